Background: an optimization exercise with open tools, aiming at a short achievable clock period and few clock cycles. Do not read the settings as production practice.
The RTL was checked by simulation tests, not by an equivalence proof against the original design.
The runs stand in the order in which they began. Some may have run side by side, so a run need not build on the results above it, and the first need not be the original design.
Not every run is shown, and edits may drop behaviour that the tests do not exercise.

===== flow/run.sh =====
#!/bin/bash
# synth_recipe.tcl (not shown) runs the flow's synth.tcl, then flattens the netlist and writes it again
# the make line also repeats each setting of config.mk as NAME=value (left out here)
make -C /OpenROAD-flow-scripts/flow DESIGN_CONFIG=/design/flow/config.mk WORK_HOME=/design/flow/orfs CLKGATE_MAP_FILE= SYNTH_SCRIPT=/design/flow/synth_recipe.tcl finish

===== flow/config.mk =====
export PLATFORM = sky130hd
export DESIGN_NAME = cpu
export DESIGN_NICKNAME = cpu
export VERILOG_FILES = /design/flow/design.v
export SDC_FILE = /design/flow/constraint.sdc
export NUM_CORES = 8
export LEC_CHECK = 0
export CAP_MARGIN = 40
export CORE_MARGIN = 2
export CORE_UTILIZATION = 25
export SETUP_SLACK_MARGIN = 0.5
export SLEW_MARGIN = 40

===== flow/constraint.sdc =====
create_clock -name core_clock -period 18.0 [get_ports {clk}]
set_input_delay 3.6000 -clock core_clock [delete_from_list [all_inputs] [get_ports {clk}]]
set_output_delay 3.6000 -clock core_clock [all_outputs]
set_load 0.01 [all_outputs]

===== flow/design.v =====
`timescale 1ns / 1ps
module add1(
	input add1, add2,
	input c,
	output gg,	
	output pp,	
	output data_out
	);
	assign pp = add1 | add2;
	assign data_out = add1 ^ add2 ^ c;
	assign gg = add1 & add2;
endmodule
`timescale 1ns / 1ps
module cla4(
    input [3:0] gg, pp,
    input data_in,
    output ogg,
    output oper,
    output [4:1] data_out
);
    wire [4:0] carry;
    assign carry[0] = data_in;
    genvar i;
    generate
        for (i = 1; i <= 4; i = i + 1) begin : generate_carry
            assign carry[i] = gg[i-1] | (pp[i-1] & carry[i-1]);
        end
    endgenerate
    assign data_out = carry[4:1];
    assign ogg = carry[4];
    assign oper = &pp;
endmodule
`timescale 1ns / 1ps
module add4(
    input [3:0] add1, add2,
    input data_in,
    output ogg,
    output oper,
    output [3:0] s
);
    wire [3:0] gg;
    wire [3:0] pp;
    wire [4:1] c;
    genvar i;
    generate
        for (i = 0; i < 4; i = i + 1) begin : add_block
            if (i == 0) 
                add1 u_add(add1[i], add2[i], data_in, gg[i], pp[i], s[i]);
            else 
                add1 u_add(add1[i], add2[i], c[i], gg[i], pp[i], s[i]);
        end
    endgenerate
    cla4 u_cla4(gg, pp, data_in, ogg, oper, c);
endmodule
`timescale 1ns / 1ps
module add16(
    input [15:0] add1,
    input [15:0] add2,
    input data_in,
    output ogg,
    output oper,
    output [15:0] s
);
    wire [4:1] c;
    wire [3:0] gg, pp;
    genvar i;
    generate
        for (i = 0; i < 4; i = i + 1) begin : gen_add4
            if (i == 0) begin
                add4 add_1(add1[3:0], add2[3:0], data_in, gg[0], pp[0], s[3:0]);
            end else begin
                add4 add_i(add1[(i+1)*4-1:i*4], add2[(i+1)*4-1:i*4], c[i], gg[i], pp[i], s[(i+1)*4-1:i*4]);
            end
        end
    endgenerate
    cla4 cla4_inst(gg, pp, data_in, ogg, oper, c);
endmodule
`timescale 1ns / 1ps
module add32(
    input [31:0] add1,
    input [31:0] add2,
    input data_in,
    output [31:0] res,
    output data_out
);
    wire [1:0] gg;
	wire [1:0] pp;
	wire TEMP;
	assign TEMP = gg[0]|(pp[0]&data_in);
	assign data_out = gg[1]|(pp[1]&gg[0])|(pp[1]&pp[0]&data_in);
	add16 add_1_inst(
	    .add1(add1[15:0]), 
	    .add2(add2[15:0]), 
	    .data_in(data_in), 
	    .ogg(gg[0]), 
	    .oper(pp[0]), 
	    .s(res[15:0])
	);
	add16 add_2_inst(
	.add1(add1[31:16]), 
	.add2(add2[31:16]), 
	.data_in(TEMP), 
	.ogg(gg[1]), 
	.oper(pp[1]), 
	.s(res[31:16])
	);
endmodule
`timescale 1ns / 1ps
module neg32(
    input [31:0] data_in,
    input s,
    output [31:0] data_out
);
    genvar i;
    generate
        for (i = 0; i < 32; i = i + 1) begin : neg_logic
            assign data_out[i] = s ^ data_in[i];
        end
    endgenerate
endmodule
`timescale 1ns / 1ps
module add(
	input [31:0] add1,
	input [31:0] add2,
	input aluc,
	output [31:0] res
	);
	wire c_IN, c_OUT;
	wire [31:0] b_real;
	assign c_IN = aluc ? 1: 0;
	neg32 neg32_inst(
	    .data_in(add2), 
	    .s(aluc), 
	    .data_out(b_real)
	);
	add32 add32_inst(
	    .add1(add1), 
	    .add2(b_real), 
	    .data_in(c_IN), 
	    .res(res), 
	    .data_out(c_OUT)
	);
endmodule
`timescale 1ns / 1ps
module luislt(
    input [31:0] alu1,
    input [31:0] alu2,
    input [1:0] aluc,
    output reg [31:0] res
);
    reg [2:0] cmp;
    reg res_low;
    wire [31:0] res_lui = {alu2[15:0], 16'b0};
    wire [31:0] res_slt = {31'b0, res_low};
    wire [32:0] alur1 = {1'b0, alu1};
    wire [32:0] alur2 = {1'b0, alu2};
    always @(*) begin
        cmp = (alur1 > alur2) ? 3'b100 : 
              (alur1 == alur2) ? 3'b010 : 
              3'b001;
    end
    always @(*) begin
        casez ({aluc[0], alu1[31], alu2[31]})
            3'b0_??: res_low = cmp[0]; 
            3'b1_00, 3'b1_11: res_low = cmp[0]; 
            3'b1_01: res_low = 1'b0; 
            3'b1_10: res_low = 1'b1; 
            default: res_low = 1'b0;
        endcase
    end
    always @(*) begin
        res = aluc[1] ? res_slt : res_lui;
    end
endmodule
`timescale 1ns / 1ps
module alu(
    input [31:0] alu1,
    input [31:0] alu2,
    input [3:0] aluc,
    output reg [31:0] result
);
    wire [31:0] result0;
    wire [31:0] result1;
    add add_inst(
        .add1(alu1), 
        .add2(alu2), 
        .aluc(aluc[0]),
        .res(result0)
    );
    luislt luislt_inst(
        .alu1(alu1), 
        .alu2(alu2), 
        .aluc(aluc[1:0]),
        .res(result1)
    );
function [31:0] shift_operation(
        input [31:0] value,
        input [31:0] shift,
        input is_arithmetic,
        input is_left
    );
        reg [31:0] temp;
        integer i;
        begin
            temp = value;
            for (i = 0; i < 5; i = i + 1) begin
                if (shift[i]) begin
                    if (is_left)
                        temp = temp << (1 << i);
                    else if (is_arithmetic)
                        temp = $signed(temp) >>> (1 << i);
                    else
                        temp = temp >> (1 << i);
                end
            end
            shift_operation = temp;
        end
    endfunction
    always @(*) begin
        case (aluc[3:2])
            2'b00: result = result0;
            2'b10: result = result1;
            2'b01: begin
                case (aluc[1:0])
                    2'b00: result = alu1 & alu2;
                    2'b01: result = alu1 | alu2;
                    2'b10: result = alu1 ^ alu2;
                    default: result = ~(alu1 | alu2);
                endcase
            end
            2'b11: begin
                case (aluc[1:0])
                    2'b00: result = shift_operation(alu2, alu1, 1'b1, 1'b0);
                    2'b01: result = shift_operation(alu2, alu1, 1'b0, 1'b0);
                    default: result = shift_operation(alu2, alu1, 1'b0, 1'b1);
                endcase
            end
            default: result = 32'b0;
        endcase
    end
endmodule
`timescale 1ns / 1ps
module mux (
    input [4:0] rs,
    input [4:0] rt,
    input [31:0] rs_wire,
    input [31:0] rt_wire,
    input [31:0] npc_EX,
    input [31:0] mul_EX,
    input [31:0] alu_EX,
    input [4:0] w_addr_EX,
    input write_EX,
    input is_lw_EX,
    input is_jal_EX,
    input is_mul_EX,
    input [31:0] npc_MEM,
    input [31:0] mul_MEM,
    input [31:0] alu_MEM,
    input [4:0] w_addr_MEM,
    input write_MEM,
    input is_lw_MEM,
    input is_jal_MEM,
    input is_mul_MEM,
    output reg [31:0] rs_mux,
    output reg [31:0] rt_mux,
    output reg conflict_lw
);
    reg conflict_lw_rs;
    reg conflict_lw_rt;
    task handle_mux(
        input [4:0] reg_addr,
        input [31:0] wire_data,
        input [31:0] npc_stage,
        input [31:0] mul_stage,
        input [31:0] alu_stage,
        input [4:0] w_addr_stage,
        input write_stage,
        input is_lw_stage,
        input is_jal_stage,
        input is_mul_stage,
        output reg [31:0] mux_out,
        output reg conflict_lw_out
    );
    begin
        if (write_stage && w_addr_stage == reg_addr && reg_addr != 5'b0) begin
            if (is_jal_stage) begin
                conflict_lw_out = 1'b0;
                mux_out = npc_stage;
            end else if (is_mul_stage) begin
                conflict_lw_out = 1'b0;
                mux_out = mul_stage;
            end else if (is_lw_stage) begin
                conflict_lw_out = 1'b1;
                mux_out = 32'b0;
            end else begin
                conflict_lw_out = 1'b0;
                mux_out = alu_stage;
            end
        end else begin
            conflict_lw_out = 1'b0;
            mux_out = wire_data;
        end
    end
    endtask
    always @(*) begin
        conflict_lw = conflict_lw_rs || conflict_lw_rt;
    end
    always @(*) begin
        handle_mux(
            rs, rs_wire,
            npc_EX, mul_EX, alu_EX, w_addr_EX, write_EX, is_lw_EX, is_jal_EX, is_mul_EX,
            rs_mux, conflict_lw_rs
        );
        if (!conflict_lw_rs && !(write_EX && w_addr_EX == rs && rs != 5'b0)) begin  
            handle_mux(
                rs, rs_mux,
                npc_MEM, mul_MEM, alu_MEM, w_addr_MEM, write_MEM, is_lw_MEM, is_jal_MEM, is_mul_MEM,
                rs_mux, conflict_lw_rs
            );
        end
    end
    always @(*) begin
        handle_mux(
            rt, rt_wire,
            npc_EX, mul_EX, alu_EX, w_addr_EX, write_EX, is_lw_EX, is_jal_EX, is_mul_EX,
            rt_mux, conflict_lw_rt
        );
        if (!conflict_lw_rt && !(write_EX && w_addr_EX == rt && rt != 5'b0)) begin  
            handle_mux(
                rt, rt_mux,
                npc_MEM, mul_MEM, alu_MEM, w_addr_MEM, write_MEM, is_lw_MEM, is_jal_MEM, is_mul_MEM,
                rt_mux, conflict_lw_rt
            );
        end
    end
endmodule
`timescale 1ns / 1ps
module controller(
        input [5:0] operation,
        input [5:0] funct,
        input [31:0] rs_wire,
        input [31:0] rt_wire,
        output is_jump,
        output dm_w_signal_id,
        output write_id,
        output [3:0] aluc_id,
        output [1:0] mux_pc, 
        output mux_alu1_id,
        output [1:0] mux_alu2_id, 
        output [1:0] mux_waddr_id,
        output is_lw_id,
        output is_jal_id,
        output is_mul_id
        );
        wire r_type = (operation == 6'b000000);
        wire ADD = r_type & (funct == 6'b100000);
        wire ADDU = r_type & (funct == 6'b100001);
        wire SUB = r_type & (funct == 6'b100010);
        wire SUBU = r_type & (funct == 6'b100011);
        wire AND = r_type & (funct == 6'b100100);
        wire OR = r_type & (funct == 6'b100101);
        wire XOR = r_type & (funct == 6'b100110);
        wire NOR = r_type & (funct == 6'b100111);
        wire SLT = r_type & (funct == 6'b101010);
        wire SLTU = r_type & (funct == 6'b101011);
        wire SLL = r_type & (funct == 6'b000000);
        wire SRL = r_type & (funct == 6'b000010);
        wire SRA = r_type & (funct == 6'b000011);
        wire SLLV = r_type & (funct == 6'b000100);
        wire SRLV = r_type & (funct == 6'b000110);
        wire SRAV = r_type & (funct == 6'b000111);
        wire JR = r_type & (funct == 6'b001000);
        wire MUL = (operation == 6'b011100) & (funct == 6'b000010);
        wire ADDI = (operation == 6'b001000);
        wire ADDIU = (operation == 6'b001001);
        wire ANDI = (operation == 6'b001100);
        wire ORI = (operation == 6'b001101);
        wire XORI = (operation == 6'b001110);
        wire LUI = (operation == 6'b001111);
        wire LW = (operation == 6'b100011);
        wire SW = (operation == 6'b101011);
        wire BEQ = (operation == 6'b000100);
        wire BNE = (operation == 6'b000101);
        wire SLTI = (operation == 6'b001010);
        wire SLTIU = (operation == 6'b001011);
        wire J = (operation == 6'b000010);
        wire JAL = (operation == 6'b000011);
        assign is_jal_id = JAL;
        assign is_lw_id = LW;
        assign is_mul_id = MUL;
        assign dm_w_signal_id = SW;
        assign write_id = ~(JR | SW | BEQ | BNE | J);
        assign is_jump = JR | J | JAL | (BEQ & (rs_wire == rt_wire)) | (BNE & (rs_wire != rt_wire));
        assign aluc_id = { 
            LUI | SLL | SLLV | SLT | SLTI | SLTIU | SLTU | SRA | SRAV | SRL | SRLV,
            AND | ANDI | NOR | OR | ORI | SLL | SLLV | SRA | SRAV | SRL | SRLV | XOR | XORI,
            ADD | ADDI | BEQ | BNE | LW | NOR | SLL | SLLV | SLT | SLTI | SLTIU | SLTU | SUB | SW | XOR | XORI,
            BEQ | BNE | NOR | OR | ORI | SLT | SLTI | SRL | SRLV | SUB | SUBU
        };
        assign mux_pc = (J | JAL) ? 2'b00 :
                        (JR) ? 2'b01 :
                        (BNE | BEQ) ? 2'b11 : 2'bxx;
        assign mux_alu1_id = SLL | SRA | SRL;
        assign mux_alu2_id = {~(ADDI | ADDIU | LUI | LW | SLTI | SW | ANDI | ORI | SLTIU | XORI),
                              ANDI | ORI | SLTIU | XORI};
        assign mux_waddr_id = {JAL, ~(ADDI | ADDIU | ANDI | LUI | LW | ORI | SLTI | SLTIU | XORI | JAL)};
    endmodule
`timescale 1ns / 1ps
module conflict_judge(
    input [31:0] instr,
    input is_lw_ID,
    input is_lw_EX,
    input is_lw_MEM,
    input write_ID,
    input write_EX,
    input write_MEM,
    input [4:0] w_addr_ID,
    input [4:0] w_addr_EX,
    input [4:0] w_addr_MEM,
    output is_stall
    );
    wire [4:0] rs, rt;
    assign rt = instr[20:16];
    assign rs = instr[25:21];
    wire condition1 = (is_lw_ID && write_ID && w_addr_ID != 5'b0) && ((rs == w_addr_ID) || (rt == w_addr_ID));
    wire condition2 = (is_lw_MEM && write_MEM && w_addr_MEM != 5'b0) && ((rs == w_addr_MEM) || (rt == w_addr_MEM));
    wire condition3 = (is_lw_EX && write_EX && w_addr_EX != 5'b0) && ((rs == w_addr_EX) || (rt == w_addr_EX));
    assign is_stall = condition1 || condition2 || condition3;
endmodule
`timescale 1ns / 1ps
module regfiles (
    input clk,
    input rst,
    input write,
    input [4:0] rn1,
    input [4:0] rn2,
    input [4:0] w_addr,
    input [4:0] r_addr,
    input [31:0] data_in,
    output [31:0] data_out1,
    output [31:0] data_out2,
    output [31:0] data_out
);
    reg [31:0] regs[31:0];
    integer i;
    assign data_out = (r_addr)?regs[r_addr]:0;
    assign data_out1 = (rn1)?regs[rn1]:0;
    assign data_out2 = (rn2)?regs[rn2]:0;
    always@(negedge clk or posedge rst) begin
        if(rst==1) begin
            for(i=0;i<32;i=i+1) 
            begin
                regs[i]<=0; 
            end 
        end
        else if(w_addr != 0 && write) 
            regs[w_addr]<=data_in; 
    end
endmodule
`timescale 1ns / 1ps
module PC_reg(
    input clk,
    input rst,
    input [31:0] data_in,
    output reg [31:0] data_out
    );
    localparam RESET_VALUE = 32'h00400000;
    always@(posedge rst or posedge clk) begin
        if(rst==1)
            data_out <= RESET_VALUE;
        else
            data_out <= data_in;  
    end
endmodule
`timescale 1ns / 1ps
module regs_IF_ID(
    input clk,
    input rst,
    input [31:0] npc_if,
    input [31:0] instr_if,
    output reg [31:0] npc_id,
    output reg [31:0] instr_id
    );
    localparam RESET_VALUE = 32'b0;
    always @(posedge clk or posedge rst) begin
        if(rst==1) begin
            {npc_id, instr_id} <= {RESET_VALUE, RESET_VALUE}; 
        end 
        else  begin
            {npc_id, instr_id} <= {npc_if, instr_if}; 
        end
    end
endmodule
`timescale 1ns / 1ps
module regs_ID_EX(
    input clk,
    input rst,
    input dm_w_signal_ID,
    input write_ID, is_lw_ID, is_jal_ID, is_mul_ID, mux_alu1_ID,
    input [1:0] mux_alu2_ID,
    input [3:0] aluc_ID,
    input [31:0] npc_ID,
    input [4:0] w_addr_ID,
    input [31:0] shamt_ID, simmediate_ID, uimmediate_ID, rs_wire_ID, rt_wire_ID, dm_wdata_ID,
    output reg dm_w_signal_EX,
    output reg write_EX,
    output reg is_lw_EX,
    output reg is_jal_EX,
    output reg is_mul_EX,
    output reg mux_alu1_EX,
    output reg [1:0] mux_alu2_EX,
    output reg [3:0] aluc_EX,
    output reg [31:0] npc_EX,
    output reg [4:0] w_addr_EX,
    output reg [31:0] shamt_EX,
    output reg [31:0] simmediate_EX,
    output reg [31:0] uimmediate_EX,
    output reg [31:0] rs_wire_EX,
    output reg [31:0] rt_wire_EX,
    output reg [31:0] dm_wdata_EX
);
    task assign_or_reset;
        input reset;
        begin
            dm_w_signal_EX <= reset ? 1'b0 : dm_w_signal_ID;
            write_EX <= reset ? 1'b0 : write_ID;
            is_lw_EX <= reset ? 1'b0 : is_lw_ID;
            is_jal_EX <= reset ? 1'b0 : is_jal_ID;
            is_mul_EX <= reset ? 1'b0 : is_mul_ID;
            mux_alu1_EX <= reset ? 1'b0 : mux_alu1_ID;
            mux_alu2_EX <= reset ? 2'b0 : mux_alu2_ID;
            aluc_EX <= reset ? 4'b0 : aluc_ID;
            npc_EX <= reset ? 32'b0 : npc_ID;
            w_addr_EX <= reset ? 5'b0 : w_addr_ID;
            shamt_EX <= reset ? 32'b0 : shamt_ID;
            simmediate_EX <= reset ? 32'b0 : simmediate_ID;
            uimmediate_EX <= reset ? 32'b0 : uimmediate_ID;
            rs_wire_EX <= reset ? 32'b0 : rs_wire_ID;
            rt_wire_EX <= reset ? 32'b0 : rt_wire_ID;
            dm_wdata_EX <= reset ? 32'b0 : dm_wdata_ID;
        end
    endtask
    always @(posedge rst or posedge clk) begin
        if (rst) 
            assign_or_reset(1'b1);
        else 
            assign_or_reset(1'b0);
    end
endmodule
`timescale 1ns / 1ps
module regs_EX_MEM(
    input clk,
    input rst,
    input dm_w_signal_ex,
    input write_ex, is_lw_ex, is_jal_ex, is_mul_ex,
    input [4:0] w_addr_ex,
    input [31:0] alu_ex, mul_ex, npc_ex, dm_wdata_ex,
    output reg dm_w_signal_mem,
    output reg write_mem,
    output reg is_lw_mem,
    output reg is_jal_mem,
    output reg is_mul_mem,
    output reg [4:0] w_addr_mem,
    output reg [31:0] alu_mem,
    output reg [31:0] mul_mem,
    output reg [31:0] npc_mem,
    output reg [31:0] dm_wdata_mem
);
    task assign_or_reset;
        input reset;
        begin
            dm_w_signal_mem <= reset ? 1'b0 : dm_w_signal_ex;
            write_mem <= reset ? 1'b0 : write_ex;
            is_lw_mem <= reset ? 1'b0 : is_lw_ex;
            is_jal_mem <= reset ? 1'b0 : is_jal_ex;
            is_mul_mem <= reset ? 1'b0 : is_mul_ex;
            w_addr_mem <= reset ? 5'b0 : w_addr_ex;
            alu_mem <= reset ? 32'b0 : alu_ex;
            mul_mem <= reset ? 32'b0 : mul_ex;
            npc_mem <= reset ? 32'b0 : npc_ex;
            dm_wdata_mem <= reset ? 32'b0 : dm_wdata_ex;
        end
    endtask
    always @(posedge rst or posedge clk) begin
        if (rst) 
            assign_or_reset(1'b1);
        else 
            assign_or_reset(1'b0);
    end
endmodule
`timescale 1ns / 1ps
module regs_MEM_WB(
    input clk,
    input rst,
    input write_me, is_lw_me, is_jal_me, is_mul_me,
    input [4:0] w_addr_me,
    input [31:0] alu_me, mul_me, npc_me, dm_rdata_me,
    output reg write_w,
    output reg is_lw_w,
    output reg is_jal_w,
    output reg is_mul_w,
    output reg [4:0] w_addr_w,
    output reg [31:0] alu_w,
    output reg [31:0] mul_w,
    output reg [31:0] npc_w,
    output reg [31:0] dm_rdata_w
);
    task assign_or_reset;
        input reset;
        begin
            write_w <= reset ? 1'b0 : write_me;
            is_lw_w <= reset ? 1'b0 : is_lw_me;
            is_jal_w <= reset ? 1'b0 : is_jal_me;
            is_mul_w <= reset ? 1'b0 : is_mul_me;
            w_addr_w <= reset ? 5'b0 : w_addr_me;
            alu_w <= reset ? 32'b0 : alu_me;
            mul_w <= reset ? 32'b0 : mul_me;
            npc_w <= reset ? 32'b0 : npc_me;
            dm_rdata_w <= reset ? 32'b0 : dm_rdata_me;
        end
    endtask
    always @(posedge rst or posedge clk) begin
        if (rst)
            assign_or_reset(1'b1);
        else
            assign_or_reset(1'b0);
    end
endmodule
`timescale 1ns / 1ps
module cpu(
    input clk,
    input rst,
    input [31:0] instr,
    input [4:0] raddr,
    output [31:0] dm_addr,    
    output [31:0] dm_wdata,   
    output dm_we,             
    input [31:0] dm_rdata,    
    output [31:0] pc,
    output [31:0] odata
    );
    wire is_jump, is_stall;      
    wire [31:0] npc_if, pc_id, pc_if, instr_if;
    assign npc_if   = pc + 32'd4;
    assign instr_if  = (is_stall) ? 32'b0 : instr;
    reg jump_pend;
    reg [31:0] jump_pend_pc;
    always @(posedge clk or posedge rst) begin
        if (rst) begin
            jump_pend <= 1'b0;
            jump_pend_pc <= 32'b0;
        end else if (is_stall) begin
            if (is_jump) begin
                jump_pend <= 1'b1;
                jump_pend_pc <= pc_id;
            end
        end else begin
            jump_pend <= 1'b0;
        end
    end
    assign pc_if    = (is_stall) ? pc : (jump_pend) ? jump_pend_pc : (is_jump) ? pc_id : npc_if;
    PC_reg PC_inst(
        .clk(clk),
        .rst(rst),
        .data_in(pc_if),
        .data_out(pc)
    );
    wire [31:0] instr_id, npc_id;
    regs_IF_ID regs_IF_ID_inst(
        .clk(clk),
        .rst(rst), 
        .npc_if(npc_if), 
        .instr_if(instr_if), 
        .npc_id(npc_id), 
        .instr_id(instr_id)
        );
    wire [5:0] op,func;
    wire [4:0] rs,rt,rd,shamt;
    wire [15:0] immediate;
    wire [25:0] index;
    wire [31:0] shamt_id, uimmediate_id, simmediate_id, offset; 
    assign func     = instr_id[5:0];
    assign shamt       = instr_id[10:6];
    assign immediate    = instr_id[15:0];
    assign index    = instr_id[25:0];
    assign op       = instr_id[31:26];
    assign rs       = instr_id[25:21];
    assign rt       = instr_id[20:16];
    assign rd       = instr_id[15:11];
    assign shamt_id     = {27'b0, shamt};
    assign uimmediate_id   = {16'b0, immediate};
    assign simmediate_id   = {{16{immediate[15]}}, immediate};
    assign offset = {{14{immediate[15]}}, immediate, 2'b0};
    wire [1:0] mux_pc;
    wire [31:0] rs_wire, rt_wire;  
    wire [31:0]  pc_offset, pc_index, pc_rs; 
    assign pc_rs  = rs_mux;
    assign  pc_offset  = pc + offset;
    assign  pc_index  = {npc_if[31:28], index, 2'b0};
    assign pc_id = (mux_pc[1]) ?  pc_offset : (mux_pc[0]) ? pc_rs :  pc_index;
    wire write_ex, write_mem, conflict_lw; 
    wire is_lw_ex, is_jal_ex, is_mul_ex;
    wire is_lw_mem, is_jal_mem, is_mul_mem;
    wire [4:0] w_addr_ex, w_addr_mem;  
    wire [31:0] alu_ex, mul_ex, npc_ex;
    wire [31:0] alu_mem, mul_mem, npc_mem; 
    wire [31:0] rs_mux, rt_mux;
    mux mux_INST(rs, rt, rs_wire, rt_wire, npc_ex, mul_ex, alu_ex, w_addr_ex, write_ex, is_lw_ex, is_jal_ex, is_mul_ex,
            npc_mem, mul_mem, alu_mem, w_addr_mem, write_mem, is_lw_mem, is_jal_mem, is_mul_mem, rs_mux, rt_mux, conflict_lw);
    wire dm_w_signal_id, write_id;       
    wire is_lw_id, is_jal_id, is_mul_id;
    wire [3:0] aluc_id;    
    reg [4:0] w_addr_id;    
    wire mux_alu1_id;           
    wire [1:0] mux_alu2_id, mux_w_addr_id, mux_wdata_id;   
    always @(*) begin
        if (mux_w_addr_id[1])
            w_addr_id = 5'd31;
        else if (mux_w_addr_id[0])
            w_addr_id = rd;
        else
            w_addr_id = rt;
    end
    controller controller_INST(op, func, rs_mux, rt_mux, is_jump, dm_w_signal_id, 
                               write_id, aluc_id, mux_pc, mux_alu1_id, mux_alu2_id, 
                               mux_w_addr_id, is_lw_id, is_jal_id, is_mul_id);
    conflict_judge conflict_judge_INST(instr, is_lw_id, is_lw_ex, is_lw_mem, write_id, 
                                       write_ex, write_mem, w_addr_id, w_addr_ex, 
                                       w_addr_mem, is_stall);
    wire dm_w_signal_ex;
    wire mux_alu1_ex;
    wire dm_w_id_real;
    wire [1:0] mux_alu2_ex, mux_wdata_ex;
    wire [3:0] aluc_ex;
    wire [31:0] shamt_ex, simmediate_ex, uimmediate_ex;
    wire [31:0] rs_wire_ex, rt_wire_ex, dm_wdata_ex;
    wire judge;
    assign dm_w_id_real = judge;
    assign judge = dm_w_signal_id && (~conflict_lw);
    regs_ID_EX regs_ID_EX_INST(clk,rst, dm_w_id_real, write_id, is_lw_id, is_jal_id, is_mul_id, mux_alu1_id,
                            mux_alu2_id, aluc_id, npc_id, w_addr_id, shamt_id, simmediate_id, uimmediate_id,
                            rs_mux, rt_mux, rt_mux, dm_w_signal_ex, write_ex, is_lw_ex, is_jal_ex, 
                            is_mul_ex, mux_alu1_ex, mux_alu2_ex, aluc_ex, npc_ex, w_addr_ex,
                            shamt_ex, simmediate_ex, uimmediate_ex, rs_wire_ex, rt_wire_ex, dm_wdata_ex);
    reg [31:0] alu1, alu2;
    wire [63:0] mul_out;
    always @(*) begin
        if (mux_alu1_ex) alu1 = shamt_ex;
        else alu1 = rs_wire_ex;
        if (mux_alu2_ex[1])
            alu2 = rt_wire_ex;
        else if (mux_alu2_ex[0])
            alu2 = uimmediate_ex;
        else
            alu2 = simmediate_ex;
    end
    alu alu_inst(
        .alu1(alu1),
        .alu2(alu2),
        .aluc(aluc_ex),
        .result(alu_ex)
    );
    assign mul_out = alu1 * alu2;
    assign mul_ex = mul_out[31:0];
    wire DM_W_SIGNAL_MEM;
    wire [1:0] MUX_WDATA_MEM;
    wire [31:0] DM_WDATA_MEM;
    regs_EX_MEM regs_EX_MEM_INST(
        clk, 
        rst, 
        dm_w_signal_ex, 
        write_ex, 
        is_lw_ex, 
        is_jal_ex, 
        is_mul_ex, 
        w_addr_ex,
        npc_ex, 
        alu_ex, 
        mul_ex, 
        dm_wdata_ex, 
        DM_W_SIGNAL_MEM, 
        write_mem, 
        is_lw_mem, 
        is_jal_mem, 
        is_mul_mem, 
        w_addr_mem, 
        npc_mem, 
        alu_mem, 
        mul_mem, 
        DM_WDATA_MEM
    );
    wire [31:0] dm_addr_int, dm_rdata_int, dm_wdata_int;
    wire dm_w;
    assign dm_addr_int = alu_mem;
    assign dm_wdata_int = DM_WDATA_MEM;
    assign dm_w = DM_W_SIGNAL_MEM;
    assign dm_we = dm_w;
    assign dm_addr = dm_addr_int;
    assign dm_wdata = dm_wdata_int;
    assign dm_rdata_int = dm_rdata;
    wire [1:0] mux_wdata_wb;
    wire [4:0] w_addr_wb;
    wire write_wb, is_lw_wb, is_jal_wb, is_mul_wb;
    wire [31:0] alu_wb, mul_wb, npc_wb, dm_rdata_wb;
    wire [31:0] wb_signals[3:0];
    assign alu_wb = wb_signals[0];
    assign mul_wb = wb_signals[1];
    assign npc_wb = wb_signals[2];
    assign dm_rdata_wb = wb_signals[3];
    regs_MEM_WB regs_MEM_WB_INST(
        clk, 
        rst, 
        write_mem, 
        is_lw_mem, 
        is_jal_mem, 
        is_mul_mem, 
        w_addr_mem, 
        alu_mem,
        mul_mem, 
        npc_mem, 
        dm_rdata_int, 
        write_wb, 
        is_lw_wb, 
        is_jal_wb, 
        is_mul_wb,
        w_addr_wb, 
        wb_signals[0], 
        wb_signals[1], 
        wb_signals[2], 
        wb_signals[3]
    );
    reg [31:0] wdata_wb;
    always @(*) begin
        if (is_lw_wb)
            wdata_wb = dm_rdata_wb;
        else if (is_jal_wb)
            wdata_wb = npc_wb;
        else if (is_mul_wb)
            wdata_wb = mul_wb;
        else
            wdata_wb = alu_wb;
    end
    regfiles regfiles_INST(
        .clk(clk),
        .rst(rst),
        .write(write_wb),
        .rn1(rs),
        .rn2(rt),
        .w_addr(w_addr_wb),
        .r_addr(raddr),
        .data_in(wdata_wb),
        .data_out1(rs_wire),
        .data_out2(rt_wire),
        .data_out(odata)
    );
endmodule

==> reports/results.txt, run 1 <==
Outcome -> no timing/DRC/antenna violations
Largest net degree at the start of global routing -> 151
Compound-Gate Fraction of Synth Area -> 0.236
Share of cells above drive strength 1 -> 0.105
Clk_skew -> 0.125 ns
Register area share after synthesis -> 0.377
DR WL/cell -> 36.9 um
Post-DP Area -> 112000 um^2
Post-Syn Instances -> 11536
First-pass iteration count of the detailed router -> 21
# DRC -> 0
Synth-to-Final Area Change -> 17.2%
Chip height -> 640 um
Worst path required time -> 18.70 ns
Largest family of logic cells by synthesized area -> compound AO/OA/AOI/OAI gates
Worst r2r src -> regs_ID_EX_INST.mux_alu2_EX[1]$_DFF_PP0_
Asr flop ratio synth -> 1.00
R2R Setup Slk -> 0.82 ns
Initial antenna violation count -> 79
Final worst slack -> 0.823 ns
TritonCTS Buffers -> 171
Avg Cell Area, Syn -> 8.77 um^2
Number of flops mapped to enable cells by yosys -> 0
Synthesis-stage register bit count -> 1525
Least-Margin Pin Slew -> 1.07 ns
Design area -> 119000 um^2
Vias in the first global route -> 98279
CP max stage delay -> 0.49 ns
Fin crit period -> 17.18 ns
Arrival time worst endpoint -> 17.88 ns
PortBufs -> 199
Fraction of the cycle the final worst path needs -> 0.954
Hold_sp -> regs_IF_ID_inst.npc_id[29]$_DFF_PP0_
Post-synthesis mux area share -> 0.0200
Final #Nets -> 12251
CTS Buffer Depth -> 4
Die X -> 640 um
Dominant cell type by area after synthesis -> dfrtn_1
Crit path kind -> flop to flop
Die area -> 410000 um^2
Fillers -> 42644
RePlAce Congestion -> 1.07
Setup TNS -> 0 ns
Detail Route Antenna Nets -> 0
Grt ovf -> 0
Row Count -> 233
Simple-gate share of the synthesized area -> 0.161
TritonCTS clock tree -> done
Root Buffer -> clkbuf_16
Worst path slowest cell -> or4_4
Ys flop type -> dfrtn_1
Area of the multi-input gates -> 58400 um^2
XOR/XNOR share of the synthesized area -> 0.0210
Cell mode on critical path -> fa_2
Final setup viols -> 0
RSZ-0062 raised after global routing -> false
Reg clk slew, reported paths -> 0.06 ns
Hold_ws -> 0.335 ns
HP Class -> flop to flop
Most common cell after layout, fill and taps aside -> nand2_1
Mapped Area -> 101000 um^2
Maximum Capacitance Violations -> 0
DR iter-0 viols -> 20944
Total I/O pin count -> 200
Worst setup SP type -> flop
Setup WS pre-CTS -> -1.72 ns
Worst Setup SP -> regs_ID_EX_INST.mux_alu2_EX[1]$_DFF_PP0_
DRT Wirelength -> 629000 um
Library cells used by synthesis -> 109
DR vias -> 107240
Synth top area share -> 0.245
Starting Density -> 0.251
Ys Warns -> 11
Crit path max fanout -> 7
Most frequent cells in the layout -> nand2_1, nor2_1, a22oi_1
Area share of fa/ha/maj cells after synthesis -> 0.121
Core Region -> 403000 um^2
HPWL Detailed -> 412000 um
Slew margin rel. -> 0.284
Clk sinks -> 1525
Vias per inst -> 6.29
Top cells by area, synth -> dfrtn_1, dfrtp_1, fa_1
Pins Over Slew Limit -> 0
First-pass GRT wire length -> 846000 um
Fin. Hold Viols -> 0
Seq. cell area -> 38200 um^2
CTS H-tree lvls -> 4
Hold_buf cts -> 0
Crit end category -> flop
FMAX -> 58.2 MHz
Gr usage total -> 0.295
Clock Latency Late Sink -> 0.92 ns
## routing by layer
| metal | up-vias | GRT usage | routed length, um |
|---|---|---|---|
| met4 | 53 | 0.226 | 64000 |
| met1 | 52589 | 0.363 | 228000 |
| met5 | - | 0.0132 | 620 |
| met2 | 10273 | 0.396 | 241000 |
| met3 | 3313 | 0.134 | 95500 |
| li1 | 41012 | - | - |
## through the flow
step | cells | utilization
after floorplan | 11536 | -
after global placement | 16631 | 0.275
after CTS | 16972 | 0.293
final | 17052 | 0.294
after global routing | 17014 | 0.294
after detailed placement | 16663 | 0.278
## worst max-delay path, delay by kind of cell, from the launching register on
| family | cells | cell delay, ns |
|---|---|---|
| buffers and inverters | 5 | 0.58 |
| flip-flops | 1 | 0.42 |
| adder cells (fa/ha/maj) | 30 | 11.32 |
| AO/OA/AOI/OAI | 12 | 2.38 |
| multiplexers | 2 | 0.64 |
| XOR/XNOR | 5 | 0.66 |
| AND/OR/NAND/NOR | 4 | 1.00 |
## sequential cells by signal, summed over array words and instances, names as in the netlist, 2 cells and up
name,count
PC_inst.data_out,32
jump_pend_pc,32
regfiles_INST.regs,992
regs_EX_MEM_INST.alu_mem,32
regs_EX_MEM_INST.dm_wdata_mem,32
regs_EX_MEM_INST.mul_mem,32
regs_EX_MEM_INST.npc_mem,32
regs_EX_MEM_INST.w_addr_mem,5
regs_ID_EX_INST.aluc_EX,4
regs_ID_EX_INST.mux_alu2_EX,2
regs_ID_EX_INST.npc_EX,32
regs_ID_EX_INST.rs_wire_EX,32
regs_ID_EX_INST.rt_wire_EX,32
regs_ID_EX_INST.simmediate_EX,15
regs_ID_EX_INST.w_addr_EX,5
regs_IF_ID_inst.instr_id,32
regs_IF_ID_inst.npc_id,32
regs_MEM_WB_INST.alu_w,32
regs_MEM_WB_INST.dm_rdata_w,32
regs_MEM_WB_INST.mul_w,32
regs_MEM_WB_INST.npc_w,32
regs_MEM_WB_INST.w_addr_w,5
## cell type report
| type | instances | share of cell area |
|---|---|---|
| antenna | 59 | 0.00125 |
| inverter | 714 | 0.0227 |
| timing repair buffer | 703 | 0.0555 |
| multi-input combinational | 8348 | 0.493 |
| tap | 5405 | 0.0571 |
| sequential | 1525 | 0.322 |
| clock buffer | 236 | 0.0418 |
| clock inverter | 62 | 0.00674 |
## cell usage after synthesis, drive strengths merged, types with 41 or more instances
cell and instances:
nand2 1313, nor2 1224, a22oi 1051, dfrtn 992, a21oi 925, clkbuf 754, inv 700, o21ai 635
dfrtp 532, fa 439, ha 278, nand3 202, buf 195, nand4 194, xnor2 183, a221oi 164
and3 147, a22o 145, nor3 126, mux2i 122, nor4 81, a222oi 63, a211oi 61, xor2 59
and2 57, a2111oi 55, nand2b 52, nor2b 52, o22ai 50, a31oi 49, mux2 48, or3 46
or4 42, o211ai 41
## repair_timing
item,4_1_cts,5_1_grt
setup buffers,10,7
pin swaps,22,40
endpoints found under the setup margin,67,65
gates cloned,1,0
resized for setup,43,30
endpoints found under the hold margin,0,0
## final timing paths
path,end,cells after the start
hold / removal,regs_ID_EX_INST.npc_EX[29]$_DFF_PP0_,0
setup reg to reg,jump_pend_pc[24]$_DFFE_PP0P_,58
hold reg to reg,regs_ID_EX_INST.npc_EX[29]$_DFF_PP0_,0
max in group asynchronous,regfiles_INST.regs[31][18]$_DFFE_NP0P_,4
min in group asynchronous,regs_MEM_WB_INST.dm_rdata_w[3]$_DFF_PP0_,3
setup / recovery,jump_pend_pc[24]$_DFFE_PP0P_,58
## kinds of logic after synthesis
group                      count (synthesis)
and+or+nand+nor                         3641
muxes                                    179
xor gates and xnor gates                 242
AOI/OAI and AO/OA                       3569
DFF                                     1525
buffers and inverters                   1663
adders and majority gates                717
Testbench counts, summed over its fixed seeds: cycles 204,167.
Power of run 1 is not shown: default switching activity piles up to over one toggle a cycle in this logic, so the estimate is an artifact.
==> run 2, diff against run 1 <==
==> flow/design.v (replaced) <==
`timescale 1ns / 1ps
module cpu(
    input clk,
    input rst,
    input [31:0] instr,
    input [4:0] raddr,
    output [31:0] dm_addr,    
    output [31:0] dm_wdata,   
    output dm_we,             
    input [31:0] dm_rdata,    
    output [31:0] pc,
    output [31:0] odata
    );
    reg [31:0] pc_r;
    reg [31:0] ex_a, ex_b, ex_sd, ex_tgt;
    reg [4:0]  ex_samt, ex_wd;
    reg        ex_wen, ex_sw, ex_lw;
    reg        ex_beq, ex_bne, ex_jmp;
    reg        ex_add, ex_sub, ex_and, ex_or, ex_xor, ex_nor;
    reg        ex_slt, ex_sltu, ex_sll, ex_srl, ex_sra, ex_mul, ex_passb;
    wire [5:0]  op  = instr[31:26];
    wire [4:0]  rs  = instr[25:21];
    wire [4:0]  rt  = instr[20:16];
    wire [4:0]  rd  = instr[15:11];
    wire [4:0]  sh  = instr[10:6];
    wire [5:0]  fn  = instr[5:0];
    wire [15:0] imm = instr[15:0];
    wire r_type = (op == 6'h00);
    wire f_add  = r_type & ((fn == 6'h20) | (fn == 6'h21));
    wire f_sub  = r_type & ((fn == 6'h22) | (fn == 6'h23));
    wire f_and  = r_type & (fn == 6'h24);
    wire f_or   = r_type & (fn == 6'h25);
    wire f_xor  = r_type & (fn == 6'h26);
    wire f_nor  = r_type & (fn == 6'h27);
    wire f_slt  = r_type & (fn == 6'h2a);
    wire f_sltu = r_type & (fn == 6'h2b);
    wire f_sll  = r_type & (fn == 6'h00);
    wire f_srl  = r_type & (fn == 6'h02);
    wire f_sra  = r_type & (fn == 6'h03);
    wire f_sllv = r_type & (fn == 6'h04);
    wire f_srlv = r_type & (fn == 6'h06);
    wire f_srav = r_type & (fn == 6'h07);
    wire f_jr   = r_type & (fn == 6'h08);
    wire i_mul  = (op == 6'h1c);
    wire i_addi = (op == 6'h08) | (op == 6'h09);
    wire i_andi = (op == 6'h0c);
    wire i_ori  = (op == 6'h0d);
    wire i_xori = (op == 6'h0e);
    wire i_slti = (op == 6'h0a);
    wire i_sltiu= (op == 6'h0b);
    wire i_lui  = (op == 6'h0f);
    wire i_lw   = (op == 6'h23);
    wire i_sw   = (op == 6'h2b);
    wire i_beq  = (op == 6'h04);
    wire i_bne  = (op == 6'h05);
    wire i_j    = (op == 6'h02);
    wire i_jal  = (op == 6'h03);
    wire use_simm = i_addi | i_slti | i_lw | i_sw;
    wire use_zimm = i_andi | i_ori | i_xori | i_sltiu;
    wire wr_rt    = i_addi | i_andi | i_ori | i_xori | i_slti | i_sltiu | i_lui | i_lw;
    wire wr_rd    = r_type & ~f_jr | i_mul;
    wire [4:0] wd = i_jal ? 5'd31 : wr_rt ? rt : rd;
    wire wen      = (wr_rt | wr_rd | i_jal) & (wd != 5'd0);
    wire [31:0] ex_res;
    wire [31:0] rfv [0:31];
    assign rfv[0] = 32'd0;
    genvar g;
    generate
        for (g = 1; g < 32; g = g + 1) begin : RF
            reg [31:0] q;
            always @(posedge clk or posedge rst) begin
                if (rst)
                    q <= 32'd0;
                else if (ex_wen && ex_wd == g)
                    q <= ex_res;
            end
            assign rfv[g] = q;
        end
    endgenerate
    assign odata = rfv[raddr];
    wire [31:0] rs_rf = rfv[rs];
    wire [31:0] rt_rf = rfv[rt];
    wire fw_rs = ex_wen & (ex_wd == rs);
    wire fw_rt = ex_wen & (ex_wd == rt);
    wire [31:0] rs_v = fw_rs ? ex_res : rs_rf;
    wire [31:0] rt_v = fw_rt ? ex_res : rt_rf;
    wire [31:0] pc4   = pc_r + 32'd4;
    wire [31:0] simm  = {{16{imm[15]}}, imm};
    wire [31:0] btgt  = pc4 + {simm[29:0], 2'b00};
    wire [31:0] jtgt  = {pc4[31:28], instr[25:0], 2'b00};
    wire [31:0] b_in = use_simm ? simm :
                       use_zimm ? {16'd0, imm} :
                       i_lui    ? {imm, 16'd0} :
                       i_jal    ? pc4 : rt_v;
    wire shv = f_sllv | f_srlv | f_srav;
    always @(posedge clk or posedge rst) begin
        if (rst) begin
            ex_a <= 32'd0; ex_b <= 32'd0; ex_sd <= 32'd0; ex_tgt <= 32'd0;
            ex_samt <= 5'd0; ex_wd <= 5'd0;
            ex_wen <= 1'b0; ex_sw <= 1'b0; ex_lw <= 1'b0;
            ex_beq <= 1'b0; ex_bne <= 1'b0; ex_jmp <= 1'b0;
            ex_add <= 1'b0; ex_sub <= 1'b0; ex_and <= 1'b0; ex_or <= 1'b0;
            ex_xor <= 1'b0; ex_nor <= 1'b0; ex_slt <= 1'b0; ex_sltu <= 1'b0;
            ex_sll <= 1'b0; ex_srl <= 1'b0; ex_sra <= 1'b0; ex_mul <= 1'b0;
            ex_passb <= 1'b0;
        end else begin
            ex_a    <= rs_v;
            ex_b    <= b_in;
            ex_sd   <= rt_v;
            ex_tgt  <= f_jr ? rs_v : (i_j | i_jal) ? jtgt : btgt;
            ex_samt <= shv ? rs_v[4:0] : sh;
            ex_wd   <= wd;
            ex_wen  <= wen;
            ex_sw   <= i_sw;
            ex_lw   <= i_lw;
            ex_beq  <= i_beq;
            ex_bne  <= i_bne;
            ex_jmp  <= f_jr | i_j | i_jal;
            ex_add  <= f_add | i_addi;
            ex_sub  <= f_sub;
            ex_and  <= f_and | i_andi;
            ex_or   <= f_or | i_ori;
            ex_xor  <= f_xor | i_xori;
            ex_nor  <= f_nor;
            ex_slt  <= f_slt | i_slti;
            ex_sltu <= f_sltu | i_sltiu;
            ex_sll  <= f_sll | f_sllv;
            ex_srl  <= f_srl | f_srlv;
            ex_sra  <= f_sra | f_srav;
            ex_mul  <= i_mul;
            ex_passb <= i_lui | i_jal;
        end
    end
    wire [31:0] sum  = ex_a + ex_b;
    wire [31:0] diff = ex_a - ex_b;
    wire        lts  = $signed(ex_a) < $signed(ex_b);
    wire        ltu  = ex_a < ex_b;
    wire [31:0] prod = ex_a * ex_b;
    wire [31:0] shl  = ex_b << ex_samt;
    wire [31:0] shr  = ex_b >> ex_samt;
    wire [31:0] sha  = $signed(ex_b) >>> ex_samt;
    assign ex_res = ex_lw   ? dm_rdata :
                    ({32{ex_add}}  & sum)  |
                    ({32{ex_sub}}  & diff) |
                    ({32{ex_and}}  & (ex_a & ex_b)) |
                    ({32{ex_or}}   & (ex_a | ex_b)) |
                    ({32{ex_xor}}  & (ex_a ^ ex_b)) |
                    ({32{ex_nor}}  & ~(ex_a | ex_b)) |
                    ({32{ex_slt}}  & {31'd0, lts}) |
                    ({32{ex_sltu}} & {31'd0, ltu}) |
                    ({32{ex_sll}}  & shl) |
                    ({32{ex_srl}}  & shr) |
                    ({32{ex_sra}}  & sha) |
                    ({32{ex_mul}}  & prod) |
                    ({32{ex_passb}} & ex_b);
    assign dm_addr  = sum;
    assign dm_wdata = ex_sd;
    assign dm_we    = ex_sw;
    wire eq    = (ex_a == ex_sd);
    wire taken = ex_jmp | (ex_beq & eq) | (ex_bne & ~eq);
    always @(posedge clk or posedge rst) begin
        if (rst)
            pc_r <= 32'h00400000;
        else
            pc_r <= taken ? ex_tgt : pc4;
    end
    assign pc = pc_r;
endmodule
==> reports/results.txt, run 2 <==
Avg Cell Area, Syn -> 9.64 um^2
R2r worst-path depth -> 25
RSZ-0062 raised after global routing -> false
Pins Over Slew Limit -> 0
RePlAce Congestion -> 1.02
Post-CTS Resized -> 0
Reg-to-Reg End -> ex_tgt[31]$_DFF_PP0_
DR iter-0 viols -> 18052
CTS Buffer Depth -> 3
Setup TNS -> 0 ns
Vias in the first global route -> 83271
Fillers -> 36166
Dominant cell type by area after synthesis -> dfrtp_1
Hold_ws -> 0.455 ns
Synthesis-stage register bit count -> 1181
Worst path required time -> 14.40 ns
Row Count -> 216
# DRC -> 0
Synth cell count leaders -> dfrtp_1, nand2_1, a22oi_1, clkbuf_1, nor2_1
Mapped Area -> 86600 um^2
HPWL Detailed -> 340000 um
Final setup viols -> 0
Ys flop type -> dfrtp_1
Ys Warns -> 1
Core Region -> 345000 um^2
First-pass GRT wire length -> 719000 um
Total I/O pin count -> 200
Clk_skew -> 0.0633 ns
Least-Margin Pin Slew -> 1.09 ns
Crit end category -> primary output
Hold_sp -> ex_tgt[31]$_DFF_PP0_
Detail Route Antenna Nets -> 0
HP Class -> flop to flop
Final #Nets -> 9613
TritonCTS Buffers -> 139
Worst Hold Path EP -> pc_r[31]$_DFF_PP0_
Clk sinks -> 1181
Fraction of the cycle the final worst path needs -> 0.622
Reg clk slew, reported paths -> 0.06 ns
Top cells by area, synth -> dfrtp_1, fa_1, mux2_2
Most common cell after layout, fill and taps aside -> dfrtp_1
Maximum Capacitance Violations -> 0
Setup WS pre-CTS -> 6.96 ns
Post-Syn Instances -> 8983
DRT Wirelength -> 534000 um
Worst r2r src -> ex_b[4]$_DFF_PP0_
Crit path max fanout -> 21
Die area -> 351000 um^2
CTS H-tree lvls -> 4
FMAX -> 89.3 MHz
Largest net degree at the start of global routing -> 156
DR WL/cell -> 39.3 um
First-pass iteration count of the detailed router -> 13
DR vias -> 88792
Initial antenna violation count -> 71
Register area share after synthesis -> 0.341
Share of cells above drive strength 1 -> 0.165
Die X -> 593 um
Outcome -> no timing/DRC/antenna violations
Fin. Hold Viols -> 0
Asr flop ratio synth -> 1.00
Crit path kind -> input pin to primary output
R2R Setup Slk -> 8.49 ns
Synth top area share -> 0.341
Final worst slack -> 6.81 ns
Clock Latency Late Sink -> 0.85 ns
Chip height -> 593 um
TritonCTS clock tree -> done
Starting Density -> 0.251
Register name with the most flops -> RF.q
Post-CTS setup buffers -> 0
Vias per inst -> 6.53
Library cells used by synthesis -> 104
Number of flops mapped to enable cells by yosys -> 0
Synth-to-Final Area Change -> 16.1%
Hold path cells -> 2
Hold_buf cts -> 0
Most frequent cells in the layout -> dfrtp_1, nand2_1, a22oi_1
PortBufs -> 199
Fin crit period -> 11.19 ns
Root Buffer -> clkbuf_16
Grt ovf -> 0
Worst setup SP type -> input pin
Arrival time worst endpoint -> 7.59 ns
Gr usage total -> 0.295
Count leader, synth -> dfrtp_1
Max FFs per register -> 992
Slew margin rel. -> 0.271
==> run 2: changes by cell type after synthesis, moves of 204 or more <==
cell      change
a21oi_1     -743
a22o_1      +207
nor2_1      -591
a22oi_1     -378
dfrtp_1     +648
mux2_2      +571
dfrtn_1     -992
a221oi_1    +204
nand2_1     -474
==> run 2: critical path: stages <==
cell	delay, ns
clkdlybuf4s50_1	0.55
nand2_1	0.48
nor2_4	0.75
buf_4	0.66
a22o_1	0.24
a221oi_1	0.05
nand3_1	0.12
or4_1	0.45
clkdlybuf4s50_1	0.65
==> run 2: logic make-up (layout without fill, tap and decap cells) <==
family | after synthesis | count (layout) | share of synthesized area
xor gates and xnor gates | 217 | 217 | 0.0221
other | 0 | 37 | 0
and+or+nand+nor | 2186 | 2186 | 0.112
AOI/OAI and AO/OA | 2694 | 2694 | 0.228
DFF | 1181 | 1181 | 0.341
muxes | 735 | 735 | 0.106
buffers and inverters | 1310 | 1316 | 0.0597
adders and majority gates | 660 | 660 | 0.131
==> run 2: metrics by stage <==
step                      area (um^2)  instances   util
after global placement          94900      13294  0.275
final                          100000      13604  0.291
after floorplan                 86600       8983      -
after detailed placement        95500      13311  0.276
after global routing           100000      13574  0.291
after CTS                      100000      13559  0.290
==> run 2: worst max path at each step <==
stage,from,end,slack [ns],depth (start not counted)
CTS,raddr[2],odata[30],6.95,9
finish,raddr[3],odata[5],6.81,9
global route,raddr[3],odata[5],6.88,9
floorplan,rst,RF[10].q[0]$_DFFE_PP0P_,-1.91,1
detailed placement,raddr[2],odata[30],6.96,9
global placement,raddr[0],odata[5],6.92,9
==> run 2: layer usage <==
layer / vias to the layer above / track usage / wire [um]
li1: 33081 / - / -
met1: 43660 / 0.347 / 187000
met2: 8776 / 0.405 / 208000
met3: 3204 / 0.155 / 86500
met4: 71 / 0.207 / 52000
met5: - / 0.0233 / 1340
==> run 2: cell type report <==
| class | count | area (um^2) | area share |
|---|---|---|---|
| multi-input cells | 6492 | 53400 | 0.531 |
| flip-flops and latches | 1181 | 29600 | 0.294 |
| well taps | 4578 | 5730 | 0.0570 |
| repair buffers | 542 | 5060 | 0.0503 |
| clock buffers | 191 | 4020 | 0.0400 |
| inverters | 526 | 1980 | 0.0197 |
| clock inverters | 57 | 649 | 0.00646 |
| diodes | 37 | 92.6 | 0.000921 |
Testbench counts for the RTL of run 2, summed over its fixed seeds: cycles 170,631.
Power of run 2 is not shown: the default activity estimate is doubtful for this run.
==> run 3, diff against run 2 <==
==> flow/design.v (replaced) <==
`timescale 1ns / 1ps
module mul32(
    input  [31:0] a,
    input  [31:0] b,
    output [31:0] p
    );
    wire one0 = b[0] ^ 1'b0;
    wire two0 = (b[1] & ~b[0] & ~1'b0) | (~b[1] & b[0] & 1'b0);
    wire neg0 = b[1];
    wire one1 = b[2] ^ b[1];
    wire two1 = (b[3] & ~b[2] & ~b[1]) | (~b[3] & b[2] & b[1]);
    wire neg1 = b[3];
    wire one2 = b[4] ^ b[3];
    wire two2 = (b[5] & ~b[4] & ~b[3]) | (~b[5] & b[4] & b[3]);
    wire neg2 = b[5];
    wire one3 = b[6] ^ b[5];
    wire two3 = (b[7] & ~b[6] & ~b[5]) | (~b[7] & b[6] & b[5]);
    wire neg3 = b[7];
    wire one4 = b[8] ^ b[7];
    wire two4 = (b[9] & ~b[8] & ~b[7]) | (~b[9] & b[8] & b[7]);
    wire neg4 = b[9];
    wire one5 = b[10] ^ b[9];
    wire two5 = (b[11] & ~b[10] & ~b[9]) | (~b[11] & b[10] & b[9]);
    wire neg5 = b[11];
    wire one6 = b[12] ^ b[11];
    wire two6 = (b[13] & ~b[12] & ~b[11]) | (~b[13] & b[12] & b[11]);
    wire neg6 = b[13];
    wire one7 = b[14] ^ b[13];
    wire two7 = (b[15] & ~b[14] & ~b[13]) | (~b[15] & b[14] & b[13]);
    wire neg7 = b[15];
    wire one8 = b[16] ^ b[15];
    wire two8 = (b[17] & ~b[16] & ~b[15]) | (~b[17] & b[16] & b[15]);
    wire neg8 = b[17];
    wire one9 = b[18] ^ b[17];
    wire two9 = (b[19] & ~b[18] & ~b[17]) | (~b[19] & b[18] & b[17]);
    wire neg9 = b[19];
    wire one10 = b[20] ^ b[19];
    wire two10 = (b[21] & ~b[20] & ~b[19]) | (~b[21] & b[20] & b[19]);
    wire neg10 = b[21];
    wire one11 = b[22] ^ b[21];
    wire two11 = (b[23] & ~b[22] & ~b[21]) | (~b[23] & b[22] & b[21]);
    wire neg11 = b[23];
    wire one12 = b[24] ^ b[23];
    wire two12 = (b[25] & ~b[24] & ~b[23]) | (~b[25] & b[24] & b[23]);
    wire neg12 = b[25];
    wire one13 = b[26] ^ b[25];
    wire two13 = (b[27] & ~b[26] & ~b[25]) | (~b[27] & b[26] & b[25]);
    wire neg13 = b[27];
    wire one14 = b[28] ^ b[27];
    wire two14 = (b[29] & ~b[28] & ~b[27]) | (~b[29] & b[28] & b[27]);
    wire neg14 = b[29];
    wire one15 = b[30] ^ b[29];
    wire two15 = (b[31] & ~b[30] & ~b[29]) | (~b[31] & b[30] & b[29]);
    wire neg15 = b[31];
    wire pp1, pp2, pp3, pp4, pp5, pp6, pp7, pp8, pp9, pp10, pp11, pp12, pp13, pp14, pp15, pp16;
    wire pp17, pp18, pp19, pp20, pp21, pp22, pp23, pp24, pp25, pp26, pp27, pp28, pp29, pp30, pp31, pp32;
    wire pp33, pp34, pp35, pp36, pp37, pp38, pp39, pp40, pp41, pp42, pp43, pp44, pp45, pp46, pp47, pp48;
    wire pp49, pp50, pp51, pp52, pp53, pp54, pp55, pp56, pp57, pp58, pp59, pp60, pp61, pp62, pp63, pp64;
    wire pp65, pp66, pp67, pp68, pp69, pp70, pp71, pp72, pp73, pp74, pp75, pp76, pp77, pp78, pp79, pp80;
    wire pp81, pp82, pp83, pp84, pp85, pp86, pp87, pp88, pp89, pp90, pp91, pp92, pp93, pp94, pp95, pp96;
    wire pp97, pp98, pp99, pp100, pp101, pp102, pp103, pp104, pp105, pp106, pp107, pp108, pp109, pp110, pp111, pp112;
    wire pp113, pp114, pp115, pp116, pp117, pp118, pp119, pp120, pp121, pp122, pp123, pp124, pp125, pp126, pp127, pp128;
    wire pp129, pp130, pp131, pp132, pp133, pp134, pp135, pp136, pp137, pp138, pp139, pp140, pp141, pp142, pp143, pp144;
    wire pp145, pp146, pp147, pp148, pp149, pp150, pp151, pp152, pp153, pp154, pp155, pp156, pp157, pp158, pp159, pp160;
    wire pp161, pp162, pp163, pp164, pp165, pp166, pp167, pp168, pp169, pp170, pp171, pp172, pp173, pp174, pp175, pp176;
    wire pp177, pp178, pp179, pp180, pp181, pp182, pp183, pp184, pp185, pp186, pp187, pp188, pp189, pp190, pp191, pp192;
    wire pp193, pp194, pp195, pp196, pp197, pp198, pp199, pp200, pp201, pp202, pp203, pp204, pp205, pp206, pp207, pp208;
    wire pp209, pp210, pp211, pp212, pp213, pp214, pp215, pp216, pp217, pp218, pp219, pp220, pp221, pp222, pp223, pp224;
    wire pp225, pp226, pp227, pp228, pp229, pp230, pp231, pp232, pp233, pp234, pp235, pp236, pp237, pp238, pp239, pp240;
    wire pp241, pp242, pp243, pp244, pp245, pp246, pp247, pp248, pp249, pp250, pp251, pp252, pp253, pp254, pp255, pp256;
    wire pp257, pp258, pp259, pp260, pp261, pp262, pp263, pp264, pp265, pp266, pp267, pp268, pp269, pp270, pp271, pp272;
    wire s273, c274, s275, c276, s277, c278, s279, c280, s281, c282, s283, c284, s285, c286, s287, c288;
    wire s289, c290, s291, c292, s293, c294, s295, c296, s297, c298, s299, c300, s301, c302, s303, c304;
    wire s305, c306, s307, c308, s309, c310, s311, c312, s313, c314, s315, c316, s317, c318, s319, c320;
    wire s321, c322, s323, c324, s325, c326, s327, c328, s329, c330, s331, c332, s333, c334, s335, c336;
    wire s337, c338, s339, c340, s341, c342, s343, c344, s345, c346, s347, c348, s349, c350, s351, c352;
    wire s353, c354, s355, c356, s357, c358, s359, c360, s361, c362, s363, c364, s365, c366, s367, c368;
    wire s369, c370, s371, c372, s373, c374, s375, c376, s377, c378, s379, c380, s381, c382, s383, c384;
    wire s385, c386, s387, c388, s389, c390, s391, c392, s393, c394, s395, c396, s397, c398, s399, c400;
    wire s401, c402, s403, c404, s405, c406, s407, c408, s409, c410, s411, c412, s413, c414, s415, c416;
    wire s417, c418, s419, c420, s421, c422, s423, c424, s425, c426, s427, c428, s429, c430, s431, c432;
    wire s433, c434, s435, c436, s437, c438, s439, c440, s441, c442, s443, c444, s445, c446, s447, c448;
    wire s449, c450, s451, c452, s453, c454, s455, c456, s457, c458, s459, c460, s461, c462, s463, c464;
    wire s465, c466, s467, c468, s469, c470, s471, c472, s473, c474, s475, c476, s477, c478, s479, c480;
    wire s481, c482, s483, c484, s485, c486, s487, c488, s489, c490, s491, c492, s493, c494, s495, c496;
    wire s497, c498, s499, c500, s501, c502, s503, c504, s505, c506, s507, c508, s509, c510, s511, c512;
    wire s513, c514, s515, c516, s517, c518, s519, c520, s521, c522, s523, c524, s525, c526, s527, c528;
    wire s529, c530, s531, c532, s533, c534, s535, c536, s537, c538, s539, c540, s541, c542, s543, c544;
    wire s545, c546, s547, c548, s549, c550, s551, c552, s553, c554, s555, c556, s557, c558, s559, c560;
    wire s561, c562, s563, c564, s565, c566, s567, c568, s569, c570, s571, c572, s573, c574, s575, c576;
    wire s577, c578, s579, c580, s581, c582, s583, c584, s585, c586, s587, c588, s589, c590, s591, c592;
    wire s593, c594, s595, c596, s597, c598, s599, c600, s601, c602, s603, c604, s605, c606, s607, c608;
    wire s609, c610, s611, c612, s613, c614, s615, c616, s617, c618, s619, c620, s621, c622, s623, c624;
    wire s625, c626, s627, c628, s629, c630, s631, c632, s633, c634, s635, c636, s637, c638, s639, c640;
    wire s641, c642, s643, c644, s645, c646, s647, c648, s649, c650, s651, c652, s653, c654, s655, c656;
    wire s657, c658, s659, c660, s661, c662, s663, c664, s665, c666, s667, c668, s669, c670, s671, c672;
    wire s673, c674, s675, c676, s677, c678, s679, c680, s681, c682, s683, c684, s685, c686, s687, c688;
    wire s689, c690, s691, c692, s693, c694, s695, c696, s697, c698, s699, c700, s701, c702, s703, c704;
    wire s705, c706, s707, c708, s709, c710, s711, c712, s713, c714, s715, c716, s717, c718, s719, c720;
    wire s721, c722, s723, c724, s725, c726, s727, c728, s729, c730, s731, c732, s733, c734, s735, c736;
    wire s737, c738, s739, c740, s741, c742, s743, c744, s745, c746, s747, c748, s749, c750, s751, c752;
    assign pp1 = ((one0 & a[0]) | (two0 & 1'b0)) ^ neg0;
    assign pp2 = ((one0 & a[1]) | (two0 & a[0])) ^ neg0;
    assign pp3 = ((one0 & a[2]) | (two0 & a[1])) ^ neg0;
    assign pp4 = ((one0 & a[3]) | (two0 & a[2])) ^ neg0;
    assign pp5 = ((one0 & a[4]) | (two0 & a[3])) ^ neg0;
    assign pp6 = ((one0 & a[5]) | (two0 & a[4])) ^ neg0;
    assign pp7 = ((one0 & a[6]) | (two0 & a[5])) ^ neg0;
    assign pp8 = ((one0 & a[7]) | (two0 & a[6])) ^ neg0;
    assign pp9 = ((one0 & a[8]) | (two0 & a[7])) ^ neg0;
    assign pp10 = ((one0 & a[9]) | (two0 & a[8])) ^ neg0;
    assign pp11 = ((one0 & a[10]) | (two0 & a[9])) ^ neg0;
    assign pp12 = ((one0 & a[11]) | (two0 & a[10])) ^ neg0;
    assign pp13 = ((one0 & a[12]) | (two0 & a[11])) ^ neg0;
    assign pp14 = ((one0 & a[13]) | (two0 & a[12])) ^ neg0;
    assign pp15 = ((one0 & a[14]) | (two0 & a[13])) ^ neg0;
    assign pp16 = ((one0 & a[15]) | (two0 & a[14])) ^ neg0;
    assign pp17 = ((one0 & a[16]) | (two0 & a[15])) ^ neg0;
    assign pp18 = ((one0 & a[17]) | (two0 & a[16])) ^ neg0;
    assign pp19 = ((one0 & a[18]) | (two0 & a[17])) ^ neg0;
    assign pp20 = ((one0 & a[19]) | (two0 & a[18])) ^ neg0;
    assign pp21 = ((one0 & a[20]) | (two0 & a[19])) ^ neg0;
    assign pp22 = ((one0 & a[21]) | (two0 & a[20])) ^ neg0;
    assign pp23 = ((one0 & a[22]) | (two0 & a[21])) ^ neg0;
    assign pp24 = ((one0 & a[23]) | (two0 & a[22])) ^ neg0;
    assign pp25 = ((one0 & a[24]) | (two0 & a[23])) ^ neg0;
    assign pp26 = ((one0 & a[25]) | (two0 & a[24])) ^ neg0;
    assign pp27 = ((one0 & a[26]) | (two0 & a[25])) ^ neg0;
    assign pp28 = ((one0 & a[27]) | (two0 & a[26])) ^ neg0;
    assign pp29 = ((one0 & a[28]) | (two0 & a[27])) ^ neg0;
    assign pp30 = ((one0 & a[29]) | (two0 & a[28])) ^ neg0;
    assign pp31 = ((one0 & a[30]) | (two0 & a[29])) ^ neg0;
    assign pp32 = ((one0 & a[31]) | (two0 & a[30])) ^ neg0;
    assign pp33 = ((one1 & a[0]) | (two1 & 1'b0)) ^ neg1;
    assign pp34 = ((one1 & a[1]) | (two1 & a[0])) ^ neg1;
    assign pp35 = ((one1 & a[2]) | (two1 & a[1])) ^ neg1;
    assign pp36 = ((one1 & a[3]) | (two1 & a[2])) ^ neg1;
    assign pp37 = ((one1 & a[4]) | (two1 & a[3])) ^ neg1;
    assign pp38 = ((one1 & a[5]) | (two1 & a[4])) ^ neg1;
    assign pp39 = ((one1 & a[6]) | (two1 & a[5])) ^ neg1;
    assign pp40 = ((one1 & a[7]) | (two1 & a[6])) ^ neg1;
    assign pp41 = ((one1 & a[8]) | (two1 & a[7])) ^ neg1;
    assign pp42 = ((one1 & a[9]) | (two1 & a[8])) ^ neg1;
    assign pp43 = ((one1 & a[10]) | (two1 & a[9])) ^ neg1;
    assign pp44 = ((one1 & a[11]) | (two1 & a[10])) ^ neg1;
    assign pp45 = ((one1 & a[12]) | (two1 & a[11])) ^ neg1;
    assign pp46 = ((one1 & a[13]) | (two1 & a[12])) ^ neg1;
    assign pp47 = ((one1 & a[14]) | (two1 & a[13])) ^ neg1;
    assign pp48 = ((one1 & a[15]) | (two1 & a[14])) ^ neg1;
    assign pp49 = ((one1 & a[16]) | (two1 & a[15])) ^ neg1;
    assign pp50 = ((one1 & a[17]) | (two1 & a[16])) ^ neg1;
    assign pp51 = ((one1 & a[18]) | (two1 & a[17])) ^ neg1;
    assign pp52 = ((one1 & a[19]) | (two1 & a[18])) ^ neg1;
    assign pp53 = ((one1 & a[20]) | (two1 & a[19])) ^ neg1;
    assign pp54 = ((one1 & a[21]) | (two1 & a[20])) ^ neg1;
    assign pp55 = ((one1 & a[22]) | (two1 & a[21])) ^ neg1;
    assign pp56 = ((one1 & a[23]) | (two1 & a[22])) ^ neg1;
    assign pp57 = ((one1 & a[24]) | (two1 & a[23])) ^ neg1;
    assign pp58 = ((one1 & a[25]) | (two1 & a[24])) ^ neg1;
    assign pp59 = ((one1 & a[26]) | (two1 & a[25])) ^ neg1;
    assign pp60 = ((one1 & a[27]) | (two1 & a[26])) ^ neg1;
    assign pp61 = ((one1 & a[28]) | (two1 & a[27])) ^ neg1;
    assign pp62 = ((one1 & a[29]) | (two1 & a[28])) ^ neg1;
    assign pp63 = ((one2 & a[0]) | (two2 & 1'b0)) ^ neg2;
    assign pp64 = ((one2 & a[1]) | (two2 & a[0])) ^ neg2;
    assign pp65 = ((one2 & a[2]) | (two2 & a[1])) ^ neg2;
    assign pp66 = ((one2 & a[3]) | (two2 & a[2])) ^ neg2;
    assign pp67 = ((one2 & a[4]) | (two2 & a[3])) ^ neg2;
    assign pp68 = ((one2 & a[5]) | (two2 & a[4])) ^ neg2;
    assign pp69 = ((one2 & a[6]) | (two2 & a[5])) ^ neg2;
    assign pp70 = ((one2 & a[7]) | (two2 & a[6])) ^ neg2;
    assign pp71 = ((one2 & a[8]) | (two2 & a[7])) ^ neg2;
    assign pp72 = ((one2 & a[9]) | (two2 & a[8])) ^ neg2;
    assign pp73 = ((one2 & a[10]) | (two2 & a[9])) ^ neg2;
    assign pp74 = ((one2 & a[11]) | (two2 & a[10])) ^ neg2;
    assign pp75 = ((one2 & a[12]) | (two2 & a[11])) ^ neg2;
    assign pp76 = ((one2 & a[13]) | (two2 & a[12])) ^ neg2;
    assign pp77 = ((one2 & a[14]) | (two2 & a[13])) ^ neg2;
    assign pp78 = ((one2 & a[15]) | (two2 & a[14])) ^ neg2;
    assign pp79 = ((one2 & a[16]) | (two2 & a[15])) ^ neg2;
    assign pp80 = ((one2 & a[17]) | (two2 & a[16])) ^ neg2;
    assign pp81 = ((one2 & a[18]) | (two2 & a[17])) ^ neg2;
    assign pp82 = ((one2 & a[19]) | (two2 & a[18])) ^ neg2;
    assign pp83 = ((one2 & a[20]) | (two2 & a[19])) ^ neg2;
    assign pp84 = ((one2 & a[21]) | (two2 & a[20])) ^ neg2;
    assign pp85 = ((one2 & a[22]) | (two2 & a[21])) ^ neg2;
    assign pp86 = ((one2 & a[23]) | (two2 & a[22])) ^ neg2;
    assign pp87 = ((one2 & a[24]) | (two2 & a[23])) ^ neg2;
    assign pp88 = ((one2 & a[25]) | (two2 & a[24])) ^ neg2;
    assign pp89 = ((one2 & a[26]) | (two2 & a[25])) ^ neg2;
    assign pp90 = ((one2 & a[27]) | (two2 & a[26])) ^ neg2;
    assign pp91 = ((one3 & a[0]) | (two3 & 1'b0)) ^ neg3;
    assign pp92 = ((one3 & a[1]) | (two3 & a[0])) ^ neg3;
    assign pp93 = ((one3 & a[2]) | (two3 & a[1])) ^ neg3;
    assign pp94 = ((one3 & a[3]) | (two3 & a[2])) ^ neg3;
    assign pp95 = ((one3 & a[4]) | (two3 & a[3])) ^ neg3;
    assign pp96 = ((one3 & a[5]) | (two3 & a[4])) ^ neg3;
    assign pp97 = ((one3 & a[6]) | (two3 & a[5])) ^ neg3;
    assign pp98 = ((one3 & a[7]) | (two3 & a[6])) ^ neg3;
    assign pp99 = ((one3 & a[8]) | (two3 & a[7])) ^ neg3;
    assign pp100 = ((one3 & a[9]) | (two3 & a[8])) ^ neg3;
    assign pp101 = ((one3 & a[10]) | (two3 & a[9])) ^ neg3;
    assign pp102 = ((one3 & a[11]) | (two3 & a[10])) ^ neg3;
    assign pp103 = ((one3 & a[12]) | (two3 & a[11])) ^ neg3;
    assign pp104 = ((one3 & a[13]) | (two3 & a[12])) ^ neg3;
    assign pp105 = ((one3 & a[14]) | (two3 & a[13])) ^ neg3;
    assign pp106 = ((one3 & a[15]) | (two3 & a[14])) ^ neg3;
    assign pp107 = ((one3 & a[16]) | (two3 & a[15])) ^ neg3;
    assign pp108 = ((one3 & a[17]) | (two3 & a[16])) ^ neg3;
    assign pp109 = ((one3 & a[18]) | (two3 & a[17])) ^ neg3;
    assign pp110 = ((one3 & a[19]) | (two3 & a[18])) ^ neg3;
    assign pp111 = ((one3 & a[20]) | (two3 & a[19])) ^ neg3;
    assign pp112 = ((one3 & a[21]) | (two3 & a[20])) ^ neg3;
    assign pp113 = ((one3 & a[22]) | (two3 & a[21])) ^ neg3;
    assign pp114 = ((one3 & a[23]) | (two3 & a[22])) ^ neg3;
    assign pp115 = ((one3 & a[24]) | (two3 & a[23])) ^ neg3;
    assign pp116 = ((one3 & a[25]) | (two3 & a[24])) ^ neg3;
    assign pp117 = ((one4 & a[0]) | (two4 & 1'b0)) ^ neg4;
    assign pp118 = ((one4 & a[1]) | (two4 & a[0])) ^ neg4;
    assign pp119 = ((one4 & a[2]) | (two4 & a[1])) ^ neg4;
    assign pp120 = ((one4 & a[3]) | (two4 & a[2])) ^ neg4;
    assign pp121 = ((one4 & a[4]) | (two4 & a[3])) ^ neg4;
    assign pp122 = ((one4 & a[5]) | (two4 & a[4])) ^ neg4;
    assign pp123 = ((one4 & a[6]) | (two4 & a[5])) ^ neg4;
    assign pp124 = ((one4 & a[7]) | (two4 & a[6])) ^ neg4;
    assign pp125 = ((one4 & a[8]) | (two4 & a[7])) ^ neg4;
    assign pp126 = ((one4 & a[9]) | (two4 & a[8])) ^ neg4;
    assign pp127 = ((one4 & a[10]) | (two4 & a[9])) ^ neg4;
    assign pp128 = ((one4 & a[11]) | (two4 & a[10])) ^ neg4;
    assign pp129 = ((one4 & a[12]) | (two4 & a[11])) ^ neg4;
    assign pp130 = ((one4 & a[13]) | (two4 & a[12])) ^ neg4;
    assign pp131 = ((one4 & a[14]) | (two4 & a[13])) ^ neg4;
    assign pp132 = ((one4 & a[15]) | (two4 & a[14])) ^ neg4;
    assign pp133 = ((one4 & a[16]) | (two4 & a[15])) ^ neg4;
    assign pp134 = ((one4 & a[17]) | (two4 & a[16])) ^ neg4;
    assign pp135 = ((one4 & a[18]) | (two4 & a[17])) ^ neg4;
    assign pp136 = ((one4 & a[19]) | (two4 & a[18])) ^ neg4;
    assign pp137 = ((one4 & a[20]) | (two4 & a[19])) ^ neg4;
    assign pp138 = ((one4 & a[21]) | (two4 & a[20])) ^ neg4;
    assign pp139 = ((one4 & a[22]) | (two4 & a[21])) ^ neg4;
    assign pp140 = ((one4 & a[23]) | (two4 & a[22])) ^ neg4;
    assign pp141 = ((one5 & a[0]) | (two5 & 1'b0)) ^ neg5;
    assign pp142 = ((one5 & a[1]) | (two5 & a[0])) ^ neg5;
    assign pp143 = ((one5 & a[2]) | (two5 & a[1])) ^ neg5;
    assign pp144 = ((one5 & a[3]) | (two5 & a[2])) ^ neg5;
    assign pp145 = ((one5 & a[4]) | (two5 & a[3])) ^ neg5;
    assign pp146 = ((one5 & a[5]) | (two5 & a[4])) ^ neg5;
    assign pp147 = ((one5 & a[6]) | (two5 & a[5])) ^ neg5;
    assign pp148 = ((one5 & a[7]) | (two5 & a[6])) ^ neg5;
    assign pp149 = ((one5 & a[8]) | (two5 & a[7])) ^ neg5;
    assign pp150 = ((one5 & a[9]) | (two5 & a[8])) ^ neg5;
    assign pp151 = ((one5 & a[10]) | (two5 & a[9])) ^ neg5;
    assign pp152 = ((one5 & a[11]) | (two5 & a[10])) ^ neg5;
    assign pp153 = ((one5 & a[12]) | (two5 & a[11])) ^ neg5;
    assign pp154 = ((one5 & a[13]) | (two5 & a[12])) ^ neg5;
    assign pp155 = ((one5 & a[14]) | (two5 & a[13])) ^ neg5;
    assign pp156 = ((one5 & a[15]) | (two5 & a[14])) ^ neg5;
    assign pp157 = ((one5 & a[16]) | (two5 & a[15])) ^ neg5;
    assign pp158 = ((one5 & a[17]) | (two5 & a[16])) ^ neg5;
    assign pp159 = ((one5 & a[18]) | (two5 & a[17])) ^ neg5;
    assign pp160 = ((one5 & a[19]) | (two5 & a[18])) ^ neg5;
    assign pp161 = ((one5 & a[20]) | (two5 & a[19])) ^ neg5;
    assign pp162 = ((one5 & a[21]) | (two5 & a[20])) ^ neg5;
    assign pp163 = ((one6 & a[0]) | (two6 & 1'b0)) ^ neg6;
    assign pp164 = ((one6 & a[1]) | (two6 & a[0])) ^ neg6;
    assign pp165 = ((one6 & a[2]) | (two6 & a[1])) ^ neg6;
    assign pp166 = ((one6 & a[3]) | (two6 & a[2])) ^ neg6;
    assign pp167 = ((one6 & a[4]) | (two6 & a[3])) ^ neg6;
    assign pp168 = ((one6 & a[5]) | (two6 & a[4])) ^ neg6;
    assign pp169 = ((one6 & a[6]) | (two6 & a[5])) ^ neg6;
    assign pp170 = ((one6 & a[7]) | (two6 & a[6])) ^ neg6;
    assign pp171 = ((one6 & a[8]) | (two6 & a[7])) ^ neg6;
    assign pp172 = ((one6 & a[9]) | (two6 & a[8])) ^ neg6;
    assign pp173 = ((one6 & a[10]) | (two6 & a[9])) ^ neg6;
    assign pp174 = ((one6 & a[11]) | (two6 & a[10])) ^ neg6;
    assign pp175 = ((one6 & a[12]) | (two6 & a[11])) ^ neg6;
    assign pp176 = ((one6 & a[13]) | (two6 & a[12])) ^ neg6;
    assign pp177 = ((one6 & a[14]) | (two6 & a[13])) ^ neg6;
    assign pp178 = ((one6 & a[15]) | (two6 & a[14])) ^ neg6;
    assign pp179 = ((one6 & a[16]) | (two6 & a[15])) ^ neg6;
    assign pp180 = ((one6 & a[17]) | (two6 & a[16])) ^ neg6;
    assign pp181 = ((one6 & a[18]) | (two6 & a[17])) ^ neg6;
    assign pp182 = ((one6 & a[19]) | (two6 & a[18])) ^ neg6;
    assign pp183 = ((one7 & a[0]) | (two7 & 1'b0)) ^ neg7;
    assign pp184 = ((one7 & a[1]) | (two7 & a[0])) ^ neg7;
    assign pp185 = ((one7 & a[2]) | (two7 & a[1])) ^ neg7;
    assign pp186 = ((one7 & a[3]) | (two7 & a[2])) ^ neg7;
    assign pp187 = ((one7 & a[4]) | (two7 & a[3])) ^ neg7;
    assign pp188 = ((one7 & a[5]) | (two7 & a[4])) ^ neg7;
    assign pp189 = ((one7 & a[6]) | (two7 & a[5])) ^ neg7;
    assign pp190 = ((one7 & a[7]) | (two7 & a[6])) ^ neg7;
    assign pp191 = ((one7 & a[8]) | (two7 & a[7])) ^ neg7;
    assign pp192 = ((one7 & a[9]) | (two7 & a[8])) ^ neg7;
    assign pp193 = ((one7 & a[10]) | (two7 & a[9])) ^ neg7;
    assign pp194 = ((one7 & a[11]) | (two7 & a[10])) ^ neg7;
    assign pp195 = ((one7 & a[12]) | (two7 & a[11])) ^ neg7;
    assign pp196 = ((one7 & a[13]) | (two7 & a[12])) ^ neg7;
    assign pp197 = ((one7 & a[14]) | (two7 & a[13])) ^ neg7;
    assign pp198 = ((one7 & a[15]) | (two7 & a[14])) ^ neg7;
    assign pp199 = ((one7 & a[16]) | (two7 & a[15])) ^ neg7;
    assign pp200 = ((one7 & a[17]) | (two7 & a[16])) ^ neg7;
    assign pp201 = ((one8 & a[0]) | (two8 & 1'b0)) ^ neg8;
    assign pp202 = ((one8 & a[1]) | (two8 & a[0])) ^ neg8;
    assign pp203 = ((one8 & a[2]) | (two8 & a[1])) ^ neg8;
    assign pp204 = ((one8 & a[3]) | (two8 & a[2])) ^ neg8;
    assign pp205 = ((one8 & a[4]) | (two8 & a[3])) ^ neg8;
    assign pp206 = ((one8 & a[5]) | (two8 & a[4])) ^ neg8;
    assign pp207 = ((one8 & a[6]) | (two8 & a[5])) ^ neg8;
    assign pp208 = ((one8 & a[7]) | (two8 & a[6])) ^ neg8;
    assign pp209 = ((one8 & a[8]) | (two8 & a[7])) ^ neg8;
    assign pp210 = ((one8 & a[9]) | (two8 & a[8])) ^ neg8;
    assign pp211 = ((one8 & a[10]) | (two8 & a[9])) ^ neg8;
    assign pp212 = ((one8 & a[11]) | (two8 & a[10])) ^ neg8;
    assign pp213 = ((one8 & a[12]) | (two8 & a[11])) ^ neg8;
    assign pp214 = ((one8 & a[13]) | (two8 & a[12])) ^ neg8;
    assign pp215 = ((one8 & a[14]) | (two8 & a[13])) ^ neg8;
    assign pp216 = ((one8 & a[15]) | (two8 & a[14])) ^ neg8;
    assign pp217 = ((one9 & a[0]) | (two9 & 1'b0)) ^ neg9;
    assign pp218 = ((one9 & a[1]) | (two9 & a[0])) ^ neg9;
    assign pp219 = ((one9 & a[2]) | (two9 & a[1])) ^ neg9;
    assign pp220 = ((one9 & a[3]) | (two9 & a[2])) ^ neg9;
    assign pp221 = ((one9 & a[4]) | (two9 & a[3])) ^ neg9;
    assign pp222 = ((one9 & a[5]) | (two9 & a[4])) ^ neg9;
    assign pp223 = ((one9 & a[6]) | (two9 & a[5])) ^ neg9;
    assign pp224 = ((one9 & a[7]) | (two9 & a[6])) ^ neg9;
    assign pp225 = ((one9 & a[8]) | (two9 & a[7])) ^ neg9;
    assign pp226 = ((one9 & a[9]) | (two9 & a[8])) ^ neg9;
    assign pp227 = ((one9 & a[10]) | (two9 & a[9])) ^ neg9;
    assign pp228 = ((one9 & a[11]) | (two9 & a[10])) ^ neg9;
    assign pp229 = ((one9 & a[12]) | (two9 & a[11])) ^ neg9;
    assign pp230 = ((one9 & a[13]) | (two9 & a[12])) ^ neg9;
    assign pp231 = ((one10 & a[0]) | (two10 & 1'b0)) ^ neg10;
    assign pp232 = ((one10 & a[1]) | (two10 & a[0])) ^ neg10;
    assign pp233 = ((one10 & a[2]) | (two10 & a[1])) ^ neg10;
    assign pp234 = ((one10 & a[3]) | (two10 & a[2])) ^ neg10;
    assign pp235 = ((one10 & a[4]) | (two10 & a[3])) ^ neg10;
    assign pp236 = ((one10 & a[5]) | (two10 & a[4])) ^ neg10;
    assign pp237 = ((one10 & a[6]) | (two10 & a[5])) ^ neg10;
    assign pp238 = ((one10 & a[7]) | (two10 & a[6])) ^ neg10;
    assign pp239 = ((one10 & a[8]) | (two10 & a[7])) ^ neg10;
    assign pp240 = ((one10 & a[9]) | (two10 & a[8])) ^ neg10;
    assign pp241 = ((one10 & a[10]) | (two10 & a[9])) ^ neg10;
    assign pp242 = ((one10 & a[11]) | (two10 & a[10])) ^ neg10;
    assign pp243 = ((one11 & a[0]) | (two11 & 1'b0)) ^ neg11;
    assign pp244 = ((one11 & a[1]) | (two11 & a[0])) ^ neg11;
    assign pp245 = ((one11 & a[2]) | (two11 & a[1])) ^ neg11;
    assign pp246 = ((one11 & a[3]) | (two11 & a[2])) ^ neg11;
    assign pp247 = ((one11 & a[4]) | (two11 & a[3])) ^ neg11;
    assign pp248 = ((one11 & a[5]) | (two11 & a[4])) ^ neg11;
    assign pp249 = ((one11 & a[6]) | (two11 & a[5])) ^ neg11;
    assign pp250 = ((one11 & a[7]) | (two11 & a[6])) ^ neg11;
    assign pp251 = ((one11 & a[8]) | (two11 & a[7])) ^ neg11;
    assign pp252 = ((one11 & a[9]) | (two11 & a[8])) ^ neg11;
    assign pp253 = ((one12 & a[0]) | (two12 & 1'b0)) ^ neg12;
    assign pp254 = ((one12 & a[1]) | (two12 & a[0])) ^ neg12;
    assign pp255 = ((one12 & a[2]) | (two12 & a[1])) ^ neg12;
    assign pp256 = ((one12 & a[3]) | (two12 & a[2])) ^ neg12;
    assign pp257 = ((one12 & a[4]) | (two12 & a[3])) ^ neg12;
    assign pp258 = ((one12 & a[5]) | (two12 & a[4])) ^ neg12;
    assign pp259 = ((one12 & a[6]) | (two12 & a[5])) ^ neg12;
    assign pp260 = ((one12 & a[7]) | (two12 & a[6])) ^ neg12;
    assign pp261 = ((one13 & a[0]) | (two13 & 1'b0)) ^ neg13;
    assign pp262 = ((one13 & a[1]) | (two13 & a[0])) ^ neg13;
    assign pp263 = ((one13 & a[2]) | (two13 & a[1])) ^ neg13;
    assign pp264 = ((one13 & a[3]) | (two13 & a[2])) ^ neg13;
    assign pp265 = ((one13 & a[4]) | (two13 & a[3])) ^ neg13;
    assign pp266 = ((one13 & a[5]) | (two13 & a[4])) ^ neg13;
    assign pp267 = ((one14 & a[0]) | (two14 & 1'b0)) ^ neg14;
    assign pp268 = ((one14 & a[1]) | (two14 & a[0])) ^ neg14;
    assign pp269 = ((one14 & a[2]) | (two14 & a[1])) ^ neg14;
    assign pp270 = ((one14 & a[3]) | (two14 & a[2])) ^ neg14;
    assign pp271 = ((one15 & a[0]) | (two15 & 1'b0)) ^ neg15;
    assign pp272 = ((one15 & a[1]) | (two15 & a[0])) ^ neg15;
    assign s273 = pp25 ^ pp55;
    assign c274 = pp25 & pp55;
    assign s275 = pp26 ^ pp56;
    assign c276 = pp26 & pp56;
    assign s277 = pp27 ^ pp57 ^ pp85;
    assign c278 = (pp27 & pp57) | (pp27 & pp85) | (pp57 & pp85);
    assign s279 = pp111 ^ pp135;
    assign c280 = pp111 & pp135;
    assign s281 = pp28 ^ pp58 ^ pp86;
    assign c282 = (pp28 & pp58) | (pp28 & pp86) | (pp58 & pp86);
    assign s283 = pp112 ^ pp136;
    assign c284 = pp112 & pp136;
    assign s285 = pp29 ^ pp59 ^ pp87;
    assign c286 = (pp29 & pp59) | (pp29 & pp87) | (pp59 & pp87);
    assign s287 = pp113 ^ pp137 ^ pp159;
    assign c288 = (pp113 & pp137) | (pp113 & pp159) | (pp137 & pp159);
    assign s289 = pp179 ^ pp197;
    assign c290 = pp179 & pp197;
    assign s291 = pp30 ^ pp60 ^ pp88;
    assign c292 = (pp30 & pp60) | (pp30 & pp88) | (pp60 & pp88);
    assign s293 = pp114 ^ pp138 ^ pp160;
    assign c294 = (pp114 & pp138) | (pp114 & pp160) | (pp138 & pp160);
    assign s295 = pp180 ^ pp198;
    assign c296 = pp180 & pp198;
    assign s297 = pp31 ^ pp61 ^ pp89;
    assign c298 = (pp31 & pp61) | (pp31 & pp89) | (pp61 & pp89);
    assign s299 = pp115 ^ pp139 ^ pp161;
    assign c300 = (pp115 & pp139) | (pp115 & pp161) | (pp139 & pp161);
    assign s301 = pp181 ^ pp199 ^ pp215;
    assign c302 = (pp181 & pp199) | (pp181 & pp215) | (pp199 & pp215);
    assign s303 = pp229 ^ pp241;
    assign c304 = pp229 & pp241;
    assign s305 = pp32 ^ pp62 ^ pp90;
    assign c306 = (pp32 & pp62) | (pp32 & pp90) | (pp62 & pp90);
    assign s307 = pp116 ^ pp140 ^ pp162;
    assign c308 = (pp116 & pp140) | (pp116 & pp162) | (pp140 & pp162);
    assign s309 = pp182 ^ pp200 ^ pp216;
    assign c310 = (pp182 & pp200) | (pp182 & pp216) | (pp200 & pp216);
    assign s311 = pp230 ^ pp242;
    assign c312 = pp230 & pp242;
    assign s313 = pp17 ^ pp47;
    assign c314 = pp17 & pp47;
    assign s315 = pp18 ^ pp48;
    assign c316 = pp18 & pp48;
    assign s317 = pp19 ^ pp49 ^ pp77;
    assign c318 = (pp19 & pp49) | (pp19 & pp77) | (pp49 & pp77);
    assign s319 = pp103 ^ pp127;
    assign c320 = pp103 & pp127;
    assign s321 = pp20 ^ pp50 ^ pp78;
    assign c322 = (pp20 & pp50) | (pp20 & pp78) | (pp50 & pp78);
    assign s323 = pp104 ^ pp128;
    assign c324 = pp104 & pp128;
    assign s325 = pp21 ^ pp51 ^ pp79;
    assign c326 = (pp21 & pp51) | (pp21 & pp79) | (pp51 & pp79);
    assign s327 = pp105 ^ pp129 ^ pp151;
    assign c328 = (pp105 & pp129) | (pp105 & pp151) | (pp129 & pp151);
    assign s329 = pp171 ^ pp189;
    assign c330 = pp171 & pp189;
    assign s331 = pp22 ^ pp52 ^ pp80;
    assign c332 = (pp22 & pp52) | (pp22 & pp80) | (pp52 & pp80);
    assign s333 = pp106 ^ pp130 ^ pp152;
    assign c334 = (pp106 & pp130) | (pp106 & pp152) | (pp130 & pp152);
    assign s335 = pp172 ^ pp190;
    assign c336 = pp172 & pp190;
    assign s337 = pp23 ^ pp53 ^ pp81;
    assign c338 = (pp23 & pp53) | (pp23 & pp81) | (pp53 & pp81);
    assign s339 = pp107 ^ pp131 ^ pp153;
    assign c340 = (pp107 & pp131) | (pp107 & pp153) | (pp131 & pp153);
    assign s341 = pp173 ^ pp191 ^ pp207;
    assign c342 = (pp173 & pp191) | (pp173 & pp207) | (pp191 & pp207);
    assign s343 = pp221 ^ pp233;
    assign c344 = pp221 & pp233;
    assign s345 = pp24 ^ pp54 ^ pp82;
    assign c346 = (pp24 & pp54) | (pp24 & pp82) | (pp54 & pp82);
    assign s347 = pp108 ^ pp132 ^ pp154;
    assign c348 = (pp108 & pp132) | (pp108 & pp154) | (pp132 & pp154);
    assign s349 = pp174 ^ pp192 ^ pp208;
    assign c350 = (pp174 & pp192) | (pp174 & pp208) | (pp192 & pp208);
    assign s351 = pp222 ^ pp234;
    assign c352 = pp222 & pp234;
    assign s353 = s273 ^ pp83 ^ pp109;
    assign c354 = (s273 & pp83) | (s273 & pp109) | (pp83 & pp109);
    assign s355 = pp133 ^ pp155 ^ pp175;
    assign c356 = (pp133 & pp155) | (pp133 & pp175) | (pp155 & pp175);
    assign s357 = pp193 ^ pp209 ^ pp223;
    assign c358 = (pp193 & pp209) | (pp193 & pp223) | (pp209 & pp223);
    assign s359 = pp235 ^ pp245 ^ pp253;
    assign c360 = (pp235 & pp245) | (pp235 & pp253) | (pp245 & pp253);
    assign s361 = c274 ^ s275 ^ pp84;
    assign c362 = (c274 & s275) | (c274 & pp84) | (s275 & pp84);
    assign s363 = pp110 ^ pp134 ^ pp156;
    assign c364 = (pp110 & pp134) | (pp110 & pp156) | (pp134 & pp156);
    assign s365 = pp176 ^ pp194 ^ pp210;
    assign c366 = (pp176 & pp194) | (pp176 & pp210) | (pp194 & pp210);
    assign s367 = pp224 ^ pp236 ^ pp246;
    assign c368 = (pp224 & pp236) | (pp224 & pp246) | (pp236 & pp246);
    assign s369 = c276 ^ s277 ^ s279;
    assign c370 = (c276 & s277) | (c276 & s279) | (s277 & s279);
    assign s371 = pp157 ^ pp177 ^ pp195;
    assign c372 = (pp157 & pp177) | (pp157 & pp195) | (pp177 & pp195);
    assign s373 = pp211 ^ pp225 ^ pp237;
    assign c374 = (pp211 & pp225) | (pp211 & pp237) | (pp225 & pp237);
    assign s375 = pp247 ^ pp255 ^ pp261;
    assign c376 = (pp247 & pp255) | (pp247 & pp261) | (pp255 & pp261);
    assign s377 = c278 ^ c280 ^ s281;
    assign c378 = (c278 & c280) | (c278 & s281) | (c280 & s281);
    assign s379 = s283 ^ pp158 ^ pp178;
    assign c380 = (s283 & pp158) | (s283 & pp178) | (pp158 & pp178);
    assign s381 = pp196 ^ pp212 ^ pp226;
    assign c382 = (pp196 & pp212) | (pp196 & pp226) | (pp212 & pp226);
    assign s383 = pp238 ^ pp248 ^ pp256;
    assign c384 = (pp238 & pp248) | (pp238 & pp256) | (pp248 & pp256);
    assign s385 = c282 ^ c284 ^ s285;
    assign c386 = (c282 & c284) | (c282 & s285) | (c284 & s285);
    assign s387 = s287 ^ s289 ^ pp213;
    assign c388 = (s287 & s289) | (s287 & pp213) | (s289 & pp213);
    assign s389 = pp227 ^ pp239 ^ pp249;
    assign c390 = (pp227 & pp239) | (pp227 & pp249) | (pp239 & pp249);
    assign s391 = pp257 ^ pp263 ^ pp267;
    assign c392 = (pp257 & pp263) | (pp257 & pp267) | (pp263 & pp267);
    assign s393 = c286 ^ c288 ^ c290;
    assign c394 = (c286 & c288) | (c286 & c290) | (c288 & c290);
    assign s395 = s291 ^ s293 ^ s295;
    assign c396 = (s291 & s293) | (s291 & s295) | (s293 & s295);
    assign s397 = pp214 ^ pp228 ^ pp240;
    assign c398 = (pp214 & pp228) | (pp214 & pp240) | (pp228 & pp240);
    assign s399 = pp250 ^ pp258 ^ pp264;
    assign c400 = (pp250 & pp258) | (pp250 & pp264) | (pp258 & pp264);
    assign s401 = c292 ^ c294 ^ c296;
    assign c402 = (c292 & c294) | (c292 & c296) | (c294 & c296);
    assign s403 = s297 ^ s299 ^ s301;
    assign c404 = (s297 & s299) | (s297 & s301) | (s299 & s301);
    assign s405 = s303 ^ pp251 ^ pp259;
    assign c406 = (s303 & pp251) | (s303 & pp259) | (pp251 & pp259);
    assign s407 = pp265 ^ pp269 ^ pp271;
    assign c408 = (pp265 & pp269) | (pp265 & pp271) | (pp269 & pp271);
    assign s409 = c298 ^ c300 ^ c302;
    assign c410 = (c298 & c300) | (c298 & c302) | (c300 & c302);
    assign s411 = c304 ^ s305 ^ s307;
    assign c412 = (c304 & s305) | (c304 & s307) | (s305 & s307);
    assign s413 = s309 ^ s311 ^ pp252;
    assign c414 = (s309 & s311) | (s309 & pp252) | (s311 & pp252);
    assign s415 = pp260 ^ pp266 ^ pp270;
    assign c416 = (pp260 & pp266) | (pp260 & pp270) | (pp266 & pp270);
    assign s417 = pp11 ^ pp41;
    assign c418 = pp11 & pp41;
    assign s419 = pp12 ^ pp42;
    assign c420 = pp12 & pp42;
    assign s421 = pp13 ^ pp43 ^ pp71;
    assign c422 = (pp13 & pp43) | (pp13 & pp71) | (pp43 & pp71);
    assign s423 = pp97 ^ pp121;
    assign c424 = pp97 & pp121;
    assign s425 = pp14 ^ pp44 ^ pp72;
    assign c426 = (pp14 & pp44) | (pp14 & pp72) | (pp44 & pp72);
    assign s427 = pp98 ^ pp122;
    assign c428 = pp98 & pp122;
    assign s429 = pp15 ^ pp45 ^ pp73;
    assign c430 = (pp15 & pp45) | (pp15 & pp73) | (pp45 & pp73);
    assign s431 = pp99 ^ pp123 ^ pp145;
    assign c432 = (pp99 & pp123) | (pp99 & pp145) | (pp123 & pp145);
    assign s433 = pp165 ^ pp183;
    assign c434 = pp165 & pp183;
    assign s435 = pp16 ^ pp46 ^ pp74;
    assign c436 = (pp16 & pp46) | (pp16 & pp74) | (pp46 & pp74);
    assign s437 = pp100 ^ pp124 ^ pp146;
    assign c438 = (pp100 & pp124) | (pp100 & pp146) | (pp124 & pp146);
    assign s439 = pp166 ^ pp184;
    assign c440 = pp166 & pp184;
    assign s441 = s313 ^ pp75 ^ pp101;
    assign c442 = (s313 & pp75) | (s313 & pp101) | (pp75 & pp101);
    assign s443 = pp125 ^ pp147 ^ pp167;
    assign c444 = (pp125 & pp147) | (pp125 & pp167) | (pp147 & pp167);
    assign s445 = pp185 ^ pp201 ^ neg8;
    assign c446 = (pp185 & pp201) | (pp185 & neg8) | (pp201 & neg8);
    assign s447 = c314 ^ s315 ^ pp76;
    assign c448 = (c314 & s315) | (c314 & pp76) | (s315 & pp76);
    assign s449 = pp102 ^ pp126 ^ pp148;
    assign c450 = (pp102 & pp126) | (pp102 & pp148) | (pp126 & pp148);
    assign s451 = pp168 ^ pp186 ^ pp202;
    assign c452 = (pp168 & pp186) | (pp168 & pp202) | (pp186 & pp202);
    assign s453 = c316 ^ s317 ^ s319;
    assign c454 = (c316 & s317) | (c316 & s319) | (s317 & s319);
    assign s455 = pp149 ^ pp169 ^ pp187;
    assign c456 = (pp149 & pp169) | (pp149 & pp187) | (pp169 & pp187);
    assign s457 = pp203 ^ pp217 ^ neg9;
    assign c458 = (pp203 & pp217) | (pp203 & neg9) | (pp217 & neg9);
    assign s459 = c318 ^ c320 ^ s321;
    assign c460 = (c318 & c320) | (c318 & s321) | (c320 & s321);
    assign s461 = s323 ^ pp150 ^ pp170;
    assign c462 = (s323 & pp150) | (s323 & pp170) | (pp150 & pp170);
    assign s463 = pp188 ^ pp204 ^ pp218;
    assign c464 = (pp188 & pp204) | (pp188 & pp218) | (pp204 & pp218);
    assign s465 = c322 ^ c324 ^ s325;
    assign c466 = (c322 & c324) | (c322 & s325) | (c324 & s325);
    assign s467 = s327 ^ s329 ^ pp205;
    assign c468 = (s327 & s329) | (s327 & pp205) | (s329 & pp205);
    assign s469 = pp219 ^ pp231 ^ neg10;
    assign c470 = (pp219 & pp231) | (pp219 & neg10) | (pp231 & neg10);
    assign s471 = c326 ^ c328 ^ c330;
    assign c472 = (c326 & c328) | (c326 & c330) | (c328 & c330);
    assign s473 = s331 ^ s333 ^ s335;
    assign c474 = (s331 & s333) | (s331 & s335) | (s333 & s335);
    assign s475 = pp206 ^ pp220 ^ pp232;
    assign c476 = (pp206 & pp220) | (pp206 & pp232) | (pp220 & pp232);
    assign s477 = c332 ^ c334 ^ c336;
    assign c478 = (c332 & c334) | (c332 & c336) | (c334 & c336);
    assign s479 = s337 ^ s339 ^ s341;
    assign c480 = (s337 & s339) | (s337 & s341) | (s339 & s341);
    assign s481 = s343 ^ pp243 ^ neg11;
    assign c482 = (s343 & pp243) | (s343 & neg11) | (pp243 & neg11);
    assign s483 = c338 ^ c340 ^ c342;
    assign c484 = (c338 & c340) | (c338 & c342) | (c340 & c342);
    assign s485 = c344 ^ s345 ^ s347;
    assign c486 = (c344 & s345) | (c344 & s347) | (s345 & s347);
    assign s487 = s349 ^ s351 ^ pp244;
    assign c488 = (s349 & s351) | (s349 & pp244) | (s351 & pp244);
    assign s489 = c346 ^ c348 ^ c350;
    assign c490 = (c346 & c348) | (c346 & c350) | (c348 & c350);
    assign s491 = c352 ^ s353 ^ s355;
    assign c492 = (c352 & s353) | (c352 & s355) | (s353 & s355);
    assign s493 = s357 ^ s359 ^ neg12;
    assign c494 = (s357 & s359) | (s357 & neg12) | (s359 & neg12);
    assign s495 = c354 ^ c356 ^ c358;
    assign c496 = (c354 & c356) | (c354 & c358) | (c356 & c358);
    assign s497 = c360 ^ s361 ^ s363;
    assign c498 = (c360 & s361) | (c360 & s363) | (s361 & s363);
    assign s499 = s365 ^ s367 ^ pp254;
    assign c500 = (s365 & s367) | (s365 & pp254) | (s367 & pp254);
    assign s501 = c362 ^ c364 ^ c366;
    assign c502 = (c362 & c364) | (c362 & c366) | (c364 & c366);
    assign s503 = c368 ^ s369 ^ s371;
    assign c504 = (c368 & s369) | (c368 & s371) | (s369 & s371);
    assign s505 = s373 ^ s375 ^ neg13;
    assign c506 = (s373 & s375) | (s373 & neg13) | (s375 & neg13);
    assign s507 = c370 ^ c372 ^ c374;
    assign c508 = (c370 & c372) | (c370 & c374) | (c372 & c374);
    assign s509 = c376 ^ s377 ^ s379;
    assign c510 = (c376 & s377) | (c376 & s379) | (s377 & s379);
    assign s511 = s381 ^ s383 ^ pp262;
    assign c512 = (s381 & s383) | (s381 & pp262) | (s383 & pp262);
    assign s513 = c378 ^ c380 ^ c382;
    assign c514 = (c378 & c380) | (c378 & c382) | (c380 & c382);
    assign s515 = c384 ^ s385 ^ s387;
    assign c516 = (c384 & s385) | (c384 & s387) | (s385 & s387);
    assign s517 = s389 ^ s391 ^ neg14;
    assign c518 = (s389 & s391) | (s389 & neg14) | (s391 & neg14);
    assign s519 = c386 ^ c388 ^ c390;
    assign c520 = (c386 & c388) | (c386 & c390) | (c388 & c390);
    assign s521 = c392 ^ s393 ^ s395;
    assign c522 = (c392 & s393) | (c392 & s395) | (s393 & s395);
    assign s523 = s397 ^ s399 ^ pp268;
    assign c524 = (s397 & s399) | (s397 & pp268) | (s399 & pp268);
    assign s525 = c394 ^ c396 ^ c398;
    assign c526 = (c394 & c396) | (c394 & c398) | (c396 & c398);
    assign s527 = c400 ^ s401 ^ s403;
    assign c528 = (c400 & s401) | (c400 & s403) | (s401 & s403);
    assign s529 = s405 ^ s407 ^ neg15;
    assign c530 = (s405 & s407) | (s405 & neg15) | (s407 & neg15);
    assign s531 = c402 ^ c404 ^ c406;
    assign c532 = (c402 & c404) | (c402 & c406) | (c404 & c406);
    assign s533 = c408 ^ s409 ^ s411;
    assign c534 = (c408 & s409) | (c408 & s411) | (s409 & s411);
    assign s535 = s413 ^ s415 ^ pp272;
    assign c536 = (s413 & s415) | (s413 & pp272) | (s415 & pp272);
    assign s537 = pp7 ^ pp37;
    assign c538 = pp7 & pp37;
    assign s539 = pp8 ^ pp38;
    assign c540 = pp8 & pp38;
    assign s541 = pp9 ^ pp39 ^ pp67;
    assign c542 = (pp9 & pp39) | (pp9 & pp67) | (pp39 & pp67);
    assign s543 = pp93 ^ pp117;
    assign c544 = pp93 & pp117;
    assign s545 = pp10 ^ pp40 ^ pp68;
    assign c546 = (pp10 & pp40) | (pp10 & pp68) | (pp40 & pp68);
    assign s547 = pp94 ^ pp118;
    assign c548 = pp94 & pp118;
    assign s549 = s417 ^ pp69 ^ pp95;
    assign c550 = (s417 & pp69) | (s417 & pp95) | (pp69 & pp95);
    assign s551 = pp119 ^ pp141 ^ neg5;
    assign c552 = (pp119 & pp141) | (pp119 & neg5) | (pp141 & neg5);
    assign s553 = c418 ^ s419 ^ pp70;
    assign c554 = (c418 & s419) | (c418 & pp70) | (s419 & pp70);
    assign s555 = pp96 ^ pp120 ^ pp142;
    assign c556 = (pp96 & pp120) | (pp96 & pp142) | (pp120 & pp142);
    assign s557 = c420 ^ s421 ^ s423;
    assign c558 = (c420 & s421) | (c420 & s423) | (s421 & s423);
    assign s559 = pp143 ^ pp163 ^ neg6;
    assign c560 = (pp143 & pp163) | (pp143 & neg6) | (pp163 & neg6);
    assign s561 = c422 ^ c424 ^ s425;
    assign c562 = (c422 & c424) | (c422 & s425) | (c424 & s425);
    assign s563 = s427 ^ pp144 ^ pp164;
    assign c564 = (s427 & pp144) | (s427 & pp164) | (pp144 & pp164);
    assign s565 = c426 ^ c428 ^ s429;
    assign c566 = (c426 & c428) | (c426 & s429) | (c428 & s429);
    assign s567 = s431 ^ s433 ^ neg7;
    assign c568 = (s431 & s433) | (s431 & neg7) | (s433 & neg7);
    assign s569 = c430 ^ c432 ^ c434;
    assign c570 = (c430 & c432) | (c430 & c434) | (c432 & c434);
    assign s571 = s435 ^ s437 ^ s439;
    assign c572 = (s435 & s437) | (s435 & s439) | (s437 & s439);
    assign s573 = c436 ^ c438 ^ c440;
    assign c574 = (c436 & c438) | (c436 & c440) | (c438 & c440);
    assign s575 = s441 ^ s443 ^ s445;
    assign c576 = (s441 & s443) | (s441 & s445) | (s443 & s445);
    assign s577 = c442 ^ c444 ^ c446;
    assign c578 = (c442 & c444) | (c442 & c446) | (c444 & c446);
    assign s579 = s447 ^ s449 ^ s451;
    assign c580 = (s447 & s449) | (s447 & s451) | (s449 & s451);
    assign s581 = c448 ^ c450 ^ c452;
    assign c582 = (c448 & c450) | (c448 & c452) | (c450 & c452);
    assign s583 = s453 ^ s455 ^ s457;
    assign c584 = (s453 & s455) | (s453 & s457) | (s455 & s457);
    assign s585 = c454 ^ c456 ^ c458;
    assign c586 = (c454 & c456) | (c454 & c458) | (c456 & c458);
    assign s587 = s459 ^ s461 ^ s463;
    assign c588 = (s459 & s461) | (s459 & s463) | (s461 & s463);
    assign s589 = c460 ^ c462 ^ c464;
    assign c590 = (c460 & c462) | (c460 & c464) | (c462 & c464);
    assign s591 = s465 ^ s467 ^ s469;
    assign c592 = (s465 & s467) | (s465 & s469) | (s467 & s469);
    assign s593 = c466 ^ c468 ^ c470;
    assign c594 = (c466 & c468) | (c466 & c470) | (c468 & c470);
    assign s595 = s471 ^ s473 ^ s475;
    assign c596 = (s471 & s473) | (s471 & s475) | (s473 & s475);
    assign s597 = c472 ^ c474 ^ c476;
    assign c598 = (c472 & c474) | (c472 & c476) | (c474 & c476);
    assign s599 = s477 ^ s479 ^ s481;
    assign c600 = (s477 & s479) | (s477 & s481) | (s479 & s481);
    assign s601 = c478 ^ c480 ^ c482;
    assign c602 = (c478 & c480) | (c478 & c482) | (c480 & c482);
    assign s603 = s483 ^ s485 ^ s487;
    assign c604 = (s483 & s485) | (s483 & s487) | (s485 & s487);
    assign s605 = c484 ^ c486 ^ c488;
    assign c606 = (c484 & c486) | (c484 & c488) | (c486 & c488);
    assign s607 = s489 ^ s491 ^ s493;
    assign c608 = (s489 & s491) | (s489 & s493) | (s491 & s493);
    assign s609 = c490 ^ c492 ^ c494;
    assign c610 = (c490 & c492) | (c490 & c494) | (c492 & c494);
    assign s611 = s495 ^ s497 ^ s499;
    assign c612 = (s495 & s497) | (s495 & s499) | (s497 & s499);
    assign s613 = c496 ^ c498 ^ c500;
    assign c614 = (c496 & c498) | (c496 & c500) | (c498 & c500);
    assign s615 = s501 ^ s503 ^ s505;
    assign c616 = (s501 & s503) | (s501 & s505) | (s503 & s505);
    assign s617 = c502 ^ c504 ^ c506;
    assign c618 = (c502 & c504) | (c502 & c506) | (c504 & c506);
    assign s619 = s507 ^ s509 ^ s511;
    assign c620 = (s507 & s509) | (s507 & s511) | (s509 & s511);
    assign s621 = c508 ^ c510 ^ c512;
    assign c622 = (c508 & c510) | (c508 & c512) | (c510 & c512);
    assign s623 = s513 ^ s515 ^ s517;
    assign c624 = (s513 & s515) | (s513 & s517) | (s515 & s517);
    assign s625 = c514 ^ c516 ^ c518;
    assign c626 = (c514 & c516) | (c514 & c518) | (c516 & c518);
    assign s627 = s519 ^ s521 ^ s523;
    assign c628 = (s519 & s521) | (s519 & s523) | (s521 & s523);
    assign s629 = c520 ^ c522 ^ c524;
    assign c630 = (c520 & c522) | (c520 & c524) | (c522 & c524);
    assign s631 = s525 ^ s527 ^ s529;
    assign c632 = (s525 & s527) | (s525 & s529) | (s527 & s529);
    assign s633 = c526 ^ c528 ^ c530;
    assign c634 = (c526 & c528) | (c526 & c530) | (c528 & c530);
    assign s635 = s531 ^ s533 ^ s535;
    assign c636 = (s531 & s533) | (s531 & s535) | (s533 & s535);
    assign s637 = pp5 ^ pp35;
    assign c638 = pp5 & pp35;
    assign s639 = pp6 ^ pp36;
    assign c640 = pp6 & pp36;
    assign s641 = s537 ^ pp65 ^ pp91;
    assign c642 = (s537 & pp65) | (s537 & pp91) | (pp65 & pp91);
    assign s643 = c538 ^ s539 ^ pp66;
    assign c644 = (c538 & s539) | (c538 & pp66) | (s539 & pp66);
    assign s645 = c540 ^ s541 ^ s543;
    assign c646 = (c540 & s541) | (c540 & s543) | (s541 & s543);
    assign s647 = c542 ^ c544 ^ s545;
    assign c648 = (c542 & c544) | (c542 & s545) | (c544 & s545);
    assign s649 = c546 ^ c548 ^ s549;
    assign c650 = (c546 & c548) | (c546 & s549) | (c548 & s549);
    assign s651 = c550 ^ c552 ^ s553;
    assign c652 = (c550 & c552) | (c550 & s553) | (c552 & s553);
    assign s653 = c554 ^ c556 ^ s557;
    assign c654 = (c554 & c556) | (c554 & s557) | (c556 & s557);
    assign s655 = c558 ^ c560 ^ s561;
    assign c656 = (c558 & c560) | (c558 & s561) | (c560 & s561);
    assign s657 = c562 ^ c564 ^ s565;
    assign c658 = (c562 & c564) | (c562 & s565) | (c564 & s565);
    assign s659 = c566 ^ c568 ^ s569;
    assign c660 = (c566 & c568) | (c566 & s569) | (c568 & s569);
    assign s661 = c570 ^ c572 ^ s573;
    assign c662 = (c570 & c572) | (c570 & s573) | (c572 & s573);
    assign s663 = c574 ^ c576 ^ s577;
    assign c664 = (c574 & c576) | (c574 & s577) | (c576 & s577);
    assign s665 = c578 ^ c580 ^ s581;
    assign c666 = (c578 & c580) | (c578 & s581) | (c580 & s581);
    assign s667 = c582 ^ c584 ^ s585;
    assign c668 = (c582 & c584) | (c582 & s585) | (c584 & s585);
    assign s669 = c586 ^ c588 ^ s589;
    assign c670 = (c586 & c588) | (c586 & s589) | (c588 & s589);
    assign s671 = c590 ^ c592 ^ s593;
    assign c672 = (c590 & c592) | (c590 & s593) | (c592 & s593);
    assign s673 = c594 ^ c596 ^ s597;
    assign c674 = (c594 & c596) | (c594 & s597) | (c596 & s597);
    assign s675 = c598 ^ c600 ^ s601;
    assign c676 = (c598 & c600) | (c598 & s601) | (c600 & s601);
    assign s677 = c602 ^ c604 ^ s605;
    assign c678 = (c602 & c604) | (c602 & s605) | (c604 & s605);
    assign s679 = c606 ^ c608 ^ s609;
    assign c680 = (c606 & c608) | (c606 & s609) | (c608 & s609);
    assign s681 = c610 ^ c612 ^ s613;
    assign c682 = (c610 & c612) | (c610 & s613) | (c612 & s613);
    assign s683 = c614 ^ c616 ^ s617;
    assign c684 = (c614 & c616) | (c614 & s617) | (c616 & s617);
    assign s685 = c618 ^ c620 ^ s621;
    assign c686 = (c618 & c620) | (c618 & s621) | (c620 & s621);
    assign s687 = c622 ^ c624 ^ s625;
    assign c688 = (c622 & c624) | (c622 & s625) | (c624 & s625);
    assign s689 = c626 ^ c628 ^ s629;
    assign c690 = (c626 & c628) | (c626 & s629) | (c628 & s629);
    assign s691 = c630 ^ c632 ^ s633;
    assign c692 = (c630 & c632) | (c630 & s633) | (c632 & s633);
    assign s693 = pp3 ^ pp33;
    assign c694 = pp3 & pp33;
    assign s695 = pp4 ^ pp34;
    assign c696 = pp4 & pp34;
    assign s697 = s637 ^ pp63 ^ neg2;
    assign c698 = (s637 & pp63) | (s637 & neg2) | (pp63 & neg2);
    assign s699 = c638 ^ s639 ^ pp64;
    assign c700 = (c638 & s639) | (c638 & pp64) | (s639 & pp64);
    assign s701 = c640 ^ s641 ^ neg3;
    assign c702 = (c640 & s641) | (c640 & neg3) | (s641 & neg3);
    assign s703 = c642 ^ s643 ^ pp92;
    assign c704 = (c642 & s643) | (c642 & pp92) | (s643 & pp92);
    assign s705 = c644 ^ s645 ^ neg4;
    assign c706 = (c644 & s645) | (c644 & neg4) | (s645 & neg4);
    assign s707 = c646 ^ s647 ^ s547;
    assign c708 = (c646 & s647) | (c646 & s547) | (s647 & s547);
    assign s709 = c648 ^ s649 ^ s551;
    assign c710 = (c648 & s649) | (c648 & s551) | (s649 & s551);
    assign s711 = c650 ^ s651 ^ s555;
    assign c712 = (c650 & s651) | (c650 & s555) | (s651 & s555);
    assign s713 = c652 ^ s653 ^ s559;
    assign c714 = (c652 & s653) | (c652 & s559) | (s653 & s559);
    assign s715 = c654 ^ s655 ^ s563;
    assign c716 = (c654 & s655) | (c654 & s563) | (s655 & s563);
    assign s717 = c656 ^ s657 ^ s567;
    assign c718 = (c656 & s657) | (c656 & s567) | (s657 & s567);
    assign s719 = c658 ^ s659 ^ s571;
    assign c720 = (c658 & s659) | (c658 & s571) | (s659 & s571);
    assign s721 = c660 ^ s661 ^ s575;
    assign c722 = (c660 & s661) | (c660 & s575) | (s661 & s575);
    assign s723 = c662 ^ s663 ^ s579;
    assign c724 = (c662 & s663) | (c662 & s579) | (s663 & s579);
    assign s725 = c664 ^ s665 ^ s583;
    assign c726 = (c664 & s665) | (c664 & s583) | (s665 & s583);
    assign s727 = c666 ^ s667 ^ s587;
    assign c728 = (c666 & s667) | (c666 & s587) | (s667 & s587);
    assign s729 = c668 ^ s669 ^ s591;
    assign c730 = (c668 & s669) | (c668 & s591) | (s669 & s591);
    assign s731 = c670 ^ s671 ^ s595;
    assign c732 = (c670 & s671) | (c670 & s595) | (s671 & s595);
    assign s733 = c672 ^ s673 ^ s599;
    assign c734 = (c672 & s673) | (c672 & s599) | (s673 & s599);
    assign s735 = c674 ^ s675 ^ s603;
    assign c736 = (c674 & s675) | (c674 & s603) | (s675 & s603);
    assign s737 = c676 ^ s677 ^ s607;
    assign c738 = (c676 & s677) | (c676 & s607) | (s677 & s607);
    assign s739 = c678 ^ s679 ^ s611;
    assign c740 = (c678 & s679) | (c678 & s611) | (s679 & s611);
    assign s741 = c680 ^ s681 ^ s615;
    assign c742 = (c680 & s681) | (c680 & s615) | (s681 & s615);
    assign s743 = c682 ^ s683 ^ s619;
    assign c744 = (c682 & s683) | (c682 & s619) | (s683 & s619);
    assign s745 = c684 ^ s685 ^ s623;
    assign c746 = (c684 & s685) | (c684 & s623) | (s685 & s623);
    assign s747 = c686 ^ s687 ^ s627;
    assign c748 = (c686 & s687) | (c686 & s627) | (s687 & s627);
    assign s749 = c688 ^ s689 ^ s631;
    assign c750 = (c688 & s689) | (c688 & s631) | (s689 & s631);
    assign s751 = c690 ^ s691 ^ s635;
    assign c752 = (c690 & s691) | (c690 & s635) | (s691 & s635);
    wire [31:0] r0 = {c750, c748, c746, c744, c742, c740, c738, c736, c734, c732, c730, c728, c726, c724, c722, c720, c718, c716, c714, c712, c710, c708, c706, c704, c702, c700, c698, c696, c694, s693, pp2, pp1};
    wire [31:0] r1 = {s751, s749, s747, s745, s743, s741, s739, s737, s735, s733, s731, s729, s727, s725, s723, s721, s719, s717, s715, s713, s711, s709, s707, s705, s703, s701, s699, s697, s695, neg1, 1'b0, neg0};
    assign p = r0 + r1;
endmodule
`timescale 1ns / 1ps
module add3(
    input  [31:0] a,
    input  [31:0] b,
    input  [31:0] c,
    output [31:0] y
    );
    assign y = a + b + c;
endmodule
module add2(
    input  [31:0] a,
    input  [31:0] b,
    output [31:0] y
    );
    assign y = a + b;
endmodule
`timescale 1ns / 1ps
module brcond(
    input  [31:0] a,
    input  [31:0] b,
    input         bj,
    input         unc,
    input         beq,
    input         bne,
    output        taken
    );
    wire eqv = (a == b);
    assign taken = bj & (unc | (beq & eqv) | (bne & ~eqv));
endmodule
`timescale 1ns / 1ps
module xalu(
    input  [31:0] a,
    input  [31:0] b,
    input  [4:0]  samt,
    input         o_add,
    input         o_sub,
    input         o_and,
    input         o_or,
    input         o_xor,
    input         o_nor,
    input         o_slt,
    input         o_sltu,
    input         o_sll,
    input         o_srl,
    input         o_sra,
    input         o_passb,
    output [31:0] y
    );
    wire [31:0] sum  = a + b;
    wire [31:0] diff = a - b;
    wire        lts  = $signed(a) < $signed(b);
    wire        ltu  = a < b;
    wire [31:0] shl  = b << samt;
    wire [31:0] shr  = b >> samt;
    wire [31:0] sha  = $signed(b) >>> samt;
    assign y = ({32{o_add}}  & sum)  |
               ({32{o_sub}}  & diff) |
               ({32{o_and}}  & (a & b)) |
               ({32{o_or}}   & (a | b)) |
               ({32{o_xor}}  & (a ^ b)) |
               ({32{o_nor}}  & ~(a | b)) |
               ({32{o_slt}}  & {31'd0, lts}) |
               ({32{o_sltu}} & {31'd0, ltu}) |
               ({32{o_sll}}  & shl) |
               ({32{o_srl}}  & shr) |
               ({32{o_sra}}  & sha) |
               ({32{o_passb}} & b);
endmodule
`timescale 1ns / 1ps
module mux32x32(
    input  [1023:0] d,        
    input  [4:0]    s,
    output [31:0]   y
    );
    assign y = d[s*32 +: 32];
endmodule
`timescale 1ns / 1ps
module dec(
    input  [31:0] ins,
    output [4:0]  rs,
    output [4:0]  rt,
    output        rd_rs,      
    output        rd_rt,      
    output [4:0]  wd,         
    output        wen,        
    output        alu,        
    output        ld,
    output        st,
    output        mul,
    output        beq,
    output        bne,
    output        jabs,       
    output        jal,
    output        jr,
    output        ctrl,       
    output        use_simm,
    output        use_zimm,
    output        lui,
    output        shv,        
    output        o_add,
    output        o_sub,
    output        o_and,
    output        o_or,
    output        o_xor,
    output        o_nor,
    output        o_slt,
    output        o_sltu,
    output        o_sll,
    output        o_srl,
    output        o_sra,
    output        o_passb
    );
    wire [5:0] op = ins[31:26];
    wire [5:0] fn = ins[5:0];
    assign rs = ins[25:21];
    assign rt = ins[20:16];
    wire [4:0] rd = ins[15:11];
    wire r_type = (op == 6'h00);
    wire f_add  = r_type & ((fn == 6'h20) | (fn == 6'h21));
    wire f_sub  = r_type & ((fn == 6'h22) | (fn == 6'h23));
    wire f_and  = r_type & (fn == 6'h24);
    wire f_or   = r_type & (fn == 6'h25);
    wire f_xor  = r_type & (fn == 6'h26);
    wire f_nor  = r_type & (fn == 6'h27);
    wire f_slt  = r_type & (fn == 6'h2a);
    wire f_sltu = r_type & (fn == 6'h2b);
    wire f_sll  = r_type & (fn == 6'h00);
    wire f_srl  = r_type & (fn == 6'h02);
    wire f_sra  = r_type & (fn == 6'h03);
    wire f_sllv = r_type & (fn == 6'h04);
    wire f_srlv = r_type & (fn == 6'h06);
    wire f_srav = r_type & (fn == 6'h07);
    wire f_jr   = r_type & (fn == 6'h08);
    wire i_mul  = (op == 6'h1c);
    wire i_addi = (op == 6'h08) | (op == 6'h09);
    wire i_andi = (op == 6'h0c);
    wire i_ori  = (op == 6'h0d);
    wire i_xori = (op == 6'h0e);
    wire i_slti = (op == 6'h0a);
    wire i_sltiu= (op == 6'h0b);
    wire i_lui  = (op == 6'h0f);
    wire i_lw   = (op == 6'h23);
    wire i_sw   = (op == 6'h2b);
    wire i_beq  = (op == 6'h04);
    wire i_bne  = (op == 6'h05);
    wire i_j    = (op == 6'h02);
    wire i_jal  = (op == 6'h03);
    assign use_simm = i_addi | i_slti | i_lw | i_sw;
    assign use_zimm = i_andi | i_ori | i_xori | i_sltiu;
    assign lui      = i_lui;
    wire wr_rt      = i_addi | i_andi | i_ori | i_xori | i_slti | i_sltiu | i_lui | i_lw;
    wire wr_rd      = r_type & ~f_jr | i_mul;
    assign wd       = i_jal ? 5'd31 : wr_rt ? rt : rd;
    assign wen      = (wr_rt | wr_rd | i_jal) & (wd != 5'd0);
    assign rd_rs    = ~(i_j | i_jal | i_lui);
    assign rd_rt    = r_type | i_mul | i_sw | i_beq | i_bne;
    assign ld   = i_lw;
    assign st   = i_sw;
    assign mul  = i_mul;
    assign beq  = i_beq;
    assign bne  = i_bne;
    assign jabs = i_j | i_jal;
    assign jal  = i_jal;
    assign jr   = f_jr;
    assign ctrl = i_beq | i_bne | i_j | i_jal | f_jr;
    assign shv  = f_sllv | f_srlv | f_srav;
    assign o_add  = f_add | i_addi | i_lui;    
    assign o_sub  = f_sub;
    assign o_and  = f_and | i_andi;
    assign o_or   = f_or | i_ori;
    assign o_xor  = f_xor | i_xori;
    assign o_nor  = f_nor;
    assign o_slt  = f_slt | i_slti;
    assign o_sltu = f_sltu | i_sltiu;
    assign o_sll  = f_sll | f_sllv;
    assign o_srl  = f_srl | f_srlv;
    assign o_sra  = f_sra | f_srav;
    assign o_passb = i_jal;
    assign alu = o_add | o_sub | o_and | o_or | o_xor | o_nor | o_slt | o_sltu |
                 o_sll | o_srl | o_sra;
endmodule
`timescale 1ns / 1ps
module icrd(
    input  [64*37-1:0] e,     
    input  [63:0]      v,
    input  [31:0]      a,
    output             hit,
    output [31:0]      w
    );
    wire [36:0] x = e[a[7:2]*37 +: 37];
    assign hit = v[a[7:2]] & (x[36:32] == a[12:8]) & (a[31:13] == 19'h00200);
    assign w   = x[31:0];
endmodule
`timescale 1ns / 1ps
module cpu(
    input clk,
    input rst,
    input [31:0] instr,
    input [4:0] raddr,
    output [31:0] dm_addr,    
    output [31:0] dm_wdata,   
    output dm_we,             
    input [31:0] dm_rdata,    
    output [31:0] pc,
    output [31:0] odata
    );
    genvar g;
    reg [31:0] nseq, nseq4;           
    reg [31:0] ex_a0, ex_b0, ex_a1, ex_b1;
    reg [4:0]  ex_s0, ex_s1, ex_wd0, ex_wd1;
    reg        ex_wen0, ex_wen1;
    reg [11:0] ex_op0, ex_op1;        
    reg        ex_ld0, ex_ld1, ex_mul0, ex_mul1;
    reg        ex_cha, ex_chb, ex_chs;  
    reg [31:0] ex_mx, ex_my, ex_moff, ex_msd;    
    reg        ex_mwe;
    reg [31:0] ex_mua, ex_mub;
    reg [31:0] ex_bra, ex_brb, ex_tgt, ex_tgt4;
    reg        ex_bj, ex_ds, ex_beq, ex_bne, ex_unc, ex_jr;
    reg        ex_late, ex_ptk, ex_bcha, ex_bchb, ex_msl1;
    reg        lt_q;                  
    reg [31:0] lt_tgt, lt_tgt4;
    wire [31:0] prod;
    mul32 mul_i(.a(ex_mua), .b(ex_mub), .p(prod));
    wire [31:0] alu0, alu1, res0, res1;
    xalu alu0_i(
        .a(ex_a0), .b(ex_b0), .samt(ex_s0),
        .o_add(ex_op0[0]), .o_sub(ex_op0[1]), .o_and(ex_op0[2]), .o_or(ex_op0[3]),
        .o_xor(ex_op0[4]), .o_nor(ex_op0[5]), .o_slt(ex_op0[6]), .o_sltu(ex_op0[7]),
        .o_sll(ex_op0[8]), .o_srl(ex_op0[9]), .o_sra(ex_op0[10]), .o_passb(ex_op0[11]),
        .y(alu0));
    assign res0 = ex_ld0 ? dm_rdata : ex_mul0 ? prod : alu0;
    wire [31:0] ch0 = ex_ld0 ? dm_rdata : alu0;
    wire [31:0] a1e = ex_cha ? ch0 : ex_a1;
    wire [31:0] b1e = ex_chb ? ch0 : ex_b1;
    wire [4:0]  s1e = ex_chs ? ch0[4:0] : ex_s1;
    xalu alu1_i(
        .a(a1e), .b(b1e), .samt(s1e),
        .o_add(ex_op1[0]), .o_sub(ex_op1[1]), .o_and(ex_op1[2]), .o_or(ex_op1[3]),
        .o_xor(ex_op1[4]), .o_nor(ex_op1[5]), .o_slt(ex_op1[6]), .o_sltu(ex_op1[7]),
        .o_sll(ex_op1[8]), .o_srl(ex_op1[9]), .o_sra(ex_op1[10]), .o_passb(ex_op1[11]),
        .y(alu1));
    assign res1 = ex_ld1 ? dm_rdata : ex_mul1 ? prod : alu1;
    add3 agen_i(.a(ex_mx), .b(ex_my), .c(ex_moff), .y(dm_addr));
    assign dm_wdata = ex_msd;
    assign dm_we    = ex_mwe & ~(lt_q & ex_msl1);
    wire wen1e = ex_wen1 & ~lt_q;
    wire taken_n;
    brcond brc_i(.a(ex_bra), .b(ex_brb), .bj(ex_bj & ~ex_late), .unc(ex_unc), .beq(ex_beq),
                 .bne(ex_bne), .taken(taken_n));
    wire [31:0] bra_l = ex_bcha ? ch0 : ex_bra;
    wire [31:0] brb_l = ex_bchb ? ch0 : ex_brb;
    wire taken_l;
    brcond brl_i(.a(bra_l), .b(brb_l), .bj(1'b1), .unc(1'b0), .beq(ex_beq),
                 .bne(ex_bne), .taken(taken_l));
    wire late_ok = ex_late & ~lt_q;
    wire mispred = late_ok & (taken_l ^ ex_ptk);
    wire taken = lt_q | taken_n | (late_ok & ex_ptk);
    wire [31:0] b_tgt  = lt_q ? lt_tgt : ex_tgt;
    wire [31:0] b_tgt4 = lt_q ? lt_tgt4 : ex_tgt4;
    wire        b_ds   = lt_q | ex_ds;
    wire        b_jr   = ~lt_q & ex_jr;
    wire [1023:0] rfb;
    assign rfb[31:0] = 32'd0;
    generate
        for (g = 1; g < 32; g = g + 1) begin : RF
            reg [31:0] q;
            always @(posedge clk or posedge rst) begin
                if (rst)
                    q <= 32'd0;
                else if (wen1e && ex_wd1 == g)
                    q <= res1;
                else if (ex_wen0 && ex_wd0 == g)
                    q <= res0;
            end
            assign rfb[32*g +: 32] = q;
        end
    endgenerate
    reg        dw_en0, dw_en1;
    reg [4:0]  dw_a0, dw_a1;
    reg [31:0] dw_d0, dw_d1;
    always @(posedge clk or posedge rst) begin
        if (rst) begin
            dw_en0 <= 1'b0; dw_en1 <= 1'b0;
        end else begin
            dw_en0 <= ex_wen0; dw_en1 <= wen1e;
        end
    end
    always @(posedge clk) begin
        dw_a0 <= ex_wd0; dw_a1 <= ex_wd1;
        dw_d0 <= res0;   dw_d1 <= res1;
    end
    wire [1023:0] dbb;
    assign dbb[31:0] = 32'd0;
    generate
        for (g = 1; g < 32; g = g + 1) begin : DB
            reg [31:0] q;
            always @(posedge clk or posedge rst) begin
                if (rst)
                    q <= 32'd0;
                else if (dw_en1 && dw_a1 == g)
                    q <= dw_d1;
                else if (dw_en0 && dw_a0 == g)
                    q <= dw_d0;
            end
            assign dbb[32*g +: 32] = q;
        end
    endgenerate
    mux32x32 dbrd_i(.d(dbb), .s(raddr), .y(odata));
    reg  [5:0]  icw_idx;
    reg  [4:0]  icw_tag;
    reg  [31:0] icw_data;
    reg         icw_en;
    always @(posedge clk) begin
        icw_idx  <= pc[7:2];
        icw_tag  <= pc[12:8];
        icw_data <= instr;
    end
    always @(posedge clk or posedge rst) begin
        if (rst)
            icw_en <= 1'b0;
        else
            icw_en <= (pc[31:13] == 19'h00200);
    end
    wire [64*37-1:0] ic_e;
    reg  [63:0] ic_v;
    generate
        for (g = 0; g < 64; g = g + 1) begin : IC
            reg [36:0] q;
            always @(posedge clk) begin
                if (icw_en && icw_idx == g)
                    q <= {icw_tag, icw_data};
            end
            assign ic_e[37*g +: 37] = q;
        end
    endgenerate
    always @(posedge clk or posedge rst) begin
        if (rst)
            ic_v <= 64'd0;
        else if (icw_en)
            ic_v[icw_idx] <= 1'b1;
    end
    wire [31:0] b_tgtp4 = b_tgt + 32'd4;
    wire [31:0] tD = b_jr ? b_tgtp4 : b_tgt4;    
    wire [31:0] yaddr = b_ds ? b_tgt4 : b_tgt;
    wire hX, hYr;
    wire [31:0] eX, eY;
    icrd icx_i(.e(ic_e), .v(ic_v), .a(nseq4), .hit(hX), .w(eX));
    icrd icy_i(.e(ic_e), .v(ic_v), .a(yaddr), .hit(hYr), .w(eY));
    wire hY = hYr & ~(b_ds & b_jr);
    wire sel_t0 = taken & b_ds;      
    wire [31:0] fa0 = sel_t0 ? b_tgt : nseq;
    wire [31:0] fa1 = taken ? (b_ds ? tD : b_tgt) : nseq4;
    wire hit1 = taken ? hY : hX;
    wire [31:0] cd1 = taken ? eY[31:0] : eX[31:0];
    assign pc = fa0;
    wire [31:0] inst0 = instr;
    wire [31:0] inst1 = cd1;
    wire avail1 = hit1;
    wire [4:0] rs0, rt0, wd0, rs1, rt1, wd1;
    wire rdrs0, rdrt0, wen0, alu0c, ld0, st0, mul0, beq0, bne0, jabs0, jal0, jr0, ctrl0;
    wire simm0, zimm0, lui0, shv0;
    wire rdrs1, rdrt1, wen1, alu1c, ld1, st1, mul1, beq1, bne1, jabs1, jal1, jr1, ctrl1;
    wire simm1, zimm1, lui1, shv1;
    wire [11:0] op0, op1;
    dec dec0_i(.ins(inst0), .rs(rs0), .rt(rt0), .rd_rs(rdrs0), .rd_rt(rdrt0), .wd(wd0), .wen(wen0),
        .alu(alu0c), .ld(ld0), .st(st0), .mul(mul0), .beq(beq0), .bne(bne0), .jabs(jabs0),
        .jal(jal0), .jr(jr0), .ctrl(ctrl0), .use_simm(simm0), .use_zimm(zimm0), .lui(lui0),
        .shv(shv0),
        .o_add(op0[0]), .o_sub(op0[1]), .o_and(op0[2]), .o_or(op0[3]), .o_xor(op0[4]),
        .o_nor(op0[5]), .o_slt(op0[6]), .o_sltu(op0[7]), .o_sll(op0[8]), .o_srl(op0[9]),
        .o_sra(op0[10]), .o_passb(op0[11]));
    dec dec1_i(.ins(inst1), .rs(rs1), .rt(rt1), .rd_rs(rdrs1), .rd_rt(rdrt1), .wd(wd1), .wen(wen1),
        .alu(alu1c), .ld(ld1), .st(st1), .mul(mul1), .beq(beq1), .bne(bne1), .jabs(jabs1),
        .jal(jal1), .jr(jr1), .ctrl(ctrl1), .use_simm(simm1), .use_zimm(zimm1), .lui(lui1),
        .shv(shv1),
        .o_add(op1[0]), .o_sub(op1[1]), .o_and(op1[2]), .o_or(op1[3]), .o_xor(op1[4]),
        .o_nor(op1[5]), .o_slt(op1[6]), .o_sltu(op1[7]), .o_sll(op1[8]), .o_srl(op1[9]),
        .o_sra(op1[10]), .o_passb(op1[11]));
    wire dep_s = wen0 & rdrs1 & (rs1 == wd0);
    wire dep_t = wen0 & rdrt1 & (rt1 == wd0);
    wire pair_ok = ~((ld0 | st0) & (ld1 | st1)) & ~(mul0 & mul1) &
                   (~(dep_s | dep_t) | ((alu0c | ld0 | jal0) & alu1c) |
                    ((ld1 | st1) & (~dep_s | op0[0]) & ~dep_t) |
                    ((alu0c | ld0) & (beq1 | bne1)));
    wire late1 = (beq1 | bne1) & (dep_s | dep_t);
    wire issue1 = avail1 & pair_ok;
    wire [31:0] rs0_rf, rt0_rf, rs1_rf, rt1_rf;
    mux32x32 rd0_i(.d(rfb), .s(rs0), .y(rs0_rf));
    mux32x32 rd1_i(.d(rfb), .s(rt0), .y(rt0_rf));
    mux32x32 rd2_i(.d(rfb), .s(rs1), .y(rs1_rf));
    mux32x32 rd3_i(.d(rfb), .s(rt1), .y(rt1_rf));
    wire [31:0] vs0 = (wen1e && ex_wd1 == rs0) ? res1 : (ex_wen0 && ex_wd0 == rs0) ? res0 : rs0_rf;
    wire [31:0] vt0 = (wen1e && ex_wd1 == rt0) ? res1 : (ex_wen0 && ex_wd0 == rt0) ? res0 : rt0_rf;
    wire [31:0] vs1 = (wen1e && ex_wd1 == rs1) ? res1 : (ex_wen0 && ex_wd0 == rs1) ? res0 : rs1_rf;
    wire [31:0] vt1 = (wen1e && ex_wd1 == rt1) ? res1 : (ex_wen0 && ex_wd0 == rt1) ? res0 : rt1_rf;
    wire [31:0] nseq8    = nseq4 + 32'd4;
    wire [31:0] nseq12   = nseq4 + 32'd8;
    wire [31:0] b_tgtp8 = b_tgt + 32'd8;
    wire [31:0] yp4      = yaddr + 32'd4;
    wire [31:0] yp8      = yaddr + 32'd8;
    wire [31:0] lk0   = sel_t0 ? b_tgtp4 : nseq4;
    wire [31:0] lk8_0 = sel_t0 ? b_tgtp8 : nseq8;
    wire [31:0] lk1   = taken ? yp4 : nseq8;
    wire [31:0] lk8_1 = taken ? yp8 : nseq12;
    wire [31:0] si0 = {{16{inst0[15]}}, inst0[15:0]};
    wire [31:0] si1 = {{16{inst1[15]}}, inst1[15:0]};
    wire [31:0] b0 = simm0 ? si0 : zimm0 ? {16'd0, inst0[15:0]} :
                     lui0 ? {inst0[15:0], 16'd0} : jal0 ? lk0 : vt0;
    wire [31:0] b1 = simm1 ? si1 : zimm1 ? {16'd0, inst1[15:0]} :
                     lui1 ? {inst1[15:0], 16'd0} : jal1 ? lk1 : vt1;
    wire [31:0] ja0 = {lk0[31:28], inst0[25:0], 2'b00};
    wire [31:0] bt0, bt40;
    add2 bt0_i(.a(lk0), .b({si0[29:0], 2'b00}), .y(bt0));
    add2 bt40_i(.a(lk8_0), .b({si0[29:0], 2'b00}), .y(bt40));
    wire [31:0] tg0 = jr0 ? vs0 : jabs0 ? ja0 : bt0;
    wire [31:0] tp0 = jabs0 ? {ja0[31:2] + 30'd1, 2'b00} : bt40;
    wire [31:0] offX = {{14{eX[15]}}, eX[15:0], 2'b00};
    wire [31:0] offY = {{14{eY[15]}}, eY[15:0], 2'b00};
    wire [31:0] jaX  = {nseq8[31:28], eX[25:0], 2'b00};
    wire [31:0] jaY  = {yp4[31:28], eY[25:0], 2'b00};
    wire [31:0] btX, btY, bt4X, bt4Y;
    add2 btx_i(.a(nseq8), .b(offX), .y(btX));
    add2 bty_i(.a(yp4), .b(offY), .y(btY));
    add2 bt4x_i(.a(nseq12), .b(offX), .y(bt4X));
    add2 bt4y_i(.a(yp8), .b(offY), .y(bt4Y));
    wire [31:0] ja4X = {jaX[31:2] + 30'd1, 2'b00};
    wire [31:0] ja4Y = {jaY[31:2] + 30'd1, 2'b00};
    wire [31:0] ja1  = taken ? jaY : jaX;
    wire [31:0] bt1  = taken ? btY : btX;
    wire [31:0] ja41 = taken ? ja4Y : ja4X;
    wire [31:0] bt41 = taken ? bt4Y : bt4X;
    wire [31:0] tg1 = jr1 ? vs1 : jabs1 ? ja1 : bt1;
    wire [31:0] tp1 = jabs1 ? ja41 : bt41;
    wire m0 = ld0 | st0;
    wire [31:0] a0 = lui0 ? 32'd0 : vs0;
    wire br1 = issue1 & ctrl1;
    wire [31:0] tgn = ctrl0 ? tg0 : tg1;
    wire [31:0] fa1p4 = (taken & b_ds & b_jr) ? b_tgtp8 : lk1;
    wire [31:0] fa1p8 = lk8_1;
    always @(posedge clk or posedge rst) begin
        if (rst) begin
            nseq <= 32'h00400000; nseq4 <= 32'h00400004;
            ex_a0 <= 32'd0; ex_b0 <= 32'd0; ex_a1 <= 32'd0; ex_b1 <= 32'd0;
            ex_s0 <= 5'd0; ex_s1 <= 5'd0; ex_wd0 <= 5'd0; ex_wd1 <= 5'd0;
            ex_wen0 <= 1'b0; ex_wen1 <= 1'b0;
            ex_op0 <= 12'd0; ex_op1 <= 12'd0;
            ex_ld0 <= 1'b0; ex_ld1 <= 1'b0; ex_mul0 <= 1'b0; ex_mul1 <= 1'b0;
            ex_cha <= 1'b0; ex_chb <= 1'b0; ex_chs <= 1'b0;
            ex_mx <= 32'd0; ex_my <= 32'd0; ex_moff <= 32'd0; ex_msd <= 32'd0; ex_mwe <= 1'b0;
            ex_mua <= 32'd0; ex_mub <= 32'd0;
            ex_bra <= 32'd0; ex_brb <= 32'd0; ex_tgt <= 32'd0; ex_tgt4 <= 32'd0; ex_jr <= 1'b0;
            ex_bj <= 1'b0; ex_ds <= 1'b0; ex_beq <= 1'b0; ex_bne <= 1'b0; ex_unc <= 1'b0;
            ex_late <= 1'b0; ex_ptk <= 1'b0; ex_bcha <= 1'b0; ex_bchb <= 1'b0; ex_msl1 <= 1'b0;
            lt_q <= 1'b0; lt_tgt <= 32'd0; lt_tgt4 <= 32'd0;
        end else begin
            nseq  <= issue1 ? fa1p4 : fa1;
            nseq4 <= issue1 ? fa1p8 : fa1p4;
            ex_a0   <= a0;
            ex_b0   <= b0;
            ex_s0   <= shv0 ? vs0[4:0] : inst0[10:6];
            ex_wd0  <= wd0;
            ex_wen0 <= wen0;
            ex_op0  <= op0;
            ex_ld0  <= ld0;
            ex_mul0 <= mul0;
            ex_a1   <= vs1;
            ex_b1   <= b1;
            ex_s1   <= shv1 ? vs1[4:0] : inst1[10:6];
            ex_wd1  <= wd1;
            ex_wen1 <= issue1 & wen1;
            ex_op1  <= issue1 ? op1 : 12'd0;
            ex_ld1  <= issue1 & ld1;
            ex_mul1 <= issue1 & mul1;
            ex_cha  <= dep_s;
            ex_chb  <= dep_t;
            ex_chs  <= dep_s & shv1;
            ex_mx    <= m0 ? vs0 : dep_s ? a0 : vs1;
            ex_my    <= (~m0 & dep_s) ? b0 : 32'd0;
            ex_moff  <= m0 ? si0 : si1;
            ex_msd   <= m0 ? vt0 : vt1;
            ex_mwe   <= st0 | (issue1 & st1);
            ex_msl1  <= ~m0 & issue1 & (ld1 | st1);
            ex_mua <= mul0 ? vs0 : vs1;
            ex_mub <= mul0 ? vt0 : vt1;
            ex_bj   <= ctrl0 | br1;
            ex_ds   <= ctrl0 & issue1;
            ex_bra  <= ctrl0 ? vs0 : vs1;
            ex_brb  <= ctrl0 ? vt0 : vt1;
            ex_beq  <= ctrl0 ? beq0 : beq1;
            ex_bne  <= ctrl0 ? bne0 : bne1;
            ex_unc  <= ctrl0 ? (jabs0 | jr0) : (jabs1 | jr1);
            ex_tgt  <= tgn;
            ex_tgt4 <= ctrl0 ? tp0 : tp1;
            ex_late <= ~ctrl0 & issue1 & late1;
            ex_ptk  <= inst1[15];
            ex_bcha <= dep_s;
            ex_bchb <= dep_t;
            lt_q    <= mispred;
            lt_tgt  <= ex_ptk ? nseq4 : ex_tgt;
            lt_tgt4 <= ex_ptk ? nseq8 : ex_tgt4;
            ex_jr   <= ctrl0 ? jr0 : jr1;
        end
    end
endmodule
==> flow/flow/run.sh (new file) <==
#!/bin/bash
set -euo pipefail
bash standard.sh SETUP_SLACK_MARGIN=9 finish > standard.log 2>&1
==> flow/standard.sh (new file) <==
#!/bin/bash
# synth_recipe.tcl (not shown) runs the flow's synth.tcl, then flattens the netlist and writes it again
# the make line also repeats each setting of config.mk as NAME=value (left out here)
make -C /OpenROAD-flow-scripts/flow DESIGN_CONFIG=/design/flow/config.mk WORK_HOME=/design/flow/orfs CLKGATE_MAP_FILE= SYNTH_SCRIPT=/design/flow/synth_recipe.tcl "${@:-finish}"
--- a/flow/config.mk
+++ b/flow/config.mk
@@ -7,6 +7,7 @@
 export LEC_CHECK = 0
 export CAP_MARGIN = 40
 export CORE_MARGIN = 2
-export CORE_UTILIZATION = 25
+export CORE_UTILIZATION = 30
 export SETUP_SLACK_MARGIN = 0.5
 export SLEW_MARGIN = 40
+export SYNTH_HIERARCHICAL = 1
removed: flow/run.sh
==> reports/results.txt, run 3 <==
CTS Buffer Depth -> 5
Avg Cell Area, Syn -> 10.4 um^2
Share of cells above drive strength 1 -> 0.153
DR WL/cell -> 35.6 um
Fin. Hold Viols -> 0
DRT Wirelength -> 1700000 um
Slew margin rel. -> 0.293
DR vias -> 296409
Max FFs per register -> 2368
Maximum Capacitance Violations -> 0
Final setup viols -> 0
Fraction of the cycle the final worst path needs -> 0.513
Most frequent cells in the layout -> mux2i_1, a21oi_1, nor2_1
Gr usage total -> 0.284
Row Count -> 391
Die X -> 1070 um
Clk sinks -> 5160
Clock Latency Late Sink -> 1.15 ns
Arrival time worst endpoint -> 5.63 ns
HP Class -> flop to flop
Total I/O pin count -> 200
Reg clk slew, reported paths -> 0.06 ns
Mapped Area -> 340000 um^2
Final #Nets -> 32679
CTS H-tree lvls -> 6
Crit path kind -> flop to primary output
Vias per inst -> 6.23
TritonCTS clock tree -> done
Crit path max fanout -> 6
Register name with the most flops -> IC.q
R2R Setup Slk -> 8.89 ns
Worst path required time -> 14.40 ns
TritonCTS Buffers -> 579
Post-Syn Instances -> 32742
Worst setup SP type -> flop
FMAX -> 108 MHz
RSZ-0062 raised after global routing -> true
First-pass GRT wire length -> 2300000 um
Ys Warns -> 7
Core Util, Final -> 0.340
Fillers -> 112062
Grt ovf -> 0
Synth-to-Final Area Change -> 13.3%
Outcome -> no timing/DRC/antenna violations
Starting Density -> 0.300
PortBufs -> 199
Chip height -> 1070 um
Largest net degree at the start of global routing -> 153
Largest registers -> IC.q: 2368 flops, DB.q: 992 flops, RF.q: 992 flops
Detail Route Antenna Nets -> 0
Initial antenna violation count -> 181
Vias in the first global route -> 280090
Setup TNS -> 0 ns
# DRC -> 0
RePlAce Congestion -> 1.03
Least-Margin Pin Slew -> 1.05 ns
HPWL Detailed -> 1090000 um
DR iter-0 viols -> 47450
First-pass iteration count of the detailed router -> 9
Die area -> 1140000 um^2
Pins Over Slew Limit -> 0
Core Region -> 1130000 um^2
Clk_skew -> 0.122 ns
Fin crit period -> 9.23 ns
Most common cell after layout, fill and taps aside -> mux2i_1
Root Buffer -> clkbuf_16
Crit end category -> primary output
[run 3: stage by stage]
stage	area, um^2	cells	hold WS [ns]	setup slack [ns]
floorplan	341000	32921	0.345	-22.80
global placement	358000	46187	0.412	6.55
detailed placement	360000	46252	0.434	6.78
CTS	383000	47397	0.476	8.90
global route	385000	47500	0.480	8.96
finish	385000	47573	0.467	8.77
[run 3: critical path, cell delays in order (launching register included)]
cell and delay (ns):
dfrtp_1 0.44, fa_1 0.51, ha_1 0.55, a21oi_1 0.80, o221ai_2 0.58, xor2_1 0.77, clkdlybuf4s50_1 0.91
[run 3: per-layer routing]
layer  wire (um)  GRT usage  share of wire  up-vias
met3      232000     0.0999           0.14     5794
li1            -          -              -   119683
met5         815   0.000207        0.00048        -
met4      142000      0.191          0.084      116
met1      621000      0.358           0.37   148194
met2      699000      0.408           0.41    22622
[run 3: layout make-up]
| class | instances | area (um^2) | share of cell area |
|---|---|---|---|
| clock inverter | 229 | 2340 | 0.00608 |
| tap | 15130 | 18900 | 0.0491 |
| inverter | 715 | 2800 | 0.00727 |
| timing repair inverter | 2 | 13.8 | 0.0000357 |
| clock buffer | 805 | 16200 | 0.0420 |
| multi-input combinational | 23954 | 188000 | 0.488 |
| antenna | 94 | 235 | 0.000611 |
| timing repair buffer | 1484 | 16100 | 0.0418 |
| sequential | 5160 | 141000 | 0.365 |
[run 3: worst paths after layout]
| path | from | end | depth (start not counted) |
|---|---|---|---|
| worst max-delay path | ex_my[12]$_DFF_PP0_ | dm_addr[13] | 6 |
| worst min-delay path | icw_data[6]$_DFF_P_ | IC[62].q[6]$_DFFE_PP_ | 0 |
| worst max register to register | ex_b0[11]$_DFF_PP0_ | ex_b1[8]$_DFF_PP0_ | 31 |
| worst min register to register | icw_data[6]$_DFF_P_ | IC[62].q[6]$_DFFE_PP_ | 0 |
| max in group asynchronous | rst | lt_q$_DFF_PP0_ | 7 |
| min in group asynchronous | rst | RF[8].q[23]$_DFFE_PP0P_ | 3 |
[run 3: timing repair]
item                                    4_1_cts  5_1_grt
gates cloned                                 54       11
hold buffers                                  0        0
hold endpoints to repair                      0        0
endpoints found under the setup margin      555      343
buffers inserted                             57       47
pin swaps                                    54       38
gates resized for setup                     472      216
Testbench counts for the RTL of run 3, summed over its fixed seeds: cycles 93,274.
Power of run 3 is left out: the tool's default activity adds up to more than one toggle a clock period on the data nets, which glitch-free logic cannot reach.
==> run 4, diff against run 3 <==
==> flow/flow/run.sh (replaced) <==
#!/bin/bash
# The standard layout (standard.sh: the standard synthesis and the ORFS
# steps, unchanged), with two make variables added:
#  - the port buffers that ORFS puts on every input and output are plain
#    buffers instead of the delay cells it picks by default.
set -euo pipefail
bash standard.sh "BUFFER_PORTS_ARGS=-buffer_cell sky130_fd_sc_hd__buf_4" \
    SETUP_SLACK_MARGIN=9.5 finish > standard.log 2>&1
==> reports/results.txt, run 4 <==
Crit path max fanout -> 6
First-pass iteration count of the detailed router -> 10
Ys Warns -> 7
Worst r2r src -> ex_ds$_DFF_PP0_
TritonCTS Buffers -> 582
HP Class -> flop to flop
Reg-to-Reg End -> ex_tgt[30]$_DFF_PP0_
Worst Setup SP -> raddr[1]
Reg clk slew, reported paths -> 0.06 ns
Avg Cell Area, Syn -> 10.4 um^2
Detail Route Antenna Nets -> 0
Register name with the most flops -> IC.q
HPWL Detailed -> 1070000 um
Row Count -> 391
CTS H-tree lvls -> 6
Chip height -> 1070 um
Largest registers -> IC.q: 2368 flops, DB.q: 992 flops, RF.q: 992 flops
FMAX -> 111 MHz
DRT Wirelength -> 1680000 um
Final #Nets -> 32753
Crit end category -> primary output
Die X -> 1070 um
R2R Setup Slk -> 9.05 ns
Setup TNS -> 0 ns
Cell mode on critical path -> buf_16
Final setup viols -> 0
# DRC -> 0
CTS Buffer Depth -> 5
Die area -> 1140000 um^2
Fin. Hold Viols -> 0
Crit path kind -> input pin to primary output
Worst path slowest cell -> a31oi_1
Mapped Area -> 340000 um^2
Clock Latency Late Sink -> 1.14 ns
Starting Density -> 0.300
Fraction of the cycle the final worst path needs -> 0.502
Worst path required time -> 14.40 ns
RePlAce Congestion -> 1.06
DR iter-0 viols -> 49066
Share of cells above drive strength 1 -> 0.164
Core Region -> 1130000 um^2
Critical Path Sink -> odata[6]
Total I/O pin count -> 200
Worst setup SP type -> input pin
Synth-to-Final Area Change -> 14.1%
Arrival time worst endpoint -> 5.44 ns
Max FFs per register -> 2368
Vias in the first global route -> 280065
Hold_buf cts -> 0
Grt ovf -> 0
Gr usage total -> 0.281
Initial antenna violation count -> 182
Maximum Capacitance Violations -> 0
First-pass GRT wire length -> 2280000 um
Outcome -> no timing/DRC/antenna violations
DR vias -> 299411
Least-Margin Pin Slew -> 1.08 ns
DR WL/cell -> 35.3 um
Fin crit period -> 9.04 ns
TritonCTS clock tree -> done
Root Buffer -> clkbuf_16
PortBufs -> 199
Most common cell after layout, fill and taps aside -> mux2i_1
Vias per inst -> 6.28
Hold path cells -> 1
Clk_skew -> 0.117 ns
Slew margin rel. -> 0.274
Largest net degree at the start of global routing -> 156
Clk sinks -> 5160
R2r worst-path depth -> 26
CP max stage delay -> 0.31 ns
Post-Syn Instances -> 32742
RSZ-0062 raised after global routing -> true
Pins Over Slew Limit -> 0
Most frequent cells in the layout -> mux2i_1, a21oi_1, nor2_1
Sequence of cells on the critical path -> buf_16, buf_4, clkbuf_16, buf_16, mux2i_1, a22o_1, nor3_1, a31oi_1, nand3_2, buf_6
[run 4: area by class of cell]
class                            count  area [um^2]
Fill cell                       111544       744000
Multi-Input combinational cell   23959       189000
Timing Repair inverter               3         21.3
Clock buffer                       800        16400
Tap cell                         15130        18900
Timing Repair Buffer              1549        17400
Inverter                           715         2860
Clock inverter                     231         2420
Sequential cell                   5160       141000
Antenna cell                       133          333
[run 4: repair_timing]
action                     in CTS  in global routing
setup endpoints to repair     690                473
pin swaps                      94                 76
gates resized for setup       561                364
setup buffers                 122                 99
gates cloned                   69                 19
[run 4: through the flow]
stage          cells  utilization  hold WS (ns)  setup WS, ns  instance area, um^2
2_1_floorplan  32921            -         0.345        -22.80               341000
3_3_place_gp   46120        0.315         0.467          6.84               357000
3_5_place_dp   46193        0.318         0.475          6.80               360000
4_1_cts        47415        0.339         0.495          9.08               384000
5_1_grt        47570        0.343         0.512          9.00               388000
6_report       47680        0.343         0.493          8.96               388000
[run 4: layer usage]
layer	share of wire	global-route usage
met1	0.36	0.347
met2	0.41	0.397
met3	0.15	0.113
met4	0.088	0.200
met5	0.00092	0.00352
[run 4: how the worst min path moves through the flow]
stage                         start                   end  slack (ns)
5_1_grt        ic_v[43]$_DFFE_PP0P_  ic_v[43]$_DFFE_PP0P_        0.51
3_3_place_gp   ic_v[46]$_DFFE_PP0P_  ic_v[46]$_DFFE_PP0P_        0.47
2_1_floorplan   ex_wd0[0]$_DFF_PP0_      dw_a0[0]$_DFF_P_        0.35
4_1_cts        ic_v[32]$_DFFE_PP0P_  ic_v[32]$_DFFE_PP0P_        0.50
3_5_place_dp   ic_v[42]$_DFFE_PP0P_  ic_v[42]$_DFFE_PP0P_        0.48
6_report       ic_v[13]$_DFFE_PP0P_  ic_v[13]$_DFFE_PP0P_        0.49
[run 4: worst max-delay path, delay by kind of cell]
family / cells / cell delay (ns)
AOI/OAI and AO/OA: 2 / 0.48
buffers and inverters: 5 / 0.86
muxes: 1 / 0.17
and+or+nand+nor: 2 / 0.29
Power of run 4 is left out for the same reason.
==> run 5, diff against run 4 <==
--- a/flow/flow/run.sh
+++ b/flow/flow/run.sh
@@ -5,4 +5,4 @@
 #    buffers instead of the delay cells it picks by default.
 set -euo pipefail
 bash standard.sh "BUFFER_PORTS_ARGS=-buffer_cell sky130_fd_sc_hd__buf_4" \
-    SETUP_SLACK_MARGIN=9.5 finish > standard.log 2>&1
+    SETUP_SLACK_MARGIN=10 finish > standard.log 2>&1
==> reports/results.txt, run 5 <==
Mapped Area -> 340000 um^2
Reg clk slew, reported paths -> 0.06 ns
Starting Density -> 0.300
Clock Latency Late Sink -> 1.14 ns
CTS H-tree lvls -> 6
Least-Margin Pin Slew -> 1.09 ns
Outcome -> no timing/DRC/antenna violations
First-pass GRT wire length -> 2300000 um
Vias in the first global route -> 281680
Fraction of the cycle the final worst path needs -> 0.503
DR WL/cell -> 35.7 um
Hold_buf cts -> 0
HPWL Detailed -> 1070000 um
Final setup viols -> 0
Chip height -> 1070 um
Clk sinks -> 5160
R2R Setup Slk -> 9.45 ns
Ys Warns -> 7
Row Count -> 391
Max FFs per register -> 2368
Gr usage total -> 0.283
# DRC -> 0
PortBufs -> 199
Most common cell after layout, fill and taps aside -> mux2i_1
Total I/O pin count -> 200
CTS Buffer Depth -> 5
Largest net degree at the start of global routing -> 156
FMAX -> 110 MHz
Detail Route Antenna Nets -> 0
Most frequent cells in the layout -> mux2i_1, a21oi_1, nor2_1
Largest registers -> IC.q: 2368 flops, DB.q: 992 flops, RF.q: 992 flops
TritonCTS clock tree -> done
Maximum Capacitance Violations -> 0
Vias per inst -> 6.29
Crit path kind -> input pin to primary output
RSZ-0062 raised after global routing -> true
Worst setup SP type -> input pin
Worst path required time -> 14.40 ns
Fin. Hold Viols -> 0
HP Class -> flop to flop
TritonCTS Buffers -> 582
Core Region -> 1130000 um^2
Pins Over Slew Limit -> 0
Share of cells above drive strength 1 -> 0.185
RePlAce Congestion -> 1.06
Clk_skew -> 0.111 ns
First-pass iteration count of the detailed router -> 10
DR vias -> 302009
Register name with the most flops -> IC.q
Avg Cell Area, Syn -> 10.4 um^2
Crit end category -> primary output
Setup TNS -> 0 ns
Die area -> 1140000 um^2
Crit path max fanout -> 6
Arrival time worst endpoint -> 5.46 ns
Initial antenna violation count -> 176
Fin crit period -> 9.06 ns
Root Buffer -> clkbuf_16
Synth-to-Final Area Change -> 16.3%
DR iter-0 viols -> 49264
DRT Wirelength -> 1710000 um
Post-Syn Instances -> 32742
Grt ovf -> 0
Die X -> 1070 um
Final #Nets -> 33099
Slew margin rel. -> 0.267
## run 5: layout make-up
class,instances,area (um^2)
clock inverter,231,2420
inverter,715,2930
tap,15130,18900
timing repair inverter,5,38.8
multi-input combinational,23965,192000
timing repair buffer,1887,22000
sequential,5160,141000
antenna,111,278
fill,110996,736000
clock buffer,800,16400
## run 5: path summary, 6_finish.rpt
check,startpoint,endpoint,cells past startpoint
worst max-delay path,raddr[1],odata[6],10
max in group asynchronous,rst,RF[17].q[16]$_DFFE_PP0P_,7
min in group asynchronous,rst,ex_msd[2]$_DFF_PP0_,2
worst max register to register,ex_brb[16]$_DFF_PP0_,ex_b1[25]$_DFF_PP0_,28
worst min register to register,ic_v[13]$_DFFE_PP0P_,ic_v[13]$_DFFE_PP0P_,1
worst min-delay path,ic_v[13]$_DFFE_PP0P_,ic_v[13]$_DFFE_PP0P_,1
## run 5: layer usage
layer,vias to the layer above,share of wire,track usage
li1,120548,-,-
met4,116,0.090,0.202
met3,6605,0.15,0.117
met1,150308,0.35,0.348
met5,-,0.00073,0.00393
met2,24432,0.41,0.400
## run 5: critical path, stage by stage
cell	delay, ns
buf_16	0.15
buf_4	0.17
clkbuf_16	0.19
buf_16	0.17
mux2i_1	0.17
a22o_1	0.17
nor3_1	0.05
a31oi_1	0.33
nand3_2	0.24
buf_6	0.19
## run 5: repair_timing
action	4_1_cts	5_1_grt
gates cloned	88	54
endpoints found under the setup margin	1346	519
endpoints found under the hold margin	0	0
pin swaps	153	245
resized for setup	1113	709
setup buffers	246	263
## run 5: per-stage QoR
stage	hold slack (ns)	util	instance area [um^2]	cells	setup WS, ns
2_1_floorplan	0.345	-	341000	32921	-22.80
3_3_place_gp	0.467	0.315	357000	46120	6.84
3_5_place_dp	0.475	0.318	360000	46193	6.80
4_1_cts	0.495	0.343	388000	47558	9.08
5_1_grt	0.512	0.349	395000	47911	9.00
6_report	0.493	0.349	395000	48004	8.94
Power of run 5 is left out for the same reason.
==> run 6, diff against run 5 <==
--- a/flow/design.v
+++ b/flow/design.v
@@ -1073,6 +1073,7 @@
     reg        ex_mwe;
     reg [31:0] ex_mua, ex_mub;
     reg [31:0] ex_bra, ex_brb, ex_tgt, ex_tgt4;
+    reg [31:0] ex_yad;                
     reg        ex_bj, ex_ds, ex_beq, ex_bne, ex_unc, ex_jr;
     reg        ex_late, ex_ptk, ex_bcha, ex_bchb, ex_msl1;
     reg        lt_q;                  
@@ -1199,12 +1200,12 @@
     end
     wire [31:0] b_tgtp4 = b_tgt + 32'd4;
     wire [31:0] tD = b_jr ? b_tgtp4 : b_tgt4;    
-    wire [31:0] yaddr = b_ds ? b_tgt4 : b_tgt;
+    wire [31:0] yaddr = ex_yad;
     wire hX, hYr;
     wire [31:0] eX, eY;
     icrd icx_i(.e(ic_e), .v(ic_v), .a(nseq4), .hit(hX), .w(eX));
     icrd icy_i(.e(ic_e), .v(ic_v), .a(yaddr), .hit(hYr), .w(eY));
-    wire hY = hYr & ~(b_ds & b_jr);
+    wire hY = hYr & ~(ex_ds & ex_jr) & ~lt_q;
     wire sel_t0 = taken & b_ds;      
     wire [31:0] fa0 = sel_t0 ? b_tgt : nseq;
     wire [31:0] fa1 = taken ? (b_ds ? tD : b_tgt) : nseq4;
@@ -1293,7 +1294,7 @@
     wire [31:0] a0 = lui0 ? 32'd0 : vs0;
     wire br1 = issue1 & ctrl1;
     wire [31:0] tgn = ctrl0 ? tg0 : tg1;
-    wire [31:0] fa1p4 = (taken & b_ds & b_jr) ? b_tgtp8 : lk1;
+    wire [31:0] fa1p4 = ((taken & b_ds & b_jr) | lt_q) ? b_tgtp8 : lk1;
     wire [31:0] fa1p8 = lk8_1;
     always @(posedge clk or posedge rst) begin
         if (rst) begin
@@ -1306,7 +1307,7 @@
             ex_cha <= 1'b0; ex_chb <= 1'b0; ex_chs <= 1'b0;
             ex_mx <= 32'd0; ex_my <= 32'd0; ex_moff <= 32'd0; ex_msd <= 32'd0; ex_mwe <= 1'b0;
             ex_mua <= 32'd0; ex_mub <= 32'd0;
-            ex_bra <= 32'd0; ex_brb <= 32'd0; ex_tgt <= 32'd0; ex_tgt4 <= 32'd0; ex_jr <= 1'b0;
+            ex_bra <= 32'd0; ex_brb <= 32'd0; ex_tgt <= 32'd0; ex_tgt4 <= 32'd0; ex_jr <= 1'b0; ex_yad <= 32'd0;
             ex_bj <= 1'b0; ex_ds <= 1'b0; ex_beq <= 1'b0; ex_bne <= 1'b0; ex_unc <= 1'b0;
             ex_late <= 1'b0; ex_ptk <= 1'b0; ex_bcha <= 1'b0; ex_bchb <= 1'b0; ex_msl1 <= 1'b0;
             lt_q <= 1'b0; lt_tgt <= 32'd0; lt_tgt4 <= 32'd0;
@@ -1349,6 +1350,7 @@
             ex_unc  <= ctrl0 ? (jabs0 | jr0) : (jabs1 | jr1);
             ex_tgt  <= tgn;
             ex_tgt4 <= ctrl0 ? tp0 : tp1;
+            ex_yad  <= (ctrl0 & issue1) ? tp0 : tgn;
             ex_late <= ~ctrl0 & issue1 & late1;
             ex_ptk  <= inst1[15];
             ex_bcha <= dep_s;
--- a/flow/flow/run.sh
+++ b/flow/flow/run.sh
@@ -5,4 +5,4 @@
 #    buffers instead of the delay cells it picks by default.
 set -euo pipefail
 bash standard.sh "BUFFER_PORTS_ARGS=-buffer_cell sky130_fd_sc_hd__buf_4" \
-    SETUP_SLACK_MARGIN=10 finish > standard.log 2>&1
+    SETUP_SLACK_MARGIN=9.5 finish > standard.log 2>&1
==> reports/results.txt, run 6 <==
Total I/O pin count -> 200
Gr usage total -> 0.277
Hold path cells -> 1
Hold_sp -> ic_v[36]$_DFFE_PP0P_
Pins Over Slew Limit -> 0
Core Region -> 1130000 um^2
Register name with the most flops -> IC.q
Post-DP Area -> 360000 um^2
Crit end category -> primary output
Post-Syn Instances -> 32859
Fin crit period -> 9.07 ns
Crit path max fanout -> 5
Clock Latency Late Sink -> 1.13 ns
CTS Buffer Depth -> 5
Worst Hold Path EP -> ic_v[36]$_DFFE_PP0P_
Crit path kind -> input pin to primary output
Most common cell after layout, fill and taps aside -> mux2i_1
Synth-to-Final Area Change -> 14.6%
Chip height -> 1070 um
Die area -> 1140000 um^2
Reg clk slew, reported paths -> 0.06 ns
R2R Setup Slk -> 9.18 ns
Arrival time worst endpoint -> 5.47 ns
First-pass GRT wire length -> 2270000 um
Slew margin rel. -> 0.229
HP Class -> flop to flop
Final worst slack -> 8.93 ns
# DRC -> 0
Share of cells above drive strength 1 -> 0.170
Design area -> 390000 um^2
DR WL/cell -> 34.9 um
Setup WS pre-CTS -> 6.74 ns
PortBufs -> 199
DR vias -> 298579
Clk sinks -> 5192
Clk_skew -> 0.101 ns
TritonCTS Buffers -> 582
DR iter-0 viols -> 48791
Initial antenna violation count -> 185
Max FFs per register -> 2368
Most frequent cells in the layout -> mux2i_1, a21oi_1, nor2_1
Root Buffer -> clkbuf_16
Mapped Area -> 341000 um^2
Row Count -> 391
Maximum Capacitance Violations -> 0
Vias per inst -> 6.24
Outcome -> no timing/DRC/antenna violations
Die X -> 1070 um
Largest registers -> IC.q: 2368 flops, DB.q: 992 flops, RF.q: 992 flops
Worst setup SP type -> input pin
CTS H-tree lvls -> 6
Reg-to-Reg End -> ex_yad[9]$_DFF_PP0_
Final setup viols -> 0
Largest net degree at the start of global routing -> 154
First-pass iteration count of the detailed router -> 12
RSZ-0062 raised after global routing -> true
RePlAce Congestion -> 1.05
DRT Wirelength -> 1670000 um
Hold_buf cts -> 0
R2r worst-path depth -> 34
Grt ovf -> 0
Worst r2r src -> ex_b0[19]$_DFF_PP0_
HPWL Detailed -> 1060000 um
FMAX -> 110 MHz
Starting Density -> 0.301
Avg Cell Area, Syn -> 10.4 um^2
Fraction of the cycle the final worst path needs -> 0.504
Detail Route Antenna Nets -> 0
TritonCTS clock tree -> done
Least-Margin Pin Slew -> 1.15 ns
Worst path required time -> 14.40 ns
Setup TNS -> 0 ns
Fin. Hold Viols -> 0
Vias in the first global route -> 280633
Ys Warns -> 7
Final #Nets -> 32892
run 6: cell count changes in the layout (fill, tap and decap cells not counted), sizes merged, moves of 24 or more:
cell / before / now
a21oi: 3449 / 3748
nand3: 787 / 823
a211oi: 157 / 129
mux2i: 4270 / 4225
o221ai: 101 / 71
diode: 111 / 139
clkbuf: 849 / 821
buf: 1806 / 1527
xor2: 310 / 344
nand2: 2846 / 2606
nor2: 3162 / 3461
clkinv: 146 / 170
o21ai: 1792 / 1574
dfrtp: 2672 / 2704
run 6: worst max-delay path, stage by stage:
cell and delay (ns):
buf_12 0.11, and2b_4 0.26, buf_12 0.14, buf_16 0.16, buf_4 0.16, a22o_1 0.13
nor3_1 0.07, a31oi_2 0.39, nand3_2 0.24, buf_6 0.19
run 6: how the worst max path moves through the flow:
stage | startpoint | to | slack (ns) | cells after the start
detailed placement | raddr[1] | odata[15] | 6.74 | 8
floorplan | rst | DB[10].q[0]$_DFFE_PP0P_ | -23.25 | 1
global route | raddr[2] | odata[9] | 8.95 | 11
finish | raddr[2] | odata[18] | 8.93 | 10
CTS | raddr[0] | odata[1] | 8.99 | 10
global placement | dm_rdata[4] | ex_b0[27]$_DFF_PP0_ | 6.41 | 21
run 6: metal layers:
| metal | share of wire | global-route usage | up-vias |
|---|---|---|---|
| li1 | - | - | 120155 |
| met1 | 0.36 | 0.347 | 148697 |
| met2 | 0.41 | 0.398 | 23749 |
| met3 | 0.14 | 0.0965 | 5876 |
| met4 | 0.087 | 0.194 | 102 |
| met5 | 0.00046 | 0.000538 | - |
run 6: stage by stage:
stage | std cells | util | hold slack [ns]
final | 47833 | 0.345 | 0.495
after CTS | 47530 | 0.340 | 0.495
after floorplan | 33038 | - | 0.345
after global placement | 46238 | 0.316 | 0.469
after global routing | 47740 | 0.344 | 0.514
after detailed placement | 46282 | 0.318 | 0.475
run 6: final cells by class:
cell class / instances / area, um^2
fillers: 111828 / 742000
multi-input cells: 24034 / 190000
flip-flops and latches: 5192 / 141000
well taps: 15130 / 18900
repair buffers: 1585 / 17500
clock buffers: 792 / 16300
inverters: 712 / 2760
clock inverters: 247 / 2510
diodes: 139 / 348
repair inverters: 2 / 10.0
run 6: what timing repair did:
item,4_1_cts,5_1_grt
setup endpoints to repair,1172,355
pin swaps,108,122
buffers inserted,145,130
resized for setup,787,469
cloned,64,21
Testbench counts for the RTL of run 6, summed over its fixed seeds: cycles 93,351.
Power of run 6 is left out for the same reason.
==> run 7, diff against run 6 <==
--- a/flow/design.v
+++ b/flow/design.v
@@ -931,6 +931,39 @@
     );
     assign y = d[s*32 +: 32];
 endmodule
+module dec5to32(
+    input  [4:0]  s,
+    output [31:0] oh
+    );
+    assign oh = 32'd1 << s;
+endmodule
+module selbit(
+    input  [31:0] oh,
+    input  [31:0] v,
+    output        y
+    );
+    assign y = |(oh & v);
+endmodule
+module dbgport(
+    input  [1023:0] d,        
+    input  [4:0]    s,
+    output [31:0]   y
+    );
+    genvar q, b, i;
+    generate
+        for (q = 0; q < 4; q = q + 1) begin : Q
+            wire [31:0] oh;
+            dec5to32 dec_i(.s(s), .oh(oh));
+            for (b = 8*q; b < 8*q + 8; b = b + 1) begin : B
+                wire [31:0] v;
+                for (i = 0; i < 32; i = i + 1) begin : V
+                    assign v[i] = d[32*i + b];
+                end
+                selbit sel_i(.oh(oh), .v(v), .y(y[b]));
+            end
+        end
+    endgenerate
+endmodule
 `timescale 1ns / 1ps
 module dec(
     input  [31:0] ins,
@@ -1164,7 +1197,7 @@
             assign dbb[32*g +: 32] = q;
         end
     endgenerate
-    mux32x32 dbrd_i(.d(dbb), .s(raddr), .y(odata));
+    dbgport dbrd_i(.d(dbb), .s(raddr), .y(odata));
     reg  [5:0]  icw_idx;
     reg  [4:0]  icw_tag;
     reg  [31:0] icw_data;
==> reports/results.txt, run 7 <==
Grt ovf -> 0
DR vias -> 297881
RSZ-0062 raised after global routing -> true
Chip height -> 1070 um
Most frequent cells in the layout -> mux2i_1, a21oi_1, nor2_1
FMAX -> 107 MHz
Fraction of the cycle the final worst path needs -> 0.518
Vias in the first global route -> 279221
DR WL/cell -> 34.9 um
Setup TNS -> 0 ns
Die X -> 1070 um
Avg Cell Area, Syn -> 10.4 um^2
DRT Wirelength -> 1650000 um
Share of cells above drive strength 1 -> 0.175
# DRC -> 0
Initial antenna violation count -> 157
First-pass GRT wire length -> 2250000 um
Core Region -> 1120000 um^2
Post-Syn Instances -> 32573
Slew margin rel. -> 0.279
Total I/O pin count -> 200
Synth-to-Final Area Change -> 14.5%
Mapped Area -> 338000 um^2
Outcome -> no timing/DRC/antenna violations
Hold_buf cts -> 0
Largest net degree at the start of global routing -> 162
Gr usage total -> 0.277
HPWL Detailed -> 1080000 um
Clk sinks -> 5192
DR iter-0 viols -> 49047
Row Count -> 389
Least-Margin Pin Slew -> 1.08 ns
Crit path max fanout -> 16
Most common cell after layout, fill and taps aside -> mux2i_1
Max FFs per register -> 2368
Clk_skew -> 0.106 ns
Root Buffer -> clkbuf_16
Worst path required time -> 14.40 ns
Worst setup SP type -> input pin
Arrival time worst endpoint -> 5.73 ns
Reg clk slew, reported paths -> 0.06 ns
Pins Over Slew Limit -> 0
Fin crit period -> 9.33 ns
Vias per inst -> 6.29
Ys Warns -> 7
CTS Buffer Depth -> 5
CTS H-tree lvls -> 6
Starting Density -> 0.301
PortBufs -> 199
Maximum Capacitance Violations -> 0
Crit path kind -> input pin to primary output
Largest registers -> IC.q: 2368 flops, DB.q: 992 flops, RF.q: 992 flops
TritonCTS Buffers -> 581
Die area -> 1130000 um^2
TritonCTS clock tree -> done
Final setup viols -> 0
HP Class -> flop to flop
First-pass iteration count of the detailed router -> 13
Detail Route Antenna Nets -> 0
Clock Latency Late Sink -> 1.12 ns
Final #Nets -> 32668
Register name with the most flops -> IC.q
RePlAce Congestion -> 1.05
Crit end category -> primary output
Fin. Hold Viols -> 0
-- run 7: timing repair --
item / CTS / global route
pin swaps: 196 / 223
buffers inserted: 170 / 126
setup endpoints to repair: 1149 / 447
gates resized for setup: 809 / 529
cloned: 21 / 18
-- run 7: final timing paths --
check	startpoint	to	slack (ns)	cells after the start
max in group asynchronous	rst	ex_a0[16]$_DFF_PP0_	11.55	7
min in group asynchronous	rst	DB[5].q[25]$_DFFE_PP0P_	2.62	2
hold reg to reg	ic_v[33]$_DFFE_PP0P_	ic_v[33]$_DFFE_PP0P_	0.49	1
setup / recovery	raddr[4]	odata[3]	8.67	8
setup reg to reg	ex_yad[3]$_DFF_PP0_	ex_yad[3]$_DFF_PP0_	9.15	21
hold / removal	ic_v[33]$_DFFE_PP0P_	ic_v[33]$_DFFE_PP0P_	0.49	1
-- run 7: layout make-up --
type	count	area [um^2]
Timing Repair inverter	2	12.5
Tap cell	14858	18600
Antenna cell	160	400
Clock buffer	805	16500
Fill cell	110530	736000
Timing Repair Buffer	1540	16100
Multi-Input combinational cell	23859	188000
Inverter	709	2770
Clock inverter	225	2770
Sequential cell	5192	141000
-- run 7: stage by stage --
step | hold slack, ns | cell area [um^2] | utilization | worst slack, ns | instances
4_1_cts | 0.492 | 382000 | 0.340 | 8.83 | 47023
6_report | 0.492 | 387000 | 0.345 | 8.67 | 47350
3_3_place_gp | 0.466 | 355000 | 0.316 | 7.08 | 45739
3_5_place_dp | 0.475 | 357000 | 0.318 | 7.36 | 45802
5_1_grt | 0.514 | 386000 | 0.344 | 8.68 | 47218
2_1_floorplan | 0.345 | 339000 | - | -23.25 | 32752
-- run 7: metal layers --
| metal | track usage | vias up | wire length (um) |
|---|---|---|---|
| met3 | 0.110 | 5890 | 242000 |
| li1 | - | 119700 | - |
| met4 | 0.189 | 94 | 138000 |
| met5 | 0.000500 | - | 796 |
| met2 | 0.391 | 23602 | 675000 |
| met1 | 0.348 | 148595 | 599000 |
-- run 7: worst max-delay path, stage by stage --
cell and delay (ns):
buf_16 0.16, nand3b_1 0.16, buf_12 0.14, nor2_4 0.08, a22oi_2 0.17, nand4_1 0.46
or4_4 0.76, buf_6 0.17
Testbench counts for the RTL of run 7, summed over its fixed seeds: cycles 93,351.
Power of run 7 is left out for the same reason.
==> run 8, diff against run 7 <==
--- a/flow/design.v
+++ b/flow/design.v
@@ -931,39 +931,6 @@
     );
     assign y = d[s*32 +: 32];
 endmodule
-module dec5to32(
-    input  [4:0]  s,
-    output [31:0] oh
-    );
-    assign oh = 32'd1 << s;
-endmodule
-module selbit(
-    input  [31:0] oh,
-    input  [31:0] v,
-    output        y
-    );
-    assign y = |(oh & v);
-endmodule
-module dbgport(
-    input  [1023:0] d,        
-    input  [4:0]    s,
-    output [31:0]   y
-    );
-    genvar q, b, i;
-    generate
-        for (q = 0; q < 4; q = q + 1) begin : Q
-            wire [31:0] oh;
-            dec5to32 dec_i(.s(s), .oh(oh));
-            for (b = 8*q; b < 8*q + 8; b = b + 1) begin : B
-                wire [31:0] v;
-                for (i = 0; i < 32; i = i + 1) begin : V
-                    assign v[i] = d[32*i + b];
-                end
-                selbit sel_i(.oh(oh), .v(v), .y(y[b]));
-            end
-        end
-    endgenerate
-endmodule
 `timescale 1ns / 1ps
 module dec(
     input  [31:0] ins,
@@ -1102,8 +1069,10 @@
     reg [11:0] ex_op0, ex_op1;        
     reg        ex_ld0, ex_ld1, ex_mul0, ex_mul1;
     reg        ex_cha, ex_chb, ex_chs;  
-    reg [31:0] ex_mx, ex_my, ex_moff, ex_msd;    
-    reg        ex_mwe;
+    reg [31:0] ex_mx, ex_my, ex_moff, ex_msd;
+    reg        ex_mwe, ex_pv;
+    reg [31:0] ex_cx, ex_coff;       
+    reg        ex_cv, ex_csl;         
     reg [31:0] ex_mua, ex_mub;
     reg [31:0] ex_bra, ex_brb, ex_tgt, ex_tgt4;
     reg [31:0] ex_yad;                
@@ -1120,7 +1089,8 @@
         .o_xor(ex_op0[4]), .o_nor(ex_op0[5]), .o_slt(ex_op0[6]), .o_sltu(ex_op0[7]),
         .o_sll(ex_op0[8]), .o_srl(ex_op0[9]), .o_sra(ex_op0[10]), .o_passb(ex_op0[11]),
         .y(alu0));
-    assign res0 = ex_ld0 ? dm_rdata : ex_mul0 ? prod : alu0;
+    wire [31:0] ld0data, ld1data;
+    assign res0 = ex_ld0 ? ld0data : ex_mul0 ? prod : alu0;
     wire [31:0] ch0 = ex_ld0 ? dm_rdata : alu0;
     wire [31:0] a1e = ex_cha ? ch0 : ex_a1;
     wire [31:0] b1e = ex_chb ? ch0 : ex_b1;
@@ -1131,11 +1101,43 @@
         .o_xor(ex_op1[4]), .o_nor(ex_op1[5]), .o_slt(ex_op1[6]), .o_sltu(ex_op1[7]),
         .o_sll(ex_op1[8]), .o_srl(ex_op1[9]), .o_sra(ex_op1[10]), .o_passb(ex_op1[11]),
         .y(alu1));
-    assign res1 = ex_ld1 ? dm_rdata : ex_mul1 ? prod : alu1;
-    add3 agen_i(.a(ex_mx), .b(ex_my), .c(ex_moff), .y(dm_addr));
+    assign res1 = ex_ld1 ? ld1data : ex_mul1 ? prod : alu1;
+    wire [31:0] paddr, caddr;
+    add3 agen_i(.a(ex_mx), .b(ex_my), .c(ex_moff), .y(paddr));
+    add2 cgen_i(.a(ex_cx), .b(ex_coff), .y(caddr));
+    wire cport = ex_cv & lt_q & ~ex_csl;
+    assign dm_addr  = cport ? caddr : paddr;
     assign dm_wdata = ex_msd;
     assign dm_we    = ex_mwe & ~(lt_q & ex_msl1);
-    wire wen1e = ex_wen1 & ~lt_q;
+    wire [16*58-1:0] dc_e;            
+    reg  [15:0]      dc_v;
+    wire dport = cport | (ex_pv & ~(lt_q & ex_msl1));
+    wire [31:0] dc_wd = dm_we ? dm_wdata : dm_rdata;
+    generate
+        for (g = 0; g < 16; g = g + 1) begin : DC
+            reg [57:0] q;
+            always @(posedge clk) begin
+                if (dport && dm_addr[5:2] == g)
+                    q <= {dm_addr[31:6], dc_wd};
+            end
+            assign dc_e[58*g +: 58] = q;
+        end
+    endgenerate
+    always @(posedge clk or posedge rst) begin
+        if (rst)
+            dc_v <= 16'd0;
+        else if (dport)
+            dc_v[dm_addr[5:2]] <= 1'b1;
+    end
+    wire [57:0] dce = dc_e[caddr[5:2]*58 +: 58];
+    wire dhit = dc_v[caddr[5:2]] & (dce[57:32] == caddr[31:6]);
+    wire fwdst = ex_csl & (caddr == paddr);
+    wire [31:0] cdata = fwdst ? ex_msd : dce[31:0];
+    wire stall = ex_cv & ~lt_q & ~(fwdst | dhit);
+    assign ld0data = (ex_cv & ~ex_csl & ~cport) ? cdata : dm_rdata;
+    assign ld1data = (ex_cv & ex_csl) ? cdata : dm_rdata;
+    wire wen0e = ex_wen0 & ~(stall & ~ex_csl);
+    wire wen1e = ex_wen1 & ~lt_q & ~(stall & ex_csl);
     wire taken_n;
     brcond brc_i(.a(ex_bra), .b(ex_brb), .bj(ex_bj & ~ex_late), .unc(ex_unc), .beq(ex_beq),
                  .bne(ex_bne), .taken(taken_n));
@@ -1161,7 +1163,7 @@
                     q <= 32'd0;
                 else if (wen1e && ex_wd1 == g)
                     q <= res1;
-                else if (ex_wen0 && ex_wd0 == g)
+                else if (wen0e && ex_wd0 == g)
                     q <= res0;
             end
             assign rfb[32*g +: 32] = q;
@@ -1174,7 +1176,7 @@
         if (rst) begin
             dw_en0 <= 1'b0; dw_en1 <= 1'b0;
         end else begin
-            dw_en0 <= ex_wen0; dw_en1 <= wen1e;
+            dw_en0 <= wen0e; dw_en1 <= wen1e;
         end
     end
     always @(posedge clk) begin
@@ -1197,7 +1199,7 @@
             assign dbb[32*g +: 32] = q;
         end
     endgenerate
-    dbgport dbrd_i(.d(dbb), .s(raddr), .y(odata));
+    mux32x32 dbrd_i(.d(dbb), .s(raddr), .y(odata));
     reg  [5:0]  icw_idx;
     reg  [4:0]  icw_tag;
     reg  [31:0] icw_data;
@@ -1270,7 +1272,8 @@
         .o_sra(op1[10]), .o_passb(op1[11]));
     wire dep_s = wen0 & rdrs1 & (rs1 == wd0);
     wire dep_t = wen0 & rdrt1 & (rt1 == wd0);
-    wire pair_ok = ~((ld0 | st0) & (ld1 | st1)) & ~(mul0 & mul1) &
+    wire pm_ok = ld1 & (st0 | (ld0 & (wd0 != wd1)));
+    wire pair_ok = ~((ld0 | st0) & (ld1 | st1) & ~pm_ok) & ~(mul0 & mul1) &
                    (~(dep_s | dep_t) | ((alu0c | ld0 | jal0) & alu1c) |
                     ((ld1 | st1) & (~dep_s | op0[0]) & ~dep_t) |
                     ((alu0c | ld0) & (beq1 | bne1)));
@@ -1281,10 +1284,10 @@
     mux32x32 rd1_i(.d(rfb), .s(rt0), .y(rt0_rf));
     mux32x32 rd2_i(.d(rfb), .s(rs1), .y(rs1_rf));
     mux32x32 rd3_i(.d(rfb), .s(rt1), .y(rt1_rf));
-    wire [31:0] vs0 = (wen1e && ex_wd1 == rs0) ? res1 : (ex_wen0 && ex_wd0 == rs0) ? res0 : rs0_rf;
-    wire [31:0] vt0 = (wen1e && ex_wd1 == rt0) ? res1 : (ex_wen0 && ex_wd0 == rt0) ? res0 : rt0_rf;
-    wire [31:0] vs1 = (wen1e && ex_wd1 == rs1) ? res1 : (ex_wen0 && ex_wd0 == rs1) ? res0 : rs1_rf;
-    wire [31:0] vt1 = (wen1e && ex_wd1 == rt1) ? res1 : (ex_wen0 && ex_wd0 == rt1) ? res0 : rt1_rf;
+    wire [31:0] vs0 = (wen1e && ex_wd1 == rs0) ? res1 : (wen0e && ex_wd0 == rs0) ? res0 : rs0_rf;
+    wire [31:0] vt0 = (wen1e && ex_wd1 == rt0) ? res1 : (wen0e && ex_wd0 == rt0) ? res0 : rt0_rf;
+    wire [31:0] vs1 = (wen1e && ex_wd1 == rs1) ? res1 : (wen0e && ex_wd0 == rs1) ? res0 : rs1_rf;
+    wire [31:0] vt1 = (wen1e && ex_wd1 == rt1) ? res1 : (wen0e && ex_wd0 == rt1) ? res0 : rt1_rf;
     wire [31:0] nseq8    = nseq4 + 32'd4;
     wire [31:0] nseq12   = nseq4 + 32'd8;
     wire [31:0] b_tgtp8 = b_tgt + 32'd8;
@@ -1324,6 +1327,9 @@
     wire [31:0] tg1 = jr1 ? vs1 : jabs1 ? ja1 : bt1;
     wire [31:0] tp1 = jabs1 ? ja41 : bt41;
     wire m0 = ld0 | st0;
+    wire pm  = issue1 & m0 & (ld1 | st1);     
+    wire pm0 = pm & ld0;                      
+    wire pm1 = pm & st0;                      
     wire [31:0] a0 = lui0 ? 32'd0 : vs0;
     wire br1 = issue1 & ctrl1;
     wire [31:0] tgn = ctrl0 ? tg0 : tg1;
@@ -1339,11 +1345,26 @@
             ex_ld0 <= 1'b0; ex_ld1 <= 1'b0; ex_mul0 <= 1'b0; ex_mul1 <= 1'b0;
             ex_cha <= 1'b0; ex_chb <= 1'b0; ex_chs <= 1'b0;
             ex_mx <= 32'd0; ex_my <= 32'd0; ex_moff <= 32'd0; ex_msd <= 32'd0; ex_mwe <= 1'b0;
+            ex_pv <= 1'b0; ex_cv <= 1'b0; ex_csl <= 1'b0; ex_cx <= 32'd0; ex_coff <= 32'd0;
             ex_mua <= 32'd0; ex_mub <= 32'd0;
             ex_bra <= 32'd0; ex_brb <= 32'd0; ex_tgt <= 32'd0; ex_tgt4 <= 32'd0; ex_jr <= 1'b0; ex_yad <= 32'd0;
             ex_bj <= 1'b0; ex_ds <= 1'b0; ex_beq <= 1'b0; ex_bne <= 1'b0; ex_unc <= 1'b0;
             ex_late <= 1'b0; ex_ptk <= 1'b0; ex_bcha <= 1'b0; ex_bchb <= 1'b0; ex_msl1 <= 1'b0;
             lt_q <= 1'b0; lt_tgt <= 32'd0; lt_tgt4 <= 32'd0;
+        end else if (stall) begin
+            ex_mx   <= ex_cx;
+            ex_my   <= 32'd0;
+            ex_moff <= ex_coff;
+            ex_mwe  <= 1'b0;
+            ex_msl1 <= ex_csl;
+            ex_pv   <= 1'b1;
+            ex_cv   <= 1'b0;
+            if (ex_csl) begin
+                ex_wen0 <= 1'b0; ex_ld0 <= 1'b0; ex_op0 <= 12'd0; ex_mul0 <= 1'b0;
+            end else begin
+                ex_wen1 <= 1'b0; ex_ld1 <= 1'b0; ex_op1 <= 12'd0; ex_mul1 <= 1'b0;
+            end
+            lt_q <= 1'b0;
         end else begin
             nseq  <= issue1 ? fa1p4 : fa1;
             nseq4 <= issue1 ? fa1p8 : fa1p4;
@@ -1366,12 +1387,17 @@
             ex_cha  <= dep_s;
             ex_chb  <= dep_t;
             ex_chs  <= dep_s & shv1;
-            ex_mx    <= m0 ? vs0 : dep_s ? a0 : vs1;
+            ex_mx    <= (m0 & ~pm0) ? vs0 : (~m0 & dep_s) ? a0 : vs1;
             ex_my    <= (~m0 & dep_s) ? b0 : 32'd0;
-            ex_moff  <= m0 ? si0 : si1;
+            ex_moff  <= (m0 & ~pm0) ? si0 : si1;
             ex_msd   <= m0 ? vt0 : vt1;
             ex_mwe   <= st0 | (issue1 & st1);
-            ex_msl1  <= ~m0 & issue1 & (ld1 | st1);
+            ex_msl1  <= (~m0 & issue1 & (ld1 | st1)) | pm0;
+            ex_pv    <= m0 | (issue1 & (ld1 | st1));
+            ex_cv    <= pm;
+            ex_csl   <= pm1;
+            ex_cx    <= pm1 ? vs1 : vs0;
+            ex_coff  <= pm1 ? si1 : si0;
             ex_mua <= mul0 ? vs0 : vs1;
             ex_mub <= mul0 ? vt0 : vt1;
             ex_bj   <= ctrl0 | br1;
--- a/flow/flow/run.sh
+++ b/flow/flow/run.sh
@@ -5,4 +5,4 @@
 #    buffers instead of the delay cells it picks by default.
 set -euo pipefail
 bash standard.sh "BUFFER_PORTS_ARGS=-buffer_cell sky130_fd_sc_hd__buf_4" \
-    SETUP_SLACK_MARGIN=9.5 finish > standard.log 2>&1
+    SETUP_SLACK_MARGIN=10 finish > standard.log 2>&1
==> reports/results.txt, run 8 <==
Maximum Capacitance Violations -> 2
Avg Cell Area, Syn -> 10.9 um^2
Placed insts -> 51179
Layout Check Fails -> max-capacitance violations, max-slew violations
Row Count -> 419
Outcome -> complete, but fails checks
Total I/O pin count -> 200
Die area -> 1310000 um^2
FMAX -> 112 MHz
PortBufs -> 199
Initial antenna violation count -> 194
Slew margin rel. -> -0.0768
First-pass iteration count of the detailed router -> 15
Crit path kind -> input pin to primary output
Core Region -> 1300000 um^2
Vias in the first global route -> 322988
# DRC -> 0
Crit end category -> primary output
Max FFs per register -> 2368
Most common cell after layout, fill and taps aside -> mux2i_1
Share of cells above drive strength 1 -> 0.205
HPWL Detailed -> 1290000 um
DR WL/cell -> 37.7 um
Final non-filler cell total -> 53396
Clk_skew -> 0.161 ns
Post-Syn Instances -> 35844
Seq. cell area -> 171000 um^2
Die X -> 1150 um
Fin. Hold Viols -> 0
Area of the multi-input gates -> 214000 um^2
CTS Buffer Depth -> 5
R2r worst-path depth -> 28
CTS H-tree lvls -> 6
Largest net degree at the start of global routing -> 159
Reg clk slew, reported paths -> 0.06 ns
Fin crit period -> 8.94 ns
First-pass GRT wire length -> 2700000 um
Worst setup SP type -> input pin
Fraction of the cycle the final worst path needs -> 0.496
Clk sinks -> 6187
Pins Over Slew Limit -> 17
Largest registers -> IC.q: 2368 flops, DB.q: 992 flops, RF.q: 992 flops
Hold_buf cts -> 0
Grt ovf -> 0
Mapped Area -> 391000 um^2
Crit path max fanout -> 8
Clock Latency Late Sink -> 1.22 ns
DR iter-0 viols -> 54777
Register name with the most flops -> IC.q
Hold path cells -> 1
Core Util, Final -> 0.352
Final #Nets -> 36264
HP Class -> flop to flop
Detail Route Antenna Nets -> 0
RePlAce Congestion -> 1.07
Root Buffer -> clkbuf_16
Gr usage total -> 0.290
Chip height -> 1150 um
DR vias -> 343219
Least-Margin Pin Slew -> 1.62 ns
RSZ-0062 raised after global routing -> true
Worst path required time -> 14.40 ns
Setup TNS -> 0 ns
Vias per inst -> 6.43
Synth-to-Final Area Change -> 17.2%
TritonCTS Buffers -> 681
Starting Density -> 0.301
Arrival time worst endpoint -> 5.34 ns
Final setup viols -> 0
Ys Warns -> 7
Fillers -> 127191
TritonCTS clock tree -> done
DRT Wirelength -> 2010000 um
Most frequent cells in the layout -> mux2i_1, edfxtp_1, dfrtp_1
-- run 8: per-layer routing --
metal,vias to the layer above,wire length (um),share of wire,GRT usage
met5,-,2630,0.0013,0.00728
met4,114,193000,0.096,0.221
li1,135598,-,-,-
met2,27453,820000,0.41,0.410
met3,7258,272000,0.14,0.108
met1,172796,723000,0.36,0.358
-- run 8: layout make-up --
class,instances,area share
Sequential cell,6187,0.373
Tap cell,17261,0.0471
Multi-Input combinational cell,25538,0.466
Antenna cell,140,0.000765
Timing Repair inverter,3,0.0000410
Clock inverter,328,0.00840
Timing Repair Buffer,2360,0.0571
Inverter,673,0.00590
Clock buffer,906,0.0412
-- run 8: path summary, 6_finish.rpt --
check | slack (ns) | from | endpoint
max in group asynchronous | 11.51 | rst | ic_v[12]$_DFFE_PP0P_
min in group asynchronous | 2.52 | rst | RF[18].q[15]$_DFFE_PP0P_
max | 9.06 | raddr[2] | odata[20]
min | 0.45 | dc_v[10]$_DFFE_PP0N_ | dc_v[10]$_DFFE_PP0N_
max reg2reg | 9.52 | ex_bra[6]$_DFFE_PP0N_ | ex_yad[6]$_DFFE_PP0N_
min reg2reg | 0.45 | dc_v[10]$_DFFE_PP0N_ | dc_v[10]$_DFFE_PP0N_
-- run 8: critical path: stages --
cell and delay [ns]:
buf_12 0.11, and2b_4 0.25, buf_12 0.19, buf_12 0.14, buf_16 0.13, a22o_1 0.14
nor3_2 0.07, a31oi_2 0.33, nand3_4 0.17, buf_6 0.16
-- run 8: metrics by stage --
step                setup WS (ns)  hold slack (ns)  instance area (um^2)
global placement             6.78            0.433                411000
global route                 9.10            0.459                458000
CTS                          9.09            0.453                449000
finish                       9.06            0.454                458000
detailed placement           7.11            0.441                414000
floorplan                  -24.19            0.345                392000
-- run 8: repair_timing --
action,4_1_cts,5_1_grt
setup buffers,387,296
pin swaps,214,342
endpoints found under the setup margin,1723,828
cloned,89,42
resized for setup,1393,986
Testbench counts for the RTL of run 8, summed over its fixed seeds: cycles 92,285.
Power of run 8 is left out for the same reason.
==> run 9, diff against run 8 <==
--- a/flow/design.v
+++ b/flow/design.v
@@ -1077,7 +1077,7 @@
     reg [31:0] ex_bra, ex_brb, ex_tgt, ex_tgt4;
     reg [31:0] ex_yad;                
     reg        ex_bj, ex_ds, ex_beq, ex_bne, ex_unc, ex_jr;
-    reg        ex_late, ex_ptk, ex_bcha, ex_bchb, ex_msl1;
+    reg        ex_late, ex_bcha, ex_bchb, ex_msl1;
     reg        lt_q;                  
     reg [31:0] lt_tgt, lt_tgt4;
     wire [31:0] prod;
@@ -1109,28 +1109,28 @@
     assign dm_addr  = cport ? caddr : paddr;
     assign dm_wdata = ex_msd;
     assign dm_we    = ex_mwe & ~(lt_q & ex_msl1);
-    wire [16*58-1:0] dc_e;            
-    reg  [15:0]      dc_v;
+    wire [64*56-1:0] dc_e;            
+    reg  [63:0]      dc_v;
     wire dport = cport | (ex_pv & ~(lt_q & ex_msl1));
     wire [31:0] dc_wd = dm_we ? dm_wdata : dm_rdata;
     generate
-        for (g = 0; g < 16; g = g + 1) begin : DC
-            reg [57:0] q;
+        for (g = 0; g < 64; g = g + 1) begin : DC
+            reg [55:0] q;
             always @(posedge clk) begin
-                if (dport && dm_addr[5:2] == g)
-                    q <= {dm_addr[31:6], dc_wd};
+                if (dport && dm_addr[7:2] == g)
+                    q <= {dm_addr[31:8], dc_wd};
             end
-            assign dc_e[58*g +: 58] = q;
+            assign dc_e[56*g +: 56] = q;
         end
     endgenerate
     always @(posedge clk or posedge rst) begin
         if (rst)
-            dc_v <= 16'd0;
+            dc_v <= 64'd0;
         else if (dport)
-            dc_v[dm_addr[5:2]] <= 1'b1;
+            dc_v[dm_addr[7:2]] <= 1'b1;
     end
-    wire [57:0] dce = dc_e[caddr[5:2]*58 +: 58];
-    wire dhit = dc_v[caddr[5:2]] & (dce[57:32] == caddr[31:6]);
+    wire [55:0] dce = dc_e[caddr[7:2]*56 +: 56];
+    wire dhit = dc_v[caddr[7:2]] & (dce[55:32] == caddr[31:8]);
     wire fwdst = ex_csl & (caddr == paddr);
     wire [31:0] cdata = fwdst ? ex_msd : dce[31:0];
     wire stall = ex_cv & ~lt_q & ~(fwdst | dhit);
@@ -1147,8 +1147,8 @@
     brcond brl_i(.a(bra_l), .b(brb_l), .bj(1'b1), .unc(1'b0), .beq(ex_beq),
                  .bne(ex_bne), .taken(taken_l));
     wire late_ok = ex_late & ~lt_q;
-    wire mispred = late_ok & (taken_l ^ ex_ptk);
-    wire taken = lt_q | taken_n | (late_ok & ex_ptk);
+    wire mispred = late_ok & ~taken_l;
+    wire taken = lt_q | taken_n | late_ok;
     wire [31:0] b_tgt  = lt_q ? lt_tgt : ex_tgt;
     wire [31:0] b_tgt4 = lt_q ? lt_tgt4 : ex_tgt4;
     wire        b_ds   = lt_q | ex_ds;
@@ -1349,7 +1349,7 @@
             ex_mua <= 32'd0; ex_mub <= 32'd0;
             ex_bra <= 32'd0; ex_brb <= 32'd0; ex_tgt <= 32'd0; ex_tgt4 <= 32'd0; ex_jr <= 1'b0; ex_yad <= 32'd0;
             ex_bj <= 1'b0; ex_ds <= 1'b0; ex_beq <= 1'b0; ex_bne <= 1'b0; ex_unc <= 1'b0;
-            ex_late <= 1'b0; ex_ptk <= 1'b0; ex_bcha <= 1'b0; ex_bchb <= 1'b0; ex_msl1 <= 1'b0;
+            ex_late <= 1'b0; ex_bcha <= 1'b0; ex_bchb <= 1'b0; ex_msl1 <= 1'b0;
             lt_q <= 1'b0; lt_tgt <= 32'd0; lt_tgt4 <= 32'd0;
         end else if (stall) begin
             ex_mx   <= ex_cx;
@@ -1411,12 +1411,11 @@
             ex_tgt4 <= ctrl0 ? tp0 : tp1;
             ex_yad  <= (ctrl0 & issue1) ? tp0 : tgn;
             ex_late <= ~ctrl0 & issue1 & late1;
-            ex_ptk  <= inst1[15];
             ex_bcha <= dep_s;
             ex_bchb <= dep_t;
             lt_q    <= mispred;
-            lt_tgt  <= ex_ptk ? nseq4 : ex_tgt;
-            lt_tgt4 <= ex_ptk ? nseq8 : ex_tgt4;
+            lt_tgt  <= nseq4;
+            lt_tgt4 <= nseq8;
             ex_jr   <= ctrl0 ? jr0 : jr1;
         end
     end
==> reports/results.txt, run 9 <==
Outcome -> no timing/DRC/antenna violations
RSZ-0062 raised after global routing -> true
Starting Density -> 0.300
Die area -> 1660000 um^2
Crit path max fanout -> 6
DR iter-0 viols -> 61317
Avg Cell Area, Syn -> 12.4 um^2
Die X -> 1290 um
Vias per inst -> 6.03
Fin crit period -> 8.96 ns
Final non-filler cell total -> 62251
Reg clk slew, reported paths -> 0.06 ns
Pins Over Slew Limit -> 0
DRT Wirelength -> 2160000 um
Initial antenna violation count -> 177
Slew margin rel. -> 0.197
Ys Warns -> 7
Most common cell after layout, fill and taps aside -> edfxtp_1
PortBufs -> 199
Fin. Hold Viols -> 0
Fraction of the cycle the final worst path needs -> 0.498
Least-Margin Pin Slew -> 1.20 ns
Grt ovf -> 0
CP max stage delay -> 0.30 ns
FMAX -> 112 MHz
Hold_buf cts -> 0
RePlAce Congestion -> 1.03
Core Region -> 1640000 um^2
Chip height -> 1290 um
Largest registers -> DC.q: 3584 flops, IC.q: 2368 flops
Final #Nets -> 40391
Most frequent cells in the layout -> edfxtp_1, mux2i_1, a21oi_1
DR vias -> 375327
Final setup viols -> 0
Register name with the most flops -> DC.q
Worst path required time -> 14.40 ns
Total I/O pin count -> 200
Crit path kind -> input pin to primary output
Synth-to-Final Area Change -> 16.8%
Largest net degree at the start of global routing -> 137
Clock Latency Late Sink -> 1.40 ns
Arrival time worst endpoint -> 5.36 ns
Row Count -> 471
DR WL/cell -> 34.6 um
# DRC -> 0
Clk sinks -> 8888
Worst setup SP type -> input pin
Detail Route Antenna Nets -> 0
WP buf/inv -> 5
CP top delay family -> buffers and inverters
Worst path slowest cell -> and2b_4
Share of cells above drive strength 1 -> 0.210
Root Buffer -> clkbuf_16
First-pass GRT wire length -> 2910000 um
CTS H-tree lvls -> 6
Crit end category -> primary output
Sequence of cells on the critical path -> buf_12, and2b_4, buf_12, buf_16, buf_16, a22o_1, nor3_2, a31oi_2, nand3_2, buf_6
First-pass iteration count of the detailed router -> 10
Mapped Area -> 493000 um^2
Max FFs per register -> 3584
CTS Buffer Depth -> 5
Clk_skew -> 0.230 ns
Maximum Capacitance Violations -> 0
HPWL Detailed -> 1330000 um
Setup TNS -> 0 ns
Placed insts -> 59602
TritonCTS Buffers -> 939
HP Class -> flop to flop
Post-Syn Instances -> 39652
Vias in the first global route -> 345375
Gr usage total -> 0.247
TritonCTS clock tree -> done
## run 9: cell count changes in the layout (fill, tap and decap cells not counted), sizes merged, moves of 309 or more
cell,before,now
mux2i,4263,5468
edfxtp,3296,5952
o211ai,1254,151
clkbuf,946,1255
nand3,2621,954
mux4,1814,2499
nand2,2634,2945
nor2,2017,2820
a21oi,2244,2943
## run 9: final cells by class
class / instances / area (um^2)
tap: 21758 / 27200
inverter: 658 / 2570
multi-input combinational: 26734 / 234000
fill: 157864 / 1070000
timing repair inverter: 3 / 21.3
timing repair buffer: 2347 / 28200
clock inverter: 544 / 6090
clock buffer: 1210 / 25500
sequential: 8888 / 252000
antenna: 109 / 273
## run 9: worst paths after layout
kind                                         from                       to  slack (ns)  depth (start not counted)
max                                      raddr[2]                odata[29]        9.04                         10
min                          dc_v[56]$_DFFE_PP0P_     dc_v[56]$_DFFE_PP0P_        0.45                          1
max reg2reg                ex_bra[23]$_DFFE_PP0N_    ex_b1[25]$_DFFE_PP0N_        9.69                         29
min reg2reg                  dc_v[56]$_DFFE_PP0P_     dc_v[56]$_DFFE_PP0P_        0.45                          1
max in group asynchronous                     rst     ex_b0[3]$_DFFE_PP0N_       11.95                          8
min in group asynchronous                     rst  DB[17].q[0]$_DFFE_PP0P_        2.52                          2
## run 9: stage by stage
step	area (um^2)	hold slack, ns	worst slack [ns]	utilization
after floorplan	494000	0.345	-24.82	-
after global placement	520000	0.437	6.96	0.317
after detailed placement	524000	0.440	6.98	0.319
after CTS	569000	0.459	9.08	0.347
after global routing	576000	0.469	9.05	0.351
final	576000	0.453	9.04	0.351
## run 9: repair_timing
| action | CTS | global route |
|---|---|---|
| resized for setup | 1508 | 672 |
| buffers inserted | 366 | 235 |
| cloned | 123 | 43 |
| pin swaps | 206 | 257 |
| setup endpoints to repair | 1836 | 1200 |
## run 9: layer usage
layer  share of wire  track usage  vias to the layer above
met2            0.41        0.346                    27304
li1                -            -                   151381
met5         0.00089      0.00400                        -
met4           0.073        0.146                       86
met3            0.14       0.0869                     5648
met1            0.38        0.328                   190908
Testbench counts for the RTL of run 9, summed over its fixed seeds: cycles 90,935.
Power of run 9 is left out for the same reason.
==> run 10, diff against run 9 <==
--- a/flow/design.v
+++ b/flow/design.v
@@ -1109,28 +1109,28 @@
     assign dm_addr  = cport ? caddr : paddr;
     assign dm_wdata = ex_msd;
     assign dm_we    = ex_mwe & ~(lt_q & ex_msl1);
-    wire [64*56-1:0] dc_e;            
-    reg  [63:0]      dc_v;
+    wire [16*58-1:0] dc_e;            
+    reg  [15:0]      dc_v;
     wire dport = cport | (ex_pv & ~(lt_q & ex_msl1));
     wire [31:0] dc_wd = dm_we ? dm_wdata : dm_rdata;
     generate
-        for (g = 0; g < 64; g = g + 1) begin : DC
-            reg [55:0] q;
+        for (g = 0; g < 16; g = g + 1) begin : DC
+            reg [57:0] q;
             always @(posedge clk) begin
-                if (dport && dm_addr[7:2] == g)
-                    q <= {dm_addr[31:8], dc_wd};
+                if (dport && dm_addr[5:2] == g)
+                    q <= {dm_addr[31:6], dc_wd};
             end
-            assign dc_e[56*g +: 56] = q;
+            assign dc_e[58*g +: 58] = q;
         end
     endgenerate
     always @(posedge clk or posedge rst) begin
         if (rst)
-            dc_v <= 64'd0;
+            dc_v <= 16'd0;
         else if (dport)
-            dc_v[dm_addr[7:2]] <= 1'b1;
+            dc_v[dm_addr[5:2]] <= 1'b1;
     end
-    wire [55:0] dce = dc_e[caddr[7:2]*56 +: 56];
-    wire dhit = dc_v[caddr[7:2]] & (dce[55:32] == caddr[31:8]);
+    wire [57:0] dce = dc_e[caddr[5:2]*58 +: 58];
+    wire dhit = dc_v[caddr[5:2]] & (dce[57:32] == caddr[31:6]);
     wire fwdst = ex_csl & (caddr == paddr);
     wire [31:0] cdata = fwdst ? ex_msd : dce[31:0];
     wire stall = ex_cv & ~lt_q & ~(fwdst | dhit);
--- a/flow/config.mk
+++ b/flow/config.mk
@@ -5,9 +5,9 @@
 export SDC_FILE = /design/flow/constraint.sdc
 export NUM_CORES = 8
 export LEC_CHECK = 0
-export CAP_MARGIN = 40
+export CAP_MARGIN = 55
 export CORE_MARGIN = 2
 export CORE_UTILIZATION = 30
 export SETUP_SLACK_MARGIN = 0.5
-export SLEW_MARGIN = 40
+export SLEW_MARGIN = 55
 export SYNTH_HIERARCHICAL = 1
==> reports/results.txt, run 10 <==
GRT busiest layer -> met2
Fin crit period -> 9.09 ns
Initial antenna violation count -> 182
PortBufs -> 199
Arrival time worst endpoint -> 5.49 ns
Clock Latency Late Sink -> 1.21 ns
# DRC -> 0
RSZ-0062 raised after global routing -> true
Chip height -> 1140 um
Grt ovf -> 0
Fin. Hold Viols -> 0
Die area -> 1300000 um^2
Die X -> 1140 um
Share of cells above drive strength 1 -> 0.213
Met3 global-route usage -> 0.105
DR vias -> 335950
Mapped Area -> 387000 um^2
Vias per inst -> 6.32
Hold_buf cts -> 0
Total I/O pin count -> 200
Detail Route Antenna Nets -> 0
TritonCTS clock tree -> done
Crit path kind -> input pin to primary output
Maximum Capacitance Violations -> 0
Fraction of the cycle the final worst path needs -> 0.505
Most common cell after layout, fill and taps aside -> mux2i_1
Root Buffer -> clkbuf_16
First-pass GRT wire length -> 2630000 um
Avg Cell Area, Syn -> 10.9 um^2
Crit end category -> primary output
Largest registers -> IC.q: 2368 flops, DB.q: 992 flops, RF.q: 992 flops
RePlAce Congestion -> 1.05
First-pass iteration count of the detailed router -> 10
Max FFs per register -> 2368
CTS H-tree lvls -> 6
Final #Nets -> 36102
HPWL Detailed -> 1260000 um
Hold_ws -> 0.453 ns
M2 GR Usage -> 0.402
Clk sinks -> 6184
Gr usage total -> 0.284
Slew margin rel. -> 0.382
Core Region -> 1290000 um^2
TritonCTS Buffers -> 675
HP Class -> flop to flop
Ys Warns -> 7
Worst path required time -> 14.40 ns
CTS Buffer Depth -> 5
Largest net degree at the start of global routing -> 112
Setup TNS -> 0 ns
DR WL/cell -> 36.7 um
Post-Syn Instances -> 35442
Clk_skew -> 0.163 ns
Worst setup SP type -> input pin
Row Count -> 417
Crit path max fanout -> 7
Met1 Use GR -> 0.353
FMAX -> 110 MHz
Pins Over Slew Limit -> 0
Least-Margin Pin Slew -> 0.909 ns
Synth-to-Final Area Change -> 18.6%
Starting Density -> 0.301
Vias in the first global route -> 314537
Final setup viols -> 0
DR iter-0 viols -> 55956
Core Util, Final -> 0.357
Reg clk slew, reported paths -> 0.06 ns
Outcome -> no timing/DRC/antenna violations
DRT Wirelength -> 1950000 um
Most frequent cells in the layout -> mux2i_1, nand2_1, edfxtp_1
Register name with the most flops -> IC.q
-- run 10: repair_timing --
action / 4_1_cts / 5_1_grt
cloned: 88 / 50
setup endpoints to repair: 1703 / 1010
gates resized for setup: 1238 / 1009
setup buffers: 320 / 336
pin swaps: 203 / 417
-- run 10: layout make-up --
class	count	area [um^2]
well taps	17179	21500
clock buffers	884	18500
clock inverters	329	4290
flip-flops and latches	6184	171000
diodes	156	390
multi-input cells	25296	211000
repair buffers	2388	29500
inverters	737	2950
fillers	124792	829000
-- run 10: worst paths after layout --
check,to,cells after the start,start,slack [ns]
min in group asynchronous,DB[3].q[27]$_DFFE_PP0P_,3,rst,2.49
setup / recovery,odata[8],10,raddr[1],8.91
hold / removal,dc_v[4]$_DFFE_PP0N_,1,dc_v[4]$_DFFE_PP0N_,0.45
setup reg to reg,ex_yad[18]$_DFFE_PP0N_,26,ex_brb[9]$_DFFE_PP0N_,9.55
max in group asynchronous,nseq4[25]$_DFFE_PP0N_,10,rst,12.13
hold reg to reg,dc_v[4]$_DFFE_PP0N_,1,dc_v[4]$_DFFE_PP0N_,0.45
-- run 10: worst max-delay path, cell delays in order --
cell and delay (ns):
buf_16 0.12, buf_16 0.14, buf_16 0.17, buf_16 0.16, mux2i_2 0.24, a22o_1 0.17
nor3_1 0.08, a31oi_2 0.29, nand3_2 0.24, buf_4 0.22
-- run 10: per-layer routing --
layer  wire (um)  vias up  part of all wire
met5        2260        -            0.0012
met4      183000       98             0.094
met3      266000     6982              0.14
met2      799000    26293              0.41
met1      700000   169259              0.36
li1            -   133318                 -
-- run 10: stage by stage --
step / area [um^2] / instances / setup WS [ns]
floorplan: 388000 / 35621 / -24.15
global placement: 407000 / 50703 / 6.88
detailed placement: 415000 / 50935 / 7.36
CTS: 449000 / 52556 / 8.98
global route: 459000 / 53020 / 8.91
finish: 459000 / 53153 / 8.91
Testbench counts for the RTL of run 10, summed over its fixed seeds: cycles 91,416.
Power of run 10 is left out for the same reason.
==> run 11, diff against run 10 <==
--- a/flow/design.v
+++ b/flow/design.v
@@ -1073,6 +1073,10 @@
     reg        ex_mwe, ex_pv;
     reg [31:0] ex_cx, ex_coff;       
     reg        ex_cv, ex_csl;         
+    reg [31:0] ex_csd;
+    reg        ex_s2;
+    reg        sb_v;
+    reg [31:0] sb_addr, sb_data;
     reg [31:0] ex_mua, ex_mub;
     reg [31:0] ex_bra, ex_brb, ex_tgt, ex_tgt4;
     reg [31:0] ex_yad;                
@@ -1091,7 +1095,7 @@
         .y(alu0));
     wire [31:0] ld0data, ld1data;
     assign res0 = ex_ld0 ? ld0data : ex_mul0 ? prod : alu0;
-    wire [31:0] ch0 = ex_ld0 ? dm_rdata : alu0;
+    wire [31:0] ch0 = ex_ld0 ? pdata : alu0;
     wire [31:0] a1e = ex_cha ? ch0 : ex_a1;
     wire [31:0] b1e = ex_chb ? ch0 : ex_b1;
     wire [4:0]  s1e = ex_chs ? ch0[4:0] : ex_s1;
@@ -1106,36 +1110,57 @@
     add3 agen_i(.a(ex_mx), .b(ex_my), .c(ex_moff), .y(paddr));
     add2 cgen_i(.a(ex_cx), .b(ex_coff), .y(caddr));
     wire cport = ex_cv & lt_q & ~ex_csl;
-    assign dm_addr  = cport ? caddr : paddr;
-    assign dm_wdata = ex_msd;
-    assign dm_we    = ex_mwe & ~(lt_q & ex_msl1);
-    wire [16*58-1:0] dc_e;            
-    reg  [15:0]      dc_v;
-    wire dport = cport | (ex_pv & ~(lt_q & ex_msl1));
-    wire [31:0] dc_wd = dm_we ? dm_wdata : dm_rdata;
+    wire p_alive = ex_pv & ~(lt_q & ex_msl1);
+    wire p_st = p_alive & ex_mwe;                 
+    wire p_ld = (p_alive & ~ex_mwe) | cport;      
+    wire s2   = ex_s2 & ~lt_q;                    
+    wire sb_out = sb_v & ~p_ld;                   
+    wire [31:0] laddr = cport ? caddr : paddr;
+    assign dm_addr  = sb_out ? sb_addr : laddr;
+    assign dm_wdata = sb_out ? sb_data : ex_msd;
+    assign dm_we    = sb_out | (p_st & ~sb_v);
+    wire ldfw = sb_v & (laddr == sb_addr);
+    wire [31:0] pdata = ldfw ? sb_data : dm_rdata;
+    wire sb_next = sb_v ? (p_ld | p_st) : (p_st & s2);
+    wire [64*56-1:0] dc_e;            
+    reg  [63:0]      dc_v;
+    wire dport = dm_we | p_ld;
+    wire [31:0] dc_wd = dm_we ? dm_wdata : pdata;
     generate
-        for (g = 0; g < 16; g = g + 1) begin : DC
-            reg [57:0] q;
+        for (g = 0; g < 64; g = g + 1) begin : DC
+            reg [55:0] q;
             always @(posedge clk) begin
-                if (dport && dm_addr[5:2] == g)
-                    q <= {dm_addr[31:6], dc_wd};
+                if (dport && dm_addr[7:2] == g)
+                    q <= {dm_addr[31:8], dc_wd};
             end
-            assign dc_e[58*g +: 58] = q;
+            assign dc_e[56*g +: 56] = q;
         end
     endgenerate
     always @(posedge clk or posedge rst) begin
         if (rst)
-            dc_v <= 16'd0;
+            dc_v <= 64'd0;
         else if (dport)
-            dc_v[dm_addr[5:2]] <= 1'b1;
+            dc_v[dm_addr[7:2]] <= 1'b1;
     end
-    wire [57:0] dce = dc_e[caddr[5:2]*58 +: 58];
-    wire dhit = dc_v[caddr[5:2]] & (dce[57:32] == caddr[31:6]);
+    wire [55:0] dce = dc_e[caddr[7:2]*56 +: 56];
+    wire dhit = dc_v[caddr[7:2]] & (dce[55:32] == caddr[31:8]);
     wire fwdst = ex_csl & (caddr == paddr);
-    wire [31:0] cdata = fwdst ? ex_msd : dce[31:0];
-    wire stall = ex_cv & ~lt_q & ~(fwdst | dhit);
-    assign ld0data = (ex_cv & ~ex_csl & ~cport) ? cdata : dm_rdata;
-    assign ld1data = (ex_cv & ex_csl) ? cdata : dm_rdata;
+    wire fwdsb = sb_v & (caddr == sb_addr);
+    wire [31:0] cdata = fwdst ? ex_msd : fwdsb ? sb_data : dce[31:0];
+    wire stall = ex_cv & ~lt_q & ~(fwdst | fwdsb | dhit);
+    assign ld0data = (ex_cv & ~ex_csl & ~cport) ? cdata : pdata;
+    assign ld1data = (ex_cv & ex_csl) ? cdata : pdata;
+    always @(posedge clk or posedge rst) begin
+        if (rst) begin
+            sb_v <= 1'b0; sb_addr <= 32'd0; sb_data <= 32'd0;
+        end else begin
+            sb_v <= sb_next;
+            if (sb_v ? p_st : (p_st & s2)) begin
+                sb_addr <= sb_v ? paddr : caddr;
+                sb_data <= sb_v ? ex_msd : ex_csd;
+            end
+        end
+    end
     wire wen0e = ex_wen0 & ~(stall & ~ex_csl);
     wire wen1e = ex_wen1 & ~lt_q & ~(stall & ex_csl);
     wire taken_n;
@@ -1272,7 +1297,7 @@
         .o_sra(op1[10]), .o_passb(op1[11]));
     wire dep_s = wen0 & rdrs1 & (rs1 == wd0);
     wire dep_t = wen0 & rdrt1 & (rt1 == wd0);
-    wire pm_ok = ld1 & (st0 | (ld0 & (wd0 != wd1)));
+    wire pm_ok = (ld1 & (st0 | (ld0 & (wd0 != wd1)))) | (st0 & st1 & ~sb_next);
     wire pair_ok = ~((ld0 | st0) & (ld1 | st1) & ~pm_ok) & ~(mul0 & mul1) &
                    (~(dep_s | dep_t) | ((alu0c | ld0 | jal0) & alu1c) |
                     ((ld1 | st1) & (~dep_s | op0[0]) & ~dep_t) |
@@ -1329,7 +1354,8 @@
     wire m0 = ld0 | st0;
     wire pm  = issue1 & m0 & (ld1 | st1);     
     wire pm0 = pm & ld0;                      
-    wire pm1 = pm & st0;                      
+    wire pm1 = pm & st0 & ld1;                
+    wire pss = pm & st0 & st1;                
     wire [31:0] a0 = lui0 ? 32'd0 : vs0;
     wire br1 = issue1 & ctrl1;
     wire [31:0] tgn = ctrl0 ? tg0 : tg1;
@@ -1346,6 +1372,7 @@
             ex_cha <= 1'b0; ex_chb <= 1'b0; ex_chs <= 1'b0;
             ex_mx <= 32'd0; ex_my <= 32'd0; ex_moff <= 32'd0; ex_msd <= 32'd0; ex_mwe <= 1'b0;
             ex_pv <= 1'b0; ex_cv <= 1'b0; ex_csl <= 1'b0; ex_cx <= 32'd0; ex_coff <= 32'd0;
+            ex_csd <= 32'd0; ex_s2 <= 1'b0;
             ex_mua <= 32'd0; ex_mub <= 32'd0;
             ex_bra <= 32'd0; ex_brb <= 32'd0; ex_tgt <= 32'd0; ex_tgt4 <= 32'd0; ex_jr <= 1'b0; ex_yad <= 32'd0;
             ex_bj <= 1'b0; ex_ds <= 1'b0; ex_beq <= 1'b0; ex_bne <= 1'b0; ex_unc <= 1'b0;
@@ -1394,10 +1421,12 @@
             ex_mwe   <= st0 | (issue1 & st1);
             ex_msl1  <= (~m0 & issue1 & (ld1 | st1)) | pm0;
             ex_pv    <= m0 | (issue1 & (ld1 | st1));
-            ex_cv    <= pm;
+            ex_cv    <= pm0 | pm1;
             ex_csl   <= pm1;
-            ex_cx    <= pm1 ? vs1 : vs0;
-            ex_coff  <= pm1 ? si1 : si0;
+            ex_cx    <= pm0 ? vs0 : vs1;
+            ex_coff  <= pm0 ? si0 : si1;
+            ex_csd   <= vt1;
+            ex_s2    <= pss;
             ex_mua <= mul0 ? vs0 : vs1;
             ex_mub <= mul0 ? vt0 : vt1;
             ex_bj   <= ctrl0 | br1;
--- a/flow/config.mk
+++ b/flow/config.mk
@@ -5,9 +5,9 @@
 export SDC_FILE = /design/flow/constraint.sdc
 export NUM_CORES = 8
 export LEC_CHECK = 0
-export CAP_MARGIN = 55
+export CAP_MARGIN = 40
 export CORE_MARGIN = 2
 export CORE_UTILIZATION = 30
 export SETUP_SLACK_MARGIN = 0.5
-export SLEW_MARGIN = 55
+export SLEW_MARGIN = 40
 export SYNTH_HIERARCHICAL = 1
==> reports/results.txt, run 11 <==
Die area -> 1680000 um^2
Clk sinks -> 8986
Max FFs per register -> 3584
DR WL/cell -> 36.1 um
Vias per inst -> 6.06
DR vias -> 388619
Pins Over Slew Limit -> 0
Reg clk slew, reported paths -> 0.07 ns
Chip height -> 1300 um
TritonCTS clock tree -> done
R2R Setup Slk -> 8.10 ns
Crit path max fanout -> 5
TritonCTS Buffers -> 971
DRT Wirelength -> 2310000 um
PortBufs -> 199
Final setup viols -> 0
Starting Density -> 0.301
Fraction of the cycle the final worst path needs -> 0.550
R2r worst-path depth -> 46
Vias in the first global route -> 361099
Gr usage total -> 0.263
Worst path slowest cell -> fa_1
Root Buffer -> clkbuf_16
CTS H-tree lvls -> 6
First-pass iteration count of the detailed router -> 10
Reg-to-Reg End -> ex_b0[20]$_DFFE_PP0N_
Worst path required time -> 19.19 ns
Most frequent cells in the layout -> edfxtp_1, mux2i_1, dfrtp_1
CTS Buffer Depth -> 5
FMAX -> 101 MHz
Maximum Capacitance Violations -> 0
Setup TNS -> 0 ns
Ys Warns -> 7
Largest net degree at the start of global routing -> 160
DR iter-0 viols -> 60728
RSZ-0062 raised after global routing -> true
Crit path kind -> flop to flop
CP max stage delay -> 0.53 ns
First-pass GRT wire length -> 3110000 um
Outcome -> no timing/DRC/antenna violations
HP Class -> flop to flop
# DRC -> 0
Initial antenna violation count -> 243
Cell mode on critical path -> buf_12
Slew margin rel. -> 0.292
Share of cells above drive strength 1 -> 0.254
Clock Latency Late Sink -> 1.43 ns
Critical Path Sink -> ex_b0[20]$_DFFE_PP0N_
RePlAce Congestion -> 1.02
HPWL Detailed -> 1450000 um
Row Count -> 474
Fin crit period -> 9.90 ns
Grt ovf -> 0
Total I/O pin count -> 200
Fin. Hold Viols -> 0
Crit end category -> flop
Worst Setup SP -> ex_moff[1]$_DFF_PP0_
Worst setup SP type -> flop
Final #Nets -> 41751
Worst r2r src -> ex_moff[1]$_DFF_PP0_
Die X -> 1300 um
Least-Margin Pin Slew -> 1.03 ns
Arrival time worst endpoint -> 11.08 ns
Mapped Area -> 501000 um^2
Clk_skew -> 0.277 ns
Core Region -> 1660000 um^2
Largest registers -> DC.q: 3584 flops, IC.q: 2368 flops
Post-Syn Instances -> 39937
Register name with the most flops -> DC.q
Synth-to-Final Area Change -> 20.9%
Avg Cell Area, Syn -> 12.5 um^2
Most common cell after layout, fill and taps aside -> edfxtp_1
Detail Route Antenna Nets -> 0
==> run 11: changes by cell type in the layout (fill, tap and decap cells not counted), moves of 191 or more <==
cell	before	now
a21oi_2	80	300
a22oi_1	645	836
buf_4	1215	1752
buf_6	446	739
clkbuf_16	733	1002
dfrtp_1	2630	2858
edfxtp_1	3296	5952
mux2_2	175	382
mux2i_1	4056	5642
mux4_2	1817	2485
nand2_1	3386	2731
o211ai_1	875	136
o21ai_0	2068	1281
==> run 11: critical path: cells and delay by family (launching register included) <==
family	cells	cell delay, ns
compound gates	15	2.61
xor+xnor	1	0.22
fa+ha+maj	4	1.33
buf+inv	11	1.49
flops	1	0.39
mux	3	0.90
simple gates	12	2.76
==> run 11: per-layer routing <==
metal,up-vias,part of all wire,global-route usage
li1,154671,-,-
met1,199733,0.38,0.343
met2,27651,0.41,0.371
met3,6432,0.13,0.0930
met4,132,0.077,0.165
met5,-,0.00094,0.00479
==> run 11: area by class of cell <==
type | count | area (um^2)
Antenna cell | 171 | 428
Clock buffer | 1245 | 26200
Clock inverter | 573 | 6980
Fill cell | 159129 | 1060000
Inverter | 838 | 3690
Multi-Input combinational cell | 26737 | 245000
Sequential cell | 8986 | 254000
Tap cell | 22134 | 27700
Timing Repair Buffer | 3392 | 41500
Timing Repair inverter | 5 | 66.3
==> run 11: stage by stage <==
stage	utilization	area (um^2)	hold slack [ns]	setup slack (ns)	instances
CTS	0.357	595000	0.458	8.27	63433
global placement	0.319	530000	0.435	4.12	60397
global route	0.363	605000	0.471	8.03	63930
detailed placement	0.320	533000	0.443	3.96	60474
floorplan	-	501000	0.345	-26.19	40116
finish	0.364	605000	0.463	8.10	64081
==> run 11: worst min path at each step <==
stage | cells after the start | from | slack (ns) | endpoint
global placement | 1 | dc_v[20]$_DFFE_PP0P_ | 0.43 | dc_v[20]$_DFFE_PP0P_
floorplan | 0 | ex_wd0[2]$_DFFE_PP0N_ | 0.35 | dw_a0[2]$_DFF_P_
CTS | 1 | dc_v[56]$_DFFE_PP0P_ | 0.46 | dc_v[56]$_DFFE_PP0P_
detailed placement | 1 | dc_v[20]$_DFFE_PP0P_ | 0.44 | dc_v[20]$_DFFE_PP0P_
global route | 1 | dc_v[44]$_DFFE_PP0P_ | 0.47 | dc_v[44]$_DFFE_PP0P_
finish | 1 | dc_v[24]$_DFFE_PP0P_ | 0.46 | dc_v[24]$_DFFE_PP0P_
==> run 11: timing repair <==
| item | CTS | global route |
|---|---|---|
| hold buffers | 0 | 0 |
| resized for setup | 3328 | 1342 |
| pin swaps | 697 | 459 |
| gates cloned | 206 | 31 |
| setup endpoints to repair | 1976 | 1739 |
| buffers inserted | 935 | 426 |
Testbench counts for the RTL of run 11, summed over its fixed seeds: cycles 90,456.
Power of run 11 is left out for the same reason.
==> run 12, diff against run 11 <==
--- a/flow/design.v
+++ b/flow/design.v
@@ -884,6 +884,14 @@
     wire eqv = (a == b);
     assign taken = bj & (unc | (beq & eqv) | (bne & ~eqv));
 endmodule
+module ltcmp(
+    input  [31:0] a,
+    input  [31:0] b,
+    input         sgn,
+    output        lt
+    );
+    assign lt = sgn ? ($signed(a) < $signed(b)) : (a < b);
+endmodule
 `timescale 1ns / 1ps
 module xalu(
     input  [31:0] a,
@@ -1082,6 +1090,7 @@
     reg [31:0] ex_yad;                
     reg        ex_bj, ex_ds, ex_beq, ex_bne, ex_unc, ex_jr;
     reg        ex_late, ex_bcha, ex_bchb, ex_msl1;
+    reg        ex_fuse;
     reg        lt_q;                  
     reg [31:0] lt_tgt, lt_tgt4;
     wire [31:0] prod;
@@ -1095,7 +1104,7 @@
         .y(alu0));
     wire [31:0] ld0data, ld1data;
     assign res0 = ex_ld0 ? ld0data : ex_mul0 ? prod : alu0;
-    wire [31:0] ch0 = ex_ld0 ? pdata : alu0;
+    wire [31:0] ch0 = ex_ld0 ? dm_rdata : alu0;
     wire [31:0] a1e = ex_cha ? ch0 : ex_a1;
     wire [31:0] b1e = ex_chb ? ch0 : ex_b1;
     wire [4:0]  s1e = ex_chs ? ch0[4:0] : ex_s1;
@@ -1164,7 +1173,7 @@
     wire wen0e = ex_wen0 & ~(stall & ~ex_csl);
     wire wen1e = ex_wen1 & ~lt_q & ~(stall & ex_csl);
     wire taken_n;
-    brcond brc_i(.a(ex_bra), .b(ex_brb), .bj(ex_bj & ~ex_late), .unc(ex_unc), .beq(ex_beq),
+    brcond brc_i(.a(ex_bra), .b(ex_brb), .bj(ex_bj & ~ex_late & ~ex_fuse), .unc(ex_unc), .beq(ex_beq),
                  .bne(ex_bne), .taken(taken_n));
     wire [31:0] bra_l = ex_bcha ? ch0 : ex_bra;
     wire [31:0] brb_l = ex_bchb ? ch0 : ex_brb;
@@ -1173,7 +1182,10 @@
                  .bne(ex_bne), .taken(taken_l));
     wire late_ok = ex_late & ~lt_q;
     wire mispred = late_ok & ~taken_l;
-    wire taken = lt_q | taken_n | late_ok;
+    wire ltf;
+    ltcmp ltf_i(.a(ex_a0), .b(ex_b0), .sgn(ex_op0[6]), .lt(ltf));
+    wire taken_f = ex_fuse & ~lt_q & (ex_beq ? ~ltf : ltf);
+    wire taken = lt_q | taken_n | late_ok | taken_f;
     wire [31:0] b_tgt  = lt_q ? lt_tgt : ex_tgt;
     wire [31:0] b_tgt4 = lt_q ? lt_tgt4 : ex_tgt4;
     wire        b_ds   = lt_q | ex_ds;
@@ -1266,7 +1278,7 @@
     icrd icx_i(.e(ic_e), .v(ic_v), .a(nseq4), .hit(hX), .w(eX));
     icrd icy_i(.e(ic_e), .v(ic_v), .a(yaddr), .hit(hYr), .w(eY));
     wire hY = hYr & ~(ex_ds & ex_jr) & ~lt_q;
-    wire sel_t0 = taken & b_ds;      
+    wire sel_t0 = lt_q | (taken_n & ex_ds);   
     wire [31:0] fa0 = sel_t0 ? b_tgt : nseq;
     wire [31:0] fa1 = taken ? (b_ds ? tD : b_tgt) : nseq4;
     wire hit1 = taken ? hY : hX;
@@ -1299,10 +1311,12 @@
     wire dep_t = wen0 & rdrt1 & (rt1 == wd0);
     wire pm_ok = (ld1 & (st0 | (ld0 & (wd0 != wd1)))) | (st0 & st1 & ~sb_next);
     wire pair_ok = ~((ld0 | st0) & (ld1 | st1) & ~pm_ok) & ~(mul0 & mul1) &
-                   (~(dep_s | dep_t) | ((alu0c | ld0 | jal0) & alu1c) |
+                   (~(dep_s | dep_t) | ((alu0c | (ld0 & ~sb_next) | jal0) & alu1c) |
                     ((ld1 | st1) & (~dep_s | op0[0]) & ~dep_t) |
-                    ((alu0c | ld0) & (beq1 | bne1)));
+                    ((alu0c | (ld0 & ~sb_next)) & (beq1 | bne1)));
     wire late1 = (beq1 | bne1) & (dep_s | dep_t);
+    wire fuse1 = (op0[6] | op0[7]) & (beq1 | bne1) &
+                 (((rs1 == wd0) & (rt1 == 5'd0)) | ((rt1 == wd0) & (rs1 == 5'd0)));
     wire issue1 = avail1 & pair_ok;
     wire [31:0] rs0_rf, rt0_rf, rs1_rf, rt1_rf;
     mux32x32 rd0_i(.d(rfb), .s(rs0), .y(rs0_rf));
@@ -1376,7 +1390,7 @@
             ex_mua <= 32'd0; ex_mub <= 32'd0;
             ex_bra <= 32'd0; ex_brb <= 32'd0; ex_tgt <= 32'd0; ex_tgt4 <= 32'd0; ex_jr <= 1'b0; ex_yad <= 32'd0;
             ex_bj <= 1'b0; ex_ds <= 1'b0; ex_beq <= 1'b0; ex_bne <= 1'b0; ex_unc <= 1'b0;
-            ex_late <= 1'b0; ex_bcha <= 1'b0; ex_bchb <= 1'b0; ex_msl1 <= 1'b0;
+            ex_late <= 1'b0; ex_fuse <= 1'b0; ex_bcha <= 1'b0; ex_bchb <= 1'b0; ex_msl1 <= 1'b0;
             lt_q <= 1'b0; lt_tgt <= 32'd0; lt_tgt4 <= 32'd0;
         end else if (stall) begin
             ex_mx   <= ex_cx;
@@ -1439,7 +1453,8 @@
             ex_tgt  <= tgn;
             ex_tgt4 <= ctrl0 ? tp0 : tp1;
             ex_yad  <= (ctrl0 & issue1) ? tp0 : tgn;
-            ex_late <= ~ctrl0 & issue1 & late1;
+            ex_late <= ~ctrl0 & issue1 & late1 & ~fuse1;
+            ex_fuse <= ~ctrl0 & issue1 & late1 & fuse1;
             ex_bcha <= dep_s;
             ex_bchb <= dep_t;
             lt_q    <= mispred;
==> reports/results.txt, run 12 <==
Mapped Area -> 500000 um^2
Most common cell after layout, fill and taps aside -> edfxtp_1
Pins Over Slew Limit -> 0
Register name with the most flops -> DC.q
CP top delay family -> buffers and inverters
Gr usage total -> 0.265
Fin crit period -> 8.94 ns
Starting Density -> 0.300
Core Region -> 1660000 um^2
Crit path kind -> input pin to primary output
RePlAce Congestion -> 1.09
Reg clk slew, reported paths -> 0.07 ns
Grt ovf -> 0
Row Count -> 474
Avg Cell Area, Syn -> 12.2 um^2
Fraction of the cycle the final worst path needs -> 0.497
Fin. Hold Viols -> 0
DR WL/cell -> 36.2 um
Final #Nets -> 41907
Max FFs per register -> 3584
Clock Latency Late Sink -> 1.35 ns
First-pass GRT wire length -> 3130000 um
RSZ-0062 raised after global routing -> true
PortBufs -> 199
Chip height -> 1290 um
Detail Route Antenna Nets -> 0
Share of cells above drive strength 1 -> 0.209
Die X -> 1290 um
TritonCTS clock tree -> done
Slew margin rel. -> 0.127
CP max stage delay -> 0.35 ns
DRT Wirelength -> 2340000 um
Maximum Capacitance Violations -> 0
Root Buffer -> clkbuf_16
Crit end category -> primary output
Post-Syn Instances -> 41089
Worst setup SP type -> input pin
WP buf/inv -> 5
HPWL Detailed -> 1430000 um
Largest registers -> DC.q: 3584 flops, IC.q: 2368 flops
Sequence of cells on the critical path -> buf_16, buf_16, buf_12, buf_16, mux2i_1, a22o_1, nor3_1, a31oi_2, nand3_4, buf_4
Crit path max fanout -> 6
Least-Margin Pin Slew -> 1.31 ns
Worst path required time -> 14.40 ns
Vias per inst -> 6.24
DR iter-0 viols -> 65992
HP Class -> flop to flop
TritonCTS Buffers -> 954
Arrival time worst endpoint -> 5.34 ns
Ys Warns -> 7
Vias in the first global route -> 367949
Outcome -> no timing/DRC/antenna violations
Setup TNS -> 0 ns
Worst path slowest cell -> a31oi_2
Clk_skew -> 0.192 ns
Total I/O pin count -> 200
Clk sinks -> 8987
Die area -> 1680000 um^2
Final setup viols -> 0
CTS H-tree lvls -> 6
Initial antenna violation count -> 261
First-pass iteration count of the detailed router -> 15
Largest net degree at the start of global routing -> 155
CTS Buffer Depth -> 5
Synth-to-Final Area Change -> 17.7%
Most frequent cells in the layout -> edfxtp_1, mux2i_1, nand2_1
Cell mode on critical path -> buf_16
# DRC -> 0
DR vias -> 403112
FMAX -> 112 MHz
run 12: worst paths after layout:
check / from / endpoint / slack, ns / cells past startpoint
max reg2reg: ex_b0[29]$_DFFE_PP0N_ / ex_b1[29]$_DFFE_PP0N_ / 9.54 / 28
max in group asynchronous: rst / dc_v[41]$_DFFE_PP0P_ / 11.73 / 9
max: raddr[1] / odata[31] / 9.06 / 10
min in group asynchronous: rst / RF[17].q[27]$_DFFE_PP0P_ / 2.84 / 3
min reg2reg: dc_v[16]$_DFFE_PP0P_ / dc_v[16]$_DFFE_PP0P_ / 0.46 / 1
min: dc_v[16]$_DFFE_PP0P_ / dc_v[16]$_DFFE_PP0P_ / 0.46 / 1
run 12: worst register-to-register path: cells and delay by family (launching register included):
family / cells / cell delay [ns]
mux: 2 / 0.51
compound gates: 9 / 2.50
simple gates: 5 / 1.61
fa+ha+maj: 1 / 0.30
flops: 1 / 0.57
xor+xnor: 1 / 0.20
buf+inv: 10 / 2.62
run 12: final cells by class:
cell class | instances | area [um^2]
inverter | 765 | 3090
fill | 161035 | 1070000
multi-input combinational | 27767 | 238000
sequential | 8987 | 254000
clock inverter | 579 | 6810
timing repair inverter | 3 | 25.0
antenna | 576 | 1440
clock buffer | 1207 | 25700
tap | 22134 | 27700
timing repair buffer | 2578 | 31000
run 12: through the flow:
| stage | util | setup WS [ns] | instances | hold WS, ns | area (um^2) |
|---|---|---|---|---|---|
| 6_report | 0.354 | 9.06 | 64596 | 0.460 | 588000 |
| 3_5_place_dp | 0.319 | 7.00 | 61262 | 0.444 | 530000 |
| 5_1_grt | 0.353 | 9.07 | 64378 | 0.473 | 587000 |
| 3_3_place_gp | 0.316 | 5.32 | 61132 | 0.440 | 526000 |
| 2_1_floorplan | - | -26.20 | 41268 | 0.345 | 500000 |
| 4_1_cts | 0.348 | 9.06 | 63709 | 0.459 | 579000 |
run 12: what timing repair did:
action                     4_1_cts  5_1_grt
setup endpoints to repair     1879     1429
hold endpoints to repair         0        0
cloned                         161       36
resized for setup             1669      829
buffers inserted               500      248
hold buffers                     0        0
pin swaps                      292      313
run 12: layer usage:
layer | share of wire | GRT usage | vias to the layer above
met5 | 0.0025 | 0.0195 | -
met4 | 0.097 | 0.202 | 184
met3 | 0.15 | 0.108 | 8699
met2 | 0.40 | 0.364 | 32809
met1 | 0.35 | 0.328 | 203045
li1 | - | - | 158375
Testbench counts for the RTL of run 12, summed over its fixed seeds: cycles 88,198.
Power of run 12 is left out for the same reason.
==> run 13, diff against run 12 <==
--- a/flow/design.v
+++ b/flow/design.v
@@ -1125,24 +1125,28 @@
     wire s2   = ex_s2 & ~lt_q;                    
     wire sb_out = sb_v & ~p_ld;                   
     wire [31:0] laddr = cport ? caddr : paddr;
+    wire [11:0] lkey  = {laddr[18:16], laddr[10:2]};
+    wire [11:0] pkey  = {paddr[18:16], paddr[10:2]};
+    wire [11:0] ckey  = {caddr[18:16], caddr[10:2]};
+    wire [11:0] sbkey = {sb_addr[18:16], sb_addr[10:2]};
     assign dm_addr  = sb_out ? sb_addr : laddr;
     assign dm_wdata = sb_out ? sb_data : ex_msd;
     assign dm_we    = sb_out | (p_st & ~sb_v);
-    wire ldfw = sb_v & (laddr == sb_addr);
+    wire ldfw = sb_v & (lkey == sbkey);
     wire [31:0] pdata = ldfw ? sb_data : dm_rdata;
     wire sb_next = sb_v ? (p_ld | p_st) : (p_st & s2);
-    wire [64*56-1:0] dc_e;            
+    wire [64*38-1:0] dc_e;            
     reg  [63:0]      dc_v;
     wire dport = dm_we | p_ld;
     wire [31:0] dc_wd = dm_we ? dm_wdata : pdata;
     generate
         for (g = 0; g < 64; g = g + 1) begin : DC
-            reg [55:0] q;
+            reg [37:0] q;
             always @(posedge clk) begin
                 if (dport && dm_addr[7:2] == g)
-                    q <= {dm_addr[31:8], dc_wd};
+                    q <= {dm_addr[18:16], dm_addr[10:8], dc_wd};
             end
-            assign dc_e[56*g +: 56] = q;
+            assign dc_e[38*g +: 38] = q;
         end
     endgenerate
     always @(posedge clk or posedge rst) begin
@@ -1151,10 +1155,10 @@
         else if (dport)
             dc_v[dm_addr[7:2]] <= 1'b1;
     end
-    wire [55:0] dce = dc_e[caddr[7:2]*56 +: 56];
-    wire dhit = dc_v[caddr[7:2]] & (dce[55:32] == caddr[31:8]);
-    wire fwdst = ex_csl & (caddr == paddr);
-    wire fwdsb = sb_v & (caddr == sb_addr);
+    wire [37:0] dce = dc_e[caddr[7:2]*38 +: 38];
+    wire dhit = dc_v[caddr[7:2]] & (dce[37:32] == {caddr[18:16], caddr[10:8]});
+    wire fwdst = ex_csl & (ckey == pkey);
+    wire fwdsb = sb_v & (ckey == sbkey);
     wire [31:0] cdata = fwdst ? ex_msd : fwdsb ? sb_data : dce[31:0];
     wire stall = ex_cv & ~lt_q & ~(fwdst | fwdsb | dhit);
     assign ld0data = (ex_cv & ~ex_csl & ~cport) ? cdata : pdata;
==> reports/results.txt, run 13 <==
PortBufs -> 199
Mapped Area -> 453000 um^2
Row Count -> 451
Die X -> 1230 um
Final setup viols -> 0
Most common cell after layout, fill and taps aside -> edfxtp_1
Gr usage total -> 0.268
Share of cells above drive strength 1 -> 0.214
Register name with the most flops -> DC.q
DR iter-0 viols -> 57422
Outcome -> no timing/DRC/antenna violations
Chip height -> 1230 um
Fraction of the cycle the final worst path needs -> 0.502
Worst path required time -> 14.40 ns
CTS H-tree lvls -> 6
Maximum Capacitance Violations -> 0
Crit end category -> primary output
Die area -> 1520000 um^2
First-pass GRT wire length -> 2880000 um
DR vias -> 367560
Fin. Hold Viols -> 0
CP top delay family -> compound AO/OA/AOI/OAI gates
CP max stage delay -> 0.64 ns
Root Buffer -> clkbuf_16
DR WL/cell -> 35.9 um
Largest registers -> DC.q: 2432 flops, IC.q: 2368 flops
HPWL Detailed -> 1360000 um
Reg clk slew, reported paths -> 0.07 ns
# DRC -> 0
Worst setup SP type -> flop
Final non-filler cell total -> 59640
Sequence of cells on the critical path -> fa_1, ha_4, fa_2, a211oi_4, o21ai_2, a211oi_2, buf_4, o31ai_4, a211o_1, a21oi_2, xnor2_1, nand2_1, a31oi_4, buf_6
First-pass iteration count of the detailed router -> 11
Synth-to-Final Area Change -> 18.1%
Largest net degree at the start of global routing -> 180
Worst path slowest cell -> a31oi_4
Setup TNS -> 0 ns
Arrival time worst endpoint -> 5.44 ns
Detail Route Antenna Nets -> 0
Post-DP Area -> 482000 um^2
Initial antenna violation count -> 234
Slew margin rel. -> 0.281
Ys Warns -> 7
Final #Nets -> 39420
HP Class -> flop to flop
Design area -> 535000 um^2
Fillers -> 146203
FMAX -> 111 MHz
Placed insts -> 56956
RePlAce Congestion -> 1.03
CTS Buffer Depth -> 5
Max FFs per register -> 2432
Least-Margin Pin Slew -> 1.06 ns
Post-Syn Instances -> 38550
DRT Wirelength -> 2140000 um
TritonCTS clock tree -> done
Core Region -> 1510000 um^2
Starting Density -> 0.301
Crit path max fanout -> 4
Clk_skew -> 0.250 ns
WP buf/inv -> 2
Setup WS pre-CTS -> 7.39 ns
Fin crit period -> 9.04 ns
Total I/O pin count -> 200
Clk sinks -> 7835
Hold_buf cts -> 0
Vias per inst -> 6.16
TritonCTS Buffers -> 856
Final worst slack -> 8.96 ns
Most frequent cells in the layout -> edfxtp_1, mux2i_1, nand2_1
Grt ovf -> 0
RSZ-0062 raised after global routing -> true
Crit path kind -> flop to primary output
Avg Cell Area, Syn -> 11.8 um^2
Clock Latency Late Sink -> 1.40 ns
Vias in the first global route -> 339249
Pins Over Slew Limit -> 0
[run 13: routing by layer]
metal / GRT usage / share of wire / vias to the layer above
li1: - / - / 146830
met1: 0.344 / 0.37 / 186506
met2: 0.376 / 0.41 / 27419
met3: 0.0978 / 0.14 / 6653
met4: 0.180 / 0.084 / 152
met5: 0.00315 / 0.0010 / -
[run 13: worst register-to-register path, delay by kind of cell (launching register included)]
kind | cells | cell delay, ns
compound gates | 20 | 4.20
fa+ha+maj | 4 | 0.74
buf+inv | 13 | 1.61
flops | 1 | 0.43
mux | 2 | 0.45
simple gates | 4 | 0.95
[run 13: cell type report]
cell class	instances	area, um^2	share of cell area
timing repair inverter	3	25.0	0.0000467
sequential	7835	220000	0.411
antenna	188	470	0.000879
multi-input combinational	26576	228000	0.426
clock buffer	1131	23500	0.0438
tap	20158	25200	0.0471
clock inverter	452	5260	0.00983
inverter	781	3120	0.00582
timing repair buffer	2516	29700	0.0554
[run 13: worst paths after layout]
check,start,end,slack (ns),cells past startpoint
setup / recovery,ex_my[1]$_DFF_PP0_,dm_addr[19],8.96,14
hold / removal,dc_v[24]$_DFFE_PP0P_,dc_v[24]$_DFFE_PP0P_,0.45,1
setup reg to reg,ex_b0[0]$_DFFE_PP0N_,ex_mua[18]$_DFFE_PP0N_,9.57,43
hold reg to reg,dc_v[24]$_DFFE_PP0P_,dc_v[24]$_DFFE_PP0P_,0.45,1
max in group asynchronous,rst,ex_s0[3]$_DFFE_PP0N_,11.77,8
min in group asynchronous,rst,DB[10].q[0]$_DFFE_PP0P_,2.51,2
[run 13: repair_timing]
action / CTS / global route
pin swaps: 275 / 378
cloned: 117 / 48
hold endpoints to repair: 0 / 0
resized for setup: 1745 / 1107
buffers inserted: 422 / 306
endpoints found under the setup margin: 1843 / 1146
[run 13: per-stage QoR]
step | util | hold slack (ns)
final | 0.355 | 0.453
after global routing | 0.355 | 0.472
after CTS | 0.349 | 0.457
after detailed placement | 0.320 | 0.442
after global placement | 0.318 | 0.434
after floorplan | - | 0.345
Testbench counts for the RTL of run 13, summed over its fixed seeds: cycles 88,198.
Power of run 13 is left out for the same reason.

## port drivers added, routing unchanged
No port has a modelled driver above. Below, the same layouts with a new extraction and two added sets of constraints.
Step 1, drivers: a clkbuf_16 drives clk and a buf_2 each remaining input, both assumed.
Step 2 also shifts input and output timing later by t, the mid clock arrival at the registers, as if the neighbouring blocks saw the same clock.
Three values: ideal ports, drivers, drivers and shift; two values: the first two.
run	t (ns)	setup WS [ns]	latest minus earliest clock arrival (ns)
run 2	0.917	6.805 / 6.773 / 6.773	0.064 / 0.064
run 3	1.218	8.766 / 8.607 / 7.647	0.145 / 0.144
run 4	1.218	8.963 / 8.680 / 8.552	0.127 / 0.128
run 5	1.221	8.944 / 8.644 / 8.644	0.122 / 0.122
run 6	1.223	8.929 / 8.755 / 7.914	0.111 / 0.111
run 7	1.216	8.672 / 8.285 / 8.285	0.116 / 0.115
run 8	1.310	9.064 / 8.737 / 8.219	0.167 / 0.166
run 9	1.493	9.037 / 8.740 / 8.487	0.235 / 0.236
run 10	1.302	8.914 / 8.741 / 8.549	0.164 / 0.164
run 11	1.509	8.102 / 8.102 / 8.102	0.279 / 0.280
run 12	1.487	9.061 / 8.733 / 7.936	0.277 / 0.277
run 13	1.446	8.962 / 8.786 / 8.224	0.261 / 0.261
For run 12, which loses most, drivers alone change the setup slack by -0.328 ns; drivers and shift together by -1.125 ns.
